What follows belongs to an exercise in optimizing a design on an open flow for small area; a production flow would make more cautious choices. Function was checked by simulation only, so behaviour that the tests miss may differ from the original. Order is by start time. A run may have started before the one above it ended, and the first run may already hold edits. The series may have gaps, and a smaller design here may also do less where the tests do not look. Power is estimated from default activity; no workload was simulated.

`flow/design.v`:
```
module hvsync_generator_1(clk, rst, vga_h_sync, vga_v_sync, inDisplayArea, CounterX, CounterY);
input clk;
input rst;
output vga_h_sync, vga_v_sync;
output inDisplayArea;
output [10:0] CounterX;
output [8:0] CounterY;
reg [10:0] CounterX;
reg [8:0] CounterY;
wire CounterXmaxed = (CounterX==11'h5FF);  
always @(posedge clk)  
if(rst)
	CounterX <= 0;
else if(CounterXmaxed)
	CounterX <= 0;
else
	CounterX <= CounterX + 1;
always @(posedge clk)  
if(rst) CounterY <= 0;
else if(CounterXmaxed) CounterY <= CounterY + 1;
reg	vga_HS, vga_VS;
always @(posedge clk)
begin
	vga_HS <= (CounterX[10:5]==6'h00);  
	vga_VS <= (CounterY==500);  
end
reg inDisplayArea;
always @(posedge clk)
if(rst)
	inDisplayArea <= 0;
else if(inDisplayArea==0)
	inDisplayArea <= (CounterXmaxed) && (CounterY<480);
else
	inDisplayArea <= !(CounterX==1278);
assign vga_h_sync = ~vga_HS;
assign vga_v_sync = ~vga_VS;
endmodule
module bannerpart1_9 (
    input clk,   
    input wire [7:0] address,   
    output reg [56:0] outdata
  );
  (* rom_style = "block" *)
  reg [7:0] address_reg;
  always @* begin
    case (address_reg)
        0: outdata = 57'b000000000000000000000000000000000000000000000000000000111;
        1: outdata = 57'b000000000000000000000000000000000000000000000000000000111;
        2: outdata = 57'b000000000000000000000000000000000000000000000000000000111;
        3: outdata = 57'b000000000000000000000000000000000000000000000000111111000;
        4: outdata = 57'b000000000000000000000000000000000000000000000000111111000;
        5: outdata = 57'b000000000000000000000000000000000000000000000000111111000;
        6: outdata = 57'b000000000000000000000000000000000000000000000111000000000;
        7: outdata = 57'b000000000000000000000000000000000000000000000111000000000;
        8: outdata = 57'b000000000000000000000000000000000000000000000111000000000;
        9: outdata = 57'b000000000000000000000000000000000000000111111000000000000;
        10: outdata = 57'b000000000000000000000000000000000000000111111000000000000;
        11: outdata = 57'b000000000000000000000000000000000000000111111000000000000;
        12: outdata = 57'b000000000000000000000000000000000111111000000000000000000;
        13: outdata = 57'b000000000000000000000000000000000111111000000000000000000;
        14: outdata = 57'b000000000000000000000000000000000111111000000000000000000;
        15: outdata = 57'b000000000000000000000000000111111000000000000000000000000;
        16: outdata = 57'b000000000000000000000000000111111000000000000000000000000;
        17: outdata = 57'b000000000000000000000000000111111000000000000000000000000;
        18: outdata = 57'b000000000000000000000000111000000000000000000000000000000;
        19: outdata = 57'b000000000000000000000000111000000000000000000000000000000;
        20: outdata = 57'b000000000000000000000000111000000000000000000000000000000;
        21: outdata = 57'b000000000000000000111111000000000000000000000000000000000;
        22: outdata = 57'b000000000000000000111111000000000000000000000000000000000;
        23: outdata = 57'b000000000000000000111111000000000000000000000000000000000;
        24: outdata = 57'b000000000000111111000000000000000000000000000000000000000;
        25: outdata = 57'b000000000000111111000000000000000000000000000000000000000;
        26: outdata = 57'b000000000000111111000000000000000000000000000000000000000;
        27: outdata = 57'b000000111111000000000000000000000000000000000000000000000;
        28: outdata = 57'b000000111111000000000000000000000000000000000000000000000;
        29: outdata = 57'b000000111111000000000000000000000000000000000000000000000;
        30: outdata = 57'b111111000000000000000000000000000000000000000000000000000;
        31: outdata = 57'b111111000000000000000000000000000000000000000000000000000;
        32: outdata = 57'b111111000000000000000000000000000000000000000000000000000;
        33: outdata = 57'b111000000000000000000000000000000000000000000000000000000;
        34: outdata = 57'b111000000000000000000000000000000000000000000000000000000;
        35: outdata = 57'b111000000000000000000000000000000000000000000000000000000;
        36: outdata = 57'b111000000000000000000000000000000000000000000000000000000;
        37: outdata = 57'b111000000000000000000000000000000000000000000000000000000;
        38: outdata = 57'b111000000000000000000000000000000000000000000000000000000;
        39: outdata = 57'b111000000000000000000000000000000000000000000000000000000;
        40: outdata = 57'b111000000000000000000000000000000000000000000000000000000;
        41: outdata = 57'b111000000000000000000000000000000000000000000000000000000;
        42: outdata = 57'b111000000000000000000000000000000000000000000000000000000;
        43: outdata = 57'b111000000000000000000000000000000000000000000000000000000;
        44: outdata = 57'b111000000000000000000000000000000000000000000000000000000;
        45: outdata = 57'b111000000000000000000000000000000000000000000000000000000;
        46: outdata = 57'b111000000000000000000000000000000000000000000000000000000;
        47: outdata = 57'b111000000000000000000000000000000000000000000000000000000;
        48: outdata = 57'b111000000000000000000000000000000000000000000000000000000;
        49: outdata = 57'b111000000000000000000000000000000000000000000000000000000;
        50: outdata = 57'b111000000000000000000000000000000000000000000000000000000;
        51: outdata = 57'b111000000000000000000000000000000000000000000000000000000;
        52: outdata = 57'b111000000000000000000000000000000000000000000000000000000;
        53: outdata = 57'b111000000000000000000000000000000000000000000000000000000;
        54: outdata = 57'b111000000000000000000000000000000000000000000000000000000;
        55: outdata = 57'b111000000000000000000000000000000000000000000000000000000;
        56: outdata = 57'b111000000000000000000000000000000000000000000000000000000;
        57: outdata = 57'b111000000000000000111111111111000000000000111000000111000;
        58: outdata = 57'b111000000000000000111111111111000000000000111000000111000;
        59: outdata = 57'b111000000000000000111111111111000000000000111000000111000;
        60: outdata = 57'b111000000000000000111111000000111000000000111000000111000;
        61: outdata = 57'b111000000000000000111111000000111000000000111000000111000;
        62: outdata = 57'b111000000000000000111111000000111000000000111000000111000;
        63: outdata = 57'b111000000000000000111111000000111000000000111111111111000;
        64: outdata = 57'b111000000000000000111111000000111000000000111111111111000;
        65: outdata = 57'b111000000000000000111111000000111000000000111111111111000;
        66: outdata = 57'b111000000000000000111111111111000000000000000000111111000;
        67: outdata = 57'b111000000000000000111111111111000000000000000000111111000;
        68: outdata = 57'b111000000000000000111111111111000000000000000000111111000;
        69: outdata = 57'b111000000000000000111111000000000000000000000000111111000;
        70: outdata = 57'b111000000000000000111111000000000000000000000000111111000;
        71: outdata = 57'b111000000000000000111111000000000000000000000000111111000;
        72: outdata = 57'b111000000000000000111111000000000000000000111111111000000;
        73: outdata = 57'b111000000000000000111111000000000000000000111111111000000;
        74: outdata = 57'b111000000000000000111111000000000000000000111111111000000;
        75: outdata = 57'b111000000000000000000000000000000000000000000000000000000;
        76: outdata = 57'b111000000000000000000000000000000000000000000000000000000;
        77: outdata = 57'b111000000000000000000000000000000000000000000000000000000;
        78: outdata = 57'b111000000000000000000000000000000000000000000000000000000;
        79: outdata = 57'b111000000000000000000000000000000000000000000000000000000;
        80: outdata = 57'b111000000000000000000000000000000000000000000000000000000;
        81: outdata = 57'b111000000000000000000000000000000000000000000000000000000;
        82: outdata = 57'b111000000000000000000000000000000000000000000000000000000;
        83: outdata = 57'b111000000000000000000000000000000000000000000000000000000;
        84: outdata = 57'b111000000000000000000000000000000000000000000000000000000;
        85: outdata = 57'b111000000000000000000000000000000000000000000000000000000;
        86: outdata = 57'b111000000000000000000000000000000000000000000000000000000;
        87: outdata = 57'b111000000000000000000000000000000000000000000000000000000;
        88: outdata = 57'b111000000000000000000000000000000000000000000000000000000;
        89: outdata = 57'b111000000000000000000000000000000000000000000000000000000;
        90: outdata = 57'b111000000000000000000000000000000000000000000000000000000;
        91: outdata = 57'b111000000000000000000000000000000000000000000000000000000;
        92: outdata = 57'b111000000000000000000000000000000000000000000000000000000;
        93: outdata = 57'b111000000000000000000000000000000000000000000000000000000;
        94: outdata = 57'b111000000000000000000000000000000000000000000000000000000;
        95: outdata = 57'b111000000000000000000000000000000000000000000000000000000;
        96: outdata = 57'b000111000000000000000000000000000000000000000000000000000;
        97: outdata = 57'b000111000000000000000000000000000000000000000000000000000;
        98: outdata = 57'b000111000000000000000000000000000000000000000000000000000;
        99: outdata = 57'b000000111111000000000000000000000000000000000000000000000;
        100: outdata = 57'b000000111111000000000000000000000000000000000000000000000;
        101: outdata = 57'b000000111111000000000000000000000000000000000000000000000;
        102: outdata = 57'b000000000000111111000000000000000000000000000000000000000;
        103: outdata = 57'b000000000000111111000000000000000000000000000000000000000;
        104: outdata = 57'b000000000000111111000000000000000000000000000000000000000;
        105: outdata = 57'b000000000000000000111111000000000000000000000000000000000;
        106: outdata = 57'b000000000000000000111111000000000000000000000000000000000;
        107: outdata = 57'b000000000000000000111111000000000000000000000000000000000;
        108: outdata = 57'b000000000000000000000000111000000000000000000000000000000;
        109: outdata = 57'b000000000000000000000000111000000000000000000000000000000;
        110: outdata = 57'b000000000000000000000000111000000000000000000000000000000;
        111: outdata = 57'b000000000000000000000000000111111000000000000000000000000;
        112: outdata = 57'b000000000000000000000000000111111000000000000000000000000;
        113: outdata = 57'b000000000000000000000000000111111000000000000000000000000;
        114: outdata = 57'b000000000000000000000000000000000111111000000000000000000;
        115: outdata = 57'b000000000000000000000000000000000111111000000000000000000;
        116: outdata = 57'b000000000000000000000000000000000111111000000000000000000;
        117: outdata = 57'b000000000000000000000000000000000000000111111000000000000;
        118: outdata = 57'b000000000000000000000000000000000000000111111000000000000;
        119: outdata = 57'b000000000000000000000000000000000000000111111000000000000;
        120: outdata = 57'b000000000000000000000000000000000000000000000111000000000;
        121: outdata = 57'b000000000000000000000000000000000000000000000111000000000;
        122: outdata = 57'b000000000000000000000000000000000000000000000111000000000;
        123: outdata = 57'b000000000000000000000000000000000000000000000000111111000;
        124: outdata = 57'b000000000000000000000000000000000000000000000000111111000;
        125: outdata = 57'b000000000000000000000000000000000000000000000000111111000;
        126: outdata = 57'b000000000000000000000000000000000000000000000000000000111;
        127: outdata = 57'b000000000000000000000000000000000000000000000000000000111;
        128: outdata = 57'b000000000000000000000000000000000000000000000000000000111;
        default: outdata = 57'b000000000000000000000000000000000000000000000000000000000000000;
        endcase
  end
  always @(posedge clk) begin
    address_reg <= address;
  end
endmodule
module bannerpart2_10 (
    input clk,   
    input wire [7:0] address,   
    output reg [56:0] outdata
  );
  (* rom_style = "block" *)
  reg [7:0] address_reg;
  always @* begin
    case (address_reg)
        0: outdata = 57'b111000000000000000000000000000000000000000000000000000000;
        1: outdata = 57'b111000000000000000000000000000000000000000000000000000000;
        2: outdata = 57'b111000000000000000000000000000000000000000000000000000000;
        3: outdata = 57'b000111111000000000000000000000000000000000000000000000000;
        4: outdata = 57'b000111111000000000000000000000000000000000000000000000000;
        5: outdata = 57'b000111111000000000000000000000000000000000000000000000000;
        6: outdata = 57'b000000000111000000000000000000000000000000000000000000000;
        7: outdata = 57'b000000000111000000000000000000000000000000000000000000000;
        8: outdata = 57'b000000000111000000000000000000000000000000000000000000000;
        9: outdata = 57'b000000000000111111000000000000000000000000000000000000000;
        10: outdata = 57'b000000000000111111000000000000000000000000000000000000000;
        11: outdata = 57'b000000000000111111000000000000000000000000000000000000000;
        12: outdata = 57'b000000000000000000111111000000000000000000000000000000000;
        13: outdata = 57'b000000000000000000111111000000000000000000000000000000000;
        14: outdata = 57'b000000000000000000111111000000000000000000000000000000000;
        15: outdata = 57'b000000000000000000000000111111000000000000000000000000000;
        16: outdata = 57'b000000000000000000000000111111000000000000000000000000000;
        17: outdata = 57'b000000000000000000000000111111000000000000000000000000000;
        18: outdata = 57'b000000000000000000000000000000111111000000000000000000000;
        19: outdata = 57'b000000000000000000000000000000111111000000000000000000000;
        20: outdata = 57'b000000000000000000000000000000111111000000000000000000000;
        21: outdata = 57'b000000000000000000000000000000000000111000000000000000000;
        22: outdata = 57'b000000000000000000000000000000000000111000000000000000000;
        23: outdata = 57'b000000000000000000000000000000000000111000000000000000000;
        24: outdata = 57'b000000000000000000000000000000000000000111111000000000000;
        25: outdata = 57'b000000000000000000000000000000000000000111111000000000000;
        26: outdata = 57'b000000000000000000000000000000000000000111111000000000000;
        27: outdata = 57'b000000000000000000000000000000000000000000000111111000000;
        28: outdata = 57'b000000000000000000000000000000000000000000000111111000000;
        29: outdata = 57'b000000000000000000000000000000000000000000000111111000000;
        30: outdata = 57'b000000000000000000000000000000000000000000000000000111111;
        31: outdata = 57'b000000000000000000000000000000000000000000000000000111111;
        32: outdata = 57'b000000000000000000000000000000000000000000000000000111111;
        33: outdata = 57'b000000000000000000000000000000000000000000000000000000111;
        34: outdata = 57'b000000000000000000000000000000000000000000000000000000111;
        35: outdata = 57'b000000000000000000000000000000000000000000000000000000111;
        36: outdata = 57'b000000000000000000000000000000000000000000000000000000111;
        37: outdata = 57'b000000000000000000000000000000000000000000000000000000111;
        38: outdata = 57'b000000000000000000000000000000000000000000000000000000111;
        39: outdata = 57'b000000000000000000000000000000000000000000000000000000111;
        40: outdata = 57'b000000000000000000000000000000000000000000000000000000111;
        41: outdata = 57'b000000000000000000000000000000000000000000000000000000111;
        42: outdata = 57'b000000000000000000000000000000000000000000000000000000111;
        43: outdata = 57'b000000000000000000000000000000000000000000000000000000111;
        44: outdata = 57'b000000000000000000000000000000000000000000000000000000111;
        45: outdata = 57'b000000000000000000000000000000000000000000000000000000111;
        46: outdata = 57'b000000000000000000000000000000000000000000000000000000111;
        47: outdata = 57'b000000000000000000000000000000000000000000000000000000111;
        48: outdata = 57'b000000000000000000000000000000000000000000000000000000111;
        49: outdata = 57'b000000000000000000000000000000000000000000000000000000111;
        50: outdata = 57'b000000000000000000000000000000000000000000000000000000111;
        51: outdata = 57'b000000000000000000000000000000000000000000000000000000111;
        52: outdata = 57'b000000000000000000000000000000000000000000000000000000111;
        53: outdata = 57'b000000000000000000000000000000000000000000000000000000111;
        54: outdata = 57'b000000000000000000000000000000000000000000000000000000111;
        55: outdata = 57'b000000000000000000000000000000000000000000000000000000111;
        56: outdata = 57'b000000000000000000000000000000000000000000000000000000111;
        57: outdata = 57'b000000111111111111000000000000111111111000000000000000111;
        58: outdata = 57'b000000111111111111000000000000111111111000000000000000111;
        59: outdata = 57'b000000111111111111000000000000111111111000000000000000111;
        60: outdata = 57'b000000111111000000111000000111111000000111000000000000111;
        61: outdata = 57'b000000111111000000111000000111111000000111000000000000111;
        62: outdata = 57'b000000111111000000111000000111111000000111000000000000111;
        63: outdata = 57'b000000111111000000111000000111111000000111000000000000111;
        64: outdata = 57'b000000111111000000111000000111111000000111000000000000111;
        65: outdata = 57'b000000111111000000111000000111111000000111000000000000111;
        66: outdata = 57'b000000111111111111000000000111111111111111000000000000111;
        67: outdata = 57'b000000111111111111000000000111111111111111000000000000111;
        68: outdata = 57'b000000111111111111000000000111111111111111000000000000111;
        69: outdata = 57'b000000111111000000000000000111111000000000000000000000111;
        70: outdata = 57'b000000111111000000000000000111111000000000000000000000111;
        71: outdata = 57'b000000111111000000000000000111111000000000000000000000111;
        72: outdata = 57'b000000111111000000000000000000111111111111000000000000111;
        73: outdata = 57'b000000111111000000000000000000111111111111000000000000111;
        74: outdata = 57'b000000111111000000000000000000111111111111000000000000111;
        75: outdata = 57'b000000000000000000000000000000000000000000000000000000111;
        76: outdata = 57'b000000000000000000000000000000000000000000000000000000111;
        77: outdata = 57'b000000000000000000000000000000000000000000000000000000111;
        78: outdata = 57'b000000000000000000000000000000000000000000000000000000111;
        79: outdata = 57'b000000000000000000000000000000000000000000000000000000111;
        80: outdata = 57'b000000000000000000000000000000000000000000000000000000111;
        81: outdata = 57'b000000000000000000000000000000000000000000000000000000111;
        82: outdata = 57'b000000000000000000000000000000000000000000000000000000111;
        83: outdata = 57'b000000000000000000000000000000000000000000000000000000111;
        84: outdata = 57'b000000000000000000000000000000000000000000000000000000111;
        85: outdata = 57'b000000000000000000000000000000000000000000000000000000111;
        86: outdata = 57'b000000000000000000000000000000000000000000000000000000111;
        87: outdata = 57'b000000000000000000000000000000000000000000000000000000111;
        88: outdata = 57'b000000000000000000000000000000000000000000000000000000111;
        89: outdata = 57'b000000000000000000000000000000000000000000000000000000111;
        90: outdata = 57'b000000000000000000000000000000000000000000000000000000111;
        91: outdata = 57'b000000000000000000000000000000000000000000000000000000111;
        92: outdata = 57'b000000000000000000000000000000000000000000000000000000111;
        93: outdata = 57'b000000000000000000000000000000000000000000000000000000111;
        94: outdata = 57'b000000000000000000000000000000000000000000000000000000111;
        95: outdata = 57'b000000000000000000000000000000000000000000000000000000111;
        96: outdata = 57'b000000000000000000000000000000000000000000000000000111000;
        97: outdata = 57'b000000000000000000000000000000000000000000000000000111000;
        98: outdata = 57'b000000000000000000000000000000000000000000000000000111000;
        99: outdata = 57'b000000000000000000000000000000000000000000000111111000000;
        100: outdata = 57'b000000000000000000000000000000000000000000000111111000000;
        101: outdata = 57'b000000000000000000000000000000000000000000000111111000000;
        102: outdata = 57'b000000000000000000000000000000000000000111111000000000000;
        103: outdata = 57'b000000000000000000000000000000000000000111111000000000000;
        104: outdata = 57'b000000000000000000000000000000000000000111111000000000000;
        105: outdata = 57'b000000000000000000000000000000000111111000000000000000000;
        106: outdata = 57'b000000000000000000000000000000000111111000000000000000000;
        107: outdata = 57'b000000000000000000000000000000000111111000000000000000000;
        108: outdata = 57'b000000000000000000000000000000111000000000000000000000000;
        109: outdata = 57'b000000000000000000000000000000111000000000000000000000000;
        110: outdata = 57'b000000000000000000000000000000111000000000000000000000000;
        111: outdata = 57'b000000000000000000000000111111000000000000000000000000000;
        112: outdata = 57'b000000000000000000000000111111000000000000000000000000000;
        113: outdata = 57'b000000000000000000000000111111000000000000000000000000000;
        114: outdata = 57'b000000000000000000111111000000000000000000000000000000000;
        115: outdata = 57'b000000000000000000111111000000000000000000000000000000000;
        116: outdata = 57'b000000000000000000111111000000000000000000000000000000000;
        117: outdata = 57'b000000000000111111000000000000000000000000000000000000000;
        118: outdata = 57'b000000000000111111000000000000000000000000000000000000000;
        119: outdata = 57'b000000000000111111000000000000000000000000000000000000000;
        120: outdata = 57'b000000000111000000000000000000000000000000000000000000000;
        121: outdata = 57'b000000000111000000000000000000000000000000000000000000000;
        122: outdata = 57'b000000000111000000000000000000000000000000000000000000000;
        123: outdata = 57'b000111111000000000000000000000000000000000000000000000000;
        124: outdata = 57'b000111111000000000000000000000000000000000000000000000000;
        125: outdata = 57'b000111111000000000000000000000000000000000000000000000000;
        126: outdata = 57'b111000000000000000000000000000000000000000000000000000000;
        127: outdata = 57'b111000000000000000000000000000000000000000000000000000000;
        128: outdata = 57'b111000000000000000000000000000000000000000000000000000000;
        default: outdata = 57'b000000000000000000000000000000000000000000000000000000000000000;
        endcase
  end
  always @(posedge clk) begin
    address_reg <= address;
  end
endmodule
module bannerword1_11 (
    input clk,   
    input wire [4:0] address,   
    output reg [69:0] outdata
  );
  (* rom_style = "block" *)
  reg [4:0] address_reg;
  always @* begin
    case(address_reg)
    0: outdata = 70'b1111110000001111110000001111111110000001111110000001111110000000000001;
    1: outdata = 70'b1111110000001111110000001111111110000001111110000001111110000000000001;
    2: outdata = 70'b1111110000001111110000001111111110000001111110000001111110000000000001;
    3: outdata = 70'b1110001110001110001110001110000000001110000000001110000000000000000001;
    4: outdata = 70'b1110001110001110001110001110000000001110000000001110000000000000000001;
    5: outdata = 70'b1110001110001110001110001110000000001110000000001110000000000000000001;
    6: outdata = 70'b1111111110001111110000001111110000000001110000000001110000000000000001;
    7: outdata = 70'b1111111110001111110000001111110000000001110000000001110000000000000001;
    8: outdata = 70'b1111111110001111110000001111110000000001110000000001110000000000000001;
    9: outdata = 70'b1110000000001110001110001110000000000000001110000000001110000000000001;
    10: outdata = 70'b1110000000001110001110001110000000000000001110000000001110000000000001;
    11: outdata = 70'b1110000000001110001110001110000000000000001110000000001110000000000001;
    12: outdata = 70'b1110000000001110001110001111111110001111111110001111111110000000000001;
    13: outdata = 70'b1110000000001110001110001111111110001111111110001111111110000000000001;
    14: outdata = 70'b1110000000001110001110001111111110001111111110001111111110000000000001;
    default: outdata = 0;
    endcase
  end
  always @(posedge clk) begin
    address_reg <= address;
  end
endmodule
module bannerword2_12 (
    input clk,   
    input wire [4:0] address,   
    output reg [70:0] outdata
  );
  (* rom_style = "block" *)
  reg [4:0] address_reg;
  always @* begin
    case(address_reg)
    0: outdata = 71'b11111000000111111000000111000111000000000000111111000000111000111000111;
    1: outdata = 71'b11111000000111111000000111000111000000000000111111000000111000111000111;
    2: outdata = 71'b11111000000111111000000111000111000000000000111111000000111000111000111;
    3: outdata = 71'b11000111000111000111000111000111000000000000111000111000111000111000000;
    4: outdata = 71'b11000111000111000111000111000111000000000000111000111000111000111000000;
    5: outdata = 71'b11000111000111000111000111000111000000000000111000111000111000111000000;
    6: outdata = 71'b11111111000111000111000000111000000000000000111111000000111000111000000;
    7: outdata = 71'b11111111000111000111000000111000000000000000111111000000111000111000000;
    8: outdata = 71'b11111111000111000111000000111000000000000000111111000000111000111000000;
    9: outdata = 71'b11000111000111000111000000111000000000000000111000111000111000111000000;
    10: outdata = 71'b11000111000111000111000000111000000000000000111000111000111000111000000;
    11: outdata = 71'b11000111000111000111000000111000000000000000111000111000111000111000000;
    12: outdata = 71'b11000111000111000111000000111000000000000000111111111000000111111000000;
    13: outdata = 71'b11000111000111000111000000111000000000000000111111111000000111111000000;
    14: outdata = 71'b11000111000111000111000000111000000000000000111111111000000111111000000;
    default: outdata = 0;
    endcase
  end
  always @(posedge clk) begin
    address_reg <= address;
  end
endmodule
module bannerword3_13 (
    input clk,   
    input wire [4:0] address,   
    output reg [69:0] outdata
  );
  (* rom_style = "block" *)
  reg [4:0] address_reg;
  always @* begin
    case(address_reg)
    0: outdata = 70'b1111110001111111110001111110000001111110000000000001111111110001111110;
    1: outdata = 70'b1111110001111111110001111110000001111110000000000001111111110001111110;
    2: outdata = 70'b1111110001111111110001111110000001111110000000000001111111110001111110;
    3: outdata = 70'b1110000000001110000001110001110001110001110000000000001110000001110001;
    4: outdata = 70'b1110000000001110000001110001110001110001110000000000001110000001110001;
    5: outdata = 70'b1110000000001110000001110001110001110001110000000000001110000001110001;
    6: outdata = 70'b1110000000001110000001110001110001110001110000000000001110000001110001;
    7: outdata = 70'b1110000000001110000001110001110001110001110000000000001110000001110001;
    8: outdata = 70'b1110000000001110000001110001110001110001110000000000001110000001110001;
    9: outdata = 70'b1110000000001110000001110001110001110001110000000000001110000001110001;
    10: outdata = 70'b1110000000001110000001110001110001110001110000000000001110000001110001;
    11: outdata = 70'b1110000000001110000001110001110001110001110000000000001110000001110001;
    12: outdata = 70'b1110000000001110000000001111110001110001110000000000001110000000001111;
    13: outdata = 70'b1110000000001110000000001111110001110001110000000000001110000000001111;
    14: outdata = 70'b1110000000001110000000001111110001110001110000000000001110000000001111;
    default: outdata = 0;
    endcase
  end
  always @(posedge clk) begin
    address_reg <= address;
  end
endmodule
module bannerword4_14 (
    input clk,   
    input wire [4:0] address,   
    output reg [70:0] outdata
  );
  (* rom_style = "block" *)
  reg [4:0] address_reg;
  always @* begin
    case(address_reg)
      0: outdata = 71'b00000000000000000111111000111111111000111111000000111111000000111111111;
      1: outdata = 71'b00000000000000000111111000111111111000111111000000111111000000111111111;
      2: outdata = 71'b00000000000000000111111000111111111000111111000000111111000000111111111;
      3: outdata = 71'b11000000000000111000000000000111000000111000111000111000111000000111000;
      4: outdata = 71'b11000000000000111000000000000111000000111000111000111000111000000111000;
      5: outdata = 71'b11000000000000111000000000000111000000111000111000111000111000000111000;
      6: outdata = 71'b11000000000000000111000000000111000000111111111000111111000000000111000;
      7: outdata = 71'b11000000000000000111000000000111000000111111111000111111000000000111000;
      8: outdata = 71'b11000000000000000111000000000111000000111111111000111111000000000111000;
      9: outdata = 71'b11000000000000000000111000000111000000111000111000111000111000000111000;
      10: outdata = 71'b11000000000000000000111000000111000000111000111000111000111000000111000;
      11: outdata = 71'b11000000000000000000111000000111000000111000111000111000111000000111000;
      12: outdata = 71'b11000000000000111111111000000111000000111000111000111000111000000111000;
      13: outdata = 71'b11000000000000111111111000000111000000111000111000111000111000000111000;
      14: outdata = 71'b11000000000000111111111000000111000000111000111000111000111000000111000;
    default: outdata = 0;
    endcase
  end
  always @(posedge clk) begin
    address_reg <= address;
  end
endmodule
module bannerdraw_3 (
    input clk,
    input rst,
    output reg out
  );
  wire [1-1:0] M_hvsync_vga_h_sync;
  wire [1-1:0] M_hvsync_vga_v_sync;
  wire [1-1:0] M_hvsync_inDisplayArea;
  wire [11-1:0] M_hvsync_CounterX;
  wire [9-1:0] M_hvsync_CounterY;
  hvsync_generator_1 hvsync (
    .clk(clk),
    .rst(rst),
    .vga_h_sync(M_hvsync_vga_h_sync),
    .vga_v_sync(M_hvsync_vga_v_sync),
    .inDisplayArea(M_hvsync_inDisplayArea),
    .CounterX(M_hvsync_CounterX),
    .CounterY(M_hvsync_CounterY)
  );
  wire [57-1:0] M_part1_outdata;
  reg [8-1:0] M_part1_address;
  bannerpart1_9 part1 (
    .clk(clk),
    .address(M_part1_address),
    .outdata(M_part1_outdata)
  );
  wire [57-1:0] M_part2_outdata;
  reg [8-1:0] M_part2_address;
  bannerpart2_10 part2 (
    .clk(clk),
    .address(M_part2_address),
    .outdata(M_part2_outdata)
  );
  wire [70-1:0] M_word1_outdata;
  reg [5-1:0] M_word1_address;
  bannerword1_11 word1 (
    .clk(clk),
    .address(M_word1_address),
    .outdata(M_word1_outdata)
  );
  wire [71-1:0] M_word2_outdata;
  reg [5-1:0] M_word2_address;
  bannerword2_12 word2 (
    .clk(clk),
    .address(M_word2_address),
    .outdata(M_word2_outdata)
  );
  wire [70-1:0] M_word3_outdata;
  reg [5-1:0] M_word3_address;
  bannerword3_13 word3 (
    .clk(clk),
    .address(M_word3_address),
    .outdata(M_word3_outdata)
  );
  wire [71-1:0] M_word4_outdata;
  reg [5-1:0] M_word4_address;
  bannerword4_14 word4 (
    .clk(clk),
    .address(M_word4_address),
    .outdata(M_word4_outdata)
  );
  reg [10:0] counterh;
  reg [8:0] counterv;
  reg [56:0] fullcounter;
  reg [69:0] counter70;
  reg [70:0] counter71;
  reg [10:0] bitindex;
  always @* begin
    fullcounter = 57'h0;
    counter70 = 70'h0;
    counter71 = 71'h0;
    bitindex = 11'h0;
    counterh = M_hvsync_CounterX;
    counterv = M_hvsync_CounterY;
    if (((counterh >= 9'h177 & counterh <= 9'h1e9)) & ((counterv >= 7'h78) & (counterv <= 8'hf8))) begin
      M_part1_address = counterv - 7'h78;
      M_part2_address = 1'h0;
      M_word1_address = 1'h0;
      M_word2_address = 1'h0;
      M_word3_address = 1'h0;
      M_word4_address = 1'h0;
      fullcounter = M_part1_outdata;
      bitindex = (6'h38 - ((counterh - 9'h177) / 2'h2));
      out = (bitindex < 11'd57) ? fullcounter[bitindex] : 1'h0;
    end else begin
      if (((counterh >= 9'h1eb & counterh <= 10'h25d)) & ((counterv >= 7'h78) & (counterv <= 8'hf8))) begin
        M_word1_address = 1'h0;
        M_word2_address = 1'h0;
        M_word3_address = 1'h0;
        M_word4_address = 1'h0;
        M_part1_address = 1'h0;
        M_part2_address = counterv - 7'h78;
        fullcounter = M_part2_outdata;
        bitindex = (6'h38 - ((counterh - 9'h1eb) / 2'h2));
        out = (bitindex < 11'd57) ? fullcounter[bitindex] : 1'h0;
      end else begin
        if (((counterh >= 9'h177 & counterh <= 10'h203)) & ((counterv >= 9'h10e) & (counterv <= 9'h11c))) begin
          M_word1_address = counterv - 9'h10e;
          M_word2_address = 1'h0;
          M_word3_address = 1'h0;
          M_word4_address = 1'h0;
          M_part1_address = 1'h0;
          M_part2_address = 1'h0;
          counter70 = M_word1_outdata;
          bitindex = (7'h45 - ((counterh - 9'h177) / 2'h2));
          out = (bitindex < 11'd70) ? counter70[bitindex] : 1'h0;
        end else begin
          if (((counterh >= 10'h204 & counterh <= 10'h292)) & ((counterv >= 9'h10e) & (counterv <= 9'h11c))) begin
            M_word1_address = 1'h0;
            M_word2_address = counterv - 9'h10e;
            M_word3_address = 1'h0;
            M_word4_address = 1'h0;
            M_part1_address = 1'h0;
            M_part2_address = 1'h0;
            counter71 = M_word2_outdata;
            bitindex = (7'h46 - ((counterh - 10'h204) / 2'h2));
            out = (bitindex < 11'd71) ? counter71[bitindex] : 1'h0;
          end else begin
            if (((counterh >= 10'h293 & counterh <= 10'h31f)) & ((counterv >= 9'h10e) & (counterv <= 9'h11c))) begin
              M_word1_address = 1'h0;
              M_word2_address = 1'h0;
              M_word3_address = counterv - 9'h10e;
              M_word4_address = 1'h0;
              M_part1_address = 1'h0;
              M_part2_address = 1'h0;
              counter70 = M_word3_outdata;
              bitindex = (7'h45 - ((counterh - 10'h293) / 2'h2));
              out = (bitindex < 11'd70) ? counter70[bitindex] : 1'h0;
            end else begin
              if (((counterh >= 10'h31d & counterh <= 10'h3ae)) & ((counterv >= 9'h10e) & (counterv <= 9'h11c))) begin
                M_word1_address = 1'h0;
                M_word2_address = 1'h0;
                M_word3_address = 1'h0;
                M_word4_address = counterv - 9'h10e;
                M_part1_address = 1'h0;
                M_part2_address = 1'h0;
                counter71 = M_word4_outdata;
                bitindex = (7'h46 - ((counterh - 10'h31d) / 2'h2));
                out = (bitindex < 11'd71) ? counter71[bitindex] : 1'h0;
              end else begin
                M_part1_address = 1'h0;
                M_part2_address = 1'h0;
                M_word1_address = 1'h0;
                M_word2_address = 1'h0;
                M_word3_address = 1'h0;
                M_word4_address = 1'h0;
                out = 1'h0;
              end
            end
          end
        end
      end
    end
  end
endmodule
module mojo_top_0(clk, rst, vga_h_sync, vga_v_sync, vga_R, vga_G, vga_B, quadA, quadB);
input clk;
input rst;
output vga_h_sync, vga_v_sync, vga_R, vga_G, vga_B;
input quadA, quadB;
wire inDisplayArea;
wire [10:0] CounterX;
wire [8:0] CounterY;
wire out;
hvsync_generator_1 syncgen(.clk(clk), .rst(rst), .vga_h_sync(vga_h_sync), .vga_v_sync(vga_v_sync), 
  .inDisplayArea(inDisplayArea), .CounterX(CounterX), .CounterY(CounterY));
bannerdraw_3 banner(.clk(clk), .rst(rst), .out(out));
wire R = out;
wire G = out;
wire B = out;
reg vga_R, vga_G, vga_B;
always @(posedge clk)
begin
	vga_R <= R & inDisplayArea;
	vga_G <= G & inDisplayArea;
	vga_B <= B & inDisplayArea;
end
endmodule
```
`flow/run.sh`:
```
#!/bin/bash
# synth_recipe.tcl (not shown) runs the flow's synth.tcl, then flattens the netlist and writes it again
# the make line also repeats each setting of config.mk as NAME=value (left out here)
make -C /OpenROAD-flow-scripts/flow DESIGN_CONFIG=/design/flow/config.mk WORK_HOME=/design/flow/orfs CLKGATE_MAP_FILE= SYNTH_SCRIPT=/design/flow/synth_recipe.tcl finish
```
`flow/config.mk`:
```
export PLATFORM = sky130hd
export DESIGN_NAME = mojo_top_0
export DESIGN_NICKNAME = mojo_top_0
export VERILOG_FILES = /design/flow/design.v
export SDC_FILE = /design/flow/constraint.sdc
export NUM_CORES = 4
export LEC_CHECK = 0
export CAP_MARGIN = 20
export CORE_MARGIN = 2
export CORE_UTILIZATION = 40
export SLEW_MARGIN = 20
export SYNTH_MEMORY_MAX_BITS = 32768
```
`flow/constraint.sdc`:
```
create_clock -name core_clock -period 5.0 [get_ports {clk}]
set_input_delay 1.0000 -clock core_clock [delete_from_list [all_inputs] [get_ports {clk}]]
set_output_delay 1.0000 -clock core_clock [all_outputs]
set_load 0.01 [all_outputs]
```
==> results.toml, run 1 <==
[clock_network]
cts_made_buffers = 9
cts_root_buf = "clkbuf_16"
cts_sinks = 111
cts-htree-levels = 3
ctsResizeCount = 0
cts_buffer_depth = 2
cts-hold-fix-buffers = 0
clk_pin_slew_worst_paths_ps = 80
cts_tree = "built"
clock_latency_ps = 370
post_cts_buffers = 0

[yosys]
ys_ff_latch = 111
syn_area_um2 = 8870
yosysTopAreaCellShare_pct = 25.1
syn_avg_cell_area_um2 = 7.67
synthCells = 1156
synthTopCellsByArea = "dfxtp_1 (25%), nor2_1 (6.1%), nand2_1 (5.5%)"
async_flop_share_pct = 0
ys_warn_count = 9
synth.net_count = 1191
synth_cell_types = 87
yosysSeqAreaShare_pct = 25.1
ys.flop_type = "dfxtp_1"
synth_edf_count = 0
synth_area_leader_cell = "dfxtp_1"

[timing]
drv_slew = 0
setup_viol = 0
setup_tns_ps = 0
rsz0062_at_grt = "no"
max_freq_ghz = 0.225
slew_headroom_pct = 33.6
holdWs_ps = 493
hold_viol_final = 0
worst_pin_slew_ps = 989
final.period_utilization_pct = 88.9
finalCriticalPeriod_ps = 4440
fin_worst_skew_ps = 10.3

[global_routing]
antenna_found_initial = 0
grt_overflow = 0
grt_usage_pct = 21.9
grt_pass1_vias = 7696
grt_max_degree = 44
grt_pass1_wl_um = 41400

[layout]
layout_common_cells = "nor2_1 (144), nand2_1 (130), dfxtp_1 (111)"
layout_commonest_cell = "nor2_1"
utilization_pct = 43.0
finalNetCount = 1149
diodes = 0
drive_above_1_share_pct = 8.04
final_cell_area_um2 = 9380
instances_no_fill = 1399
nFillCells = 2269
syn2layout_area_growth_pct = 5.74

[setup_path]
start_kind = "flop"
cp-end-kind = "flop"
path_max_fanout = 16
crit_buf_inv = 2
max_stage_delay_ps = 750
slowest_stage = "dfxtp_1"
reg2reg_to = "vga_B"
reg2reg_depth = 12
r2r-start = "banner.hvsync.CounterX[1]"
critPathTopFamily = "compound AO/OA/AOI/OAI gates"
r2r_slack_ps = 560
worstSetupStartpoint = "banner.hvsync.CounterX[1]"
worstSetupPathType = "flop to flop"
cp.required_ps = 5250
path_cells = "inv_1, ha_1, inv_1, ha_1, xnor3_1, mux4_2, o311ai_0, o21ai_0, o311ai_0, o21ai_0, and4_1, o211a_1"
critPathArrivalTime_ps = 4700

[detailed_routing]
via_per_inst = 5.97
drtPass1Iterations = 7
num_vias = 8350
detail-route-antenna-nets = 0
wl_per_cell_um = 18.4
remaining_drc_errors = 0
drt_wl_total_um = 25700
drtIter0Drc = 745

[die]
fp.dieH_um = 153
die_x_um = 153
fp-row-count = 54
ioPinCount = 9
initial_core_util_pct = 40.6
coreArea_um2 = 21800
dieArea_um2 = 23400

[placement]
io_buffers = 6
place_area_um2 = 9060
hpwl_um = 18900
dp.cells = 1383
gp_congestion = 0.929

[hold_path]
worstHoldPathCells = 1
hold_class = "flop to flop"
min-delay-start = "syncgen.CounterX[0]"
hold_path_end = "syncgen.CounterX[0]"

[power_and_ir_drop]
ir_drop_v = 0.000180
p_per_area_nw_per_um2 = 237
leakage_nw = 3.43

[run]
maxCapViolCount = 0

[outcome]
status = "no timing/DRC/antenna violations"
[cell usage after synthesis, drive strengths merged (7+ instances only)]
cell type,count
nand2,130
o22ai,13
and3,7
nand4,17
or3,7
a31oi,16
xnor2,56
a211oi,15
nor2b,18
mux4,8
nand3,44
mux2,9
o211ai,14
nor4,9
nand2b,13
buf,34
xor2,29
a311oi,8
nor3,24
o311ai,7
nor2,144
o31ai,8
ha,31
and2,14
a32oi,9
inv,32
o21ai,61
or2,8
dfxtp,111
mux2i,28
clkbuf,48
a21oi,71
a21o,11
[worst register-to-register path: stages (launching register included)]
cell	delay, ps
dfxtp_1	750
inv_1	300
ha_1	370
inv_1	240
ha_1	390
xnor3_1	620
mux4_2	560
o311ai_0	100
o21ai_0	160
o311ai_0	290
o21ai_0	190
and4_1	240
o211a_1	120
[logic make-up after synthesis]
| group | count (synthesis) | share of synthesized area, % |
|---|---|---|
| AO/OA/AOI/OAI | 302 | 23.5 |
| XOR/XNOR | 87 | 9.79 |
| AND/OR/NAND/NOR | 466 | 25.2 |
| buffers and inverters | 114 | 5.73 |
| multiplexers | 45 | 6.34 |
| adder cells (fa/ha/maj) | 31 | 4.37 |
| flip-flops | 111 | 25.1 |
[worst max-delay path by stage]
stage               slack (ps)  depth (start not counted)    end
floorplan                 1250                         14  vga_B
global placement           690                         12  vga_B
detailed placement         660                         12  vga_B
CTS                        630                         12  vga_B
global route               270                         12  vga_B
finish                     560                         12  vga_B
[through the flow]
stage               total power, mW  setup WS (ps)
finish                         2.22            556
global route                   2.33            265
CTS                            2.23            631
detailed placement             1.47            660
global placement               1.47            694
floorplan                      1.37           1250
[power breakdown]
part / internal (mW) / total, mW / switching [mW]
sequential: 0.887 / 0.898 / 0.0109
combinational: 0.231 / 0.561 / 0.331
clock: 0.400 / 0.762 / 0.362
total: 1.52 / 2.22 / 0.703
[per-layer routing]
metal / global-route usage (%) / vias up / routed length [um]
li1: - / 4097 / -
met1: 30.1 / 3899 / 11900
met2: 34.3 / 306 / 11400
met3: 3.40 / 48 / 1590
met4: 9.08 / 0 / 833
met5: 0 / - / 0
[area by class of cell]
type / count / area [um^2] / share of cell area (%)
inverter: 32 / 120 / 1.28
multi-input combinational: 931 / 6140 / 65.5
clock buffer: 9 / 225 / 2.40
clock inverter: 7 / 88.8 / 0.947
sequential: 111 / 2220 / 23.7
timing repair buffer: 29 / 233 / 2.48
tap: 280 / 350 / 3.74
==> inputs of run 2 (changes only) <==
==> flow/design.v (replaced) <==
module hvsync_generator_1(clk, rst, vga_h_sync, vga_v_sync, xq, xr, yq);
input clk;
input rst;
output vga_h_sync, vga_v_sync;
output [7:0] xq;
output [2:0] xr;
output [7:0] yq;
reg [7:0] xq;
reg [2:0] xr;
reg [7:0] yq;
reg [1:0] yr;
wire xr_last = (xr == 3'd5);
wire line_end = (xq == 8'hff) & (xr == 3'd2);         
wire frame_end = (yq == 8'd170) & (yr == 2'd1);       
always @(posedge clk)
if (rst) begin
	xq <= 8'hff;                                      
	xr <= 3'd3;
end else begin
	xr <= xr_last ? 3'd0 : xr + 3'd1;
	if (xr_last) xq <= xq + 8'd1;
end
always @(posedge clk)
if (rst | (line_end & frame_end)) begin
	yq <= 8'd0;
	yr <= 2'd0;
end else if (line_end) begin
	yr <= (yr == 2'd2) ? 2'd0 : yr + 2'd1;
	if (yr == 2'd2) yq <= yq + 8'd1;
end
wire hs = ((xq == 8'hff) & (xr >= 3'd3)) | (xq < 8'd4) | ((xq == 8'd4) & (xr <= 3'd4));
wire vs = (yq == 8'd166) & (yr == 2'd2);              
reg vga_HS, vga_VS;
always @(posedge clk)
begin
	vga_HS <= hs;
	vga_VS <= vs;
end
assign vga_h_sync = ~vga_HS;
assign vga_v_sync = ~vga_VS;
endmodule
module bannerdraw_3 (
    input [7:0] xq,
    input [2:0] xr,
    input [7:0] yq,
    output out
  );
  wire new_n21, new_n22, new_n23, new_n24, new_n25, new_n26, new_n27,
    new_n28, new_n29, new_n30, new_n31, new_n32, new_n33, new_n34, new_n35,
    new_n36, new_n37, new_n38, new_n39, new_n40, new_n41, new_n42, new_n43,
    new_n44, new_n45, new_n46, new_n47, new_n48, new_n49, new_n50, new_n51,
    new_n52, new_n53, new_n54, new_n55, new_n56, new_n57, new_n58, new_n59,
    new_n60, new_n61, new_n62, new_n63, new_n64, new_n65, new_n66, new_n67,
    new_n68, new_n69, new_n70, new_n71, new_n72, new_n73, new_n74, new_n75,
    new_n76, new_n77, new_n78, new_n79, new_n80, new_n81, new_n82, new_n83,
    new_n84, new_n85, new_n86, new_n87, new_n88, new_n89, new_n90, new_n91,
    new_n92, new_n93, new_n94, new_n95, new_n96, new_n97, new_n98, new_n99,
    new_n100, new_n101, new_n102, new_n103, new_n104, new_n105, new_n106,
    new_n107, new_n108, new_n109, new_n110, new_n111, new_n112, new_n113,
    new_n114, new_n115, new_n116, new_n117, new_n118, new_n119, new_n120,
    new_n121, new_n122, new_n123, new_n124, new_n125, new_n126, new_n127,
    new_n128, new_n129, new_n130, new_n131, new_n132, new_n133, new_n134,
    new_n135, new_n136, new_n137, new_n138, new_n139, new_n140, new_n141,
    new_n142, new_n143, new_n144, new_n145, new_n146, new_n147, new_n148,
    new_n149, new_n150, new_n151, new_n152, new_n153, new_n154, new_n155,
    new_n156, new_n157, new_n158, new_n159, new_n160, new_n161, new_n162,
    new_n163, new_n164, new_n165, new_n166, new_n167, new_n168, new_n169,
    new_n170, new_n171, new_n172, new_n173, new_n174, new_n175, new_n176,
    new_n177, new_n178, new_n179, new_n180, new_n181, new_n182, new_n183,
    new_n184, new_n185, new_n186, new_n187, new_n188, new_n189, new_n190,
    new_n191, new_n192, new_n193, new_n194, new_n195, new_n196, new_n197,
    new_n198, new_n199, new_n200, new_n201, new_n202, new_n203, new_n204,
    new_n205, new_n206, new_n207, new_n208, new_n209, new_n210, new_n211,
    new_n212, new_n213, new_n214, new_n215, new_n216, new_n217, new_n218,
    new_n219, new_n220, new_n221, new_n222, new_n223, new_n224, new_n225,
    new_n226, new_n227, new_n228, new_n229, new_n230, new_n231, new_n232,
    new_n233, new_n234, new_n235, new_n236, new_n237, new_n238, new_n239,
    new_n240, new_n241, new_n242, new_n243, new_n244, new_n245, new_n246,
    new_n247, new_n248, new_n249, new_n250, new_n251, new_n252, new_n253,
    new_n254, new_n255, new_n256, new_n257, new_n258, new_n259, new_n260,
    new_n261, new_n262, new_n263, new_n264, new_n265, new_n266, new_n267,
    new_n268, new_n269, new_n270, new_n271, new_n272, new_n273, new_n274,
    new_n275, new_n276, new_n277, new_n278, new_n279, new_n280, new_n281,
    new_n282, new_n283, new_n284, new_n285, new_n286, new_n287, new_n288,
    new_n289, new_n290, new_n291, new_n292, new_n293, new_n294, new_n295,
    new_n296, new_n297, new_n298, new_n299, new_n300, new_n301, new_n302,
    new_n303, new_n304, new_n305, new_n306, new_n307, new_n308, new_n309,
    new_n310, new_n311, new_n312, new_n313, new_n314, new_n315, new_n316,
    new_n317, new_n318, new_n319, new_n320, new_n321, new_n322, new_n323,
    new_n324, new_n325, new_n326, new_n327, new_n328, new_n329, new_n330,
    new_n331, new_n332, new_n333, new_n334, new_n335, new_n336, new_n337,
    new_n338, new_n339, new_n340, new_n341, new_n342, new_n343, new_n344,
    new_n345, new_n346, new_n347, new_n348, new_n349, new_n350, new_n351,
    new_n352, new_n353, new_n354, new_n355, new_n356, new_n357, new_n358,
    new_n359, new_n360, new_n361, new_n362, new_n363, new_n364, new_n365,
    new_n366, new_n367, new_n368, new_n369, new_n370, new_n371, new_n372,
    new_n373, new_n374, new_n375, new_n376, new_n377, new_n378, new_n379,
    new_n380, new_n381, new_n382, new_n383, new_n384, new_n385, new_n386,
    new_n387, new_n388, new_n389, new_n390, new_n391, new_n392, new_n393,
    new_n394, new_n395, new_n396, new_n397, new_n398, new_n399, new_n400,
    new_n401, new_n402, new_n403, new_n404, new_n405, new_n406, new_n407,
    new_n408, new_n409, new_n410, new_n411, new_n412, new_n413, new_n414,
    new_n415, new_n416, new_n417, new_n418, new_n419, new_n420, new_n421,
    new_n422, new_n423, new_n424, new_n425, new_n426, new_n427, new_n428,
    new_n429, new_n430, new_n431, new_n432, new_n433, new_n434, new_n435,
    new_n436, new_n437, new_n438, new_n439, new_n440, new_n441, new_n442,
    new_n443, new_n444, new_n445, new_n446, new_n447, new_n448, new_n449,
    new_n450, new_n451, new_n452, new_n453, new_n454, new_n455, new_n456,
    new_n457, new_n458, new_n459, new_n460, new_n461, new_n462, new_n463,
    new_n464, new_n465, new_n466, new_n467, new_n468, new_n469, new_n470,
    new_n471, new_n472, new_n473, new_n474, new_n475, new_n476, new_n477,
    new_n478, new_n479, new_n480, new_n481, new_n482, new_n483, new_n484,
    new_n485, new_n486, new_n487, new_n488, new_n489, new_n490, new_n491,
    new_n492, new_n493, new_n494, new_n495, new_n496, new_n497, new_n498,
    new_n499, new_n500, new_n501, new_n502, new_n503, new_n504, new_n505,
    new_n506, new_n507, new_n508, new_n509, new_n510, new_n511, new_n512,
    new_n513, new_n514, new_n515, new_n516, new_n517, new_n518, new_n519,
    new_n520, new_n521, new_n522, new_n523, new_n524, new_n525, new_n526,
    new_n527, new_n528, new_n529, new_n530, new_n531, new_n532, new_n533,
    new_n534, new_n535, new_n536, new_n537, new_n538, new_n539, new_n540,
    new_n541, new_n542, new_n543, new_n544, new_n545, new_n546, new_n547,
    new_n548, new_n549, new_n550, new_n551, new_n552, new_n553, new_n554,
    new_n555, new_n556, new_n557, new_n558, new_n559, new_n560, new_n561,
    new_n562, new_n563, new_n564, new_n565, new_n566, new_n567, new_n568,
    new_n569, new_n570, new_n571, new_n572, new_n573, new_n574, new_n575,
    new_n576, new_n577, new_n578, new_n579, new_n580, new_n581, new_n582,
    new_n583, new_n584, new_n585, new_n586, new_n587, new_n588, new_n589,
    new_n590, new_n591, new_n592, new_n593, new_n594, new_n595, new_n596,
    new_n597, new_n598, new_n599, new_n600, new_n601, new_n602, new_n603,
    new_n604, new_n605, new_n606, new_n607, new_n608, new_n609, new_n610,
    new_n611, new_n612, new_n613, new_n614, new_n615, new_n616, new_n617,
    new_n618, new_n619, new_n620, new_n621, new_n622, new_n623, new_n624,
    new_n625, new_n626, new_n627, new_n628, new_n629, new_n630, new_n631,
    new_n632, new_n633, new_n634, new_n635, new_n636, new_n637, new_n638,
    new_n639, new_n640, new_n641, new_n642, new_n643, new_n644, new_n645,
    new_n646, new_n647, new_n648;
  assign new_n21 = ~yq[2] & ~yq[1];
  assign new_n22 = ~yq[6] & yq[5];
  assign new_n23 = ~yq[7] & new_n22;
  assign new_n24 = yq[3] & new_n23;
  assign new_n25 = ~yq[0] & new_n24;
  assign new_n26 = new_n21 & new_n25;
  assign new_n27 = ~yq[4] & ~new_n26;
  assign new_n28 = ~yq[3] & ~yq[2];
  assign new_n29 = yq[6] & ~yq[5];
  assign new_n30 = ~yq[7] & new_n29;
  assign new_n31 = yq[1] & ~yq[0];
  assign new_n32 = new_n30 & new_n31;
  assign new_n33 = new_n28 & new_n32;
  assign new_n34 = yq[4] & ~new_n33;
  assign new_n35 = ~new_n27 & ~new_n34;
  assign new_n36 = ~xq[2] & ~new_n35;
  assign new_n37 = ~xq[3] & new_n36;
  assign new_n38 = yq[3] & new_n30;
  assign new_n39 = yq[1] & new_n38;
  assign new_n40 = yq[1] & yq[0];
  assign new_n41 = new_n23 & new_n40;
  assign new_n42 = yq[3] & new_n41;
  assign new_n43 = ~yq[2] & ~new_n42;
  assign new_n44 = ~new_n39 & new_n43;
  assign new_n45 = new_n24 & new_n31;
  assign new_n46 = yq[2] & ~new_n45;
  assign new_n47 = ~new_n44 & ~new_n46;
  assign new_n48 = yq[4] & ~new_n47;
  assign new_n49 = yq[0] & new_n39;
  assign new_n50 = ~yq[3] & new_n30;
  assign new_n51 = ~yq[0] & new_n50;
  assign new_n52 = ~yq[1] & new_n51;
  assign new_n53 = ~yq[2] & ~new_n52;
  assign new_n54 = ~new_n49 & new_n53;
  assign new_n55 = yq[2] & ~new_n42;
  assign new_n56 = ~new_n54 & ~new_n55;
  assign new_n57 = ~yq[4] & ~new_n56;
  assign new_n58 = xq[2] & ~new_n57;
  assign new_n59 = ~new_n48 & new_n58;
  assign new_n60 = new_n38 & ~new_n40;
  assign new_n61 = yq[2] & ~new_n60;
  assign new_n62 = ~yq[2] & ~new_n39;
  assign new_n63 = ~new_n61 & ~new_n62;
  assign new_n64 = yq[4] & new_n63;
  assign new_n65 = yq[2] & ~yq[1];
  assign new_n66 = yq[0] & new_n38;
  assign new_n67 = yq[0] & new_n24;
  assign new_n68 = ~new_n66 & ~new_n67;
  assign new_n69 = new_n65 & ~new_n68;
  assign new_n70 = ~yq[4] & new_n69;
  assign new_n71 = ~new_n64 & ~new_n70;
  assign new_n72 = ~xq[2] & ~new_n71;
  assign new_n73 = xq[3] & ~new_n72;
  assign new_n74 = ~new_n59 & new_n73;
  assign new_n75 = ~xq[3] & xq[2];
  assign new_n76 = yq[2] & ~new_n49;
  assign new_n77 = ~new_n43 & ~new_n76;
  assign new_n78 = ~yq[4] & ~new_n77;
  assign new_n79 = yq[1] & new_n25;
  assign new_n80 = new_n61 & ~new_n79;
  assign new_n81 = ~new_n44 & ~new_n80;
  assign new_n82 = yq[4] & ~new_n81;
  assign new_n83 = ~new_n78 & ~new_n82;
  assign new_n84 = new_n75 & ~new_n83;
  assign new_n85 = ~new_n74 & ~new_n84;
  assign new_n86 = ~new_n37 & new_n85;
  assign new_n87 = ~xq[1] & ~new_n86;
  assign new_n88 = ~yq[2] & new_n52;
  assign new_n89 = yq[1] & ~new_n25;
  assign new_n90 = ~yq[0] & new_n38;
  assign new_n91 = ~yq[1] & ~new_n90;
  assign new_n92 = ~new_n89 & ~new_n91;
  assign new_n93 = yq[2] & new_n92;
  assign new_n94 = ~yq[4] & ~new_n93;
  assign new_n95 = ~new_n88 & new_n94;
  assign new_n96 = yq[2] & ~new_n24;
  assign new_n97 = ~new_n60 & new_n96;
  assign new_n98 = ~yq[2] & ~new_n40;
  assign new_n99 = ~new_n24 & ~new_n38;
  assign new_n100 = ~yq[2] & new_n99;
  assign new_n101 = ~new_n98 & ~new_n100;
  assign new_n102 = ~new_n97 & new_n101;
  assign new_n103 = yq[4] & ~new_n102;
  assign new_n104 = ~new_n95 & ~new_n103;
  assign new_n105 = xq[3] & ~xq[2];
  assign new_n106 = ~new_n104 & new_n105;
  assign new_n107 = yq[2] & yq[1];
  assign new_n108 = new_n90 & new_n107;
  assign new_n109 = new_n25 & new_n65;
  assign new_n110 = ~new_n108 & ~new_n109;
  assign new_n111 = ~yq[4] & new_n110;
  assign new_n112 = ~yq[2] & new_n49;
  assign new_n113 = yq[4] & ~new_n112;
  assign new_n114 = ~yq[1] & ~new_n24;
  assign new_n115 = ~new_n38 & new_n114;
  assign new_n116 = yq[1] & ~new_n90;
  assign new_n117 = yq[2] & ~new_n116;
  assign new_n118 = ~new_n115 & new_n117;
  assign new_n119 = new_n113 & ~new_n118;
  assign new_n120 = ~new_n111 & ~new_n119;
  assign new_n121 = new_n75 & ~new_n120;
  assign new_n122 = ~xq[3] & ~xq[2];
  assign new_n123 = new_n21 & new_n67;
  assign new_n124 = ~yq[4] & ~new_n123;
  assign new_n125 = ~new_n88 & new_n124;
  assign new_n126 = yq[1] & ~new_n67;
  assign new_n127 = yq[0] & new_n50;
  assign new_n128 = ~yq[1] & ~new_n127;
  assign new_n129 = ~new_n126 & ~new_n128;
  assign new_n130 = ~yq[2] & ~new_n129;
  assign new_n131 = ~new_n96 & ~new_n130;
  assign new_n132 = yq[4] & ~new_n131;
  assign new_n133 = ~new_n125 & ~new_n132;
  assign new_n134 = new_n122 & ~new_n133;
  assign new_n135 = xq[3] & xq[2];
  assign new_n136 = yq[3] & new_n32;
  assign new_n137 = ~yq[2] & new_n136;
  assign new_n138 = ~yq[4] & ~new_n137;
  assign new_n139 = ~yq[3] & new_n23;
  assign new_n140 = ~yq[0] & new_n139;
  assign new_n141 = ~yq[1] & new_n140;
  assign new_n142 = new_n62 & ~new_n141;
  assign new_n143 = ~yq[2] & ~new_n142;
  assign new_n144 = yq[4] & ~new_n143;
  assign new_n145 = ~new_n138 & ~new_n144;
  assign new_n146 = new_n135 & ~new_n145;
  assign new_n147 = ~new_n134 & ~new_n146;
  assign new_n148 = ~new_n121 & new_n147;
  assign new_n149 = ~new_n106 & new_n148;
  assign new_n150 = xq[1] & ~new_n149;
  assign new_n151 = ~new_n87 & ~new_n150;
  assign new_n152 = xq[0] & ~new_n151;
  assign new_n153 = ~yq[4] & ~new_n110;
  assign new_n154 = new_n105 & ~new_n153;
  assign new_n155 = ~new_n46 & ~new_n54;
  assign new_n156 = ~yq[4] & ~new_n155;
  assign new_n157 = ~new_n43 & ~new_n46;
  assign new_n158 = yq[4] & ~new_n157;
  assign new_n159 = ~new_n156 & ~new_n158;
  assign new_n160 = new_n135 & ~new_n159;
  assign new_n161 = ~new_n154 & ~new_n160;
  assign new_n162 = ~yq[1] & ~new_n66;
  assign new_n163 = ~new_n116 & ~new_n162;
  assign new_n164 = yq[2] & ~new_n163;
  assign new_n165 = ~yq[2] & ~new_n32;
  assign new_n166 = ~new_n164 & ~new_n165;
  assign new_n167 = yq[4] & ~new_n166;
  assign new_n168 = ~xq[2] & ~new_n167;
  assign new_n169 = ~new_n27 & new_n168;
  assign new_n170 = ~xq[3] & ~new_n169;
  assign new_n171 = ~yq[1] & ~new_n51;
  assign new_n172 = ~new_n89 & ~new_n171;
  assign new_n173 = ~yq[2] & new_n172;
  assign new_n174 = ~yq[4] & ~new_n173;
  assign new_n175 = xq[2] & ~new_n174;
  assign new_n176 = ~new_n126 & ~new_n171;
  assign new_n177 = ~yq[2] & ~new_n176;
  assign new_n178 = ~new_n96 & ~new_n177;
  assign new_n179 = yq[4] & ~new_n178;
  assign new_n180 = new_n175 & ~new_n179;
  assign new_n181 = new_n170 & ~new_n180;
  assign new_n182 = new_n161 & ~new_n181;
  assign new_n183 = ~xq[1] & ~xq[0];
  assign new_n184 = ~new_n182 & new_n183;
  assign new_n185 = xq[1] & ~xq[0];
  assign new_n186 = ~new_n116 & ~new_n171;
  assign new_n187 = ~yq[2] & new_n186;
  assign new_n188 = ~yq[4] & ~new_n187;
  assign new_n189 = new_n21 & new_n140;
  assign new_n190 = yq[4] & ~new_n189;
  assign new_n191 = ~yq[2] & ~new_n141;
  assign new_n192 = ~new_n99 & ~new_n191;
  assign new_n193 = ~new_n40 & new_n192;
  assign new_n194 = new_n190 & ~new_n193;
  assign new_n195 = ~new_n188 & ~new_n194;
  assign new_n196 = new_n135 & ~new_n195;
  assign new_n197 = new_n21 & new_n127;
  assign new_n198 = yq[4] & ~new_n197;
  assign new_n199 = ~new_n124 & ~new_n198;
  assign new_n200 = ~xq[2] & ~new_n199;
  assign new_n201 = ~xq[3] & new_n200;
  assign new_n202 = yq[2] & ~new_n92;
  assign new_n203 = yq[4] & new_n136;
  assign new_n204 = yq[4] & ~new_n43;
  assign new_n205 = ~new_n203 & ~new_n204;
  assign new_n206 = ~new_n202 & ~new_n205;
  assign new_n207 = ~yq[4] & new_n77;
  assign new_n208 = xq[2] & ~new_n207;
  assign new_n209 = ~new_n206 & new_n208;
  assign new_n210 = ~xq[3] & new_n209;
  assign new_n211 = ~yq[2] & ~new_n136;
  assign new_n212 = yq[4] & ~new_n211;
  assign new_n213 = ~new_n96 & new_n212;
  assign new_n214 = ~new_n70 & ~new_n213;
  assign new_n215 = new_n105 & new_n214;
  assign new_n216 = ~new_n210 & ~new_n215;
  assign new_n217 = ~new_n201 & new_n216;
  assign new_n218 = ~new_n196 & new_n217;
  assign new_n219 = new_n185 & ~new_n218;
  assign new_n220 = ~new_n184 & ~new_n219;
  assign new_n221 = ~new_n152 & new_n220;
  assign new_n222 = xr[2] & ~new_n221;
  assign new_n223 = xr[2] & xr[1];
  assign new_n224 = ~xq[7] & xq[6];
  assign new_n225 = ~new_n223 & new_n224;
  assign new_n226 = xr[0] & new_n152;
  assign new_n227 = ~new_n78 & ~new_n158;
  assign new_n228 = new_n75 & ~new_n227;
  assign new_n229 = yq[4] & ~new_n23;
  assign new_n230 = new_n50 & new_n98;
  assign new_n231 = new_n229 & ~new_n230;
  assign new_n232 = ~new_n24 & ~new_n30;
  assign new_n233 = ~yq[4] & new_n232;
  assign new_n234 = ~new_n231 & ~new_n233;
  assign new_n235 = new_n122 & ~new_n234;
  assign new_n236 = ~new_n74 & ~new_n235;
  assign new_n237 = ~new_n228 & new_n236;
  assign new_n238 = ~xq[1] & ~new_n237;
  assign new_n239 = ~new_n150 & ~new_n238;
  assign new_n240 = xq[0] & ~xr[0];
  assign new_n241 = ~new_n239 & new_n240;
  assign new_n242 = new_n220 & ~new_n241;
  assign new_n243 = ~new_n226 & new_n242;
  assign new_n244 = xr[1] & ~new_n243;
  assign new_n245 = ~new_n39 & new_n177;
  assign new_n246 = ~new_n97 & ~new_n245;
  assign new_n247 = yq[4] & ~new_n246;
  assign new_n248 = new_n175 & ~new_n247;
  assign new_n249 = ~xq[3] & ~new_n248;
  assign new_n250 = yq[4] & ~new_n63;
  assign new_n251 = ~xq[2] & ~new_n111;
  assign new_n252 = ~new_n250 & new_n251;
  assign new_n253 = xq[2] & ~new_n48;
  assign new_n254 = ~new_n156 & new_n253;
  assign new_n255 = xq[3] & ~new_n254;
  assign new_n256 = ~new_n252 & new_n255;
  assign new_n257 = ~new_n249 & ~new_n256;
  assign new_n258 = ~xq[1] & new_n257;
  assign new_n259 = new_n24 & ~new_n142;
  assign new_n260 = ~new_n40 & new_n259;
  assign new_n261 = new_n144 & ~new_n260;
  assign new_n262 = ~new_n188 & ~new_n261;
  assign new_n263 = new_n135 & ~new_n262;
  assign new_n264 = ~yq[2] & ~new_n38;
  assign new_n265 = ~new_n98 & ~new_n264;
  assign new_n266 = yq[4] & new_n265;
  assign new_n267 = ~new_n97 & new_n266;
  assign new_n268 = ~new_n70 & ~new_n267;
  assign new_n269 = ~xq[2] & new_n268;
  assign new_n270 = xq[3] & new_n269;
  assign new_n271 = ~new_n80 & new_n101;
  assign new_n272 = yq[4] & ~new_n271;
  assign new_n273 = ~new_n78 & ~new_n272;
  assign new_n274 = new_n75 & ~new_n273;
  assign new_n275 = ~new_n201 & ~new_n274;
  assign new_n276 = ~new_n270 & new_n275;
  assign new_n277 = ~new_n263 & new_n276;
  assign new_n278 = xq[1] & new_n277;
  assign new_n279 = xq[0] & ~new_n278;
  assign new_n280 = ~new_n258 & new_n279;
  assign new_n281 = xq[2] & new_n133;
  assign new_n282 = new_n170 & ~new_n281;
  assign new_n283 = new_n24 & new_n65;
  assign new_n284 = yq[4] & new_n283;
  assign new_n285 = new_n154 & ~new_n284;
  assign new_n286 = ~new_n282 & ~new_n285;
  assign new_n287 = new_n24 & ~new_n98;
  assign new_n288 = yq[4] & ~new_n287;
  assign new_n289 = ~new_n95 & ~new_n288;
  assign new_n290 = new_n135 & ~new_n289;
  assign new_n291 = ~xq[1] & ~new_n290;
  assign new_n292 = new_n286 & new_n291;
  assign new_n293 = ~new_n36 & ~new_n209;
  assign new_n294 = ~xq[3] & ~new_n293;
  assign new_n295 = yq[4] & new_n137;
  assign new_n296 = ~new_n70 & ~new_n295;
  assign new_n297 = ~xq[2] & ~new_n296;
  assign new_n298 = ~new_n43 & ~new_n80;
  assign new_n299 = yq[4] & ~new_n298;
  assign new_n300 = new_n58 & ~new_n299;
  assign new_n301 = xq[3] & ~new_n300;
  assign new_n302 = ~new_n297 & new_n301;
  assign new_n303 = ~new_n294 & ~new_n302;
  assign new_n304 = xq[1] & new_n303;
  assign new_n305 = ~new_n292 & ~new_n304;
  assign new_n306 = ~xq[0] & new_n305;
  assign new_n307 = ~new_n280 & ~new_n306;
  assign new_n308 = ~xr[2] & ~xr[1];
  assign new_n309 = xr[0] & new_n308;
  assign new_n310 = ~new_n307 & new_n309;
  assign new_n311 = ~new_n244 & ~new_n310;
  assign new_n312 = ~xr[0] & new_n308;
  assign new_n313 = xq[1] & new_n218;
  assign new_n314 = new_n161 & ~new_n249;
  assign new_n315 = ~xq[1] & new_n314;
  assign new_n316 = xq[0] & ~new_n315;
  assign new_n317 = ~new_n313 & new_n316;
  assign new_n318 = new_n105 & ~new_n120;
  assign new_n319 = ~new_n104 & new_n135;
  assign new_n320 = ~new_n318 & ~new_n319;
  assign new_n321 = ~new_n282 & new_n320;
  assign new_n322 = new_n183 & ~new_n321;
  assign new_n323 = ~new_n86 & new_n185;
  assign new_n324 = ~new_n322 & ~new_n323;
  assign new_n325 = ~new_n317 & new_n324;
  assign new_n326 = new_n312 & ~new_n325;
  assign new_n327 = new_n311 & ~new_n326;
  assign new_n328 = new_n225 & new_n327;
  assign new_n329 = ~new_n222 & new_n328;
  assign new_n330 = yq[2] & ~new_n90;
  assign new_n331 = ~new_n107 & ~new_n330;
  assign new_n332 = new_n212 & new_n331;
  assign new_n333 = ~xq[3] & ~new_n332;
  assign new_n334 = xq[3] & ~new_n64;
  assign new_n335 = ~new_n135 & ~new_n334;
  assign new_n336 = new_n185 & new_n335;
  assign new_n337 = ~new_n333 & new_n336;
  assign new_n338 = ~xq[2] & new_n203;
  assign new_n339 = ~yq[2] & new_n338;
  assign new_n340 = xq[3] & ~new_n339;
  assign new_n341 = ~new_n164 & new_n266;
  assign new_n342 = xq[2] & ~new_n341;
  assign new_n343 = ~new_n61 & new_n266;
  assign new_n344 = ~xq[2] & ~new_n343;
  assign new_n345 = xq[1] & ~new_n344;
  assign new_n346 = ~new_n342 & new_n345;
  assign new_n347 = ~xq[1] & new_n64;
  assign new_n348 = ~xq[3] & ~new_n347;
  assign new_n349 = ~new_n346 & new_n348;
  assign new_n350 = xq[0] & ~new_n349;
  assign new_n351 = ~new_n340 & new_n350;
  assign new_n352 = ~new_n337 & ~new_n351;
  assign new_n353 = ~xq[6] & ~new_n223;
  assign new_n354 = xq[7] & new_n353;
  assign new_n355 = ~new_n352 & new_n354;
  assign new_n356 = xq[4] & ~new_n355;
  assign new_n357 = ~new_n329 & new_n356;
  assign new_n358 = xq[2] & ~new_n295;
  assign new_n359 = ~new_n108 & new_n113;
  assign new_n360 = yq[4] & ~new_n359;
  assign new_n361 = ~xq[2] & ~new_n360;
  assign new_n362 = ~new_n358 & ~new_n361;
  assign new_n363 = xq[3] & new_n362;
  assign new_n364 = ~xq[3] & new_n339;
  assign new_n365 = ~xq[1] & ~new_n364;
  assign new_n366 = ~new_n363 & new_n365;
  assign new_n367 = yq[4] & ~new_n21;
  assign new_n368 = ~new_n107 & new_n367;
  assign new_n369 = new_n38 & new_n368;
  assign new_n370 = ~xq[2] & new_n369;
  assign new_n371 = ~xq[3] & ~new_n370;
  assign new_n372 = xq[1] & new_n371;
  assign new_n373 = ~new_n366 & ~new_n372;
  assign new_n374 = new_n308 & ~new_n373;
  assign new_n375 = ~xq[3] & ~new_n338;
  assign new_n376 = xq[1] & ~new_n375;
  assign new_n377 = ~new_n308 & ~new_n376;
  assign new_n378 = ~new_n363 & new_n377;
  assign new_n379 = xq[3] & new_n358;
  assign new_n380 = ~new_n164 & new_n212;
  assign new_n381 = new_n105 & ~new_n380;
  assign new_n382 = ~new_n379 & ~new_n381;
  assign new_n383 = xq[1] & ~new_n382;
  assign new_n384 = ~new_n378 & ~new_n383;
  assign new_n385 = xq[0] & new_n384;
  assign new_n386 = ~new_n374 & new_n385;
  assign new_n387 = ~xq[3] & ~new_n339;
  assign new_n388 = xq[2] & new_n343;
  assign new_n389 = new_n387 & ~new_n388;
  assign new_n390 = ~xq[3] & ~xq[1];
  assign new_n391 = ~new_n389 & new_n390;
  assign new_n392 = xr[1] & ~new_n391;
  assign new_n393 = new_n339 & new_n390;
  assign new_n394 = xr[2] & ~new_n393;
  assign new_n395 = ~new_n392 & ~new_n394;
  assign new_n396 = xq[2] & new_n64;
  assign new_n397 = ~new_n21 & new_n90;
  assign new_n398 = yq[4] & new_n397;
  assign new_n399 = ~xq[2] & new_n398;
  assign new_n400 = ~new_n396 & ~new_n399;
  assign new_n401 = xq[3] & new_n400;
  assign new_n402 = xq[1] & ~new_n401;
  assign new_n403 = ~new_n371 & new_n402;
  assign new_n404 = ~new_n395 & ~new_n403;
  assign new_n405 = ~xq[2] & ~new_n64;
  assign new_n406 = xq[2] & ~new_n203;
  assign new_n407 = ~new_n405 & ~new_n406;
  assign new_n408 = new_n390 & new_n407;
  assign new_n409 = xq[3] & xq[1];
  assign new_n410 = ~new_n400 & new_n409;
  assign new_n411 = new_n308 & ~new_n410;
  assign new_n412 = ~new_n408 & new_n411;
  assign new_n413 = ~new_n404 & ~new_n412;
  assign new_n414 = ~xq[0] & new_n413;
  assign new_n415 = ~new_n386 & ~new_n414;
  assign new_n416 = new_n354 & ~new_n415;
  assign new_n417 = ~new_n24 & ~new_n90;
  assign new_n418 = yq[2] & ~new_n417;
  assign new_n419 = ~new_n90 & new_n126;
  assign new_n420 = ~new_n128 & ~new_n419;
  assign new_n421 = ~yq[2] & new_n420;
  assign new_n422 = yq[4] & ~new_n421;
  assign new_n423 = ~new_n418 & new_n422;
  assign new_n424 = ~new_n124 & ~new_n423;
  assign new_n425 = new_n135 & ~new_n424;
  assign new_n426 = ~new_n136 & new_n191;
  assign new_n427 = new_n331 & ~new_n426;
  assign new_n428 = yq[4] & ~new_n427;
  assign new_n429 = ~new_n138 & ~new_n428;
  assign new_n430 = new_n122 & ~new_n429;
  assign new_n431 = xq[3] & ~new_n398;
  assign new_n432 = ~new_n207 & new_n431;
  assign new_n433 = ~xq[2] & new_n432;
  assign new_n434 = ~new_n45 & new_n330;
  assign new_n435 = ~new_n205 & ~new_n434;
  assign new_n436 = ~new_n70 & ~new_n435;
  assign new_n437 = new_n75 & new_n436;
  assign new_n438 = ~new_n433 & ~new_n437;
  assign new_n439 = ~new_n430 & new_n438;
  assign new_n440 = ~new_n425 & new_n439;
  assign new_n441 = xq[1] & new_n440;
  assign new_n442 = new_n21 & new_n66;
  assign new_n443 = ~yq[4] & ~new_n442;
  assign new_n444 = ~xq[2] & ~new_n443;
  assign new_n445 = yq[0] & new_n139;
  assign new_n446 = yq[4] & ~new_n445;
  assign new_n447 = ~new_n367 & ~new_n446;
  assign new_n448 = new_n444 & new_n447;
  assign new_n449 = ~xq[3] & ~new_n448;
  assign new_n450 = new_n58 & ~new_n288;
  assign new_n451 = new_n449 & ~new_n450;
  assign new_n452 = ~xq[2] & new_n153;
  assign new_n453 = yq[0] & new_n283;
  assign new_n454 = yq[4] & ~new_n88;
  assign new_n455 = ~new_n453 & new_n454;
  assign new_n456 = new_n175 & ~new_n455;
  assign new_n457 = xq[3] & ~new_n456;
  assign new_n458 = ~new_n452 & new_n457;
  assign new_n459 = ~new_n451 & ~new_n458;
  assign new_n460 = ~xq[1] & new_n459;
  assign new_n461 = xq[0] & ~new_n460;
  assign new_n462 = ~new_n441 & new_n461;
  assign new_n463 = new_n251 & ~new_n359;
  assign new_n464 = ~yq[1] & new_n127;
  assign new_n465 = ~yq[2] & new_n464;
  assign new_n466 = ~yq[1] & ~new_n67;
  assign new_n467 = new_n418 & ~new_n466;
  assign new_n468 = new_n113 & ~new_n467;
  assign new_n469 = ~new_n465 & new_n468;
  assign new_n470 = xq[2] & ~new_n469;
  assign new_n471 = ~new_n125 & new_n470;
  assign new_n472 = ~new_n463 & ~new_n471;
  assign new_n473 = xq[3] & ~new_n472;
  assign new_n474 = ~new_n82 & ~new_n94;
  assign new_n475 = new_n75 & new_n474;
  assign new_n476 = ~new_n473 & ~new_n475;
  assign new_n477 = ~new_n61 & ~new_n142;
  assign new_n478 = yq[4] & ~new_n477;
  assign new_n479 = ~new_n138 & ~new_n478;
  assign new_n480 = new_n122 & new_n479;
  assign new_n481 = xq[1] & ~new_n480;
  assign new_n482 = new_n476 & new_n481;
  assign new_n483 = ~xq[0] & new_n482;
  assign new_n484 = ~new_n24 & new_n164;
  assign new_n485 = new_n101 & ~new_n484;
  assign new_n486 = yq[4] & ~new_n485;
  assign new_n487 = new_n58 & ~new_n486;
  assign new_n488 = ~yq[1] & new_n445;
  assign new_n489 = ~new_n265 & ~new_n488;
  assign new_n490 = new_n331 & ~new_n489;
  assign new_n491 = yq[4] & ~new_n490;
  assign new_n492 = new_n444 & ~new_n491;
  assign new_n493 = ~new_n487 & ~new_n492;
  assign new_n494 = ~xq[3] & ~new_n493;
  assign new_n495 = ~new_n114 & ~new_n116;
  assign new_n496 = yq[2] & ~new_n495;
  assign new_n497 = new_n212 & ~new_n496;
  assign new_n498 = ~xq[2] & ~new_n70;
  assign new_n499 = ~new_n497 & new_n498;
  assign new_n500 = ~new_n76 & ~new_n177;
  assign new_n501 = ~yq[4] & new_n500;
  assign new_n502 = new_n66 & ~new_n116;
  assign new_n503 = new_n496 & ~new_n502;
  assign new_n504 = ~new_n205 & ~new_n503;
  assign new_n505 = xq[2] & ~new_n504;
  assign new_n506 = ~new_n501 & new_n505;
  assign new_n507 = xq[3] & ~new_n506;
  assign new_n508 = ~new_n499 & new_n507;
  assign new_n509 = ~new_n494 & ~new_n508;
  assign new_n510 = new_n183 & new_n509;
  assign new_n511 = ~new_n483 & ~new_n510;
  assign new_n512 = new_n225 & new_n511;
  assign new_n513 = ~new_n462 & new_n512;
  assign new_n514 = ~new_n416 & ~new_n513;
  assign new_n515 = ~xq[4] & new_n514;
  assign new_n516 = ~xq[5] & ~new_n515;
  assign new_n517 = ~new_n357 & new_n516;
  assign new_n518 = ~new_n344 & ~new_n358;
  assign new_n519 = xq[3] & ~new_n518;
  assign new_n520 = xq[1] & ~new_n389;
  assign new_n521 = ~new_n519 & new_n520;
  assign new_n522 = xq[2] & new_n369;
  assign new_n523 = new_n387 & ~new_n522;
  assign new_n524 = new_n335 & ~new_n523;
  assign new_n525 = ~xq[1] & new_n524;
  assign new_n526 = ~new_n521 & ~new_n525;
  assign new_n527 = xq[0] & ~new_n526;
  assign new_n528 = ~xq[3] & ~new_n407;
  assign new_n529 = ~new_n340 & ~new_n528;
  assign new_n530 = new_n185 & new_n529;
  assign new_n531 = ~new_n527 & ~new_n530;
  assign new_n532 = xq[4] & new_n531;
  assign new_n533 = new_n308 & ~new_n532;
  assign new_n534 = new_n21 & new_n90;
  assign new_n535 = ~yq[4] & ~new_n534;
  assign new_n536 = new_n28 & new_n31;
  assign new_n537 = new_n23 & new_n536;
  assign new_n538 = yq[4] & ~new_n537;
  assign new_n539 = ~new_n535 & ~new_n538;
  assign new_n540 = new_n122 & new_n539;
  assign new_n541 = xq[3] & ~new_n358;
  assign new_n542 = ~new_n405 & new_n541;
  assign new_n543 = new_n75 & new_n341;
  assign new_n544 = ~new_n542 & ~new_n543;
  assign new_n545 = ~new_n540 & new_n544;
  assign new_n546 = xq[1] & ~new_n545;
  assign new_n547 = ~xq[2] & ~new_n369;
  assign new_n548 = ~new_n358 & ~new_n547;
  assign new_n549 = xq[3] & ~new_n548;
  assign new_n550 = ~new_n396 & new_n449;
  assign new_n551 = ~new_n549 & ~new_n550;
  assign new_n552 = ~xq[1] & new_n551;
  assign new_n553 = ~new_n546 & ~new_n552;
  assign new_n554 = xq[0] & ~new_n553;
  assign new_n555 = new_n122 & new_n145;
  assign new_n556 = ~yq[4] & ~new_n50;
  assign new_n557 = ~yq[3] & new_n21;
  assign new_n558 = new_n23 & ~new_n557;
  assign new_n559 = yq[4] & ~new_n558;
  assign new_n560 = ~new_n556 & ~new_n559;
  assign new_n561 = new_n75 & new_n560;
  assign new_n562 = ~new_n555 & ~new_n561;
  assign new_n563 = new_n183 & ~new_n562;
  assign new_n564 = ~new_n554 & ~new_n563;
  assign new_n565 = xq[2] & new_n398;
  assign new_n566 = new_n449 & ~new_n565;
  assign new_n567 = yq[2] & new_n203;
  assign new_n568 = ~xq[2] & new_n567;
  assign new_n569 = xq[3] & ~new_n396;
  assign new_n570 = ~new_n568 & new_n569;
  assign new_n571 = ~new_n566 & ~new_n570;
  assign new_n572 = new_n185 & new_n571;
  assign new_n573 = ~xr[0] & ~new_n572;
  assign new_n574 = new_n564 & new_n573;
  assign new_n575 = new_n135 & new_n295;
  assign new_n576 = ~new_n540 & ~new_n575;
  assign new_n577 = xq[1] & new_n576;
  assign new_n578 = xq[0] & ~new_n577;
  assign new_n579 = xq[3] & ~new_n567;
  assign new_n580 = ~new_n135 & ~new_n579;
  assign new_n581 = ~new_n566 & new_n580;
  assign new_n582 = ~xq[1] & ~new_n581;
  assign new_n583 = new_n578 & ~new_n582;
  assign new_n584 = xq[2] & new_n341;
  assign new_n585 = new_n449 & ~new_n584;
  assign new_n586 = xq[1] & ~new_n334;
  assign new_n587 = ~new_n585 & new_n586;
  assign new_n588 = ~new_n23 & ~new_n38;
  assign new_n589 = ~new_n114 & ~new_n588;
  assign new_n590 = ~yq[2] & ~new_n589;
  assign new_n591 = yq[4] & new_n590;
  assign new_n592 = new_n61 & new_n229;
  assign new_n593 = ~new_n556 & ~new_n592;
  assign new_n594 = ~new_n591 & new_n593;
  assign new_n595 = new_n75 & ~new_n594;
  assign new_n596 = ~new_n138 & ~new_n190;
  assign new_n597 = new_n122 & ~new_n596;
  assign new_n598 = ~new_n595 & ~new_n597;
  assign new_n599 = ~new_n549 & new_n598;
  assign new_n600 = ~xq[1] & new_n599;
  assign new_n601 = ~new_n587 & ~new_n600;
  assign new_n602 = ~xq[0] & ~new_n601;
  assign new_n603 = ~new_n583 & ~new_n602;
  assign new_n604 = xr[0] & new_n603;
  assign new_n605 = ~new_n574 & ~new_n604;
  assign new_n606 = ~xq[4] & ~new_n605;
  assign new_n607 = new_n533 & ~new_n606;
  assign new_n608 = xq[4] & new_n526;
  assign new_n609 = ~xq[0] & ~new_n608;
  assign new_n610 = ~xq[4] & new_n553;
  assign new_n611 = new_n609 & ~new_n610;
  assign new_n612 = ~xq[1] & new_n571;
  assign new_n613 = new_n122 & new_n560;
  assign new_n614 = xq[1] & new_n613;
  assign new_n615 = ~xq[4] & ~new_n614;
  assign new_n616 = ~new_n612 & new_n615;
  assign new_n617 = ~xq[1] & new_n529;
  assign new_n618 = new_n64 & new_n135;
  assign new_n619 = xq[1] & new_n618;
  assign new_n620 = xq[4] & ~new_n619;
  assign new_n621 = ~new_n617 & new_n620;
  assign new_n622 = xq[0] & ~new_n621;
  assign new_n623 = ~new_n616 & new_n622;
  assign new_n624 = ~new_n611 & ~new_n623;
  assign new_n625 = ~new_n223 & ~new_n624;
  assign new_n626 = ~new_n308 & new_n625;
  assign new_n627 = ~new_n607 & ~new_n626;
  assign new_n628 = xq[6] & ~new_n627;
  assign new_n629 = new_n185 & new_n312;
  assign new_n630 = new_n618 & new_n629;
  assign new_n631 = ~new_n38 & ~new_n139;
  assign new_n632 = new_n31 & ~new_n631;
  assign new_n633 = ~yq[2] & ~new_n632;
  assign new_n634 = new_n331 & ~new_n633;
  assign new_n635 = yq[4] & ~new_n634;
  assign new_n636 = xq[0] & ~new_n535;
  assign new_n637 = ~new_n635 & new_n636;
  assign new_n638 = ~new_n312 & new_n594;
  assign new_n639 = ~xq[0] & new_n638;
  assign new_n640 = ~new_n637 & ~new_n639;
  assign new_n641 = new_n409 & ~new_n640;
  assign new_n642 = xq[2] & new_n641;
  assign new_n643 = ~new_n630 & ~new_n642;
  assign new_n644 = new_n353 & ~new_n643;
  assign new_n645 = xq[4] & new_n644;
  assign new_n646 = ~new_n628 & ~new_n645;
  assign new_n647 = xq[5] & ~new_n646;
  assign new_n648 = ~xq[7] & new_n647;
  assign out = new_n517 | new_n648;
endmodule
module mojo_top_0(clk, rst, vga_h_sync, vga_v_sync, vga_R, vga_G, vga_B, quadA, quadB);
input clk;
input rst;
output vga_h_sync, vga_v_sync, vga_R, vga_G, vga_B;
input quadA, quadB;
wire [7:0] xq;
wire [2:0] xr;
wire [7:0] yq;
wire out;
hvsync_generator_1 syncgen(.clk(clk), .rst(rst), .vga_h_sync(vga_h_sync), .vga_v_sync(vga_v_sync),
  .xq(xq), .xr(xr), .yq(yq));
bannerdraw_3 banner(.xq(xq), .xr(xr), .yq(yq), .out(out));
reg pix;
always @(posedge clk) pix <= out;
assign vga_R = pix;
assign vga_G = pix;
assign vga_B = pix;
endmodule
--- a/flow/config.mk
+++ b/flow/config.mk
@@ -7,2 +7,3 @@
 export LEC_CHECK = 0
+export ABC_AREA = 1
 export CAP_MARGIN = 20
==> run 2 against run 1 <==
Compared with the run above:
- area after synthesis fell by 61%
- via count fell by 46%
- register-to-register slack improved by 1200 ps
- worst hold slack got worse by 25 ps
- total power fell by 76%
- sequential power fell by 75%
- cell area fell by 62%
- combinational power fell by about 70%
- core utilization fell by 1.1 points
- critical endpoint is now pix
==> results.toml, run 2 <==
[layout]
diodes = 0
syn2layout_area_growth_pct = 2.90
layout_common_cells = "nand2_1 (207), nand3_1 (90), inv_1 (73)"
nFillCells = 994
finalNetCount = 662
utilization_pct = 41.9
instances_no_fill = 758
multiInputGateArea_um2 = 2550
layout_commonest_cell = "nand2_1"
reg_top3 = "syncgen.xq x8, syncgen.yq x8, syncgen.xr x3"
regArea_um2 = 480
drive_above_1_share_pct = 4.62

[setup_path]
crit_buf_inv = 3
cp.required_ps = 5220
path_cells = "inv_1, ha_1, nand2_1, o21ai_1, nand3_1, nand2_1, inv_1, nand2_1, nand2_1, inv_1, nand2_1, a21oi_2, nand2_1, nand2_1, nand3_1, o21bai_1, nand2_1, nand2_1"
max_stage_delay_ps = 480
path_max_fanout = 13
worstSetupPathType = "flop to flop"
critPathTopFamily = "simple AND/OR/NAND/NOR gates"
critPathArrivalTime_ps = 3410
slowest_stage = "o21ai_1"
cpMostUsedCell = "nand2_1"
start_kind = "flop"
cp-end-kind = "flop"

[yosys]
synth_cell_types = 35
yosysSeqAreaShare_pct = 13.7
syn_area_um2 = 3500
synth.net_count = 685
yosysMostFrequentCell = "nand2_1"
syn_avg_cell_area_um2 = 5.19
synth_area_leader_cell = "nand2_1"
yosysTopAreaCellShare_pct = 22.2
ys_warn_count = 2
synthTopCellsByCount = "nand2_1 (207), nand3_1 (90), inv_1 (73)"
synth_edf_count = 0
ys.flop_type = "dfxtp_1"
async_flop_share_pct = 0
ys_ff_latch = 24
synthTopCellsByArea = "nand2_1 (22%), dfxtp_1 (14%), nand3_1 (13%)"
synthCells = 674

[clock_network]
cts-hold-fix-buffers = 0
cts_tree = "built"
cts_buffer_depth = 2
cts_root_buf = "clkbuf_8"
post_cts_buffers = 0
ctsResizeCount = 0
clk_pin_slew_worst_paths_ps = 80
cts-htree-levels = 1
cts_made_buffers = 3
cts_sinks = 24
clock_latency_ps = 260

[power_and_ir_drop]
ir_drop_v = 0.000213
leakage_nw = 1.72
p_per_area_nw_per_um2 = 146
finalPower_mw = 0.525

[run]
maxCapViolCount = 0

[global_routing]
grt_max_degree = 28
grt_pass1_wl_um = 20900
grt_usage_pct = 26.5
grt_pass1_vias = 4193
antenna_found_initial = 0
grt_overflow = 0

[die]
dieArea_um2 = 9510
coreArea_um2 = 8590
fp-row-count = 34
die_x_um = 97.5
ioPinCount = 9
initial_core_util_pct = 40.7
fp.dieH_um = 97.5

[placement]
dp.cells = 754
hpwl_um = 9640
io_buffers = 6
gp_congestion = 1.03

[timing]
hold_viol_final = 0
final.period_utilization_pct = 63.9
worst_pin_slew_ps = 833
slew_headroom_pct = 44.2
finalCriticalPeriod_ps = 3190
max_freq_ghz = 0.313
holdWs_ps = 468
rsz0062_at_grt = "no"
fin_worst_skew_ps = 2.74
setup_viol = 0
setup_tns_ps = 0
drv_slew = 0

[detailed_routing]
detail-route-antenna-nets = 0
wl_per_cell_um = 16.7
drt_wl_total_um = 12600
drtPass1Iterations = 7
remaining_drc_errors = 0
via_per_inst = 5.96
drtIter0Drc = 641
num_vias = 4518

[outcome]
status = "no timing/DRC/antenna violations"

[hold_path]
hold_class = "flop to flop"
-- run 2: worst register-to-register path, stage by stage, from the launching register on --
cell and delay (ps):
dfxtp_1 470, inv_1 480, ha_1 380, nand2_1 140
o21ai_1 480, nand3_1 190, nand2_1 100, inv_1 50
nand2_1 50, nand2_1 70, inv_1 50, nand2_1 60
a21oi_2 160, nand2_1 70, nand2_1 60, nand3_1 80
o21bai_1 130, nand2_1 80, nand2_1 50
-- run 2: worst paths after layout --
kind	start	end	slack (ps)	cells after the start
min	syncgen.yr[1]	syncgen.yr[1]	470	2
min reg2reg	syncgen.yr[1]	syncgen.yr[1]	470	2
max reg2reg	syncgen.yq[0]	pix	1810	18
max	syncgen.yq[0]	pix	1810	18
-- run 2: metal layers --
metal	wire, um	vias to the layer above	GRT usage, %
met5	0	-	0
met4	516	0	12.2
met3	1410	49	2.81
met2	5410	318	40.2
met1	5290	1984	37.7
li1	-	2167	-
-- run 2: final cells by class --
cell class	count	area share [%]
clock buffer	4	1.53
inverter	79	8.24
multi-input combinational	534	70.8
sequential	24	13.4
tap	108	3.76
timing repair buffer	9	2.29
-- run 2: per-stage QoR --
step                setup slack (ps)  instance area [um^2]
global placement                1970                  3540
CTS                             1910                  3600
finish                          1810                  3600
floorplan                       2810                  3500
global route                    1490                  3600
detailed placement              1930                  3540
-- run 2: where the power goes --
group          total [mW]  internal [mW]  switching [mW]  leakage, nW
sequential          0.226          0.203          0.0229        0.196
combinational       0.168         0.0563           0.112         1.49
clock               0.131         0.0702          0.0604       0.0288
-- run 2: kinds of logic after synthesis --
logic type | Yosys count | synth area share (%)
buf+inv | 116 | 13.4
simple gates | 416 | 52.1
compound gates | 108 | 17.5
xor+xnor | 3 | 0.751
fa+ha+maj | 7 | 2.50
flops | 24 | 13.7
==> inputs of run 3 (changes only) <==
==> flow/design.v (replaced) <==
module hvsync_generator_1(clk, rst, vga_h_sync, vga_v_sync, xq, xr, yq);
input clk;
input rst;
output vga_h_sync, vga_v_sync;
output [7:0] xq;
output [2:0] xr;
output [7:0] yq;
reg [7:0] xq;
reg [2:0] xr;
reg [7:0] yq;
reg [1:0] yr;
wire xr_last = (xr == 3'd5);
wire line_end = (xq == 8'hff) & (xr == 3'd2);         
wire frame_end = (yq == 8'd170) & (yr == 2'd1);       
always @(posedge clk)
if (rst) begin
	xq <= 8'hff;                                      
	xr <= 3'd3;
end else begin
	xr <= xr_last ? 3'd0 : xr + 3'd1;
	if (xr_last) xq <= xq + 8'd1;
end
always @(posedge clk)
if (rst | (line_end & frame_end)) begin
	yq <= 8'd0;
	yr <= 2'd0;
end else if (line_end) begin
	yr <= (yr == 2'd2) ? 2'd0 : yr + 2'd1;
	if (yr == 2'd2) yq <= yq + 8'd1;
end
wire hs = ((xq == 8'hff) & (xr >= 3'd3)) | (xq < 8'd4) | ((xq == 8'd4) & (xr <= 3'd4));
wire vs = (yq == 8'd166) & (yr == 2'd2);              
reg vga_HS, vga_VS;
always @(posedge clk)
begin
	vga_HS <= hs;
	vga_VS <= vs;
end
assign vga_h_sync = ~vga_HS;
assign vga_v_sync = ~vga_VS;
endmodule
module bannerdraw_3 (
    input [7:0] xq,
    input [2:0] xr,
    input [7:0] yq,
    output out
  );
  wire new_n21, new_n22, new_n23, new_n24, new_n25, new_n26, new_n27,
    new_n28, new_n29, new_n30, new_n31, new_n32, new_n33, new_n34, new_n35,
    new_n36, new_n37, new_n38, new_n39, new_n40, new_n41, new_n42, new_n43,
    new_n44, new_n45, new_n46, new_n47, new_n48, new_n49, new_n50, new_n51,
    new_n52, new_n53, new_n54, new_n55, new_n56, new_n57, new_n58, new_n59,
    new_n60, new_n61, new_n62, new_n63, new_n64, new_n65, new_n66, new_n67,
    new_n68, new_n69, new_n70, new_n71, new_n72, new_n73, new_n74, new_n75,
    new_n76, new_n77, new_n78, new_n79, new_n80, new_n81, new_n82, new_n83,
    new_n84, new_n85, new_n86, new_n87, new_n88, new_n89, new_n90, new_n91,
    new_n92, new_n93, new_n94, new_n95, new_n96, new_n97, new_n98, new_n99,
    new_n100, new_n101, new_n102, new_n103, new_n104, new_n105, new_n106,
    new_n107, new_n108, new_n109, new_n110, new_n111, new_n112, new_n113,
    new_n114, new_n115, new_n116, new_n117, new_n118, new_n119, new_n120,
    new_n121, new_n122, new_n123, new_n124, new_n125, new_n126, new_n127,
    new_n128, new_n129, new_n130, new_n131, new_n132, new_n133, new_n134,
    new_n135, new_n136, new_n137, new_n138, new_n139, new_n140, new_n141,
    new_n142, new_n143, new_n144, new_n145, new_n146, new_n147, new_n148,
    new_n149, new_n150, new_n151, new_n152, new_n153, new_n154, new_n155,
    new_n156, new_n157, new_n158, new_n159, new_n160, new_n161, new_n162,
    new_n163, new_n164, new_n165, new_n166, new_n167, new_n168, new_n169,
    new_n170, new_n171, new_n172, new_n173, new_n174, new_n175, new_n176,
    new_n177, new_n178, new_n179, new_n180, new_n181, new_n182, new_n183,
    new_n184, new_n185, new_n186, new_n187, new_n188, new_n189, new_n190,
    new_n191, new_n192, new_n193, new_n194, new_n195, new_n196, new_n197,
    new_n198, new_n199, new_n200, new_n201, new_n202, new_n203, new_n204,
    new_n205, new_n206, new_n207, new_n208, new_n209, new_n210, new_n211,
    new_n212, new_n213, new_n214, new_n215, new_n216, new_n217, new_n218,
    new_n219, new_n220, new_n221, new_n222, new_n223, new_n224, new_n225,
    new_n226, new_n227, new_n228, new_n229, new_n230, new_n231, new_n232,
    new_n233, new_n234, new_n235, new_n236, new_n237, new_n238, new_n239,
    new_n240, new_n241, new_n242, new_n243, new_n244, new_n245, new_n246,
    new_n247, new_n248, new_n249, new_n250, new_n251, new_n252, new_n253,
    new_n254, new_n255, new_n256, new_n257, new_n258, new_n259, new_n260,
    new_n261, new_n262, new_n263, new_n264, new_n265, new_n266, new_n267,
    new_n268, new_n269, new_n270, new_n271, new_n272, new_n273, new_n274,
    new_n275, new_n276, new_n277, new_n278, new_n279, new_n280, new_n281,
    new_n282, new_n283, new_n284, new_n285, new_n286, new_n287, new_n288,
    new_n289, new_n290, new_n291, new_n292, new_n293, new_n294, new_n295,
    new_n296, new_n297, new_n298, new_n299, new_n300, new_n301, new_n302,
    new_n303, new_n304, new_n305, new_n306, new_n307, new_n308, new_n309,
    new_n310, new_n311, new_n312, new_n313, new_n314, new_n315, new_n316,
    new_n317, new_n318, new_n319, new_n320, new_n321, new_n322, new_n323,
    new_n324, new_n325, new_n326, new_n327, new_n328, new_n329, new_n330,
    new_n331, new_n332, new_n333, new_n334, new_n335, new_n336, new_n337,
    new_n338, new_n339, new_n340, new_n341, new_n342, new_n343, new_n344,
    new_n345, new_n346, new_n347, new_n348, new_n349, new_n350, new_n351,
    new_n352, new_n353, new_n354, new_n355, new_n356, new_n357, new_n358,
    new_n359, new_n360, new_n361, new_n362, new_n363, new_n364, new_n365,
    new_n366, new_n367, new_n368, new_n369, new_n370, new_n371, new_n372,
    new_n373, new_n374, new_n375, new_n376, new_n377, new_n378, new_n379,
    new_n380, new_n381, new_n382, new_n383, new_n384, new_n385, new_n386,
    new_n387, new_n388, new_n389, new_n390, new_n391, new_n392, new_n393,
    new_n394, new_n395, new_n396, new_n397, new_n398, new_n399, new_n400,
    new_n401, new_n402, new_n403, new_n404, new_n405, new_n406, new_n407,
    new_n408;
  assign new_n21 = ~xr[2] & ~xr[1];
  assign new_n22 = xq[3] & xq[2];
  assign new_n23 = yq[5] & yq[1];
  assign new_n24 = ~yq[7] & yq[6];
  assign new_n25 = ~yq[5] & new_n24;
  assign new_n26 = yq[3] & new_n25;
  assign new_n27 = ~yq[7] & ~yq[6];
  assign new_n28 = yq[5] & new_n27;
  assign new_n29 = yq[3] & new_n28;
  assign new_n30 = ~new_n26 & ~new_n29;
  assign new_n31 = yq[2] & ~new_n30;
  assign new_n32 = ~yq[0] & new_n31;
  assign new_n33 = new_n23 & new_n32;
  assign new_n34 = new_n22 & ~new_n33;
  assign new_n35 = yq[1] & ~yq[0];
  assign new_n36 = yq[4] & new_n26;
  assign new_n37 = new_n35 & new_n36;
  assign new_n38 = yq[1] & yq[0];
  assign new_n39 = ~yq[2] & ~new_n38;
  assign new_n40 = new_n36 & ~new_n39;
  assign new_n41 = ~yq[2] & ~new_n29;
  assign new_n42 = yq[2] & ~new_n26;
  assign new_n43 = new_n38 & ~new_n42;
  assign new_n44 = ~new_n41 & new_n43;
  assign new_n45 = new_n40 & ~new_n44;
  assign new_n46 = ~new_n37 & ~new_n45;
  assign new_n47 = xq[3] & ~xq[2];
  assign new_n48 = ~yq[3] & new_n25;
  assign new_n49 = ~yq[2] & ~yq[0];
  assign new_n50 = ~yq[5] & ~yq[1];
  assign new_n51 = ~new_n23 & ~new_n50;
  assign new_n52 = new_n49 & ~new_n51;
  assign new_n53 = new_n48 & new_n52;
  assign new_n54 = ~yq[4] & ~new_n53;
  assign new_n55 = ~yq[1] & yq[0];
  assign new_n56 = new_n54 & new_n55;
  assign new_n57 = new_n31 & new_n56;
  assign new_n58 = new_n47 & ~new_n57;
  assign new_n59 = new_n44 & new_n54;
  assign new_n60 = yq[4] & new_n28;
  assign new_n61 = yq[3] & ~new_n39;
  assign new_n62 = new_n60 & new_n61;
  assign new_n63 = yq[4] & ~new_n62;
  assign new_n64 = ~new_n30 & new_n38;
  assign new_n65 = new_n54 & ~new_n64;
  assign new_n66 = ~new_n63 & ~new_n65;
  assign new_n67 = ~new_n59 & new_n66;
  assign new_n68 = ~new_n40 & ~new_n66;
  assign new_n69 = ~new_n38 & ~new_n68;
  assign new_n70 = new_n22 & ~new_n69;
  assign new_n71 = ~new_n67 & new_n70;
  assign new_n72 = ~new_n58 & ~new_n71;
  assign new_n73 = new_n46 & ~new_n72;
  assign new_n74 = yq[2] & new_n72;
  assign new_n75 = ~new_n73 & ~new_n74;
  assign new_n76 = new_n34 & ~new_n75;
  assign new_n77 = new_n32 & ~new_n51;
  assign new_n78 = new_n54 & ~new_n77;
  assign new_n79 = new_n32 & new_n78;
  assign new_n80 = new_n47 & ~new_n79;
  assign new_n81 = ~xq[1] & ~new_n80;
  assign new_n82 = ~new_n29 & ~new_n48;
  assign new_n83 = new_n52 & ~new_n60;
  assign new_n84 = ~new_n82 & new_n83;
  assign new_n85 = ~new_n62 & ~new_n84;
  assign new_n86 = xq[3] & ~yq[4];
  assign new_n87 = xq[2] & ~new_n86;
  assign new_n88 = new_n85 & new_n87;
  assign new_n89 = new_n81 & ~new_n88;
  assign new_n90 = ~new_n76 & new_n89;
  assign new_n91 = xq[3] & new_n90;
  assign new_n92 = xr[0] & ~new_n46;
  assign new_n93 = ~yq[4] & new_n25;
  assign new_n94 = ~new_n60 & ~new_n93;
  assign new_n95 = new_n82 & ~new_n94;
  assign new_n96 = new_n49 & new_n51;
  assign new_n97 = new_n95 & new_n96;
  assign new_n98 = new_n70 & ~new_n97;
  assign new_n99 = ~xq[3] & xq[2];
  assign new_n100 = ~new_n37 & ~new_n62;
  assign new_n101 = ~yq[2] & ~new_n100;
  assign new_n102 = ~new_n77 & ~new_n101;
  assign new_n103 = ~new_n54 & ~new_n102;
  assign new_n104 = new_n99 & ~new_n103;
  assign new_n105 = ~new_n59 & new_n104;
  assign new_n106 = ~yq[2] & new_n37;
  assign new_n107 = yq[4] & yq[2];
  assign new_n108 = new_n29 & new_n107;
  assign new_n109 = ~new_n106 & ~new_n108;
  assign new_n110 = new_n58 & new_n109;
  assign new_n111 = ~xq[3] & ~xq[2];
  assign new_n112 = ~yq[2] & new_n55;
  assign new_n113 = ~new_n82 & new_n94;
  assign new_n114 = new_n112 & new_n113;
  assign new_n115 = new_n111 & ~new_n114;
  assign new_n116 = xq[1] & ~new_n115;
  assign new_n117 = ~new_n110 & new_n116;
  assign new_n118 = ~new_n105 & new_n117;
  assign new_n119 = ~new_n98 & new_n118;
  assign new_n120 = new_n92 & ~new_n119;
  assign new_n121 = ~new_n63 & ~new_n78;
  assign new_n122 = new_n55 & new_n121;
  assign new_n123 = new_n22 & ~new_n84;
  assign new_n124 = ~new_n122 & new_n123;
  assign new_n125 = new_n81 & ~new_n124;
  assign new_n126 = new_n46 & new_n85;
  assign new_n127 = new_n125 & ~new_n126;
  assign new_n128 = ~new_n120 & ~new_n127;
  assign new_n129 = xq[2] & ~new_n76;
  assign new_n130 = ~new_n128 & new_n129;
  assign new_n131 = ~new_n47 & ~new_n99;
  assign new_n132 = ~xq[3] & new_n35;
  assign new_n133 = ~xq[1] & new_n132;
  assign new_n134 = ~new_n131 & ~new_n133;
  assign new_n135 = ~xq[1] & ~new_n132;
  assign new_n136 = new_n49 & ~new_n135;
  assign new_n137 = ~new_n134 & new_n136;
  assign new_n138 = new_n134 & ~new_n136;
  assign new_n139 = ~new_n137 & ~new_n138;
  assign new_n140 = new_n92 & new_n139;
  assign new_n141 = new_n119 & ~new_n140;
  assign new_n142 = new_n80 & new_n120;
  assign new_n143 = ~new_n141 & ~new_n142;
  assign new_n144 = ~new_n130 & new_n143;
  assign new_n145 = ~new_n91 & new_n144;
  assign new_n146 = xq[0] & ~new_n145;
  assign new_n147 = new_n69 & ~new_n77;
  assign new_n148 = ~new_n101 & ~new_n147;
  assign new_n149 = new_n26 & ~new_n148;
  assign new_n150 = new_n96 & new_n113;
  assign new_n151 = new_n111 & ~new_n150;
  assign new_n152 = ~new_n149 & new_n151;
  assign new_n153 = new_n90 & ~new_n152;
  assign new_n154 = yq[5] & ~yq[0];
  assign new_n155 = new_n121 & ~new_n154;
  assign new_n156 = ~new_n114 & ~new_n155;
  assign new_n157 = new_n102 & ~new_n156;
  assign new_n158 = ~new_n62 & ~new_n157;
  assign new_n159 = new_n111 & new_n158;
  assign new_n160 = new_n47 & ~new_n121;
  assign new_n161 = ~yq[1] & new_n108;
  assign new_n162 = new_n99 & ~new_n161;
  assign new_n163 = ~new_n79 & new_n162;
  assign new_n164 = ~new_n160 & ~new_n163;
  assign new_n165 = ~new_n45 & ~new_n164;
  assign new_n166 = new_n46 & ~new_n97;
  assign new_n167 = ~new_n69 & ~new_n166;
  assign new_n168 = new_n22 & ~new_n167;
  assign new_n169 = xq[0] & ~new_n168;
  assign new_n170 = ~new_n165 & new_n169;
  assign new_n171 = ~new_n159 & new_n170;
  assign new_n172 = ~xq[0] & new_n119;
  assign new_n173 = ~xq[1] & xq[0];
  assign new_n174 = ~new_n172 & ~new_n173;
  assign new_n175 = ~new_n171 & new_n174;
  assign new_n176 = ~new_n153 & new_n175;
  assign new_n177 = ~new_n145 & new_n176;
  assign new_n178 = xq[1] & ~xq[0];
  assign new_n179 = new_n99 & new_n158;
  assign new_n180 = ~new_n22 & ~new_n80;
  assign new_n181 = ~xq[2] & ~new_n161;
  assign new_n182 = new_n121 & ~new_n181;
  assign new_n183 = ~xr[0] & new_n45;
  assign new_n184 = ~new_n182 & ~new_n183;
  assign new_n185 = ~new_n180 & new_n184;
  assign new_n186 = ~new_n179 & ~new_n185;
  assign new_n187 = ~new_n46 & ~new_n186;
  assign new_n188 = new_n39 & new_n48;
  assign new_n189 = ~xq[3] & ~new_n29;
  assign new_n190 = new_n94 & new_n189;
  assign new_n191 = ~new_n188 & new_n190;
  assign new_n192 = new_n34 & new_n107;
  assign new_n193 = ~new_n191 & ~new_n192;
  assign new_n194 = ~new_n105 & new_n193;
  assign new_n195 = ~new_n73 & new_n194;
  assign new_n196 = ~new_n187 & ~new_n195;
  assign new_n197 = new_n178 & ~new_n196;
  assign new_n198 = ~xq[1] & ~xq[0];
  assign new_n199 = new_n186 & new_n198;
  assign new_n200 = ~new_n197 & ~new_n199;
  assign new_n201 = ~new_n152 & ~new_n200;
  assign new_n202 = ~new_n177 & new_n201;
  assign new_n203 = ~new_n146 & ~new_n202;
  assign new_n204 = new_n21 & ~new_n203;
  assign new_n205 = xr[1] & ~xr[0];
  assign new_n206 = new_n191 & ~new_n205;
  assign new_n207 = ~new_n144 & new_n206;
  assign new_n208 = new_n152 & ~new_n205;
  assign new_n209 = new_n195 & ~new_n208;
  assign new_n210 = new_n173 & ~new_n209;
  assign new_n211 = ~new_n207 & new_n210;
  assign new_n212 = xr[2] & xr[1];
  assign new_n213 = ~new_n21 & ~new_n212;
  assign new_n214 = ~new_n176 & new_n213;
  assign new_n215 = ~new_n211 & new_n214;
  assign new_n216 = ~new_n204 & ~new_n215;
  assign new_n217 = xq[4] & ~new_n216;
  assign new_n218 = xq[2] & ~new_n102;
  assign new_n219 = ~xq[3] & ~new_n218;
  assign new_n220 = ~new_n80 & ~new_n219;
  assign new_n221 = new_n46 & ~new_n220;
  assign new_n222 = ~new_n45 & ~new_n108;
  assign new_n223 = yq[1] & ~new_n222;
  assign new_n224 = ~new_n157 & ~new_n223;
  assign new_n225 = ~new_n180 & new_n224;
  assign new_n226 = ~new_n221 & ~new_n225;
  assign new_n227 = new_n111 & new_n167;
  assign new_n228 = new_n178 & ~new_n227;
  assign new_n229 = ~new_n226 & new_n228;
  assign new_n230 = ~new_n104 & ~new_n152;
  assign new_n231 = ~new_n46 & ~new_n230;
  assign new_n232 = new_n22 & ~new_n59;
  assign new_n233 = ~new_n37 & new_n58;
  assign new_n234 = ~new_n232 & ~new_n233;
  assign new_n235 = ~new_n110 & ~new_n148;
  assign new_n236 = ~new_n234 & ~new_n235;
  assign new_n237 = xq[2] & new_n67;
  assign new_n238 = ~xq[2] & new_n112;
  assign new_n239 = new_n95 & new_n238;
  assign new_n240 = ~xq[3] & ~new_n239;
  assign new_n241 = ~new_n237 & new_n240;
  assign new_n242 = ~new_n236 & ~new_n241;
  assign new_n243 = new_n198 & ~new_n242;
  assign new_n244 = ~new_n231 & new_n243;
  assign new_n245 = ~new_n57 & new_n104;
  assign new_n246 = ~new_n46 & ~new_n102;
  assign new_n247 = new_n47 & ~new_n59;
  assign new_n248 = ~new_n246 & new_n247;
  assign new_n249 = ~new_n245 & ~new_n248;
  assign new_n250 = ~new_n37 & ~new_n249;
  assign new_n251 = ~new_n97 & new_n111;
  assign new_n252 = new_n22 & new_n100;
  assign new_n253 = ~new_n114 & new_n252;
  assign new_n254 = ~new_n251 & ~new_n253;
  assign new_n255 = ~new_n246 & ~new_n254;
  assign new_n256 = xq[1] & ~new_n255;
  assign new_n257 = ~new_n250 & new_n256;
  assign new_n258 = new_n125 & ~new_n241;
  assign new_n259 = xq[0] & ~new_n258;
  assign new_n260 = ~new_n257 & new_n259;
  assign new_n261 = ~xq[4] & ~new_n212;
  assign new_n262 = ~new_n260 & new_n261;
  assign new_n263 = ~new_n244 & new_n262;
  assign new_n264 = ~new_n229 & new_n263;
  assign new_n265 = ~xq[5] & ~new_n264;
  assign new_n266 = ~new_n217 & new_n265;
  assign new_n267 = ~new_n46 & ~new_n139;
  assign new_n268 = xq[1] & ~new_n22;
  assign new_n269 = xq[2] & ~new_n46;
  assign new_n270 = ~new_n239 & ~new_n269;
  assign new_n271 = new_n249 & new_n270;
  assign new_n272 = ~new_n250 & ~new_n271;
  assign new_n273 = ~new_n268 & new_n272;
  assign new_n274 = new_n22 & ~new_n136;
  assign new_n275 = new_n273 & ~new_n274;
  assign new_n276 = ~new_n267 & new_n275;
  assign new_n277 = ~new_n106 & ~new_n267;
  assign new_n278 = ~new_n37 & new_n267;
  assign new_n279 = xq[3] & ~xq[1];
  assign new_n280 = ~new_n106 & new_n279;
  assign new_n281 = ~new_n278 & new_n280;
  assign new_n282 = ~xq[3] & xq[1];
  assign new_n283 = ~new_n251 & ~new_n282;
  assign new_n284 = ~new_n281 & new_n283;
  assign new_n285 = ~new_n104 & ~new_n284;
  assign new_n286 = ~new_n277 & ~new_n285;
  assign new_n287 = xq[1] & ~new_n37;
  assign new_n288 = ~new_n106 & ~new_n287;
  assign new_n289 = new_n111 & ~new_n288;
  assign new_n290 = new_n52 & new_n95;
  assign new_n291 = new_n289 & new_n290;
  assign new_n292 = ~xq[4] & ~new_n291;
  assign new_n293 = ~new_n286 & new_n292;
  assign new_n294 = ~new_n276 & new_n293;
  assign new_n295 = ~xr[0] & ~new_n294;
  assign new_n296 = ~yq[1] & new_n41;
  assign new_n297 = new_n60 & ~new_n296;
  assign new_n298 = ~yq[3] & new_n93;
  assign new_n299 = ~new_n297 & ~new_n298;
  assign new_n300 = xq[2] & new_n299;
  assign new_n301 = ~xq[1] & ~new_n300;
  assign new_n302 = new_n46 & ~new_n301;
  assign new_n303 = new_n239 & new_n285;
  assign new_n304 = new_n302 & ~new_n303;
  assign new_n305 = new_n285 & ~new_n302;
  assign new_n306 = ~new_n304 & ~new_n305;
  assign new_n307 = ~new_n295 & new_n306;
  assign new_n308 = ~xq[1] & ~new_n227;
  assign new_n309 = xq[1] & ~new_n272;
  assign new_n310 = ~xr[0] & ~new_n309;
  assign new_n311 = ~xq[4] & ~new_n310;
  assign new_n312 = ~new_n308 & ~new_n311;
  assign new_n313 = ~xq[0] & ~new_n312;
  assign new_n314 = ~new_n307 & new_n313;
  assign new_n315 = xr[0] & new_n275;
  assign new_n316 = xq[0] & new_n292;
  assign new_n317 = ~new_n315 & new_n316;
  assign new_n318 = ~new_n295 & new_n317;
  assign new_n319 = ~xq[3] & new_n49;
  assign new_n320 = xq[3] & ~new_n49;
  assign new_n321 = ~xq[2] & ~new_n320;
  assign new_n322 = ~new_n319 & new_n321;
  assign new_n323 = ~new_n132 & ~new_n322;
  assign new_n324 = ~new_n46 & ~new_n323;
  assign new_n325 = new_n178 & new_n324;
  assign new_n326 = xq[0] & new_n267;
  assign new_n327 = xq[4] & ~new_n326;
  assign new_n328 = ~new_n325 & new_n327;
  assign new_n329 = new_n21 & ~new_n328;
  assign new_n330 = ~new_n318 & new_n329;
  assign new_n331 = ~new_n314 & new_n330;
  assign new_n332 = xq[4] & ~new_n267;
  assign new_n333 = ~new_n294 & ~new_n332;
  assign new_n334 = ~xq[0] & ~new_n333;
  assign new_n335 = xq[4] & xq[1];
  assign new_n336 = ~xq[4] & ~xq[1];
  assign new_n337 = ~new_n335 & ~new_n336;
  assign new_n338 = new_n273 & ~new_n337;
  assign new_n339 = ~xq[1] & new_n324;
  assign new_n340 = ~xq[4] & new_n111;
  assign new_n341 = ~new_n299 & new_n340;
  assign new_n342 = ~new_n339 & ~new_n341;
  assign new_n343 = ~new_n336 & ~new_n342;
  assign new_n344 = xq[0] & ~new_n343;
  assign new_n345 = ~new_n338 & new_n344;
  assign new_n346 = new_n213 & ~new_n345;
  assign new_n347 = ~new_n334 & new_n346;
  assign new_n348 = xq[5] & ~new_n347;
  assign new_n349 = ~new_n331 & new_n348;
  assign new_n350 = ~xq[7] & xq[6];
  assign new_n351 = ~new_n349 & new_n350;
  assign new_n352 = ~new_n266 & new_n351;
  assign new_n353 = ~xq[1] & new_n224;
  assign new_n354 = xq[1] & new_n148;
  assign new_n355 = new_n47 & ~new_n354;
  assign new_n356 = ~new_n353 & new_n355;
  assign new_n357 = ~xq[2] & xq[1];
  assign new_n358 = ~new_n21 & new_n357;
  assign new_n359 = ~new_n70 & ~new_n358;
  assign new_n360 = new_n37 & ~new_n359;
  assign new_n361 = new_n21 & new_n289;
  assign new_n362 = ~new_n360 & ~new_n361;
  assign new_n363 = ~new_n356 & new_n362;
  assign new_n364 = ~xq[4] & new_n363;
  assign new_n365 = xq[0] & ~new_n364;
  assign new_n366 = xq[4] & new_n257;
  assign new_n367 = ~new_n363 & new_n366;
  assign new_n368 = ~xq[4] & ~new_n58;
  assign new_n369 = ~new_n257 & ~new_n368;
  assign new_n370 = xq[2] & ~new_n37;
  assign new_n371 = new_n21 & ~new_n370;
  assign new_n372 = xq[2] & xr[1];
  assign new_n373 = ~new_n106 & new_n372;
  assign new_n374 = ~new_n371 & ~new_n373;
  assign new_n375 = ~xq[0] & new_n289;
  assign new_n376 = new_n374 & new_n375;
  assign new_n377 = xq[3] & new_n178;
  assign new_n378 = ~xq[3] & new_n198;
  assign new_n379 = ~new_n374 & new_n378;
  assign new_n380 = ~new_n377 & ~new_n379;
  assign new_n381 = ~new_n376 & new_n380;
  assign new_n382 = ~new_n369 & ~new_n381;
  assign new_n383 = xq[4] & ~new_n322;
  assign new_n384 = ~new_n105 & new_n383;
  assign new_n385 = ~new_n125 & new_n384;
  assign new_n386 = ~new_n382 & ~new_n385;
  assign new_n387 = ~new_n367 & new_n386;
  assign new_n388 = ~new_n365 & new_n387;
  assign new_n389 = ~new_n22 & new_n178;
  assign new_n390 = new_n385 & ~new_n389;
  assign new_n391 = xq[7] & ~xq[5];
  assign new_n392 = ~new_n46 & new_n391;
  assign new_n393 = ~new_n390 & new_n392;
  assign new_n394 = ~new_n388 & new_n393;
  assign new_n395 = ~xr[0] & new_n21;
  assign new_n396 = ~new_n299 & ~new_n395;
  assign new_n397 = new_n46 & ~new_n396;
  assign new_n398 = ~xq[0] & ~new_n397;
  assign new_n399 = xq[0] & new_n290;
  assign new_n400 = ~new_n246 & ~new_n399;
  assign new_n401 = ~new_n398 & new_n400;
  assign new_n402 = ~xq[7] & xq[5];
  assign new_n403 = new_n22 & new_n402;
  assign new_n404 = new_n335 & new_n403;
  assign new_n405 = ~new_n401 & new_n404;
  assign new_n406 = ~new_n394 & ~new_n405;
  assign new_n407 = ~xq[6] & ~new_n212;
  assign new_n408 = ~new_n406 & new_n407;
  assign out = new_n352 | new_n408;
endmodule
module mojo_top_0(clk, rst, vga_h_sync, vga_v_sync, vga_R, vga_G, vga_B, quadA, quadB);
input clk;
input rst;
output vga_h_sync, vga_v_sync, vga_R, vga_G, vga_B;
input quadA, quadB;
wire [7:0] xq;
wire [2:0] xr;
wire [7:0] yq;
wire out;
hvsync_generator_1 syncgen(.clk(clk), .rst(rst), .vga_h_sync(vga_h_sync), .vga_v_sync(vga_v_sync),
  .xq(xq), .xr(xr), .yq(yq));
bannerdraw_3 banner(.xq(xq), .xr(xr), .yq(yq), .out(out));
reg pix;
always @(posedge clk) pix <= out;
assign vga_R = pix;
assign vga_G = pix;
assign vga_B = pix;
endmodule
==> run 3 against run 2 <==
Compared with the run above:
- clock power down 15%
- cell area down 15%
- synthesized cell count down 29%
- via count down 29%
- critical path depth unchanged
- first-iteration DRC count down 46%
- worst hold slack better by 14 ps
- combinational power down 5%
- global-route usage down 2.8 points
- non-clock buffer count down 2
- critical path type unchanged
==> results.toml, run 3 <==
[setup_path]
path_max_fanout = 11
r2r-start = "syncgen.yq[2]"
cp-end-kind = "flop"
reg2reg_to = "pix"
r2r_slack_ps = 1890
reg2reg_depth = 18
worstSetupPathType = "flop to flop"
worstSetupStartpoint = "syncgen.yq[2]"
start_kind = "flop"
endpoint = "pix"
critPathArrivalTime_ps = 3270
cp.required_ps = 5160

[placement]
dp_slack_ps = 1980
hpwl_um = 6910
io_buffers = 6
gp_congestion = 0.966

[timing]
setup_viol = 0
finalCriticalPeriod_ps = 3110
max_freq_ghz = 0.322
worst_pin_slew_ps = 681
setup_ws_ps = 1890
fin_worst_skew_ps = 1.23
slew_headroom_pct = 54.3
setup_tns_ps = 0
drv_slew = 0
hold_viol_final = 0
rsz0062_at_grt = "no"
holdWs_ps = 482
final.period_utilization_pct = 62.2

[detailed_routing]
detail-route-antenna-nets = 0
via_per_inst = 5.56
wl_per_cell_um = 15.3
drtIter0Drc = 349
num_vias = 3209
drtPass1Iterations = 6
remaining_drc_errors = 0
drt_wl_total_um = 8830

[global_routing]
antenna_found_initial = 0
grt_pass1_vias = 2983
busiest_layer = "met2"
grt_pass1_wl_um = 14700
grt_usage_pct = 23.7
grt_max_degree = 16
grtUsageMet3_pct = 1.39
use_met1_pct = 33.7
grt_overflow = 0
grt.met2_usage_pct = 37.0

[yosys]
synth_area_leader_cell = "dfxtp_1"
syn_area_um2 = 2910
async_flop_share_pct = 0
ys_ff_latch = 24
ys_warn_count = 2
synth.area.mux_share_pct = 0
yosysMostFrequentCell = "nand2_1"
synthAdderAreaFrac_pct = 8.60
synthTopCellsByArea = "dfxtp_1 (17%), nand2_1 (15%), ha_1 (8.6%)"
synthTopCellsByCount = "nand2_1 (118), inv_1 (54), nand3_1 (43)"
synth.net_count = 505
syn_avg_cell_area_um2 = 6.05
synth_edf_count = 0
yosysTopAreaCellShare_pct = 16.5
ys.flop_type = "dfxtp_1"
synthSimpleGateAreaFrac_pct = 43.6
synthCells = 481
synth-compound-area-share_pct = 18.9
yosysSeqAreaShare_pct = 16.5
synthXorXnorAreaFrac_pct = 0.903
synth_top_family_by_area = "simple AND/OR/NAND/NOR gates"
synth_cell_types = 46

[layout]
finalNetCount = 504
syn2layout_area_growth_pct = 5.63
layout_commonest_cell = "nand2_1"
utilization_pct = 43.1
diodes = 0
reg_top3 = "syncgen.xq x8, syncgen.yq x8, syncgen.xr x3"
layout_common_cells = "nand2_1 (118), inv_1 (54), nand3_1 (43)"
drive_above_1_share_pct = 12.8

[clock_network]
clock_latency_ps = 260
cts-htree-levels = 1
clk_pin_slew_worst_paths_ps = 80
cts_root_buf = "clkbuf_8"
cts_sinks = 24
cts_made_buffers = 3
cts_buffer_depth = 2
cts_tree = "built"
cts-hold-fix-buffers = 0
ctsResizeCount = 0
post_cts_buffers = 0

[run]
maxCapViolCount = 0

[power_and_ir_drop]
leakage_nw = 1.47
p_per_area_nw_per_um2 = 160
ir_drop_v = 0.000198

[die]
dieArea_um2 = 7970
coreArea_um2 = 7140
ioPinCount = 9
initial_core_util_pct = 40.8
fp.dieH_um = 89.3
die_x_um = 89.3
fp-row-count = 31

[outcome]
status = "no timing/DRC/antenna violations"

[hold_path]
hold_class = "flop to flop"
==> run 3: layout make-up <==
cell class              instances  area, um^2
clock buffers                   3        41.3
fillers                       815        4060
inverters                      70         265
multi-input cells             374        2090
flip-flops and latches         24         480
well taps                      99         124
repair buffers                  7        67.6
==> run 3: how the worst min path moves through the flow <==
| stage | from | endpoint | slack [ps] | cells after the start |
|---|---|---|---|---|
| floorplan | syncgen.yr[0] | syncgen.yr[0] | 440 | 1 |
| global placement | syncgen.xq[7] | syncgen.xq[7] | 460 | 2 |
| detailed placement | syncgen.yr[0] | syncgen.yr[0] | 480 | 1 |
| CTS | syncgen.xq[7] | syncgen.xq[7] | 490 | 2 |
| global route | syncgen.yr[0] | syncgen.yr[0] | 510 | 1 |
| finish | syncgen.xq[7] | syncgen.xq[7] | 480 | 2 |
==> run 3: logic make-up after synthesis <==
family,after synthesis
AO/OA/AOI/OAI,96
flip-flops,24
XOR/XNOR,3
AND/OR/NAND/NOR,255
adder cells (fa/ha/maj),20
buffers and inverters,83
==> run 3: stage by stage <==
step	area (um^2)	power (mW)	cells
2_1_floorplan	2910	0.334	481
3_3_place_gp	3030	0.380	574
3_5_place_dp	3030	0.381	574
4_1_cts	3070	0.493	577
5_1_grt	3070	0.527	577
6_report	3070	0.493	577
==> run 3: per-layer routing <==
layer / vias up / part of all wire, %
met5: - / 0
met4: 0 / 4.1
met3: 40 / 6.7
met2: 146 / 44
met1: 1437 / 46
li1: 1586 / -
==> run 3: worst max-delay path, cell delays in order, from the launching register on <==
cell	delay, ps
dfxtp_1	660
inv_2	200
ha_1	290
nor2_1	180
nand2_2	130
nand2_1	160
nand2_1	70
nand2_1	90
nand3_1	70
nand2_1	160
nand3_1	100
nand3_1	190
inv_1	80
o21ai_0	140
o211ai_1	120
a21oi_1	160
nand2_1	90
nand2_1	70
nand2_1	50
==> run 3: power breakdown <==
group | switching [mW] | total (mW) | internal (mW)
sequential | 0.0181 | 0.221 | 0.203
clock | 0.0575 | 0.111 | 0.0539
combinational | 0.105 | 0.160 | 0.0546
==> inputs of run 4 (changes only) <==
==> flow/flow/run.sh (new file) <==
#!/bin/bash
# The standard layout (standard.sh), except that ORFS's synthesis maps the
# logic with an area-oriented ABC script (flow/abc_area.script) instead of abc_area.script
# / abc_speed.script. Everything else (synth_recipe.tcl, the flow settings, the
# registers, floorplan, placement, CTS, routing) is left as standard.sh has it.
set -euo pipefail
D=$(pwd)
sed "s|^source \$::env(SCRIPTS_DIR)/synth_preamble.tcl\$|&\nset abc_args [lreplace \$abc_args 1 1 $D/flow/abc_area.script]|" \
  "$FLOW_HOME/scripts/synth.tcl" > "$D/flow_synth.tcl"
grep -q "abc_args \[lreplace" "$D/flow_synth.tcl"
sed "s|source \$::env(SCRIPTS_DIR)/synth.tcl|source $D/flow_synth.tcl|" synth_recipe.tcl > "$D/my_synth.tcl"
grep -q "flow_synth.tcl" "$D/my_synth.tcl"
sed "s|SYNTH_SCRIPT=[^ ]*|SYNTH_SCRIPT=$D/my_synth.tcl|" standard.sh > "$D/my_standard.sh"
grep -q "SYNTH_SCRIPT=$D/my_synth.tcl" "$D/my_standard.sh"
bash "$D/my_standard.sh" > "$D/make.log" 2>&1
==> flow/flow/abc_area.script (new file) <==
strash
dch -f
map -a
topo
==> flow/standard.sh (new file) <==
#!/bin/bash
# synth_recipe.tcl (not shown) runs the flow's synth.tcl, then flattens the netlist and writes it again
# the make line also repeats each setting of config.mk as NAME=value (left out here)
make -C /OpenROAD-flow-scripts/flow DESIGN_CONFIG=/design/flow/config.mk WORK_HOME=/design/flow/orfs CLKGATE_MAP_FILE= SYNTH_SCRIPT=/design/flow/synth_recipe.tcl "${@:-finish}"
removed: flow/run.sh
==> run 4 against run 3 <==
Compared with the run above:
- still clean on timing, DRC and antenna
- count of clock-buffer cells in the layout is 1 higher
- via count decreased by 8.9%
- total power rose by 3.7%
- critical path type unchanged
- critical endpoint unchanged
- highest routed layer unchanged
==> results.toml, run 4 <==
[outcome]
status = "no timing/DRC/antenna violations"

[die]
ioPinCount = 9
die_x_um = 82.2
dieArea_um2 = 6760
fp.dieH_um = 82.2
fp-row-count = 28
coreArea_um2 = 5920
initial_core_util_pct = 41.3

[timing]
setup_viol = 0
worst_pin_slew_ps = 736
slew_headroom_pct = 50.5
fin_worst_skew_ps = 4.51
finalCriticalPeriod_ps = 4320
drv_slew = 0
final.period_utilization_pct = 86.3
hold_viol_final = 0
max_freq_ghz = 0.232
setup_tns_ps = 0
rsz0062_at_grt = "no"
holdWs_ps = 473

[clock_network]
cts_buffer_depth = 2
cts_tree = "built"
cts_root_buf = "clkbuf_8"
clk_pin_slew_worst_paths_ps = 90
ctsResizeCount = 0
cts_made_buffers = 3
post_cts_buffers = 0
cts_sinks = 24
cts-hold-fix-buffers = 0
cts-htree-levels = 1
clock_latency_ps = 270

[yosys]
synth_edf_count = 0
synth_area_leader_cell = "dfxtp_1"
async_flop_share_pct = 0
syn_avg_cell_area_um2 = 6.13
yosysSeqAreaShare_pct = 19.6
synth.net_count = 423
synthTopCellsByCount = "clkinv_1 (60), nand2_1 (59), nor2_1 (57)"
yosysTopAreaCellShare_pct = 19.6
synth_cell_types = 35
synthCells = 399
yosysMostFrequentCell = "clkinv_1"
ys_warn_count = 2
synthTopCellsByArea = "dfxtp_1 (20%), ha_1 (10%), clkinv_1 (9.2%)"
ys_ff_latch = 24
ys.flop_type = "dfxtp_1"
syn_area_um2 = 2450

[layout]
utilization_pct = 45.2
nFillCells = 660
regArea_um2 = 480
multiInputGateArea_um2 = 1730
instances_no_fill = 487
finalNetCount = 437
diodes = 0
final_cell_area_um2 = 2680
drive_above_1_share_pct = 4.13
reg_top3 = "syncgen.xq x8, syncgen.yq x8, syncgen.xr x3"
syn2layout_area_growth_pct = 9.46
layout_commonest_cell = "clkinv_1"
layout_common_cells = "clkinv_1 (60), nand2_1 (59), nor2_1 (57)"

[hold_path]
hold_class = "flop to flop"
worstHoldPathCells = 2
hold_path_end = "syncgen.yr[1]"
min-delay-start = "syncgen.yr[1]"

[setup_path]
cp-end-kind = "flop"
reg2reg_depth = 21
critPathArrivalTime_ps = 4470
worstSetupPathType = "flop to flop"
start_kind = "flop"
reg2reg_to = "pix"
r2r_slack_ps = 680
r2r-start = "syncgen.yq[6]"
path_max_fanout = 10
cp.required_ps = 5160
worstSetupStartpoint = "syncgen.yq[6]"

[global_routing]
grt_pass1_vias = 2591
grt_pass1_wl_um = 12900
grt_max_degree = 14
grt_usage_pct = 25.0
antenna_found_initial = 0
grt_overflow = 0

[detailed_routing]
remaining_drc_errors = 0
drtPass1Iterations = 6
detail-route-antenna-nets = 0
wl_per_cell_um = 16.4
num_vias = 2922
via_per_inst = 6.00
drt_wl_total_um = 7990
drtIter0Drc = 358

[placement]
place_area_um2 = 2620
dp.cells = 483
hpwl_um = 6310
gp_congestion = 0.959
io_buffers = 6

[power_and_ir_drop]
ir_drop_v = 0.000182
p_per_area_nw_per_um2 = 191
leakage_nw = 1.00

[run]
maxCapViolCount = 0
[run 4: cell count changes after synthesis, moves of 9 or more]
| cell | delta |
|---|---|
| clkinv_1 | +58 |
| inv_1 | -54 |
| inv_2 | -13 |
| nand2_1 | -59 |
| nand2_2 | -14 |
| nand3_1 | -21 |
| nor2_1 | +25 |
| nor3_1 | +9 |
[run 4: critical path, cell delays in order, from the launching register on]
cell and delay (ps):
dfxtp_1 380, clkinv_1 130, nor3_1 440, nand2_1 250, a21oi_1 190, nand2_1 90, nand2_1 140, clkinv_1 80
nor2_1 520, nor2_1 190, o32ai_1 320, clkinv_1 140, nor2_1 190, a21oi_1 90, o21ai_0 120, nor2_1 100
a21oi_1 240, nor2_1 70, o211ai_1 180, a21oi_1 70, o2111ai_1 180, o31ai_1 90
[run 4: layout make-up]
cell class,instances,area share [%]
tap,75,3.50
timing repair buffer,11,3.64
inverter,60,8.41
multi-input combinational,313,64.4
sequential,24,17.9
clock buffer,4,2.06
[run 4: routing by layer]
metal,up-vias,track usage (%),share of wire (%)
li1,1424,-,-
met1,1319,34.4,46
met3,32,4.46,7.4
met2,147,37.7,43
met4,0,11.3,3.6
met5,-,0,0
[run 4: worst max-delay path by stage]
stage,endpoint,depth (start not counted)
2_1_floorplan,pix,22
3_3_place_gp,pix,21
3_5_place_dp,pix,21
4_1_cts,pix,21
5_1_grt,pix,21
6_report,pix,21
[run 4: per-stage QoR]
| step | power (mW) | setup slack [ps] |
|---|---|---|
| floorplan | 0.327 | 1520 |
| global placement | 0.378 | 857 |
| detailed placement | 0.377 | 791 |
| CTS | 0.513 | 773 |
| global route | 0.541 | 210 |
| finish | 0.511 | 685 |
[run 4: power breakdown]
part	internal [mW]	switching, mW
sequential	0.203	0.0185
combinational	0.0572	0.0980
clock	0.0703	0.0634
[run 4: cell families after synthesis]
family,Yosys count,share of synthesized area (%)
flops,24,19.6
compound gates,115,27.7
buf+inv,62,9.82
fa+ha+maj,20,10.2
simple gates,172,30.4
xor+xnor,6,2.15
==> inputs of run 5 (changes only) <==
--- a/flow/flow/run.sh
+++ b/flow/flow/run.sh
@@ -4,3 +4,5 @@
 # / abc_speed.script. Everything else (synth_recipe.tcl, the flow settings, the
-# registers, floorplan, placement, CTS, routing) is left as standard.sh has it.
+# registers, floorplan, placement, routing) is left as standard.sh has it, except:
+#  - the port buffers are sky130_fd_sc_hd__buf_1 (BUFFER_PORTS_ARGS),
+#  - CTS inserts no dummy loads (CTS_ARGS adds -dont_use_dummy_load).
 set -euo pipefail
@@ -14,2 +16,5 @@
 grep -q "SYNTH_SCRIPT=$D/my_synth.tcl" "$D/my_standard.sh"
-bash "$D/my_standard.sh" > "$D/make.log" 2>&1
+bash "$D/my_standard.sh" \
+  "BUFFER_PORTS_ARGS=-buffer_cell sky130_fd_sc_hd__buf_1" \
+  "CTS_ARGS=-sink_clustering_enable -repair_clock_nets -dont_use_dummy_load" \
+  finish > "$D/make.log" 2>&1
==> run 5 against run 4 <==
Compared with the run above:
- largest power group unchanged
- critical path depth unchanged
- cell area down 1.9%
- core utilization shrank 0.87 points
- combinational power down 3%
- non-clock buffer count unchanged
- setup slack better by 64 ps
- clock skew decreased by 1.9 ps
- still clean
- worst hold slack better by 2.4 ps
==> results.toml, run 5 <==
[detailed_routing]
wl_met3_um = 626
dr_wl_met2_um = 3430
wl_per_cell_um = 16.3
highest-signal-layer = "met4"
num_vias = 2905
m1WireLength_um = 3710
drtPass1Iterations = 5
drtIter0Drc = 438
drt_wl_total_um = 7920
via_per_inst = 5.98
detail-route-antenna-nets = 0
remaining_drc_errors = 0

[yosys]
yosysTopAreaCellShare_pct = 19.6
syn_avg_cell_area_um2 = 6.13
synth_cell_types = 35
synthTopCellsByArea = "dfxtp_1 (20%), ha_1 (10%), clkinv_1 (9.2%)"
synth_area_leader_cell = "dfxtp_1"
synthCells = 399
yosysSeqAreaShare_pct = 19.6
async_flop_share_pct = 0
ys_warn_count = 2
ys.flop_type = "dfxtp_1"
synthTopCellsByCount = "clkinv_1 (60), nand2_1 (59), nor2_1 (57)"
yosysMostFrequentCell = "clkinv_1"
ys_ff_latch = 24
synth.net_count = 423
syn_area_um2 = 2450
synth_edf_count = 0

[setup_path]
slowest_stage = "dfxtp_1"
cp-end-kind = "flop"
path_cells = "clkinv_1, ha_1, nor3_1, clkinv_1, nand2_1, nand2_1, clkinv_1, nor2_1, o21ai_0, nor2_1, a2111oi_0, clkinv_1, o21ai_0, a22oi_1, nor2_1, a22oi_1, o22ai_1, nand2_1, nand3_1, o2111ai_1, o31ai_1"
critPathTopFamily = "compound AO/OA/AOI/OAI gates"
critPathArrivalTime_ps = 4430
cpMostUsedCell = "clkinv_1"
worstSetupPathType = "flop to flop"
path_max_fanout = 9
start_kind = "flop"
max_stage_delay_ps = 540
cp.required_ps = 5180
crit_buf_inv = 4

[global_routing]
grt_max_degree = 14
grt_pass1_wl_um = 12800
grt_pass1_vias = 2625
antenna_found_initial = 0
grt_overflow = 0
grt_usage_pct = 24.3

[placement]
gp_congestion = 0.986
dp.cells = 483
io_buffers = 6
hpwl_um = 6110

[outcome]
status = "no timing/DRC/antenna violations"

[timing]
finalCriticalPeriod_ps = 4250
final.period_utilization_pct = 85.0
fin_worst_skew_ps = 2.58
drv_slew = 0
setup_viol = 0
setup_tns_ps = 0
slew_headroom_pct = 52.2
hold_viol_final = 0
worst_pin_slew_ps = 711
max_freq_ghz = 0.235
rsz0062_at_grt = "no"

[die]
coreArea_um2 = 5920
initial_core_util_pct = 41.3
fp.dieH_um = 82.2
ioPinCount = 9
fp-row-count = 28
dieArea_um2 = 6760
die_x_um = 82.2

[run]
maxCapViolCount = 0

[clock_network]
cts_sinks = 24
clk_pin_slew_worst_paths_ps = 80
cts_made_buffers = 3
cts-htree-levels = 1
clock_latency_ps = 260
cts_tree = "built"
cts-hold-fix-buffers = 0
cts_root_buf = "clkbuf_8"
cts_buffer_depth = 2
post_cts_buffers = 0
ctsResizeCount = 0

[layout]
diodes = 0
layout_common_cells = "clkinv_1 (60), nand2_1 (59), nor2_1 (57)"
instances_no_fill = 486
syn2layout_area_growth_pct = 7.37
multiInputGateArea_um2 = 1730
finalNetCount = 437
nFillCells = 608
drive_above_1_share_pct = 3.89
layout_commonest_cell = "clkinv_1"
regArea_um2 = 480
reg_top3 = "syncgen.xq x8, syncgen.yq x8, syncgen.xr x3"

[hold_path]
hold_class = "flop to flop"

[power_and_ir_drop]
p_per_area_nw_per_um2 = 184
leakage_nw = 0.979
ir_drop_v = 0.000206
==> run 5: worst paths after layout <==
path,startpoint,end,slack (ps),cells after the start
worst max-delay path,syncgen.yq[2],pix,750,21
worst min-delay path,syncgen.yr[1],syncgen.yr[1],480,2
worst max register to register,syncgen.yq[2],pix,750,21
worst min register to register,syncgen.yr[1],syncgen.yr[1],480,2
==> run 5: cell type report <==
class	count	share of cell area, %
clock buffers	3	1.57
well taps	75	3.57
multi-input cells	313	65.7
repair buffers	11	2.29
flip-flops and latches	24	18.3
inverters	60	8.58
==> run 5: cell families (layout without fill, tap and decap cells) <==
logic type	count (synthesis)	in the layout	share of synthesized area (%)
simple gates	172	172	30.4
xor+xnor	6	6	2.15
flops	24	24	19.6
buf+inv	62	74	9.82
fa+ha+maj	20	20	10.2
compound gates	115	115	27.7
==> run 5: report_power, final <==
group          switching [mW]  internal [mW]  total, mW
combinational          0.0977         0.0520      0.150
clock                  0.0578         0.0537      0.112
sequential             0.0190          0.203      0.222
total                   0.175          0.309      0.484
==> run 5: metal layers <==
layer	track usage, %	vias up
met3	1.96	24
met5	0	-
met1	35.9	1295
met2	37.2	169
met4	7.67	0
li1	-	1417
==> run 5: per-stage QoR <==
stage	util [%]	hold WS, ps	cell area (um^2)	setup WS (ps)	power, mW
floorplan	-	449	2450	1520	0.327
global placement	43.7	462	2580	824	0.371
detailed placement	43.7	466	2580	933	0.371
CTS	44.4	478	2630	889	0.484
global route	44.4	510	2630	422	0.517
finish	44.4	476	2630	749	0.484
==> run 5: worst min-delay path: stages, from the launching register on <==
cell and delay (ps):
dfxtp_1 320, nand2_1 60, a21oi_1 60
==> inputs of run 6 (changes only) <==
--- a/flow/flow/run.sh
+++ b/flow/flow/run.sh
@@ -6,3 +6,3 @@
 #  - the port buffers are sky130_fd_sc_hd__buf_1 (BUFFER_PORTS_ARGS),
-#  - CTS inserts no dummy loads (CTS_ARGS adds -dont_use_dummy_load).
+#  - CTS inserts no dummy loads and clusters up to 32 sinks per buffer (CTS_ARGS).
 set -euo pipefail
@@ -18,3 +18,3 @@
   "BUFFER_PORTS_ARGS=-buffer_cell sky130_fd_sc_hd__buf_1" \
-  "CTS_ARGS=-sink_clustering_enable -repair_clock_nets -dont_use_dummy_load" \
+  "CTS_ARGS=-sink_clustering_enable -sink_clustering_size 32 -sink_clustering_max_diameter 200 -repair_clock_nets -dont_use_dummy_load" \
   finish > "$D/make.log" 2>&1
--- a/flow/config.mk
+++ b/flow/config.mk
@@ -11,2 +11,3 @@
 export CORE_UTILIZATION = 40
+export GPL_TIMING_DRIVEN = 0
 export SLEW_MARGIN = 20
==> run 6 against run 5 <==
Compared with the run above:
- still clean on timing, DRC and antenna
- via count increased by 1.0%
- area after synthesis unchanged
- critical path depth unchanged
- wire length up 1.1%
- synthesized cell count unchanged
- largest cell class unchanged
- highest routed layer unchanged
==> results.toml, run 6 <==
[die]
die_x_um = 82.2
fp-row-count = 28
dieArea_um2 = 6760
initial_core_util_pct = 41.3
fp.dieH_um = 82.2
ioPinCount = 9
coreArea_um2 = 5920

[layout]
multiInputGateArea_um2 = 1730
layout_common_cells = "clkinv_1 (60), nand2_1 (59), nor2_1 (57)"
reg_top3 = "syncgen.xq x8, syncgen.yq x8, syncgen.xr x3"
syn2layout_area_growth_pct = 6.65
nFillCells = 646
final_cell_area_um2 = 2610
layout_commonest_cell = "clkinv_1"
diodes = 0
finalNetCount = 434
regArea_um2 = 480
drive_above_1_share_pct = 3.43
utilization_pct = 44.1

[placement]
gp_congestion = 0.983
dp_slack_ps = 377
io_buffers = 6
place_area_um2 = 2560
hpwl_um = 6120

[yosys]
synthSimpleGateAreaFrac_pct = 30.4
ys_ff_latch = 24
synth.area.mux_share_pct = 0
synthAdderAreaFrac_pct = 10.2
synth_edf_count = 0
ys.flop_type = "dfxtp_1"
synthTopCellsByCount = "clkinv_1 (60), nand2_1 (59), nor2_1 (57)"
synthTopCellsByArea = "dfxtp_1 (20%), ha_1 (10%), clkinv_1 (9.2%)"
synth_top_family_by_area = "simple AND/OR/NAND/NOR gates"
yosysTopAreaCellShare_pct = 19.6
synthCells = 399
syn_area_um2 = 2450
synthXorXnorAreaFrac_pct = 2.15
synth_cell_types = 35
ys_warn_count = 2
async_flop_share_pct = 0
synth-compound-area-share_pct = 27.7
synth_area_leader_cell = "dfxtp_1"
yosysSeqAreaShare_pct = 19.6
yosysMostFrequentCell = "clkinv_1"
synth.net_count = 423
syn_avg_cell_area_um2 = 6.13

[detailed_routing]
num_vias = 2935
remaining_drc_errors = 0
via_per_inst = 6.08
drtIter0Drc = 377
detail-route-antenna-nets = 0
wl_per_cell_um = 16.6
drt_wl_total_um = 8010
drtPass1Iterations = 5

[clock_network]
clock_latency_ps = 270
clk_pin_slew_worst_paths_ps = 90
cts_made_buffers = 3
cts_buffer_depth = 2
cts_root_buf = "clkbuf_8"
cts-htree-levels = 1
post_cts_buffers = 0
cts-hold-fix-buffers = 0
ctsResizeCount = 0
cts_sinks = 24
cts_tree = "built"

[global_routing]
grt_overflow = 0
grt_pass1_vias = 2706
grt_usage_pct = 24.7
grt_pass1_wl_um = 13000
grt_max_degree = 14
antenna_found_initial = 0

[timing]
setup_viol = 0
hold_viol_final = 0
finalCriticalPeriod_ps = 4700
setup_tns_ps = 0
drv_slew = 0
max_freq_ghz = 0.213
rsz0062_at_grt = "no"
slew_headroom_pct = 54.7
fin_worst_skew_ps = 4.49
final.period_utilization_pct = 94.0
setup_ws_ps = 299
worst_pin_slew_ps = 674

[power_and_ir_drop]
p_comb_share_pct = 30.7
p_switching_mw = 0.178
p_sw_share_pct = 36.6
p_per_area_nw_per_um2 = 187
ir_drop_v = 0.000177
seqPwrFrac_pct = 45.6
internal-power_mw = 0.308
p_clk_share_pct = 23.7
leakage_nw = 0.967

[run]
maxCapViolCount = 0

[setup_path]
cp-end-kind = "flop"
critPathArrivalTime_ps = 4890
r2r_slack_ps = 300
start_kind = "flop"
reg2reg_depth = 21
path_max_fanout = 9
worstSetupPathType = "flop to flop"
cp.required_ps = 5190
reg2reg_to = "pix"
r2r-start = "syncgen.yq[2]"

[outcome]
status = "no timing/DRC/antenna violations"

[hold_path]
min-delay-start = "syncgen.yr[1]"
worstHoldPathCells = 2
hold_class = "flop to flop"
hold_path_end = "syncgen.yr[1]"
-- run 6: cell counts after synthesis --
No cell type changed its count.
-- run 6: layout make-up --
cell class / count / area share [%]
inverter: 60 / 8.63
buffer: 2 / 0.576
sequential: 24 / 18.4
timing repair buffer: 6 / 0.863
clock buffer: 3 / 1.58
multi-input combinational: 313 / 66.3
tap: 75 / 3.60
-- run 6: kinds of logic after synthesis --
family                   Yosys count
AND/OR/NAND/NOR                  172
AO/OA/AOI/OAI                    115
buffers and inverters             62
flip-flops                        24
adder cells (fa/ha/maj)           20
XOR/XNOR                           6
-- run 6: how the worst max path moves through the flow --
stage	from	to	slack (ps)	cells after the start
2_1_floorplan	syncgen.yq[6]	pix	1520	22
3_3_place_gp	syncgen.yq[6]	pix	270	22
3_5_place_dp	syncgen.yq[6]	pix	380	22
4_1_cts	syncgen.yq[6]	pix	350	22
5_1_grt	syncgen.yq[2]	pix	30	21
6_report	syncgen.yq[2]	pix	300	21
-- run 6: metrics by stage --
stage                     hold WS, ps  total power [mW]  instances
after floorplan                   449             0.327        399
after global placement            464             0.371        480
after detailed placement          468             0.370        480
after CTS                         480             0.486        483
after global routing              488             0.516        483
final                             473             0.487        483
-- run 6: layer usage --
layer  wire, um  vias to the layer above  GRT usage, %  share of wire (%)
met4        210                        0          10.0                2.6
met2       3380                      161          37.4                 42
met3        712                       25          3.04                8.9
met5          0                        -             0                  0
li1           -                     1411             -                  -
met1       3710                     1338          35.2                 46
-- run 6: power groups by stage --
stage | registers (mW) | clock network (mW) | logic [mW]
floorplan | 0.220 | 0 | 0.107
global placement | 0.226 | 0 | 0.145
detailed placement | 0.226 | 0 | 0.144
CTS | 0.221 | 0.120 | 0.145
global route | 0.224 | 0.125 | 0.167
finish | 0.222 | 0.115 | 0.150
-- run 6: worst max-delay path, stage by stage, from the launching register on --
cell       delay, ps
dfxtp_1          560
clkinv_1         380
ha_1             360
nor3_1           510
clkinv_1         310
nand2_1          130
nand2_1           60
clkinv_1          60
nor2_1            60
o21ai_0          420
nor2_1           210
a2111oi_0        490
clkinv_1         170
o21ai_0          120
a22oi_1           90
nor2_1           110
a22oi_1           70
o22ai_1          190
nand2_1           80
nand3_1           80
o2111ai_1        100
o31ai_1           80
==> inputs of run 7 (changes only) <==
--- a/flow/flow/run.sh
+++ b/flow/flow/run.sh
@@ -3,3 +3,4 @@
 # logic with an area-oriented ABC script (flow/abc_area.script) instead of abc_area.script
-# / abc_speed.script. Everything else (synth_recipe.tcl, the flow settings, the
+# / abc_speed.script, and leaves adders to ABC too (ADDER_MAP_FILE empty: no extract_fa
+# into half/full-adder cells). Everything else (synth_recipe.tcl, the flow settings, the
 # registers, floorplan, placement, routing) is left as standard.sh has it, except:
@@ -17,2 +18,3 @@
 bash "$D/my_standard.sh" \
+  "ADDER_MAP_FILE=" \
   "BUFFER_PORTS_ARGS=-buffer_cell sky130_fd_sc_hd__buf_1" \
==> flow/flow/abc_area.script (replaced) <==
&get -n
&st
&dch -f
&nf -a -p -F 8 -A 8 -R 1000
&put
topo
==> run 7 against run 6 <==
Compared with the run above:
- sequential share of layout area up 2.2 points
- global-route usage down 2.6 points
- cell area down 10%
- fmax up 5.9%
- register-to-register slack better by 260 ps
- final cell count down 15%
- non-clock buffer count unchanged
- synthesized cell count down 17%
- wire length down 18%
- core utilization up 1.1 points
- area after synthesis down 11%
- critical endpoint unchanged
- largest cell class unchanged
==> results.toml, run 7 <==
[setup_path]
cp-end-kind = "flop"
worstSetupStartpoint = "syncgen.yq[2]"
r2r-start = "syncgen.yq[2]"
path_max_fanout = 18
critPathArrivalTime_ps = 4590
worstSetupPathType = "flop to flop"
cp.required_ps = 5150
start_kind = "flop"

[outcome]
status = "no timing/DRC/antenna violations"

[layout]
nFillCells = 568
utilization_pct = 45.2
syn2layout_area_growth_pct = 7.11
reg_top3 = "syncgen.xq x8, syncgen.yq x8, syncgen.xr x3"
diodes = 0
layout_common_cells = "nor2_1 (44), a21oi_1 (42), nand2_1 (41)"
regArea_um2 = 480
finalNetCount = 348
layout_commonest_cell = "nor2_1"
drive_above_1_share_pct = 1.75
instances_no_fill = 412
multiInputGateArea_um2 = 1650

[timing]
slew_headroom_pct = 38.6
setup_viol = 0
finalCriticalPeriod_ps = 4440
drv_slew = 0
setup_tns_ps = 0
hold_viol_final = 0
worst_pin_slew_ps = 920
max_freq_ghz = 0.225
rsz0062_at_grt = "no"
fin_worst_skew_ps = 1.53
final.period_utilization_pct = 88.8

[yosys]
ys_ff_latch = 24
synthSimpleGateAreaFrac_pct = 38.5
synth.net_count = 337
syn_area_um2 = 2180
yosysSeqAreaShare_pct = 22.0
synth_cell_types = 43
async_flop_share_pct = 0
ys_warn_count = 2
synth.area.mux_share_pct = 0
synth_top_family_by_area = "simple AND/OR/NAND/NOR gates"
yosysTopAreaCellShare_pct = 22.0
synth_area_leader_cell = "dfxtp_1"
syn_avg_cell_area_um2 = 6.55
synthAdderAreaFrac_pct = 0
synth-compound-area-share_pct = 33.3
synthTopCellsByArea = "dfxtp_1 (22%), a21oi_1 (9.6%), nor2_1 (7.6%)"
synthCells = 333
synth_edf_count = 0
ys.flop_type = "dfxtp_1"
yosysMostFrequentCell = "nor2_1"
synthTopCellsByCount = "nor2_1 (44), a21oi_1 (42), nand2_1 (41)"
synthXorXnorAreaFrac_pct = 3.61

[die]
ioPinCount = 9
fp.dieH_um = 77.8
dieArea_um2 = 6060
die_x_um = 77.8
initial_core_util_pct = 42.2
fp-row-count = 26
coreArea_um2 = 5170

[clock_network]
cts-htree-levels = 1
post_cts_buffers = 0
cts_sinks = 24
cts-hold-fix-buffers = 0
cts_root_buf = "clkbuf_8"
cts_tree = "built"
clock_latency_ps = 250
cts_made_buffers = 3
clk_pin_slew_worst_paths_ps = 80
cts_buffer_depth = 2

[detailed_routing]
wl_per_cell_um = 16.0
drtPass1Iterations = 6
remaining_drc_errors = 0
drtIter0Drc = 356
num_vias = 2608
via_per_inst = 6.33
drt_wl_total_um = 6580
detail-route-antenna-nets = 0

[placement]
io_buffers = 6
hpwl_um = 4870
gp_congestion = 0.947
dp.cells = 409

[global_routing]
grt_pass1_vias = 2381
antenna_found_initial = 0
grt_usage_pct = 22.1
grt_pass1_wl_um = 11000
grt_overflow = 0
grt_max_degree = 27

[power_and_ir_drop]
leakage_nw = 0.783
p_per_area_nw_per_um2 = 184
ir_drop_v = 0.000159
finalPower_mw = 0.430

[run]
maxCapViolCount = 0

[hold_path]
min-delay-start = "syncgen.yr[1]"
hold_class = "flop to flop"
[run 7: power by group]
group / internal [mW] / switching, mW / leakage (nW)
sequential: 0.201 / 0.0226 / 0.196
clock: 0.0537 / 0.0553 / 0.0216
combinational: 0.0392 / 0.0588 / 0.566
total: 0.294 / 0.137 / 0.783
[run 7: cells by family (layout without fill, tap and decap cells)]
group / count (synthesis) / count (layout)
AO/OA/AOI/OAI: 117 / 117
XOR/XNOR: 9 / 9
buffers and inverters: 13 / 22
flip-flops: 24 / 24
AND/OR/NAND/NOR: 170 / 170
[run 7: repair_timing]
action                                 4_1_cts  5_1_grt
setup endpoints to repair                    0        1
resized for setup                            0        2
endpoints found under the hold margin        0        0
[run 7: area by class of cell]
| cell class | instances | area share, % |
|---|---|---|
| multi-input cells | 296 | 70.5 |
| repair buffers | 6 | 0.964 |
| clock buffers | 3 | 1.77 |
| flip-flops and latches | 24 | 20.6 |
| plain buffers | 2 | 0.643 |
| inverters | 11 | 1.77 |
| well taps | 70 | 3.75 |
[run 7: path summary, 6_finish.rpt]
path,to,slack [ps],cells past startpoint
worst max-delay path,pix,560,19
worst min register to register,syncgen.yr[1],500,2
worst max register to register,pix,560,19
worst min-delay path,syncgen.yr[1],500,2
[run 7: worst max-delay path, cell delays in order (launching register included)]
cell and delay (ps):
dfxtp_1 720, nor2_1 200, and2_0 210, a21oi_1 250, o21ai_0 130, and2_0 240
a31oi_1 160, a21oi_1 90, nor2_1 250, a21oi_1 150, o21ai_0 180, nand2_1 90
nand2_1 70, a31oi_1 60, a2111oi_1 540, a21oi_1 130, a21oi_1 150, o32ai_1 110
a221o_1 370, a32o_1 210
[run 7: per-layer routing]
| metal | global-route usage [%] | vias to the layer above | wire length, um |
|---|---|---|---|
| li1 | - | 1265 | - |
| met1 | 31.2 | 1173 | 2990 |
| met2 | 34.7 | 150 | 2840 |
| met3 | 2.67 | 20 | 586 |
| met4 | 7.50 | 0 | 164 |
| met5 | 0 | - | 0 |
[run 7: stage by stage]
stage / cell area (um^2) / hold WS, ps / setup WS (ps)
5_1_grt: 2340 / 529 / 136
3_5_place_dp: 2290 / 490 / 389
6_report: 2340 / 499 / 559
2_1_floorplan: 2180 / 455 / 1210
4_1_cts: 2330 / 503 / 369
3_3_place_gp: 2290 / 482 / 349
==> inputs of run 8 (changes only) <==
==> flow/design.v (replaced) <==
module hvsync_generator_1(clk, rst, vga_h_sync, vga_v_sync, xq, xr, yq);
input clk;
input rst;
output vga_h_sync, vga_v_sync;
output [7:0] xq;
output [2:0] xr;
output [7:0] yq;
reg [7:0] xq;
reg [2:0] xr;
reg [7:0] yq;
reg [1:0] yr;
wire xr_last = (xr[2] & ~xr[1]);                                   
wire line_end = (xq == 8'd255) & (xr == 3'b000);           
wire frame_end = (yq == 8'd170) & (yr == 2'b01);             
always @(posedge clk)
if (rst) begin
	xq <= 8'd255;                                         
	xr <= 3'b001;
end else begin
	xr <= {xr[1:0], ~xr[2]};
	if (xr_last) xq <= xq + 8'd1;
end
always @(posedge clk)
if (rst | (line_end & frame_end)) begin
	yq <= 8'd0;                                         
	yr <= 2'b00;
end else if (line_end) begin
	yr <= {yr[0], ~(yr[1] | yr[0])};
	if (yr[1]) yq <= yq + 8'd1;
end
wire hs = (xq == 8'd0) |
                 (xq == 8'd1) |
                 (xq == 8'd2) |
                 (xq == 8'd3) |
                 ((xq == 8'd4) & ((xr == 3'b000) | (xr == 3'b001) | (xr == 3'b011))) |
                 ((xq == 8'd255) & ((xr == 3'b001) | (xr == 3'b011) | (xr == 3'b111) | (xr == 3'b110) | (xr == 3'b100)));       
wire vs = (yq == 8'd166) & (yr == 2'b10);                    
reg vga_HS, vga_VS;
always @(posedge clk)
begin
	vga_HS <= hs;
	vga_VS <= vs;
end
assign vga_h_sync = ~vga_HS;
assign vga_v_sync = ~vga_VS;
endmodule
module bannerdraw_3 (
    input [7:0] xq,
    input [2:0] xr,
    input [7:0] yq,
    output out
  );
  wire new_n21, new_n22, new_n23, new_n24, new_n25, new_n26, new_n27,
    new_n28, new_n29, new_n30, new_n31, new_n32, new_n33, new_n34, new_n35,
    new_n36, new_n37, new_n38, new_n39, new_n40, new_n41, new_n42, new_n43,
    new_n44, new_n45, new_n46, new_n47, new_n48, new_n49, new_n50, new_n51,
    new_n52, new_n53, new_n54, new_n55, new_n56, new_n57, new_n58, new_n59,
    new_n60, new_n61, new_n62, new_n63, new_n64, new_n65, new_n66, new_n67,
    new_n68, new_n69, new_n70, new_n71, new_n72, new_n73, new_n74, new_n75,
    new_n76, new_n77, new_n78, new_n79, new_n80, new_n81, new_n82, new_n83,
    new_n84, new_n85, new_n86, new_n87, new_n88, new_n89, new_n90, new_n91,
    new_n92, new_n93, new_n94, new_n95, new_n96, new_n97, new_n98, new_n99,
    new_n100, new_n101, new_n102, new_n103, new_n104, new_n105, new_n106,
    new_n107, new_n108, new_n109, new_n110, new_n111, new_n112, new_n113,
    new_n114, new_n115, new_n116, new_n117, new_n118, new_n119, new_n120,
    new_n121, new_n122, new_n123, new_n124, new_n125, new_n126, new_n127,
    new_n128, new_n129, new_n130, new_n131, new_n132, new_n133, new_n134,
    new_n135, new_n136, new_n137, new_n138, new_n139, new_n140, new_n141,
    new_n142, new_n143, new_n144, new_n145, new_n146, new_n147, new_n148,
    new_n149, new_n150, new_n151, new_n152, new_n153, new_n154, new_n155,
    new_n156, new_n157, new_n158, new_n159, new_n160, new_n161, new_n162,
    new_n163, new_n164, new_n165, new_n166, new_n167, new_n168, new_n169,
    new_n170, new_n171, new_n172, new_n173, new_n174, new_n175, new_n176,
    new_n177, new_n178, new_n179, new_n180, new_n181, new_n182, new_n183,
    new_n184, new_n185, new_n186, new_n187, new_n188, new_n189, new_n190,
    new_n191, new_n192, new_n193, new_n194, new_n195, new_n196, new_n197,
    new_n198, new_n199, new_n200, new_n201, new_n202, new_n203, new_n204,
    new_n205, new_n206, new_n207, new_n208, new_n209, new_n210, new_n211,
    new_n212, new_n213, new_n214, new_n215, new_n216, new_n217, new_n218,
    new_n219, new_n220, new_n221, new_n222, new_n223, new_n224, new_n225,
    new_n226, new_n227, new_n228, new_n229, new_n230, new_n231, new_n232,
    new_n233, new_n234, new_n235, new_n236, new_n237, new_n238, new_n239,
    new_n240, new_n241, new_n242, new_n243, new_n244, new_n245, new_n246,
    new_n247, new_n248, new_n249, new_n250, new_n251, new_n252, new_n253,
    new_n254, new_n255, new_n256, new_n257, new_n258, new_n259, new_n260,
    new_n261, new_n262, new_n263, new_n264, new_n265, new_n266, new_n267,
    new_n268, new_n269, new_n270, new_n271, new_n272, new_n273, new_n274,
    new_n275, new_n276, new_n277, new_n278, new_n279, new_n280, new_n281,
    new_n282, new_n283, new_n284, new_n285, new_n286, new_n287, new_n288,
    new_n289, new_n290, new_n291, new_n292, new_n293, new_n294, new_n295,
    new_n296, new_n297, new_n298, new_n299, new_n300, new_n301, new_n302,
    new_n303, new_n304, new_n305, new_n306, new_n307, new_n308, new_n309,
    new_n310, new_n311, new_n312, new_n313, new_n314, new_n315, new_n316,
    new_n317, new_n318, new_n319, new_n320, new_n321, new_n322, new_n323,
    new_n324, new_n325, new_n326, new_n327, new_n328, new_n329, new_n330,
    new_n331, new_n332, new_n333, new_n334, new_n335, new_n336, new_n337,
    new_n338, new_n339, new_n340, new_n341, new_n342, new_n343, new_n344,
    new_n345, new_n346, new_n347, new_n348, new_n349, new_n350, new_n351,
    new_n352, new_n353, new_n354, new_n355, new_n356, new_n357, new_n358,
    new_n359, new_n360, new_n361, new_n362, new_n363, new_n364, new_n365,
    new_n366, new_n367, new_n368, new_n369, new_n370, new_n371, new_n372,
    new_n373, new_n374, new_n375;
  assign new_n21 = xr[2] & ~xr[0];
  assign new_n22 = ~xq[0] & ~new_n21;
  assign new_n23 = xq[0] & new_n21;
  assign new_n24 = ~new_n22 & ~new_n23;
  assign new_n25 = xq[1] & xq[0];
  assign new_n26 = ~xq[1] & ~xq[0];
  assign new_n27 = ~new_n25 & ~new_n26;
  assign new_n28 = ~yq[0] & new_n27;
  assign new_n29 = ~new_n24 & ~new_n28;
  assign new_n30 = xq[3] & ~xq[2];
  assign new_n31 = ~xq[4] & new_n30;
  assign new_n32 = ~new_n24 & new_n27;
  assign new_n33 = ~yq[2] & ~yq[0];
  assign new_n34 = yq[1] & ~new_n33;
  assign new_n35 = ~xq[1] & ~new_n34;
  assign new_n36 = ~yq[1] & ~yq[0];
  assign new_n37 = yq[1] & yq[0];
  assign new_n38 = xq[1] & new_n37;
  assign new_n39 = ~new_n36 & ~new_n38;
  assign new_n40 = ~new_n35 & new_n39;
  assign new_n41 = ~new_n32 & ~new_n40;
  assign new_n42 = new_n31 & ~new_n41;
  assign new_n43 = new_n32 & new_n34;
  assign new_n44 = xq[1] & ~new_n22;
  assign new_n45 = xq[2] & new_n36;
  assign new_n46 = ~new_n33 & ~new_n45;
  assign new_n47 = new_n44 & ~new_n46;
  assign new_n48 = xq[4] & ~xq[3];
  assign new_n49 = ~new_n47 & new_n48;
  assign new_n50 = ~new_n43 & new_n49;
  assign new_n51 = ~new_n42 & ~new_n50;
  assign new_n52 = ~new_n29 & ~new_n51;
  assign new_n53 = yq[2] & yq[1];
  assign new_n54 = xq[1] & ~xq[0];
  assign new_n55 = ~new_n27 & new_n33;
  assign new_n56 = ~new_n54 & ~new_n55;
  assign new_n57 = ~new_n53 & new_n56;
  assign new_n58 = ~new_n25 & new_n53;
  assign new_n59 = ~xq[3] & ~xq[2];
  assign new_n60 = ~xq[4] & new_n59;
  assign new_n61 = ~new_n58 & new_n60;
  assign new_n62 = ~new_n57 & new_n61;
  assign new_n63 = new_n24 & new_n33;
  assign new_n64 = ~new_n32 & ~new_n63;
  assign new_n65 = xq[3] & xq[2];
  assign new_n66 = ~xq[4] & new_n65;
  assign new_n67 = xq[4] & new_n30;
  assign new_n68 = ~new_n66 & ~new_n67;
  assign new_n69 = ~new_n64 & ~new_n68;
  assign new_n70 = ~xq[0] & ~new_n33;
  assign new_n71 = ~xq[3] & xq[2];
  assign new_n72 = ~xq[4] & new_n71;
  assign new_n73 = ~xq[1] & ~xr[1];
  assign new_n74 = ~xr[2] & new_n73;
  assign new_n75 = new_n72 & new_n74;
  assign new_n76 = new_n70 & new_n75;
  assign new_n77 = ~new_n69 & ~new_n76;
  assign new_n78 = ~new_n62 & new_n77;
  assign new_n79 = ~new_n52 & new_n78;
  assign new_n80 = ~xq[6] & ~xq[5];
  assign new_n81 = ~new_n79 & new_n80;
  assign new_n82 = xq[7] & ~new_n81;
  assign new_n83 = ~xq[1] & ~new_n23;
  assign new_n84 = yq[0] & ~new_n23;
  assign new_n85 = ~new_n83 & ~new_n84;
  assign new_n86 = ~new_n32 & ~new_n85;
  assign new_n87 = ~xq[6] & xq[5];
  assign new_n88 = xq[4] & new_n87;
  assign new_n89 = new_n65 & new_n88;
  assign new_n90 = ~new_n86 & new_n89;
  assign new_n91 = ~yq[4] & ~yq[3];
  assign new_n92 = yq[5] & yq[4];
  assign new_n93 = ~yq[2] & ~yq[1];
  assign new_n94 = ~yq[3] & new_n93;
  assign new_n95 = new_n92 & ~new_n94;
  assign new_n96 = ~new_n91 & ~new_n95;
  assign new_n97 = ~new_n22 & ~new_n73;
  assign new_n98 = ~new_n96 & ~new_n97;
  assign new_n99 = ~yq[5] & ~yq[3];
  assign new_n100 = yq[5] & yq[3];
  assign new_n101 = ~new_n99 & ~new_n100;
  assign new_n102 = yq[0] & new_n93;
  assign new_n103 = new_n101 & new_n102;
  assign new_n104 = xq[1] & new_n23;
  assign new_n105 = new_n103 & new_n104;
  assign new_n106 = ~yq[5] & ~yq[1];
  assign new_n107 = yq[5] & yq[1];
  assign new_n108 = ~new_n106 & ~new_n107;
  assign new_n109 = new_n33 & new_n101;
  assign new_n110 = ~new_n108 & new_n109;
  assign new_n111 = new_n24 & new_n110;
  assign new_n112 = ~new_n105 & ~new_n111;
  assign new_n113 = ~new_n98 & new_n112;
  assign new_n114 = new_n90 & ~new_n113;
  assign new_n115 = yq[4] & yq[3];
  assign new_n116 = ~new_n33 & ~new_n93;
  assign new_n117 = new_n115 & new_n116;
  assign new_n118 = ~yq[0] & new_n93;
  assign new_n119 = new_n91 & new_n118;
  assign new_n120 = ~new_n117 & ~new_n119;
  assign new_n121 = new_n106 & ~new_n120;
  assign new_n122 = ~yq[5] & ~yq[4];
  assign new_n123 = ~new_n92 & ~new_n122;
  assign new_n124 = new_n33 & new_n123;
  assign new_n125 = ~new_n108 & new_n124;
  assign new_n126 = ~new_n121 & ~new_n125;
  assign new_n127 = ~xq[1] & new_n22;
  assign new_n128 = new_n126 & ~new_n127;
  assign new_n129 = yq[3] & yq[2];
  assign new_n130 = ~yq[0] & new_n129;
  assign new_n131 = new_n108 & new_n130;
  assign new_n132 = ~yq[4] & new_n131;
  assign new_n133 = new_n128 & ~new_n132;
  assign new_n134 = yq[4] & new_n131;
  assign new_n135 = ~yq[1] & yq[0];
  assign new_n136 = new_n129 & new_n135;
  assign new_n137 = ~new_n134 & ~new_n136;
  assign new_n138 = ~new_n128 & new_n137;
  assign new_n139 = ~new_n44 & ~new_n138;
  assign new_n140 = ~new_n133 & new_n139;
  assign new_n141 = ~new_n53 & ~new_n120;
  assign new_n142 = new_n104 & new_n141;
  assign new_n143 = yq[3] & new_n37;
  assign new_n144 = yq[5] & ~yq[2];
  assign new_n145 = ~yq[5] & yq[2];
  assign new_n146 = ~new_n144 & ~new_n145;
  assign new_n147 = new_n143 & new_n146;
  assign new_n148 = new_n120 & ~new_n147;
  assign new_n149 = new_n143 & new_n148;
  assign new_n150 = new_n44 & new_n149;
  assign new_n151 = ~new_n142 & ~new_n150;
  assign new_n152 = ~new_n140 & new_n151;
  assign new_n153 = new_n31 & ~new_n152;
  assign new_n154 = yq[2] & new_n37;
  assign new_n155 = ~new_n93 & new_n115;
  assign new_n156 = ~new_n154 & new_n155;
  assign new_n157 = new_n34 & new_n156;
  assign new_n158 = ~new_n108 & new_n130;
  assign new_n159 = new_n32 & ~new_n158;
  assign new_n160 = ~yq[4] & new_n136;
  assign new_n161 = xq[1] & new_n24;
  assign new_n162 = ~new_n160 & new_n161;
  assign new_n163 = ~new_n159 & ~new_n162;
  assign new_n164 = ~new_n157 & ~new_n163;
  assign new_n165 = new_n83 & new_n148;
  assign new_n166 = yq[2] & new_n115;
  assign new_n167 = ~yq[1] & new_n166;
  assign new_n168 = new_n104 & ~new_n136;
  assign new_n169 = ~new_n167 & new_n168;
  assign new_n170 = new_n72 & ~new_n169;
  assign new_n171 = ~new_n165 & new_n170;
  assign new_n172 = ~new_n164 & new_n171;
  assign new_n173 = new_n104 & new_n148;
  assign new_n174 = new_n108 & new_n109;
  assign new_n175 = ~new_n83 & ~new_n104;
  assign new_n176 = ~new_n174 & new_n175;
  assign new_n177 = new_n83 & ~new_n103;
  assign new_n178 = new_n60 & ~new_n177;
  assign new_n179 = ~new_n176 & new_n178;
  assign new_n180 = ~new_n173 & new_n179;
  assign new_n181 = ~xq[5] & ~new_n180;
  assign new_n182 = ~new_n172 & new_n181;
  assign new_n183 = ~new_n153 & new_n182;
  assign new_n184 = new_n27 & ~new_n149;
  assign new_n185 = new_n26 & ~new_n166;
  assign new_n186 = new_n126 & new_n185;
  assign new_n187 = ~new_n184 & ~new_n186;
  assign new_n188 = ~new_n157 & ~new_n187;
  assign new_n189 = new_n25 & ~new_n131;
  assign new_n190 = ~new_n167 & new_n189;
  assign new_n191 = ~new_n188 & ~new_n190;
  assign new_n192 = new_n71 & ~new_n191;
  assign new_n193 = ~xq[0] & yq[1];
  assign new_n194 = ~yq[4] & ~new_n193;
  assign new_n195 = yq[2] & ~new_n194;
  assign new_n196 = ~new_n148 & ~new_n195;
  assign new_n197 = new_n158 & new_n195;
  assign new_n198 = new_n65 & ~new_n197;
  assign new_n199 = ~new_n196 & new_n198;
  assign new_n200 = ~xq[0] & new_n132;
  assign new_n201 = xq[0] & new_n160;
  assign new_n202 = new_n30 & ~new_n201;
  assign new_n203 = ~new_n200 & new_n202;
  assign new_n204 = new_n108 & new_n124;
  assign new_n205 = xq[0] & ~xr[2];
  assign new_n206 = ~xr[0] & new_n205;
  assign new_n207 = new_n59 & ~new_n206;
  assign new_n208 = ~new_n204 & new_n207;
  assign new_n209 = ~xq[0] & new_n59;
  assign new_n210 = new_n21 & new_n209;
  assign new_n211 = ~xq[1] & ~new_n210;
  assign new_n212 = ~new_n208 & new_n211;
  assign new_n213 = ~new_n203 & new_n212;
  assign new_n214 = ~new_n199 & new_n213;
  assign new_n215 = xq[3] & new_n158;
  assign new_n216 = new_n120 & ~new_n215;
  assign new_n217 = xq[0] & ~new_n216;
  assign new_n218 = new_n102 & new_n123;
  assign new_n219 = new_n59 & ~new_n218;
  assign new_n220 = ~xq[0] & new_n136;
  assign new_n221 = new_n30 & ~new_n166;
  assign new_n222 = ~new_n220 & new_n221;
  assign new_n223 = ~new_n219 & ~new_n222;
  assign new_n224 = ~new_n217 & ~new_n223;
  assign new_n225 = ~xq[0] & ~new_n37;
  assign new_n226 = ~new_n120 & new_n225;
  assign new_n227 = new_n65 & ~new_n174;
  assign new_n228 = ~new_n226 & new_n227;
  assign new_n229 = xq[1] & ~new_n228;
  assign new_n230 = ~new_n224 & new_n229;
  assign new_n231 = ~new_n214 & ~new_n230;
  assign new_n232 = xq[4] & ~new_n231;
  assign new_n233 = ~new_n192 & new_n232;
  assign new_n234 = ~new_n24 & ~new_n141;
  assign new_n235 = ~new_n149 & new_n234;
  assign new_n236 = ~new_n44 & ~new_n235;
  assign new_n237 = ~new_n136 & new_n236;
  assign new_n238 = ~new_n104 & ~new_n218;
  assign new_n239 = new_n120 & new_n238;
  assign new_n240 = ~new_n237 & ~new_n239;
  assign new_n241 = new_n128 & ~new_n240;
  assign new_n242 = ~new_n128 & ~new_n236;
  assign new_n243 = new_n104 & ~new_n124;
  assign new_n244 = new_n66 & ~new_n243;
  assign new_n245 = ~new_n242 & new_n244;
  assign new_n246 = ~new_n241 & new_n245;
  assign new_n247 = ~new_n233 & ~new_n246;
  assign new_n248 = new_n183 & new_n247;
  assign new_n249 = new_n25 & new_n96;
  assign new_n250 = new_n54 & ~new_n110;
  assign new_n251 = ~xq[1] & ~new_n103;
  assign new_n252 = new_n60 & ~new_n251;
  assign new_n253 = ~new_n250 & new_n252;
  assign new_n254 = ~new_n249 & new_n253;
  assign new_n255 = xq[5] & ~new_n254;
  assign new_n256 = xq[6] & ~new_n255;
  assign new_n257 = ~new_n248 & new_n256;
  assign new_n258 = ~new_n114 & ~new_n257;
  assign new_n259 = yq[4] & new_n116;
  assign new_n260 = yq[6] & ~yq[5];
  assign new_n261 = ~new_n115 & new_n260;
  assign new_n262 = ~new_n259 & new_n261;
  assign new_n263 = ~yq[6] & yq[5];
  assign new_n264 = ~new_n91 & new_n263;
  assign new_n265 = ~new_n262 & ~new_n264;
  assign new_n266 = ~yq[7] & ~new_n265;
  assign new_n267 = ~new_n258 & new_n266;
  assign new_n268 = xq[1] & new_n65;
  assign new_n269 = ~new_n59 & ~new_n268;
  assign new_n270 = ~new_n70 & ~new_n269;
  assign new_n271 = new_n53 & new_n71;
  assign new_n272 = ~new_n59 & ~new_n65;
  assign new_n273 = ~xq[1] & new_n33;
  assign new_n274 = ~new_n70 & ~new_n273;
  assign new_n275 = new_n272 & ~new_n274;
  assign new_n276 = ~new_n271 & ~new_n275;
  assign new_n277 = ~new_n270 & new_n276;
  assign new_n278 = xq[2] & new_n53;
  assign new_n279 = xr[2] & ~xr[1];
  assign new_n280 = xq[0] & new_n279;
  assign new_n281 = ~new_n278 & new_n280;
  assign new_n282 = xq[2] & yq[0];
  assign new_n283 = ~xq[1] & ~new_n282;
  assign new_n284 = ~xq[3] & ~new_n283;
  assign new_n285 = new_n281 & new_n284;
  assign new_n286 = xq[5] & ~new_n285;
  assign new_n287 = ~xq[1] & ~new_n53;
  assign new_n288 = ~xq[3] & ~new_n27;
  assign new_n289 = ~new_n287 & new_n288;
  assign new_n290 = new_n286 & ~new_n289;
  assign new_n291 = ~new_n277 & new_n290;
  assign new_n292 = ~xq[3] & ~xr[0];
  assign new_n293 = new_n26 & ~new_n292;
  assign new_n294 = new_n73 & new_n292;
  assign new_n295 = ~new_n293 & ~new_n294;
  assign new_n296 = ~xq[0] & ~yq[2];
  assign new_n297 = xq[0] & yq[2];
  assign new_n298 = ~new_n296 & ~new_n297;
  assign new_n299 = new_n65 & new_n298;
  assign new_n300 = ~new_n25 & ~new_n70;
  assign new_n301 = ~new_n45 & ~new_n300;
  assign new_n302 = ~new_n56 & new_n301;
  assign new_n303 = new_n272 & ~new_n302;
  assign new_n304 = ~new_n299 & ~new_n303;
  assign new_n305 = new_n295 & ~new_n304;
  assign new_n306 = ~new_n36 & ~new_n37;
  assign new_n307 = new_n209 & new_n306;
  assign new_n308 = ~new_n295 & new_n307;
  assign new_n309 = ~new_n279 & ~new_n308;
  assign new_n310 = ~new_n305 & new_n309;
  assign new_n311 = ~new_n45 & ~new_n65;
  assign new_n312 = ~new_n25 & ~new_n298;
  assign new_n313 = ~new_n311 & new_n312;
  assign new_n314 = ~new_n275 & new_n279;
  assign new_n315 = ~new_n313 & new_n314;
  assign new_n316 = ~new_n286 & ~new_n315;
  assign new_n317 = ~new_n310 & new_n316;
  assign new_n318 = ~new_n291 & ~new_n317;
  assign new_n319 = xq[4] & ~new_n318;
  assign new_n320 = new_n64 & new_n306;
  assign new_n321 = yq[2] & new_n104;
  assign new_n322 = ~xq[2] & ~new_n321;
  assign new_n323 = new_n320 & new_n322;
  assign new_n324 = new_n22 & new_n46;
  assign new_n325 = ~new_n85 & ~new_n324;
  assign new_n326 = ~new_n36 & ~new_n282;
  assign new_n327 = new_n104 & ~new_n326;
  assign new_n328 = ~new_n325 & ~new_n327;
  assign new_n329 = ~new_n323 & new_n328;
  assign new_n330 = ~xq[3] & ~new_n329;
  assign new_n331 = ~yq[1] & new_n23;
  assign new_n332 = ~yq[0] & new_n331;
  assign new_n333 = yq[0] & ~new_n331;
  assign new_n334 = new_n44 & ~new_n333;
  assign new_n335 = ~new_n332 & new_n334;
  assign new_n336 = ~yq[1] & ~new_n282;
  assign new_n337 = ~new_n37 & ~new_n336;
  assign new_n338 = new_n127 & new_n337;
  assign new_n339 = xq[3] & ~new_n338;
  assign new_n340 = ~new_n43 & new_n339;
  assign new_n341 = ~new_n335 & new_n340;
  assign new_n342 = ~new_n330 & ~new_n341;
  assign new_n343 = ~xq[5] & ~new_n342;
  assign new_n344 = ~new_n53 & ~new_n279;
  assign new_n345 = xq[0] & new_n344;
  assign new_n346 = new_n54 & new_n279;
  assign new_n347 = ~new_n345 & ~new_n346;
  assign new_n348 = ~xq[2] & ~new_n347;
  assign new_n349 = xq[2] & ~new_n300;
  assign new_n350 = new_n53 & new_n279;
  assign new_n351 = new_n26 & ~new_n344;
  assign new_n352 = ~new_n350 & new_n351;
  assign new_n353 = new_n25 & ~new_n33;
  assign new_n354 = xq[3] & ~new_n353;
  assign new_n355 = ~new_n352 & new_n354;
  assign new_n356 = ~new_n349 & new_n355;
  assign new_n357 = ~new_n348 & new_n356;
  assign new_n358 = ~xq[1] & ~yq[0];
  assign new_n359 = ~new_n36 & ~new_n279;
  assign new_n360 = new_n70 & new_n359;
  assign new_n361 = ~new_n358 & ~new_n360;
  assign new_n362 = new_n71 & ~new_n281;
  assign new_n363 = ~new_n361 & new_n362;
  assign new_n364 = new_n286 & ~new_n363;
  assign new_n365 = ~new_n357 & new_n364;
  assign new_n366 = ~xq[4] & ~new_n365;
  assign new_n367 = ~new_n343 & new_n366;
  assign new_n368 = ~new_n319 & ~new_n367;
  assign new_n369 = xq[6] & ~new_n368;
  assign new_n370 = new_n90 & ~new_n320;
  assign new_n371 = ~xq[7] & ~new_n370;
  assign new_n372 = ~new_n369 & new_n371;
  assign new_n373 = new_n156 & new_n260;
  assign new_n374 = ~new_n372 & new_n373;
  assign new_n375 = ~new_n267 & ~new_n374;
  assign out = ~new_n82 & ~new_n375;
endmodule
module mojo_top_0(clk, rst, vga_h_sync, vga_v_sync, vga_R, vga_G, vga_B, quadA, quadB);
input clk;
input rst;
output vga_h_sync, vga_v_sync, vga_R, vga_G, vga_B;
input quadA, quadB;
wire [7:0] xq;
wire [2:0] xr;
wire [7:0] yq;
wire out;
hvsync_generator_1 syncgen(.clk(clk), .rst(rst), .vga_h_sync(vga_h_sync), .vga_v_sync(vga_v_sync),
  .xq(xq), .xr(xr), .yq(yq));
bannerdraw_3 banner(.xq(xq), .xr(xr), .yq(yq), .out(out));
reg pix;
always @(posedge clk) pix <= out;
assign vga_R = pix;
assign vga_G = pix;
assign vga_B = pix;
endmodule
==> run 8 against run 7 <==
Compared with the run above:
- critical endpoint unchanged
- clock skew rose by 9.1 ps
- synthesized cell count is 7.8% lower
- count of clock-buffer cells in the layout stayed put
- wire length down 0.87%
- clock power hardly changed
- sequential share of layout area grew 1.1 points
- sequential cell count did not move
- core utilization shrank 1.1 points
- highest routed layer unchanged
- cell area down 4.9%
- die area shrank 4.8%
- total power is 4.9% lower
- setup slack better by 790 ps
- largest power group unchanged
- largest cell class unchanged
==> results.toml, run 8 <==
[yosys]
synthCells = 307
synth.net_count = 311
yosysMostFrequentCell = "nor2_1"
ys_warn_count = 2
yosysSeqAreaShare_pct = 23.2
yosysTopAreaCellShare_pct = 23.2
syn_avg_cell_area_um2 = 6.74
syn_area_um2 = 2070
synthTopCellsByCount = "nor2_1 (46), nand2_1 (33), a21oi_1 (30)"
synth_edf_count = 0
ys_ff_latch = 24
synth_cell_types = 46
async_flop_share_pct = 0
ys.flop_type = "dfxtp_1"
synth_area_leader_cell = "dfxtp_1"
synthTopCellsByArea = "dfxtp_1 (23%), nor2_1 (8.3%), a21oi_1 (7.3%)"

[clock_network]
cts_sinks = 24
clk_pin_slew_worst_paths_ps = 80
cts-hold-fix-buffers = 0
cts-htree-levels = 1
clock_latency_ps = 270
cts_tree = "built"
cts_buffer_depth = 2
cts_root_buf = "clkbuf_8"
cts_made_buffers = 3
ctsResizeCount = 0
post_cts_buffers = 0

[timing]
holdWs_ps = 516
finalCriticalPeriod_ps = 3660
final.period_utilization_pct = 73.1
drv_slew = 0
max_freq_ghz = 0.274
fin_worst_skew_ps = 10.6
rsz0062_at_grt = "no"
worst_pin_slew_ps = 856
hold_viol_final = 0
setup_tns_ps = 0
slew_headroom_pct = 42.9
setup_viol = 0

[layout]
drive_above_1_share_pct = 1.58
syn2layout_area_growth_pct = 7.32
final_cell_area_um2 = 2220
multiInputGateArea_um2 = 1550
reg_top3 = "syncgen.xq x8, syncgen.yq x8, syncgen.xr x3"
layout_common_cells = "nor2_1 (46), nand2_1 (33), a21oi_1 (30)"
utilization_pct = 44.0
nFillCells = 548
regArea_um2 = 480
layout_commonest_cell = "nor2_1"
instances_no_fill = 386
diodes = 0
finalNetCount = 322

[global_routing]
grt_pass1_wl_um = 10800
grt_pass1_vias = 2249
antenna_found_initial = 0
grt_overflow = 0
grt_max_degree = 23
grt_usage_pct = 22.3

[setup_path]
cp-end-kind = "flop"
r2r_slack_ps = 1340
path_max_fanout = 20
critPathArrivalTime_ps = 3810
worstSetupPathType = "flop to flop"
cp.required_ps = 5150
start_kind = "flop"

[outcome]
status = "no timing/DRC/antenna violations"

[detailed_routing]
drtPass1Iterations = 5
wl_per_cell_um = 16.9
via_per_inst = 6.52
num_vias = 2515
drt_wl_total_um = 6520
drtIter0Drc = 457
remaining_drc_errors = 0
detail-route-antenna-nets = 0

[run]
maxCapViolCount = 0

[placement]
hpwl_um = 4600
gp_congestion = 0.950
io_buffers = 6
place_area_um2 = 2180
dp.cells = 383

[die]
fp-row-count = 26
die_x_um = 75.9
ioPinCount = 9
fp.dieH_um = 75.9
initial_core_util_pct = 41.0
dieArea_um2 = 5770
coreArea_um2 = 5040

[power_and_ir_drop]
leakage_nw = 0.708
p_per_area_nw_per_um2 = 184
ir_drop_v = 0.000166

[hold_path]
hold_class = "flop to flop"
-- run 8: changes by cell type after synthesis, sizes merged, moves of 4 or more --
cell    change
a21oi      -12
a31oi       -7
and2        -4
clkinv      -4
nand2       -8
nor3        +5
xor2        +4
-- run 8: worst paths after layout --
path	from	end	cells after the start
max reg2reg	syncgen.yq[2]	pix	13
max	syncgen.yq[2]	pix	13
min reg2reg	syncgen.xr[2]	syncgen.xr[0]	1
min	syncgen.xr[2]	syncgen.xr[0]	1
-- run 8: power by group --
part | internal, mW | switching [mW] | leakage (nW)
Combinational | 0.0325 | 0.0469 | 0.490
Clock | 0.0538 | 0.0566 | 0.0216
Sequential | 0.199 | 0.0205 | 0.196
Total | 0.285 | 0.124 | 0.708
-- run 8: logic make-up after synthesis --
family / count (synthesis) / share of synthesized area [%]
xor gates and xnor gates: 15 / 6.35
AOI/OAI and AO/OA: 97 / 29.4
muxes: 3 / 1.45
buffers and inverters: 9 / 2.00
DFF: 24 / 23.2
and+or+nand+nor: 159 / 37.6
-- run 8: worst max-delay path, cell delays in order (launching register included) --
cell and delay [ps]:
dfxtp_1 850, nor2_1 240, a21oi_1 440, clkinv_1 190, a31oi_1 360, nand3_1 200, a31oi_1 280, a32oi_1 80
o21ai_0 270, nand3_1 120, a31oi_1 210, nor3_1 70, a31oi_1 160, a21oi_1 60
-- run 8: stage by stage --
stage	setup slack [ps]	power (mW)
after global placement	1350	0.301
after global routing	1080	0.431
after CTS	1510	0.409
after floorplan	2340	0.277
after detailed placement	1530	0.300
final	1340	0.409
-- run 8: layout make-up --
class | count | area share, %
clock buffer | 3 | 1.86
multi-input combinational | 274 | 69.7
timing repair buffer | 6 | 1.01
buffer | 2 | 0.676
inverter | 7 | 1.18
tap | 70 | 3.94
sequential | 24 | 21.6
-- run 8: metal layers --
layer	share of wire (%)	vias up	GRT usage, %	wire, um
li1	-	1159	-	-
met1	44	1163	31.2	2860
met2	43	156	35.1	2810
met3	8.7	37	2.62	566
met4	4.4	0	8.91	289
met5	0	-	0	0

-- static timing again, ports no longer ideal --
The flow's constraints put no driver on any port. The routed layouts listed below were extracted and timed again, unchanged, in two steps.
Step 1: set_driving_cell puts a clkbuf_16 on clk and a buf_2 on each other input, an assumption about the parent block.
Step 2 moves the port delays by t, midway between the first and last clock arrival at a register: inputs arrive t later, outputs are due t later. That takes back most of the time a late clock gives input paths.
a / b / c = no drivers / after step 1 / after step 2; a / b = the first two.
run	t, ns	setup slack, ns	latest minus earliest clock arrival (ns)
run 1	0.410	0.556 / 0.556 / 0.556	0.011 / 0.011
run 2	0.286	1.806 / 1.806 / 1.806	0.002 / 0.003
run 3	0.287	1.891 / 1.891 / 1.891	0.002 / 0.001
run 4	0.293	0.685 / 0.685 / 0.685	0.004 / 0.004
run 5	0.283	0.749 / 0.749 / 0.749	0.002 / 0.003
run 6	0.292	0.299 / 0.299 / 0.299	0.004 / 0.004
run 7	0.279	0.559 / 0.559 / 0.559	0.002 / 0.002
run 8	0.287	1.344 / 1.344 / 1.344	0.010 / 0.010
After both steps every run listed still meets setup and hold.
